This is an optimization exercise on Yosys and OpenROAD, whose aim is small area and a short achievable clock period, not a production implementation. The RTL was checked by simulation tests, not by an equivalence proof against the original design. Runs are listed by start time; runs that overlapped did not see each other's results, and the first one shown may already differ from the original design. Not every run is shown, and edits may drop behaviour that the tests do not exercise. In runs 14 to 22 and 24 to 35 the design's own scripts or RTL, not TritonCTS, make the clock network. No driver is modelled on the clock port, so clock power and skew are understated where the tree is cut down; a real chip needs a root buffer or a tree. No activity file was given, so power comes from the tool's default toggle rates.

$ cat run.sh
#!/bin/bash
# synth_recipe.tcl (not shown) runs the flow's synth.tcl, then flattens the netlist and writes it again
# the make line also repeats each setting of config.mk as NAME=value (left out here)
make -C /OpenROAD-flow-scripts/flow DESIGN_CONFIG=/design/flow/config.mk WORK_HOME=/design/flow/orfs CLKGATE_MAP_FILE= SYNTH_SCRIPT=/design/flow/synth_recipe.tcl finish
$ cat config.mk
export PLATFORM = sky130hd
export DESIGN_NAME = timer
export DESIGN_NICKNAME = timer
export VERILOG_FILES = /design/flow/design.v
export SDC_FILE = /design/flow/constraint.sdc
export NUM_CORES = 4
export LEC_CHECK = 0
export ABC_CLOCK_PERIOD_IN_PS = 2000
export CAP_MARGIN = 20
export CORE_MARGIN = 2
export CORE_UTILIZATION = 40
export SETUP_SLACK_MARGIN = 1.0
export SLEW_MARGIN = 20
$ cat design.v
module timer #(
    parameter FREQUENCY_VALUE = 50_000_000 
) (
    input logic clk,
    input logic reset_n,
    input 	logic   [1:0]	avmms_address,
	input 	logic			avmms_write,
	input 	logic	[31:0]	avmms_writedata,
    input   logic   [3:0]   avmms_byteenable, 
	input 	logic			avmms_read,
	output 	logic 	[31:0]	avmms_readdata,
    output  logic           coe_interrupt
);
logic [63:0] counter, counter_reg;
logic complete;
logic busy;
logic start;
logic stop;
always_ff @ (posedge clk or negedge reset_n)
    if(!reset_n) {stop, start} <= 2'h0;
    else if(avmms_write && (avmms_address == 2'h0)) begin
        if(avmms_byteenable[0]) {stop, start} <= avmms_writedata[1:0];
    end
    else {stop, start} <= 2'h0;
always_ff @ (posedge clk or negedge reset_n)
    if(!reset_n) counter_reg[31:0] <= 32'h0;
    else if(avmms_write && (avmms_address == 2'h1)) begin
        if(avmms_byteenable[3]) counter_reg[31:24] <= avmms_writedata[31:24];
        if(avmms_byteenable[2]) counter_reg[23:16] <= avmms_writedata[23:16];
        if(avmms_byteenable[1]) counter_reg[15:8] <= avmms_writedata[15:8];
        if(avmms_byteenable[0]) counter_reg[7:0] <= avmms_writedata[7:0];
    end
always_ff @ (posedge clk or negedge reset_n)
    if(!reset_n) counter_reg[63:32] <= 32'h0;
    else if(avmms_write && (avmms_address == 2'h2)) begin
        if(avmms_byteenable[3]) counter_reg[63:56] <= avmms_writedata[31:24];
        if(avmms_byteenable[2]) counter_reg[55:48] <= avmms_writedata[23:16];
        if(avmms_byteenable[1]) counter_reg[47:40] <= avmms_writedata[15:8];
        if(avmms_byteenable[0]) counter_reg[39:32] <= avmms_writedata[7:0];
    end
always_ff @ (posedge clk) begin
    case(avmms_address)
        2'h0: avmms_readdata <= {28'h0, complete, busy, stop, start};
        2'h1: avmms_readdata <= counter_reg[31:0];
        2'h2: avmms_readdata <= counter_reg[63:32];
        2'h3: avmms_readdata <= 32'h0;
        default: avmms_readdata <= 32'h0;
    endcase
end
always_ff @ (posedge clk or negedge reset_n)
    if(!reset_n) counter <= 64'h0;
    else if(start && (counter_reg > 64'h0)) counter <= counter_reg;
    else if(stop) counter <= 64'h0;
    else if(counter > 64'h0) counter <= counter - 64'h1;
always_ff @ (posedge clk or negedge reset_n)
    if(!reset_n) complete <= 1'b0;
    else if(counter == 64'h1) complete <= 1'b1;
    else if(avmms_write && (avmms_address == 2'h0)) complete <= 1'b0;
always_ff @ (posedge clk or negedge reset_n)
    if(!reset_n) busy <= 1'b0;
    else if(start && (counter_reg > 64'h0)) busy <= 1'b1;
    else if(stop || (counter == 64'h1)) busy <= 1'b0;
assign coe_interrupt = complete;
endmodule
$ cat constraint.sdc
create_clock -name core_clock -period 3.0 [get_ports {clk}]
set_input_delay 0.6000 -clock core_clock [delete_from_list [all_inputs] [get_ports {clk}]]
set_output_delay 0.6000 -clock core_clock [all_outputs]
set_load 0.01 [all_outputs]
==> results of run 1 <==
==> kinds of logic after synthesis <==
| family | share of synthesized area |
|---|---|
| simple gates | 0.175 |
| fa+ha+maj | 0.00329 |
| mux | 0.104 |
| xor+xnor | 0.0715 |
| compound gates | 0.107 |
| flops | 0.519 |
| buf+inv | 0.0203 |
==> worst min-delay path by stage <==
stage / slack (ns) / cells past startpoint / start / end
6_report: 0.14 / 1 / reset_n / counter_reg[36]
3_5_place_dp: 0.51 / 1 / complete / complete
3_3_place_gp: 0.50 / 1 / complete / complete
4_1_cts: 0.16 / 1 / reset_n / counter_reg[5]
5_1_grt: 0.18 / 1 / reset_n / counter_reg[5]
2_1_floorplan: 0.30 / 0 / reset_n / busy
==> synthesized netlist by cell type, drive strengths merged <==
cell	count
dfrtp	132
nand2	73
mux2	64
o31ai	47
xnor2	40
nor4	36
a22o	33
dfxtp	32
nor2	29
nor3	29
clkbuf	26
xor2	22
o21ai	19
nand3	17
or4	15
nand4	14
or3	8
buf	7
mux2i	7
or2	4
inv	3
a21o	2
ha	2
nor2b	2
nor4b	2
o21bai	2
a211oi	1
and2	1
and3	1
and4	1
nand2b	1
nand3b	1
nand4bb	1
nor3b	1
o41a	1
or3b	1
or4b	1
==> layer usage <==
| layer | global-route usage | wire, um |
|---|---|---|
| met5 | 0 | 0 |
| met4 | 0.0879 | 759 |
| met2 | 0.358 | 10800 |
| met3 | 0.0381 | 1010 |
| met1 | 0.313 | 9970 |
==> where the power goes <==
part / switching, mW / internal (mW) / leakage [nW] / total (mW)
clock network: 0.975 / 1.21 / 0.287 / 2.19
registers: 0.696 / 2.72 / 1.92 / 3.42
logic: 1.20 / 1.30 / 1.92 / 2.51
total: 2.87 / 5.24 / 4.13 / 8.12
==> cell type report <==
type	instances	area, um2	share of cell area
clock inverter	13	136	0.0131
multi-input combinational	481	4150	0.398
clock buffer	19	453	0.0435
timing repair buffer	143	1430	0.137
sequential	164	3950	0.379
tap	234	293	0.0281
inverter	3	11.3	0.00108
==> layout by cell type, fill, tap and decap left out, types with 19 or more instances in the layout <==
cell type and instances:
dfxtp_1 32, clkbuf_16 19, dfrtp_1 124, clkdlybuf4s50_1 70, xor2_1 21, buf_4 55
xnor2_1 40, a22o_1 33, o31ai_1 37, nand2_1 71, nor2_1 27, mux2_2 64
==> metrics by stage <==
stage / area [um2] / worst slack [ns] / total power [mW] / utilization / cells
6_report: 10400 / 0.547 / 8.12 / 0.559 / 1057
5_1_grt: 10400 / 0.463 / 8.49 / 0.559 / 1057
4_1_cts: 9980 / 0.430 / 7.87 / 0.535 / 1046
3_5_place_dp: 8810 / 0.297 / 5.36 / 0.473 / 980
3_3_place_gp: 8810 / 0.365 / 5.30 / 0.473 / 980
2_1_floorplan: 7710 / 0.666 / 4.57 / - / 678
==> repair_timing <==
| item | CTS | global route |
|---|---|---|
| pin swaps | 14 | 23 |
| setup endpoints to repair | 130 | 98 |
| gates resized for setup | 59 | 61 |
| buffers inserted | 30 | 9 |
| cloned | 4 | 2 |
| endpoints found under the hold margin | 0 | 0 |
==> flow_metrics.py, run 1 <==
metrics = {
    "global_route": {
        "grt_pass1_vias": 6153,
        "grt_pass1_wl_um": 34700,
        "grt-ovfl-total": 0,
        "grt_max_degree": 62,
        "grt.total_usage": 0.226,
        "antenna_found_initial": 0,
    },
    "synth": {
        "yosys.area.top_type": "dfrtp_1",
        "ys_ff_latch": 164,
        "ys_seq_area_frac": 0.519,
        "synthTopCellsByArea": "dfrtp_1 43%, mux2_2 9.5%, dfxtp_1 8.4%",
        "yosys_warnings": 1,
        "synthCells": 678,
        "syn_nets": 722,
        "synth_area_um2": 7600,
        "synth.top_cell.area_share": 0.435,
        "syn_area_per_cell_um2": 11.2,
        "synth_cell_types": 49,
    },
    "clock_network": {
        "clkLatencyLatePin_ns": 0.44,
        "clockBufferDepth": 2,
        "h-tree-depth": 4,
        "clk_pin_slew_ns": 0.07,
        "cts-buffers-inserted": 17,
        "cts-root-buf": "clkbuf_16",
        "cts_sinks": 164,
        "cts_tree": "done",
        "hold_buffers": 0,
    },
    "timing": {
        "min_period_over_period": 0.818,
        "slew_headroom": 0.416,
        "final.setup.tns_ns": 0,
        "hold_ws_ns": 0.142,
        "clock-skew-final_ns": 0.00818,
        "fmaxAchievable_mhz": 408,
        "report.final.setup_viol": 0,
        "tightestPinTransition_ns": 0.876,
        "drv_slew": 0,
        "rsz0062_at_grt": "yes",
        "period_minus_slack_ns": 2.45,
        "finalHoldViolations": 0,
    },
    "layout": {
        "area_growth_pct": 37.2,
        "layout-drive-gt1-share": 0.339,
        "largest_reg_flops": 128,
        "fill_cells": 1536,
        "diodes": 0,
        "fin_nets": 854,
    },
    "power": {
        "p_per_area_nw_per_um2": 779,
        "vdd_drop_max_uv": 471,
        "p_leak_nw": 4.13,
    },
    "routing": {
        "drt_first_pass_iters": 4,
        "drc": 0,
        "wl_um": 22600,
        "drt_iter0_markers": 492,
        "wl_per_cell_um": 21.3,
        "antenna_left": 0,
        "routed_via_density": 5.80,
        "vias": 6133,
    },
    "critical_path": {
        "reg2reg_depth": 7,
        "worstSetupEndpoint": "counter[58]",
        "path_depth": 7,
        "slowest_stage": "or4_4",
        "crit_fanout": 6,
        "critical_path_class": "reg2reg",
        "cp.arrival_ns": 2.77,
        "critical_path.top_delay_family": "simple AND/OR/NAND/NOR gates",
        "cp_num_buf_inv": 1,
        "crit_start": "counter[11]",
        "cpMostUsedCell": "or2_4",
        "r2r_start": "counter[11]",
        "start_kind": "register",
        "r2r-end": "counter[58]",
        "worstSetupEndpointType": "register",
        "cp.required_ns": 3.32,
        "cp_cell_sequence": "or4_4 > or2_4 > or3_4 > o21bai_4 > buf_12 > or2_4 > o21ai_1",
        "cp_slowest_stage_delay_ns": 0.60,
        "r2r_slack_ns": 0.55,
    },
    "placement": {
        "portBuffers": 73,
        "hpwl_um": 14900,
        "gp_congestion": 0.863,
    },
    "floorplanning": {
        "rows": 50,
        "die_area_um2": 20100,
        "die_x_um": 142,
        "initial_core_util": 0.408,
        "io_pins": 75,
        "fp.coreArea_um2": 18600,
        "die_y_um": 142,
    },
    "flow_run": {
        "maxCapViolCount": 0,
    },
    "min_path": {
        "hold_class": "in2async",
    },
    "run_status": {
        "status": "timing/DRC/antenna clean",
    },
}
==> run 2, diff against run 1 <==
==> design.v (replaced) <==
module timer #(
    parameter FREQUENCY_VALUE = 50_000_000 
) (
    input logic clk,
    input logic reset_n,
    input   logic   [1:0]   avmms_address,
    input   logic           avmms_write,
    input   logic   [31:0]  avmms_writedata,
    input   logic   [3:0]   avmms_byteenable,
    input   logic           avmms_read,
    output  logic   [31:0]  avmms_readdata,
    output  logic           coe_interrupt
);
logic [63:0] counter_reg;
logic [63:0] counter;
logic complete, busy, start, stop;
logic load;      
wire wr0 = avmms_write && (avmms_address == 2'h0);
wire wr1 = avmms_write && (avmms_address == 2'h1);
wire wr2 = avmms_write && (avmms_address == 2'h2);
wire start_d = wr0 && (avmms_byteenable[0] ? avmms_writedata[0] : start);
wire stop_d  = wr0 && (avmms_byteenable[0] ? avmms_writedata[1] : stop);
always_ff @ (posedge clk or negedge reset_n)
    if (!reset_n) begin
        start <= 1'b0;
        stop  <= 1'b0;
        load  <= 1'b0;
    end else begin
        start <= start_d;
        stop  <= stop_d;
        load  <= start_d && (|counter_reg);
    end
genvar b;
generate
    for (b = 0; b < 4; b = b + 1) begin : g_r
        always_ff @ (posedge clk or negedge reset_n)
            if (!reset_n) counter_reg[8*b +: 8] <= 8'h0;
            else if (wr1 && avmms_byteenable[b]) counter_reg[8*b +: 8] <= avmms_writedata[8*b +: 8];
        always_ff @ (posedge clk or negedge reset_n)
            if (!reset_n) counter_reg[32+8*b +: 8] <= 8'h0;
            else if (wr2 && avmms_byteenable[b]) counter_reg[32+8*b +: 8] <= avmms_writedata[8*b +: 8];
    end
endgenerate
always_ff @ (posedge clk)
    case (avmms_address)
        2'h0: avmms_readdata <= {28'h0, complete, busy, stop, start};
        2'h1: avmms_readdata <= counter_reg[31:0];
        2'h2: avmms_readdata <= counter_reg[63:32];
        default: avmms_readdata <= 32'h0;
    endcase
always_ff @ (posedge clk)
    if (load) counter <= counter_reg;
    else      counter <= counter - 64'h1;
wire one = (counter == 64'h1);
always_ff @ (posedge clk or negedge reset_n)
    if (!reset_n) complete <= 1'b0;
    else complete <= (busy && one) || (complete && !wr0);
always_ff @ (posedge clk or negedge reset_n)
    if (!reset_n) busy <= 1'b0;
    else busy <= load || (busy && !stop && !one);
assign coe_interrupt = complete;
endmodule
==> run 2 against run 1 <==
Effect of this change: still clean on timing, DRC and antenna; fmax grew 5.0%; wire length increased by 2.9%; combinational power decreased by 43%; synthesized cell count up 4.4%; sequential power grew 2%; critical path depth stayed put; global-route usage up 1.3 points; design area fell by 5.7%; first-iteration DRC count rose by 9.3%; die area fell by 4.0%; largest cell class unchanged; highest routed layer unchanged.
==> flow_metrics.py, run 2 <==
metrics = {
    "run_status": {
        "status": "timing/DRC/antenna clean",
    },
    "timing": {
        "clock-skew-final_ns": 0.0107,
        "period_minus_slack_ns": 2.34,
        "fmaxAchievable_mhz": 428,
        "rsz0062_at_grt": "yes",
        "min_period_over_period": 0.779,
        "finalHoldViolations": 0,
        "slew_headroom": 0.447,
        "report.final.setup_viol": 0,
        "tightestPinTransition_ns": 0.830,
        "drv_slew": 0,
        "final.setup.tns_ns": 0,
    },
    "synth": {
        "ys_ff_latch": 165,
        "synth_most_common_cell": "dfxtp_1",
        "synth_area_um2": 7290,
        "synth_cell_types": 52,
        "yosys.area.top_type": "dfxtp_1",
        "yosys-top-cells-count": "96 x dfxtp_1, 69 x dfrtp_1, 64 x mux2_2",
        "synth.top_cell.area_share": 0.264,
        "ys_seq_area_frac": 0.501,
        "async_reset_ff_frac": 0.418,
        "syn_area_per_cell_um2": 10.3,
        "synthTopCellsByArea": "dfxtp_1 26%, dfrtp_1 24%, mux2_2 9.9%",
        "yosys_most_used_dff": "dfxtp_1",
        "synthCells": 708,
        "yosys_warnings": 1,
        "synth_edf_count": 0,
        "syn_nets": 752,
    },
    "layout": {
        "area_growth_pct": 34.9,
        "layout.cells.non_filler": 1067,
        "final_common_cell": "dfxtp_1",
        "layout_common_cells": "87 x dfxtp_1, 71 x clkdlybuf4s50_1, 68 x dfrtp_1",
        "final_util": 0.549,
        "fin_nets": 870,
        "diodes": 0,
        "largest_reg_flops": 128,
        "layout-drive-gt1-share": 0.301,
    },
    "global_route": {
        "grt_pass1_wl_um": 35800,
        "grt_max_degree": 82,
        "grt-ovfl-total": 0,
        "grt_pass1_vias": 6503,
        "antenna_found_initial": 0,
        "grt.total_usage": 0.239,
    },
    "power": {
        "vdd_drop_max_uv": 470,
        "switching_power_mw": 2.22,
        "switching_share": 0.313,
        "p_per_area_nw_per_um2": 721,
        "internal_power_mw": 4.87,
        "combinationalPowerShare": 0.203,
        "power_frac_clock": 0.304,
        "sequentialPowerShare": 0.493,
        "p_leak_nw": 3.70,
    },
    "clock_network": {
        "cts_tree": "done",
        "h-tree-depth": 4,
        "cts_sinks": 165,
        "clk_pin_slew_ns": 0.07,
        "clkLatencyLatePin_ns": 0.44,
        "hold_buffers": 0,
        "cts-root-buf": "clkbuf_16",
        "clockBufferDepth": 2,
        "cts-buffers-inserted": 17,
    },
    "critical_path": {
        "start_kind": "register",
        "worstSetupEndpoint": "counter[50]",
        "crit_fanout": 5,
        "r2r_start": "counter[13]",
        "crit_start": "counter[13]",
        "reg2reg_depth": 7,
        "r2r-end": "counter[50]",
        "cp.required_ns": 3.37,
        "r2r_slack_ns": 0.66,
        "worstSetupEndpointType": "register",
        "cp_cell_sequence": "or4_4 > nor4b_4 > buf_6 > buf_4 > nand3_4 > or4b_1 > a31oi_1",
        "slowest_stage": "or4_4",
        "cp.arrival_ns": 2.71,
        "cp_slowest_stage_delay_ns": 0.56,
        "critical_path_class": "reg2reg",
    },
    "routing": {
        "antenna_left": 0,
        "routed_via_density": 6.02,
        "drt_first_pass_iters": 5,
        "vias": 6423,
        "drc": 0,
        "drt_iter0_markers": 538,
        "wl_um": 23200,
        "wl_per_cell_um": 21.8,
    },
    "floorplanning": {
        "rows": 49,
        "die_y_um": 139,
        "io_pins": 75,
        "initial_core_util": 0.407,
        "die_x_um": 139,
        "die_area_um2": 19300,
        "fp.coreArea_um2": 17900,
    },
    "placement": {
        "hpwl_um": 15500,
        "placedCellCount": 990,
        "portBuffers": 73,
        "gp_congestion": 0.872,
    },
    "min_path": {
        "hold_class": "in2async",
    },
    "flow_run": {
        "maxCapViolCount": 0,
    },
}
==> run 2: changes by cell type after synthesis, sizes merged, moves of 17 or more <==
cell	change
a31oi	+24
dfrtp	-63
dfxtp	+64
nor2	+18
o21ai	+17
o31ai	-32
xnor2	-24
==> run 2: worst min-delay path by stage <==
stage                      startpoint          end  slack, ns  depth (start not counted)
after floorplan               reset_n         busy       0.30                          0
after global placement    counter[43]  counter[43]       0.48                          2
after detailed placement  counter[43]  counter[43]       0.49                          2
after CTS                     reset_n     complete       0.29                          1
after global routing          reset_n     complete       0.32                          1
final                         reset_n     complete       0.27                          1
==> run 2: logic make-up after synthesis <==
| kind of cell | Yosys count | share of synthesized area |
|---|---|---|
| mux | 70 | 0.107 |
| simple gates | 272 | 0.207 |
| flops | 165 | 0.501 |
| xor+xnor | 27 | 0.0325 |
| fa+ha+maj | 2 | 0.00343 |
| compound gates | 129 | 0.125 |
| buf+inv | 43 | 0.0247 |
==> run 2: worst max-delay path, delay by kind of cell, from the launching register on <==
family                 cells  cell delay, ns
AND/OR/NAND/NOR            4            1.52
flip-flops                 1            0.32
buffers and inverters      2            0.27
AO/OA/AOI/OAI              1            0.16
==> run 2: timing repair <==
action / in CTS / in global routing
cloned: 3 / 1
setup buffers: 31 / 11
resized for setup: 78 / 37
hold endpoints to repair: 0 / 0
setup endpoints to repair: 108 / 88
pin swaps: 42 / 27
==> run 2: per-stage QoR <==
| step | worst slack [ns] | hold WS (ns) | area, um2 | power, mW |
|---|---|---|---|---|
| 2_1_floorplan | 0.668 | 0.304 | 7360 | 4.07 |
| 3_3_place_gp | 0.322 | 0.485 | 8360 | 4.62 |
| 3_5_place_dp | 0.277 | 0.489 | 8360 | 4.68 |
| 4_1_cts | 0.672 | 0.285 | 9560 | 6.98 |
| 5_1_grt | 0.614 | 0.318 | 9830 | 7.41 |
| 6_report | 0.663 | 0.268 | 9830 | 7.09 |
==> run 2: power groups by stage <==
stage | clock network [mW] | registers (mW) | logic (mW)
2_1_floorplan | 0 | 3.25 | 0.823
3_3_place_gp | 0 | 3.42 | 1.20
3_5_place_dp | 0 | 3.45 | 1.23
4_1_cts | 2.18 | 3.44 | 1.36
5_1_grt | 2.28 | 3.56 | 1.57
6_report | 2.16 | 3.49 | 1.44
==> run 2: final cells by class <==
class	count	area, um2
fill	1532	8070
multi-input combinational	504	3990
sequential	165	3660
timing repair buffer	132	1290
clock buffer	22	474
tap	229	287
clock inverter	9	104
inverter	6	22.5
==> run 2: layer usage <==
| layer | up-vias | share of wire | track usage |
|---|---|---|---|
| met2 | 254 | 0.49 | 0.402 |
| met1 | 3185 | 0.41 | 0.307 |
| met3 | 59 | 0.059 | 0.0456 |
| met4 | 0 | 0.033 | 0.0888 |
| li1 | 2925 | - | - |
| met5 | - | 0 | 0 |
==> run 3, diff against run 2 <==
==> config.mk (replaced) <==
export PLATFORM = sky130hd
export DESIGN_NAME = timer
export DESIGN_NICKNAME = timer
export VERILOG_FILES = /design/flow/design.v
export SDC_FILE = /design/flow/constraint.sdc
export NUM_CORES = 4
export LEC_CHECK = 0
export ABC_CLOCK_PERIOD_IN_PS = 1200
export CAP_MARGIN = 20
export CORE_MARGIN = 2
export CORE_UTILIZATION = 60
export SETUP_SLACK_MARGIN = 1.6
export SLEW_MARGIN = 20
==> run 3 against run 2 <==
Effect of this change: still clean on timing, DRC and antenna; combinational power up 37%; non-clock buffer count rose by 50; synthesized cell count stayed put; final cell count fell by 3.0%; first-iteration DRC count up 100%; fmax decreased by 5.8%.
==> flow_metrics.py, run 3 <==
metrics = {
    "global_route": {
        "grt_pass1_vias": 7054,
        "antenna_found_initial": 0,
        "grt-ovfl-total": 0,
        "grt_max_degree": 49,
        "grt_pass1_wl_um": 39500,
        "grt.total_usage": 0.402,
    },
    "synth": {
        "yosys_most_used_dff": "dfxtp_1",
        "synthTopCellsByArea": "dfxtp_1 26%, dfrtp_1 24%, mux2_2 9.9%",
        "syn_nets": 752,
        "ys_seq_area_frac": 0.501,
        "async_reset_ff_frac": 0.418,
        "synth_area_um2": 7290,
        "yosys.area.top_type": "dfxtp_1",
        "yosys-top-cells-count": "96 x dfxtp_1, 69 x dfrtp_1, 64 x mux2_2",
        "synth_edf_count": 0,
        "ys_ff_latch": 165,
        "yosys_warnings": 1,
        "synthCells": 708,
        "syn_area_per_cell_um2": 10.3,
        "synth_most_common_cell": "dfxtp_1",
        "synth_cell_types": 52,
        "synth.top_cell.area_share": 0.264,
    },
    "clock_network": {
        "cts_tree": "done",
        "h-tree-depth": 4,
        "cts_sinks": 165,
        "clkLatencyLatePin_ns": 0.43,
        "clk_pin_slew_ns": 0.07,
        "clockBufferDepth": 2,
        "cts-buffers-inserted": 17,
        "cts-root-buf": "clkbuf_16",
        "hold_buffers": 0,
    },
    "layout": {
        "seq_area_um2": 3700,
        "layout-drive-gt1-share": 0.448,
        "layout_common_cells": "74 x dfxtp_1, 74 x buf_4, 60 x nand2_1",
        "final_util": 0.896,
        "diodes": 0,
        "multi_input_area_um2": 4510,
        "fill_cells": 485,
        "largest_reg_flops": 128,
        "fin_nets": 920,
        "area_growth_pct": 46.4,
    },
    "timing": {
        "period_minus_slack_ns": 2.48,
        "min_period_over_period": 0.827,
        "fmaxAchievable_mhz": 403,
        "clock-skew-final_ns": 0.0169,
        "finalHoldViolations": 0,
        "report.final.setup_viol": 0,
        "slew_headroom": 0.584,
        "final.setup.tns_ns": 0,
        "tightestPinTransition_ns": 0.623,
        "rsz0062_at_grt": "yes",
        "drv_slew": 0,
    },
    "routing": {
        "vias": 7536,
        "antenna_left": 0,
        "wl_per_cell_um": 28.6,
        "drt_iter0_markers": 1083,
        "drc": 0,
        "routed_via_density": 7.28,
        "drt_first_pass_iters": 9,
        "wl_um": 29600,
    },
    "power": {
        "switching_power_mw": 2.68,
        "p_leak_nw": 4.32,
        "p_per_area_nw_per_um2": 744,
        "combinationalPowerShare": 0.249,
        "internal_power_mw": 5.26,
        "switching_share": 0.337,
        "power_frac_clock": 0.285,
        "sequentialPowerShare": 0.467,
        "vdd_drop_max_uv": 567,
    },
    "placement": {
        "hpwl_um": 15600,
        "portBuffers": 73,
        "gp_congestion": 0.929,
    },
    "floorplanning": {
        "rows": 40,
        "die_area_um2": 13000,
        "die_x_um": 114,
        "initial_core_util": 0.612,
        "fp.coreArea_um2": 11900,
        "io_pins": 75,
        "die_y_um": 114,
    },
    "critical_path": {
        "r2r_slack_ns": 0.52,
        "r2r-end": "busy",
        "cp.arrival_ns": 2.79,
        "critical_path_class": "reg2reg",
        "crit_fanout": 3,
        "r2r_start": "counter[21]",
        "start_kind": "register",
        "cp.required_ns": 3.31,
        "reg2reg_depth": 8,
        "worstSetupEndpointType": "register",
    },
    "flow_run": {
        "maxCapViolCount": 0,
    },
    "min_path": {
        "hold_class": "in2async",
    },
    "run_status": {
        "status": "timing/DRC/antenna clean",
    },
}
==> run 3: cell count changes in the layout (fill, tap and decap cells not counted), sizes merged <==
cell,change
clkbuf,+1
buf,+84
bufbuf,+1
clkdlybuf4s50,-39
dlygate4sd2,+4
bufinv,+1
clkinv,-2
==> run 3: worst max-delay path by stage <==
stage | slack (ns) | startpoint | end | cells past startpoint
2_1_floorplan | 0.67 | counter[13] | counter[55] | 7
3_3_place_gp | 0.48 | counter[13] | counter[49] | 5
3_5_place_dp | 0.38 | counter[22] | counter[55] | 5
4_1_cts | 0.70 | counter[21] | counter[37] | 7
5_1_grt | 0.50 | counter[21] | counter[40] | 8
6_report | 0.52 | counter[21] | busy | 8
==> run 3: power groups by stage <==
stage	sequential (mW)	clock [mW]	combinational (mW)
3_3_place_gp	3.44	0	1.26
6_report	3.70	2.26	1.97
2_1_floorplan	3.27	0	0.920
5_1_grt	3.72	2.35	2.06
4_1_cts	3.50	2.23	1.58
3_5_place_dp	3.48	0	1.31
==> run 3: repair_timing <==
| action | CTS | global route |
|---|---|---|
| resized for setup | 263 | 90 |
| pin swaps | 58 | 47 |
| buffers inserted | 54 | 33 |
| setup endpoints to repair | 196 | 97 |
| gates cloned | 6 | 0 |
==> run 3: routing by layer <==
layer | part of all wire | GRT usage
met1 | 0.34 | 0.482
met5 | 0 | 0
met3 | 0.12 | 0.106
met4 | 0.079 | 0.198
met2 | 0.46 | 0.672
==> run 3: per-stage QoR <==
stage / cell area (um2) / setup WS (ns) / hold WS, ns / cells / total power, mW
floorplan: 7720 / 0.668 / 0.304 / 708 / 4.19
global placement: 8530 / 0.484 / 0.477 / 911 / 4.70
detailed placement: 8530 / 0.377 / 0.493 / 911 / 4.80
CTS: 10000 / 0.699 / 0.188 / 1002 / 7.31
global route: 10700 / 0.502 / 0.222 / 1035 / 8.13
finish: 10700 / 0.518 / 0.189 / 1035 / 7.93
==> run 3: cell type report <==
| cell class | count | area share |
|---|---|---|
| Timing Repair Buffer | 182 | 0.154 |
| Multi-Input combinational cell | 504 | 0.423 |
| Inverter | 6 | 0.00235 |
| Clock inverter | 8 | 0.0116 |
| Clock buffer | 23 | 0.0448 |
| Tap cell | 147 | 0.0172 |
| Sequential cell | 165 | 0.347 |
==> run 3: logic make-up (layout without fill, tap and decap cells) <==
kind of cell / Yosys count / after routing / synth area share
AOI/OAI and AO/OA: 129 / 129 / 0.125
xor gates and xnor gates: 27 / 27 / 0.0325
adders and majority gates: 2 / 2 / 0.00343
buffers and inverters: 43 / 219 / 0.0247
DFF: 165 / 165 / 0.501
muxes: 70 / 70 / 0.107
and+or+nand+nor: 272 / 276 / 0.207
==> run 3: worst max-delay path, cell delays in order (launching register included) <==
cell and delay, ns:
dfxtp_2 0.33, or4_4 0.59, nor4_4 0.25, buf_4 0.20
buf_4 0.14, buf_6 0.10, and3_4 0.20, nand4_1 0.23
a31o_2 0.33
==> run 4, diff against run 3 <==
--- a/design.v
+++ b/design.v
@@ -28,7 +28,7 @@
     end else begin
         start <= start_d;
         stop  <= stop_d;
-        load  <= start_d && (|counter_reg);
+        load  <= start_d && !zr_pre[NS];
     end
 genvar b;
 generate
@@ -48,10 +48,41 @@
         2'h2: avmms_readdata <= counter_reg[63:32];
         default: avmms_readdata <= 32'h0;
     endcase
-always_ff @ (posedge clk)
-    if (load) counter <= counter_reg;
-    else      counter <= counter - 64'h1;
-wire one = (counter == 64'h1);
+localparam NS = 8;
+logic [NS-1:1] en;
+wire [NS-1:0] zero_c, zero_r;
+wire [NS:1] zc_pre, zr_pre;
+assign zc_pre[1] = 1'b1;
+assign zr_pre[1] = zero_r[0];
+genvar k;
+generate
+    for (k = 2; k <= NS; k = k + 1) begin : g_pre
+        assign zc_pre[k] = zc_pre[k-1] & zero_c[k-1];
+        assign zr_pre[k] = zr_pre[k-1] & zero_r[k-1];
+    end
+endgenerate
+wire [7:0] seg0_next = counter[7:0] - 8'h1;
+wire seg0_one = (counter[7:0] == 8'h1);
+genvar j;
+generate
+    for (j = 0; j < NS; j = j + 1) begin : g_seg
+        assign zero_c[j] = (counter[8*j +: 8] == 8'h0);
+        assign zero_r[j] = (counter_reg[8*j +: 8] == 8'h0);
+        if (j == 0) begin : g_lo
+            always_ff @ (posedge clk)
+                if (load) counter[7:0] <= counter_reg[7:0];
+                else      counter[7:0] <= seg0_next;
+        end else begin : g_hi
+            always_ff @ (posedge clk)
+                if (load)       counter[8*j +: 8] <= counter_reg[8*j +: 8];
+                else if (en[j]) counter[8*j +: 8] <= counter[8*j +: 8] - 8'h1;
+            always_ff @ (posedge clk)
+                if (load) en[j] <= zr_pre[j];
+                else      en[j] <= seg0_one && zc_pre[j];
+        end
+    end
+endgenerate
+wire one = seg0_one && zc_pre[NS];
 always_ff @ (posedge clk or negedge reset_n)
     if (!reset_n) complete <= 1'b0;
     else complete <= (busy && one) || (complete && !wr0);
==> config.mk (replaced) <==
export PLATFORM = sky130hd
export DESIGN_NAME = timer
export DESIGN_NICKNAME = timer
export VERILOG_FILES = /design/flow/design.v
export SDC_FILE = /design/flow/constraint.sdc
export NUM_CORES = 4
export LEC_CHECK = 0
export ABC_CLOCK_PERIOD_IN_PS = 2000
export CAP_MARGIN = 20
export CORE_MARGIN = 2
export CORE_UTILIZATION = 40
export SETUP_SLACK_MARGIN = 1.0
export SLEW_MARGIN = 20
==> run 4 against run 3 <==
Effect of this change: still clean; count of clock-buffer cells in the layout down 2; die area increased by 55%; first-iteration DRC count down 71%; clock power fell by 2%; synthesized area increased by 4.8%; wire length fell by 41%; sequential power shrank 17%; setup slack better by 0.11 ns; global-route usage shrank 22 points; fmax grew 4.6%; total power is 24% lower; clock skew fell by 0.0075 ns; largest cell class is now sequential cells.
==> flow_metrics.py, run 4 <==
metrics = {
    "clock_network": {
        "cts-root-buf": "clkbuf_16",
        "cts_tree": "done",
        "clk_pin_slew_ns": 0.07,
        "h-tree-depth": 4,
        "clockBufferDepth": 2,
        "cts-buffers-inserted": 17,
        "clkLatencyLatePin_ns": 0.43,
        "cts_sinks": 172,
    },
    "synth": {
        "ys_ff_latch": 172,
        "synth_most_common_cell": "nand2_1",
        "yosys_most_used_dff": "dfrtp_1",
        "yosys-top-cells-count": "77 x nand2_1, 69 x dfrtp_1, 56 x edfxtp_1",
        "async_reset_ff_frac": 0.401,
        "synthTopCellsByArea": "dfrtp_1 23%, edfxtp_1 22%, dfxtp_1 12%",
        "yosys.area.top_type": "dfrtp_1",
        "syn_area_per_cell_um2": 11.8,
        "synth_edf_count": 56,
        "synth_cell_types": 47,
        "synth_area_um2": 7640,
        "synth.top_cell.area_share": 0.226,
        "yosys_warnings": 1,
        "syn_nets": 702,
        "synthCells": 645,
        "ys_seq_area_frac": 0.570,
    },
    "global_route": {
        "use_met2": 0.302,
        "grt.total_usage": 0.179,
        "grt_pass1_vias": 5517,
        "globalRouteMet3Util": 0.0333,
        "grt_pass1_wl_um": 28000,
        "grt-ovfl-total": 0,
        "grt_max_degree": 94,
        "antenna_found_initial": 0,
        "busiest_layer": "met2",
        "grt_use_met1": 0.223,
    },
    "critical_path": {
        "r2r_start": "counter[22]",
        "cp.arrival_ns": 2.70,
        "cpMostUsedCell": "or4_4",
        "crit_fanout": 2,
        "cp.required_ns": 3.32,
        "worstSetupEndpointType": "register",
        "cp_cell_sequence": "or4_4 > or4b_4 > or4_4 > a31o_1",
        "start_kind": "register",
        "critical_path_class": "reg2reg",
        "slowest_stage": "or4_4",
        "r2r_slack_ns": 0.63,
        "crit_start": "counter[22]",
        "cp_slowest_stage_delay_ns": 0.57,
    },
    "timing": {
        "slew_headroom": 0.403,
        "finalHoldViolations": 0,
        "fmaxAchievable_mhz": 422,
        "final.setup.tns_ns": 0,
        "period_minus_slack_ns": 2.37,
        "clock-skew-final_ns": 0.00940,
        "rsz0062_at_grt": "yes",
        "report.final.setup_viol": 0,
        "min_period_over_period": 0.791,
        "tightestPinTransition_ns": 0.896,
        "drv_slew": 0,
    },
    "routing": {
        "drt_iter0_markers": 309,
        "vias": 5292,
        "routed_via_density": 5.34,
        "antenna_left": 0,
        "drc": 0,
        "wl_um": 17400,
        "drt_first_pass_iters": 4,
        "wl_per_cell_um": 17.5,
    },
    "layout": {
        "final_common_cell": "nand2_1",
        "fin_nets": 801,
        "layout_common_cells": "76 x nand2_1, 69 x clkdlybuf4s50_1, 68 x dfrtp_1",
        "layout-drive-gt1-share": 0.181,
        "largest_reg_flops": 128,
        "layout.cells.non_filler": 991,
        "diodes": 0,
        "area_growth_pct": 25.2,
        "fin_area_um2": 9560,
    },
    "floorplanning": {
        "die_x_um": 142,
        "die_y_um": 142,
        "io_pins": 75,
        "initial_core_util": 0.408,
        "fp.coreArea_um2": 18700,
        "rows": 50,
        "die_area_um2": 20200,
    },
    "power": {
        "sequentialPowerShare": 0.509,
        "power_frac_clock": 0.365,
        "combinationalPowerShare": 0.126,
        "p_leak_nw": 3.64,
        "switching_power_mw": 1.59,
        "p_per_area_nw_per_um2": 633,
        "vdd_drop_max_uv": 365,
        "internal_power_mw": 4.46,
        "switching_share": 0.263,
    },
    "placement": {
        "hpwl_um": 12200,
        "portBuffers": 73,
        "gp_congestion": 0.805,
        "postPlaceCellArea_um2": 8690,
        "placedCellCount": 941,
    },
    "flow_run": {
        "maxCapViolCount": 0,
    },
    "run_status": {
        "status": "timing/DRC/antenna clean",
    },
    "min_path": {
        "hold_class": "in2async",
    },
}
## run 4: cell types whose count changed after synthesis, sizes merged, moves of 17 or more
cell,previous run,this run
edfxtp,0,56
dfxtp,96,47
or4,29,4
a31oi,24,0
nor2,47,26
o21ai,36,55
inv,6,23
## run 4: area by class of cell
class	instances	area [um2]
Clock buffer	21	493
Clock inverter	11	108
Fill cell	1594	9140
Inverter	23	86.3
Multi-Input combinational cell	425	3220
Sequential cell	172	4350
Tap cell	234	293
Timing Repair Buffer	105	1010
## run 4: stage by stage
stage                     utilization  total power [mW]  hold slack (ns)  setup slack, ns
final                           0.511              6.05            0.293            0.628
after global placement          0.464              3.85            0.507            0.362
after global routing            0.511              6.31            0.354            0.603
after detailed placement        0.464              3.89            0.522            0.358
after floorplan                     -              3.46            0.304            0.731
after CTS                       0.507              6.10            0.307            0.655
## run 4: power groups by stage
| stage | Sequential, mW | Combinational, mW | Clock [mW] |
|---|---|---|---|
| floorplan | 3.03 | 0.428 | 0 |
| detailed placement | 3.13 | 0.756 | 0 |
| finish | 3.08 | 0.762 | 2.21 |
| global placement | 3.12 | 0.731 | 0 |
| global route | 3.13 | 0.843 | 2.34 |
| CTS | 3.08 | 0.768 | 2.25 |
## run 4: per-layer routing
layer,vias up,part of all wire
li1,2518,-
met1,2648,0.44
met2,95,0.50
met3,31,0.029
met4,0,0.028
met5,-,0
## run 4: cell families (layout without fill, tap and decap cells)
family	count (synthesis)	after routing	synth area share
AOI/OAI and AO/OA	100	100	0.0852
DFF	172	172	0.570
muxes	83	83	0.120
adders and majority gates	15	15	0.0246
and+or+nand+nor	183	183	0.125
buffers and inverters	48	160	0.0251
xor gates and xnor gates	44	44	0.0505
## run 4: repair_timing
item | in CTS | in global routing
hold buffers | 0 | 0
endpoints found under the hold margin | 0 | 0
setup buffers | 15 | 3
setup endpoints to repair | 47 | 39
pin swaps | 9 | 3
resized for setup | 18 | 10
cloned | 0 | 0
## run 4: worst paths after layout
check	end	cells after the start
min in group core_clock	complete	2
worst min-delay path	counter_reg[46]	1
worst max-delay path	busy	4
max in group asynchronous	counter_reg[31]	2
worst max register to register	busy	4
worst min register to register	complete	2
## run 4: worst max-delay path, delay by kind of cell (launching register included)
kind               cells  cell delay, ns
AOI/OAI and AO/OA      1            0.23
DFF                    1            0.42
and+or+nand+nor        3            1.62
==> run 5, diff against run 4 <==
--- a/config.mk
+++ b/config.mk
@@ -5,9 +5,9 @@
 export SDC_FILE = /design/flow/constraint.sdc
 export NUM_CORES = 4
 export LEC_CHECK = 0
-export ABC_CLOCK_PERIOD_IN_PS = 2000
+export ABC_CLOCK_PERIOD_IN_PS = 1500
 export CAP_MARGIN = 20
 export CORE_MARGIN = 2
 export CORE_UTILIZATION = 40
-export SETUP_SLACK_MARGIN = 1.0
+export SETUP_SLACK_MARGIN = 1.5
 export SLEW_MARGIN = 20
==> run 5 against run 4 <==
Effect of this change: still clean on timing, DRC and antenna; via count grew 2.6%; final cell count grew 2.5%; die area is the same; largest power group unchanged; highest routed layer unchanged.
==> flow_metrics.py, run 5 <==
metrics = {
    "synth": {
        "synth-xor-area-share": 0.0505,
        "synthCells": 645,
        "synthSimpleGateAreaFrac": 0.125,
        "ys_seq_area_frac": 0.570,
        "async_reset_ff_frac": 0.401,
        "synth.top_cell.area_share": 0.226,
        "yosys-mux-area-fraction": 0.120,
        "synth_cell_types": 47,
        "synth_most_common_cell": "nand2_1",
        "ys_ff_latch": 172,
        "synth_edf_count": 56,
        "synth_compound_area_frac": 0.0852,
        "syn_nets": 702,
        "synthAdderAreaFrac": 0.0246,
        "synth_top_family_by_area": "simple AND/OR/NAND/NOR gates",
        "yosys-top-cells-count": "77 x nand2_1, 69 x dfrtp_1, 56 x edfxtp_1",
        "synth_area_um2": 7640,
        "syn_area_per_cell_um2": 11.8,
        "yosys_most_used_dff": "dfrtp_1",
        "yosys.area.top_type": "dfrtp_1",
        "synthTopCellsByArea": "dfrtp_1 23%, edfxtp_1 22%, dfxtp_1 12%",
        "yosys_warnings": 1,
    },
    "layout": {
        "final_common_cell": "nand2_1",
        "area_growth_pct": 33.7,
        "largest_reg_flops": 128,
        "fin_nets": 826,
        "fill_cells": 1560,
        "layout-drive-gt1-share": 0.361,
        "final_util": 0.546,
        "diodes": 0,
        "fin_area_um2": 10200,
        "layout_common_cells": "74 x nand2_1, 61 x dfrtp_1, 56 x edfxtp_1",
    },
    "timing": {
        "tightestPinTransition_ns": 0.696,
        "final.setup.tns_ns": 0,
        "finalHoldViolations": 0,
        "clock-skew-final_ns": 0.00924,
        "min_period_over_period": 0.788,
        "rsz0062_at_grt": "yes",
        "hold_ws_ns": 0.212,
        "drv_slew": 0,
        "period_minus_slack_ns": 2.36,
        "slew_headroom": 0.536,
        "report.final.setup_viol": 0,
        "setup_slack_ns": 0.637,
        "fmaxAchievable_mhz": 423,
    },
    "clock_network": {
        "clockBufferDepth": 2,
        "cts-buffers-inserted": 17,
        "clk_pin_slew_ns": 0.06,
        "cts-root-buf": "clkbuf_16",
        "clkLatencyLatePin_ns": 0.43,
        "cts_tree": "done",
        "h-tree-depth": 4,
        "hold_buffers": 0,
        "cts_sinks": 172,
    },
    "floorplanning": {
        "fp.coreArea_um2": 18700,
        "die_area_um2": 20200,
        "rows": 50,
        "die_y_um": 142,
        "initial_core_util": 0.408,
        "io_pins": 75,
        "die_x_um": 142,
    },
    "critical_path": {
        "cp.required_ns": 3.34,
        "crit_start": "counter[19]",
        "cp_cell_sequence": "or4_4 > or4b_4 > or3_4 > or2_4 > o31ai_4",
        "r2r_slack_ns": 0.64,
        "r2r-end": "en[6]",
        "reg2reg_depth": 5,
        "slowest_stage": "or4_4",
        "cp.arrival_ns": 2.71,
        "crit_fanout": 3,
        "worstSetupEndpointType": "register",
        "start_kind": "register",
        "cp_slowest_stage_delay_ns": 0.55,
        "critical_path_class": "reg2reg",
        "r2r_start": "counter[19]",
    },
    "run_status": {
        "status": "timing/DRC/antenna clean",
    },
    "placement": {
        "portBuffers": 73,
        "dp_slack_ns": 0.387,
        "gp_congestion": 0.879,
        "hpwl_um": 12500,
        "postPlaceCellArea_um2": 8970,
    },
    "routing": {
        "vias": 5427,
        "wl_per_cell_um": 18.9,
        "met2_length_um": 9270,
        "wl_um": 19200,
        "drt_first_pass_iters": 7,
        "drc": 0,
        "routed_via_density": 5.34,
        "wl_met1_um": 8900,
        "wl_met3_um": 787,
        "drt_iter0_markers": 396,
        "antenna_left": 0,
        "routed.top_layer": "met4",
    },
    "power": {
        "vdd_drop_max_uv": 396,
        "switching_share": 0.269,
        "internal_power_mw": 4.59,
        "sequentialPowerShare": 0.499,
        "power_frac_clock": 0.354,
        "p_leak_nw": 4.13,
        "p_per_area_nw_per_um2": 615,
        "switching_power_mw": 1.69,
        "combinationalPowerShare": 0.147,
    },
    "global_route": {
        "grt.total_usage": 0.193,
        "grt-ovfl-total": 0,
        "grt_pass1_wl_um": 29900,
        "antenna_found_initial": 0,
        "grt_pass1_vias": 5570,
        "grt_max_degree": 57,
    },
    "flow_run": {
        "maxCapViolCount": 0,
    },
    "min_path": {
        "hold_class": "in2async",
    },
}
[run 5: cell counts after synthesis]
No cell type changed its count.
[run 5: metrics by stage]
step | power, mW | instances
2_1_floorplan | 3.60 | 645
3_3_place_gp | 3.98 | 936
3_5_place_dp | 4.02 | 936
4_1_cts | 6.26 | 1004
5_1_grt | 6.53 | 1016
6_report | 6.27 | 1016
[run 5: layout make-up]
cell class | instances | area [um2] | area share
clock buffers | 20 | 457 | 0.0447
inverters | 23 | 86.3 | 0.00846
well taps | 234 | 293 | 0.0287
clock inverters | 12 | 134 | 0.0131
flip-flops and latches | 172 | 4370 | 0.428
multi-input cells | 425 | 3730 | 0.365
repair buffers | 130 | 1140 | 0.111
[run 5: kinds of logic (layout without fill, tap and decap cells)]
group | Yosys count | count (layout)
and+or+nand+nor | 183 | 183
DFF | 172 | 172
AOI/OAI and AO/OA | 100 | 100
muxes | 83 | 83
buffers and inverters | 48 | 185
xor gates and xnor gates | 44 | 44
adders and majority gates | 15 | 15
[run 5: worst max-delay path by stage]
stage                 endpoint  slack, ns
6_report                 en[6]       0.64
5_1_grt                   busy       0.61
4_1_cts                   busy       0.64
3_5_place_dp   counter_reg[15]       0.39
3_3_place_gp   counter_reg[19]       0.45
2_1_floorplan             busy       0.73
[run 5: timing repair]
item,4_1_cts,5_1_grt
cloned,1,0
buffers inserted,35,12
gates resized for setup,187,42
pin swaps,26,17
setup endpoints to repair,258,69
endpoints found under the hold margin,0,0
[run 5: routing by layer]
layer / global-route usage / vias up
li1: - / 2562
met1: 0.259 / 2726
met2: 0.314 / 115
met3: 0.0444 / 24
met4: 0.0532 / 0
met5: 0 / -
[run 5: power groups by stage]
stage | clock, mW | sequential [mW] | combinational, mW
after CTS | 2.24 | 3.12 | 0.899
after global routing | 2.36 | 3.18 | 0.995
after detailed placement | 0 | 3.14 | 0.881
after global placement | 0 | 3.13 | 0.856
after floorplan | 0 | 3.04 | 0.563
final | 2.22 | 3.13 | 0.920
[run 5: worst max-delay path, delay by kind of cell, from the launching register on]
family	cells	cell delay (ns)
flops	1	0.40
simple gates	4	1.71
compound gates	1	0.17
==> run 6, diff against run 5 <==
--- a/design.v
+++ b/design.v
@@ -49,36 +49,35 @@
         default: avmms_readdata <= 32'h0;
     endcase
 localparam NS = 8;
-logic [NS-1:1] en;
-wire [NS-1:0] zero_c, zero_r;
-wire [NS:1] zc_pre, zr_pre;
+logic [NS-1:1] en, z;
+wire [NS-1:0] zero_r;      
+wire [NS:1]   zr_pre;      
+wire [NS:1]   zc_pre;      
+wire seg0_one = (counter[7:0] == 8'h1);
 assign zc_pre[1] = 1'b1;
 assign zr_pre[1] = zero_r[0];
-genvar k;
-generate
-    for (k = 2; k <= NS; k = k + 1) begin : g_pre
-        assign zc_pre[k] = zc_pre[k-1] & zero_c[k-1];
-        assign zr_pre[k] = zr_pre[k-1] & zero_r[k-1];
-    end
-endgenerate
-wire [7:0] seg0_next = counter[7:0] - 8'h1;
-wire seg0_one = (counter[7:0] == 8'h1);
 genvar j;
 generate
     for (j = 0; j < NS; j = j + 1) begin : g_seg
-        assign zero_c[j] = (counter[8*j +: 8] == 8'h0);
-        assign zero_r[j] = (counter_reg[8*j +: 8] == 8'h0);
+        assign zero_r[j] = ~|counter_reg[8*j +: 8];
         if (j == 0) begin : g_lo
             always_ff @ (posedge clk)
                 if (load) counter[7:0] <= counter_reg[7:0];
-                else      counter[7:0] <= seg0_next;
+                else      counter[7:0] <= counter[7:0] - 8'h1;
         end else begin : g_hi
+            assign zc_pre[j+1] = &z[j:1];
+            assign zr_pre[j+1] = &zero_r[j:0];
             always_ff @ (posedge clk)
                 if (load)       counter[8*j +: 8] <= counter_reg[8*j +: 8];
                 else if (en[j]) counter[8*j +: 8] <= counter[8*j +: 8] - 8'h1;
             always_ff @ (posedge clk)
-                if (load) en[j] <= zr_pre[j];
-                else      en[j] <= seg0_one && zc_pre[j];
+                if (load) begin
+                    en[j] <= zr_pre[j];
+                    z[j]  <= zero_r[j];
+                end else begin
+                    en[j] <= seg0_one && zc_pre[j];
+                    if (en[j]) z[j] <= (counter[8*j +: 8] == 8'h1);
+                end
         end
     end
 endgenerate
--- a/config.mk
+++ b/config.mk
@@ -5,9 +5,9 @@
 export SDC_FILE = /design/flow/constraint.sdc
 export NUM_CORES = 4
 export LEC_CHECK = 0
-export ABC_CLOCK_PERIOD_IN_PS = 1500
+export ABC_CLOCK_PERIOD_IN_PS = 2000
 export CAP_MARGIN = 20
 export CORE_MARGIN = 2
 export CORE_UTILIZATION = 40
-export SETUP_SLACK_MARGIN = 1.5
+export SETUP_SLACK_MARGIN = 1.0
 export SLEW_MARGIN = 20
==> run 6 against run 5 <==
Effect of this change: still clean on timing, DRC and antenna; register-to-register slack better by 0.63 ns; first-iteration DRC count is 0.76% lower; sequential power is 2% higher; via count is 1.9% lower; count of clock-buffer cells in the layout is 9 higher; worst hold slack better by 0.036 ns.
==> flow_metrics.py, run 6 <==
metrics = {
    "timing": {
        "slew_headroom": 0.489,
        "finalHoldViolations": 0,
        "drv_slew": 0,
        "report.final.setup_viol": 0,
        "final.setup.tns_ns": 0,
        "hold_ws_ns": 0.248,
        "min_period_over_period": 0.654,
        "clock-skew-final_ns": 0.00803,
        "rsz0062_at_grt": "yes",
        "period_minus_slack_ns": 1.96,
        "fmaxAchievable_mhz": 510,
        "setup_slack_ns": 1.04,
        "tightestPinTransition_ns": 0.766,
    },
    "power": {
        "p_per_area_nw_per_um2": 635,
        "p_leak_nw": 3.51,
        "vdd_drop_max_uv": 416,
    },
    "layout": {
        "largest_reg_flops": 128,
        "fin_nets": 813,
        "fin_area_um2": 9600,
        "layout-drive-gt1-share": 0.171,
        "diodes": 0,
        "layout_common_cells": "89 x nand2_1, 71 x clkdlybuf4s50_1, 68 x dfrtp_1",
        "final_common_cell": "nand2_1",
        "area_growth_pct": 20.5,
    },
    "clock_network": {
        "clk_pin_slew_ns": 0.06,
        "cts-buffers-inserted": 17,
        "hold_buffers": 0,
        "clockBufferDepth": 2,
        "clkLatencyLatePin_ns": 0.42,
        "cts_tree": "done",
        "cts-root-buf": "clkbuf_16",
        "h-tree-depth": 4,
        "cts_sinks": 179,
    },
    "synth": {
        "yosys.area.top_type": "edfxtp_1",
        "synth_cell_types": 39,
        "synthTopCellsByArea": "edfxtp_1 24%, dfrtp_1 22%, dfxtp_1 12%",
        "synth.top_cell.area_share": 0.238,
        "synth_area_um2": 7970,
        "async_reset_ff_frac": 0.385,
        "synth_edf_count": 63,
        "synthCells": 680,
        "synth_most_common_cell": "nand2_1",
        "ys_seq_area_frac": 0.572,
        "yosys_most_used_dff": "dfrtp_1",
        "yosys-top-cells-count": "89 x nand2_1, 69 x dfrtp_1, 66 x mux2_2, 66 x o21ai_0, 63 x edfxtp_1",
        "syn_nets": 738,
        "yosys_warnings": 1,
        "ys_ff_latch": 179,
        "syn_area_per_cell_um2": 11.7,
    },
    "routing": {
        "drc": 0,
        "wl_um": 17500,
        "drt_first_pass_iters": 4,
        "routed_via_density": 5.15,
        "vias": 5325,
        "antenna_left": 0,
        "wl_per_cell_um": 17.0,
        "drt_iter0_markers": 393,
    },
    "floorplanning": {
        "die_area_um2": 21100,
        "rows": 51,
        "initial_core_util": 0.408,
        "die_x_um": 145,
        "fp.coreArea_um2": 19500,
        "io_pins": 75,
        "die_y_um": 145,
    },
    "placement": {
        "postPlaceCellArea_um2": 9010,
        "gp_congestion": 0.825,
        "dp_slack_ns": 0.441,
        "portBuffers": 73,
        "hpwl_um": 12400,
    },
    "critical_path": {
        "crit_start": "avmms_write",
        "r2r_start": "load",
        "critical_path_class": "in2reg",
        "cp.required_ns": 3.31,
        "start_kind": "primary input",
        "worstSetupEndpointType": "register",
        "crit_fanout": 9,
        "cp.arrival_ns": 2.27,
    },
    "global_route": {
        "use_met2": 0.274,
        "grt_pass1_wl_um": 28700,
        "busiest_layer": "met2",
        "grt_pass1_vias": 5513,
        "grt_max_degree": 79,
        "grt.total_usage": 0.170,
        "grt_use_met1": 0.231,
        "antenna_found_initial": 0,
        "grt-ovfl-total": 0,
        "globalRouteMet3Util": 0.0390,
    },
    "flow_run": {
        "maxCapViolCount": 0,
    },
    "min_path": {
        "hold_class": "in2async",
    },
    "run_status": {
        "status": "timing/DRC/antenna clean",
    },
}
==> run 6: through the flow <==
stage	std cells	total power, mW	util
6_report	1033	6.10	0.492
5_1_grt	1033	6.37	0.492
4_1_cts	1032	6.14	0.490
3_5_place_dp	1000	4.05	0.462
3_3_place_gp	1000	4.00	0.462
2_1_floorplan	680	3.62	-
==> run 6: worst max-delay path, stage by stage <==
cell             delay [ns]
clkdlybuf4s50_1        0.89
nand3_2                0.39
mux2_2                 0.38
==> run 6: area by class of cell <==
class / count / area, um2
Clock buffer: 29 / 532
Clock inverter: 3 / 20.0
Inverter: 23 / 86.3
Tap cell: 265 / 332
Fill cell: 1787 / 9930
Sequential cell: 179 / 4560
Multi-Input combinational cell: 451 / 3230
Timing Repair Buffer: 83 / 841
==> run 6: path summary, 6_finish.rpt <==
kind                              endpoint  slack (ns)  cells after the start
min reg2reg                       complete        0.53                      1
max in group asynchronous             load        2.06                      2
max                        counter_reg[49]        1.04                      3
min                        counter_reg[11]        0.25                      1
min in group core_clock           complete        0.53                      1
max reg2reg                          en[6]        1.27                      4
==> run 6: metal layers <==
| metal | share of wire | up-vias |
|---|---|---|
| li1 | - | 2587 |
| met1 | 0.48 | 2601 |
| met2 | 0.47 | 124 |
| met3 | 0.040 | 13 |
| met4 | 0.010 | 0 |
| met5 | 0 | - |
==> run 6: power breakdown <==
group	switching, mW	internal [mW]	total [mW]
Combinational	0.331	0.472	0.802
Clock	0.894	1.20	2.10
Sequential	0.344	2.86	3.20
Total	1.57	4.53	6.10
==> run 6: cells by family (layout without fill, tap and decap cells) <==
group / count (synthesis) / after routing / synth area share
xor gates and xnor gates: 48 / 48 / 0.0528
AOI/OAI and AO/OA: 103 / 103 / 0.0822
DFF: 179 / 179 / 0.572
muxes: 78 / 78 / 0.108
and+or+nand+nor: 206 / 206 / 0.134
adders and majority gates: 16 / 16 / 0.0251
buffers and inverters: 50 / 138 / 0.0248
==> run 6: repair_timing <==
| action | CTS | global route |
|---|---|---|
| resized for setup | 1 | 3 |
| pin swaps | 0 | 0 |
| setup buffers | 0 | 1 |
| setup endpoints to repair | 48 | 50 |
==> run 7, diff against run 6 <==
--- a/config.mk
+++ b/config.mk
@@ -8,6 +8,7 @@
 export ABC_CLOCK_PERIOD_IN_PS = 2000
 export CAP_MARGIN = 20
 export CORE_MARGIN = 2
-export CORE_UTILIZATION = 40
+export CORE_UTILIZATION = 65
+export CTS_BUF_LIST = sky130_fd_sc_hd__clkbuf_4 sky130_fd_sc_hd__clkbuf_8
 export SETUP_SLACK_MARGIN = 1.0
 export SLEW_MARGIN = 20
==> run 7 against run 6 <==
Effect of this change: combinational power is 1% lower; final cell count fell by 12%; synthesized cell count did not move; still clean on timing, DRC and antenna; register-to-register slack worse by 0.04 ns; non-clock buffer count decreased by 2; clock power shrank 17%; first-iteration DRC count shrank 13%; highest routed layer unchanged; wire length shrank 3.2%; synthesized area stayed put; core utilization rose by 28 points; clock skew grew 0.0061 ns.
==> flow_metrics.py, run 7 <==
metrics = {
    "clock_network": {
        "clk_pin_slew_ns": 0.09,
        "h-tree-depth": 4,
        "cts-buffers-inserted": 17,
        "clkLatencyLatePin_ns": 0.48,
        "cts-root-buf": "clkbuf_8",
        "cts_sinks": 179,
        "cts_tree": "done",
        "clockBufferDepth": 2,
    },
    "routing": {
        "drt_first_pass_iters": 4,
        "vias": 5433,
        "antenna_left": 0,
        "wl_per_cell_um": 18.6,
        "wl_um": 17000,
        "drt_iter0_markers": 343,
        "routed_via_density": 5.95,
        "drc": 0,
    },
    "critical_path": {
        "crit_fanout": 1,
        "cp_cell_sequence": "clkdlybuf4s50_1",
        "critical_path.top_delay_family": "buffers and inverters",
        "cp_num_buf_inv": 1,
        "cp.arrival_ns": 1.34,
        "critical_path_class": "reg2out",
        "start_kind": "register",
        "reg2reg_depth": 4,
        "slowest_stage": "clkdlybuf4s50_1",
        "path_depth": 1,
        "worstSetupEndpointType": "output port",
        "cp.required_ns": 2.40,
        "cp_slowest_stage_delay_ns": 0.54,
    },
    "layout": {
        "final_util": 0.775,
        "fin_area_um2": 9310,
        "layout.cells.non_filler": 913,
        "fin_nets": 811,
        "largest_reg_flops": 128,
        "layout_common_cells": "89 x nand2_1, 69 x clkdlybuf4s50_1, 68 x dfrtp_1",
        "diodes": 0,
        "area_growth_pct": 16.8,
        "layout-drive-gt1-share": 0.178,
        "final_common_cell": "nand2_1",
    },
    "placement": {
        "portBuffers": 73,
        "hpwl_um": 11600,
        "placedCellCount": 880,
        "postPlaceCellArea_um2": 8850,
        "gp_congestion": 0.856,
    },
    "floorplanning": {
        "rows": 40,
        "io_pins": 75,
        "die_y_um": 115,
        "die_area_um2": 13200,
        "fp.coreArea_um2": 12000,
        "initial_core_util": 0.663,
        "die_x_um": 115,
    },
    "synth": {
        "synth_most_common_cell": "nand2_1",
        "synthCells": 680,
        "yosys-top-cells-count": "89 x nand2_1, 69 x dfrtp_1, 66 x mux2_2, 66 x o21ai_0, 63 x edfxtp_1",
        "yosys_most_used_dff": "dfrtp_1",
        "ys_ff_latch": 179,
        "synth.top_cell.area_share": 0.238,
        "synth_cell_types": 39,
        "ys_seq_area_frac": 0.572,
        "syn_area_per_cell_um2": 11.7,
        "synth_edf_count": 63,
        "yosys.area.top_type": "edfxtp_1",
        "async_reset_ff_frac": 0.385,
        "yosys_warnings": 1,
        "synthTopCellsByArea": "edfxtp_1 24%, dfrtp_1 22%, dfxtp_1 12%",
        "syn_nets": 738,
        "synth_area_um2": 7970,
    },
    "global_route": {
        "antenna_found_initial": 0,
        "grt_max_degree": 74,
        "grt-ovfl-total": 0,
        "grt_pass1_wl_um": 27600,
        "grt.total_usage": 0.276,
        "grt_pass1_vias": 5514,
    },
    "timing": {
        "fmaxAchievable_mhz": 515,
        "final.setup.tns_ns": 0,
        "clock-skew-final_ns": 0.0142,
        "period_minus_slack_ns": 1.94,
        "report.final.setup_viol": 0,
        "rsz0062_at_grt": "no",
        "finalHoldViolations": 0,
        "min_period_over_period": 0.648,
        "drv_slew": 0,
        "hold_ws_ns": 0.140,
        "tightestPinTransition_ns": 0.614,
        "slew_headroom": 0.590,
    },
    "min_path": {
        "hold_class": "in2async",
    },
    "power": {
        "p_leak_nw": 3.46,
        "vdd_drop_max_uv": 449,
        "p_per_area_nw_per_um2": 616,
    },
    "flow_run": {
        "maxCapViolCount": 0,
    },
    "run_status": {
        "status": "timing/DRC/antenna clean",
    },
}
[run 7: repair_timing]
action,CTS,global route
resized for setup,3,3
buffers inserted,0,1
hold buffers,0,0
endpoints found under the setup margin,13,44
[run 7: kinds of logic after synthesis]
family | count (synthesis) | synth area share
AND/OR/NAND/NOR | 206 | 0.134
flip-flops | 179 | 0.572
AO/OA/AOI/OAI | 103 | 0.0822
multiplexers | 78 | 0.108
buffers and inverters | 50 | 0.0248
XOR/XNOR | 48 | 0.0528
adder cells (fa/ha/maj) | 16 | 0.0251
[run 7: final timing paths]
path,start,endpoint,slack (ns)
max,avmms_readdata[14],avmms_readdata[14],1.06
min,reset_n,counter_reg[41],0.14
max reg2reg,counter_reg[3],en[5],1.23
min reg2reg,z[5],en[6],0.53
max in group asynchronous,reset_n,load,2.50
min in group core_clock,z[5],en[6],0.53
[run 7: power breakdown]
| part | total, mW | leakage [nW] | internal (mW) | switching (mW) |
|---|---|---|---|---|
| clock | 1.74 | 0.221 | 0.879 | 0.857 |
| combinational | 0.794 | 1.45 | 0.469 | 0.325 |
| sequential | 3.20 | 1.79 | 2.85 | 0.348 |
| total | 5.73 | 3.46 | 4.20 | 1.53 |
[run 7: metrics by stage]
step / total power [mW] / setup WS (ns)
6_report: 5.73 / 1.06
4_1_cts: 5.75 / 1.02
3_5_place_dp: 4.03 / 0.467
5_1_grt: 5.99 / 1.00
3_3_place_gp: 3.98 / 0.499
2_1_floorplan: 3.62 / 1.32
[run 7: metal layers]
layer | up-vias | share of wire | global-route usage
li1 | 2588 | - | -
met1 | 2693 | 0.45 | 0.358
met2 | 125 | 0.50 | 0.462
met3 | 27 | 0.038 | 0.0603
met4 | 0 | 0.017 | 0.0988
met5 | - | 0 | 0
[run 7: cell type report]
cell class / instances / area [um2]
Sequential cell: 179 / 4560
Clock buffer: 20 / 269
Timing Repair Buffer: 81 / 820
Inverter: 23 / 86.3
Fill cell: 797 / 2710
Tap cell: 147 / 184
Clock inverter: 12 / 153
Multi-Input combinational cell: 451 / 3230
==> run 8, diff against run 7 <==
--- a/config.mk
+++ b/config.mk
@@ -10,5 +10,5 @@
 export CORE_MARGIN = 2
 export CORE_UTILIZATION = 65
 export CTS_BUF_LIST = sky130_fd_sc_hd__clkbuf_4 sky130_fd_sc_hd__clkbuf_8
-export SETUP_SLACK_MARGIN = 1.0
+export SETUP_SLACK_MARGIN = 1.4
 export SLEW_MARGIN = 20
==> run 8 against run 7 <==
Effect of this change: clock skew down 0.0052 ns; die area unchanged; global-route usage up 0.96 points; critical path type is now reg2reg; critical endpoint is now counter[15].
==> flow_metrics.py, run 8 <==
metrics = {
    "routing": {
        "drt_first_pass_iters": 5,
        "drt_iter0_markers": 386,
        "wl_um": 18100,
        "vias": 5627,
        "drc": 0,
        "wl_per_cell_um": 19.4,
        "routed_via_density": 6.02,
        "antenna_left": 0,
    },
    "clock_network": {
        "hold_buffers": 0,
        "cts_tree": "done",
        "h-tree-depth": 4,
        "clkLatencyLatePin_ns": 0.46,
        "cts-buffers-inserted": 17,
        "clk_pin_slew_ns": 0.08,
        "cts_sinks": 179,
        "cts-root-buf": "clkbuf_8",
        "clockBufferDepth": 2,
    },
    "synth": {
        "synthCells": 680,
        "yosys.area.top_type": "edfxtp_1",
        "async_reset_ff_frac": 0.385,
        "syn_area_per_cell_um2": 11.7,
        "synth.top_cell.area_share": 0.238,
        "synth_area_um2": 7970,
        "ys_seq_area_frac": 0.572,
        "synth_most_common_cell": "nand2_1",
        "synth_cell_types": 39,
        "syn_nets": 738,
        "yosys_most_used_dff": "dfrtp_1",
        "yosys_warnings": 1,
        "synthTopCellsByArea": "edfxtp_1 24%, dfrtp_1 22%, dfxtp_1 12%",
        "yosys-top-cells-count": "89 x nand2_1, 69 x dfrtp_1, 66 x mux2_2, 66 x o21ai_0, 63 x edfxtp_1",
        "synth_edf_count": 63,
        "ys_ff_latch": 179,
    },
    "timing": {
        "rsz0062_at_grt": "yes",
        "report.final.setup_viol": 0,
        "min_period_over_period": 0.542,
        "setup_slack_ns": 1.37,
        "fmaxAchievable_mhz": 615,
        "slew_headroom": 0.508,
        "clock-skew-final_ns": 0.00901,
        "period_minus_slack_ns": 1.63,
        "hold_ws_ns": 0.192,
        "tightestPinTransition_ns": 0.737,
        "final.setup.tns_ns": 0,
        "finalHoldViolations": 0,
        "drv_slew": 0,
    },
    "layout": {
        "fin_nets": 833,
        "area_growth_pct": 21.3,
        "layout_common_cells": "89 x nand2_1, 66 x mux2_2, 65 x o21ai_0",
        "diodes": 0,
        "layout-drive-gt1-share": 0.287,
        "largest_reg_flops": 128,
        "final_common_cell": "nand2_1",
    },
    "critical_path": {
        "r2r_start": "counter[13]",
        "reg2reg_depth": 4,
        "cp.required_ns": 3.21,
        "crit_start": "counter[13]",
        "start_kind": "register",
        "cp.arrival_ns": 1.84,
        "worstSetupEndpointType": "register",
        "critical_path_class": "reg2reg",
        "crit_fanout": 3,
    },
    "flow_run": {
        "maxCapViolCount": 0,
    },
    "min_path": {
        "hold_class": "in2async",
    },
    "floorplanning": {
        "die_area_um2": 13200,
        "die_y_um": 115,
        "initial_core_util": 0.663,
        "rows": 40,
        "die_x_um": 115,
        "io_pins": 75,
        "fp.coreArea_um2": 12000,
    },
    "global_route": {
        "antenna_found_initial": 0,
        "grt_pass1_vias": 5708,
        "grt.total_usage": 0.285,
        "grt-ovfl-total": 0,
        "grt_max_degree": 41,
        "grt_pass1_wl_um": 28800,
    },
    "power": {
        "vdd_drop_max_uv": 456,
        "p_leak_nw": 3.67,
        "p_per_area_nw_per_um2": 621,
    },
    "placement": {
        "gp_congestion": 0.850,
        "dp_slack_ns": 0.523,
        "portBuffers": 73,
        "hpwl_um": 11800,
    },
    "run_status": {
        "status": "timing/DRC/antenna clean",
    },
}
[run 8: cell type report]
type	instances	area, um2
repair buffers	103	832
flip-flops and latches	179	4570
clock inverters	12	210
inverters	23	86.3
clock buffers	20	263
well taps	147	184
fillers	717	2350
multi-input cells	451	3510
[run 8: final timing paths]
kind	endpoint	slack, ns
setup / recovery	counter[15]	1.37
hold / removal	counter_reg[35]	0.19
setup reg to reg	counter[15]	1.37
hold reg to reg	avmms_readdata[26]	0.54
max in group asynchronous	counter_reg[18]	2.10
min in group core_clock	avmms_readdata[26]	0.54
[run 8: logic make-up (layout without fill, tap and decap cells)]
logic type               after synthesis  in the layout  share of synthesized area
AO/OA/AOI/OAI                        103            103                     0.0822
multiplexers                          78             78                      0.108
XOR/XNOR                              48             48                     0.0528
buffers and inverters                 50            158                     0.0248
AND/OR/NAND/NOR                      206            206                      0.134
flip-flops                           179            179                      0.572
adder cells (fa/ha/maj)               16             16                     0.0251
[run 8: critical path, stage by stage (launching register included)]
cell and delay [ns]:
edfxtp_1 0.41, or4_4 0.59, nor4_4 0.16, xnor2_1 0.16, o21ai_1 0.07
[run 8: through the flow]
step / util / instances / area, um2 / power, mW
finish: 0.804 / 935 / 9660 / 6.00
global route: 0.804 / 935 / 9660 / 6.22
CTS: 0.788 / 930 / 9470 / 5.94
detailed placement: 0.740 / 883 / 8890 / 4.03
global placement: 0.740 / 883 / 8890 / 3.98
floorplan: - / 680 / 8020 / 3.63
[run 8: report_power, final]
| group | total [mW] | internal, mW | switching (mW) |
|---|---|---|---|
| registers | 3.24 | 2.85 | 0.384 |
| logic | 0.837 | 0.465 | 0.371 |
| clock network | 1.93 | 1.11 | 0.820 |
[run 8: timing repair]
item,in CTS,in global routing
gates resized for setup,161,32
endpoints found under the setup margin,186,23
buffers inserted,15,5
pin swaps,6,8
[run 8: layer usage]
metal / wire length, um / GRT usage / part of all wire / up-vias
met5: 0 / 0 / 0 / -
met4: 370 / 0.104 / 0.020 / 0
met3: 847 / 0.0566 / 0.047 / 37
met2: 9220 / 0.479 / 0.51 / 177
met1: 7700 / 0.372 / 0.42 / 2798
li1: - / - / - / 2615
==> run 9, diff against run 8 <==
--- a/config.mk
+++ b/config.mk
@@ -10,5 +10,5 @@
 export CORE_MARGIN = 2
 export CORE_UTILIZATION = 65
 export CTS_BUF_LIST = sky130_fd_sc_hd__clkbuf_4 sky130_fd_sc_hd__clkbuf_8
-export SETUP_SLACK_MARGIN = 1.4
+export SETUP_SLACK_MARGIN = 1.7
 export SLEW_MARGIN = 20
==> run 9 against run 8 <==
Effect of this change: the run now fails in 5_1_grt; synthesized area unchanged; synthesized cell count unchanged.
==> flow_metrics.py, run 9 <==
metrics = {
    "timing": {
        "grt_worst_setup_endpoint": "en[5]$_DFF_P_/D",
        "worst-ep-kind": "sequential cell input",
    },
    "synth": {
        "syn_area_per_cell_um2": 11.7,
        "yosys.area.top_type": "edfxtp_1",
        "synthCells": 680,
        "yosys_warnings": 1,
        "syn_nets": 738,
        "ys_seq_area_frac": 0.572,
        "synth.top_cell.area_share": 0.238,
        "ys_ff_latch": 179,
        "synth_cell_types": 39,
        "yosys-top-cells-count": "89 x nand2_1, 69 x dfrtp_1, 66 x mux2_2, 66 x o21ai_0, 63 x edfxtp_1",
        "async_reset_ff_frac": 0.385,
        "yosys_most_used_dff": "dfrtp_1",
        "synth_area_um2": 7970,
        "synthTopCellsByArea": "edfxtp_1 24%, dfrtp_1 22%, dfxtp_1 12%",
        "synth_edf_count": 63,
        "synth_most_common_cell": "nand2_1",
    },
    "floorplanning": {
        "io_pins": 75,
        "die_y_um": 115,
        "rows": 40,
        "initial_core_util": 0.663,
        "die_x_um": 115,
    },
    "clock_network": {
        "cts-buffers-inserted": 17,
        "hold_buffers": 0,
        "clockBufferDepth": 2,
        "cts-root-buf": "clkbuf_8",
        "h-tree-depth": 4,
        "cts_sinks": 179,
    },
    "run_status": {
        "stop_error": "[ERROR DPL-0038] Utilization greater than 100%, impossible to legalize",
        "status": "did not finish",
        "haltStage": "5_1_grt",
    },
    "placement": {
        "hpwl_um": 12000,
        "postPlaceCellArea_um2": 9050,
        "portBuffers": 73,
        "gp_congestion": 0.843,
    },
    "global_route": {
        "grt_max_degree": 45,
    },
}
run 9: cell counts after synthesis:
Identical to the previous run, type by type.
run 9: stage by stage:
stage / instances / setup slack, ns / hold WS [ns]
CTS: 1008 / 1.38 / 0.144
detailed placement: 883 / 0.454 / 0.498
global placement: 883 / 0.523 / 0.509
floorplan: 680 / 1.42 / 0.304
run 9: cell families after synthesis:
family	after synthesis	synth area share
AO/OA/AOI/OAI	103	0.0822
XOR/XNOR	48	0.0528
adder cells (fa/ha/maj)	16	0.0251
buffers and inverters	50	0.0248
flip-flops	179	0.572
multiplexers	78	0.108
AND/OR/NAND/NOR	206	0.134
run 9: repair_timing:
| item | in CTS |
|---|---|
| gates resized for setup | 353 |
| cloned | 17 |
| pin swaps | 56 |
| endpoints found under the setup margin | 272 |
| buffers inserted | 76 |
run 9: worst max-delay path by stage:
stage                      end  slack (ns)  cells after the start
2_1_floorplan   counter_reg[0]        1.42                      5
3_3_place_gp   counter_reg[53]        0.52                      5
4_1_cts            counter[15]        1.38                      4
3_5_place_dp   counter_reg[42]        0.45                      5
run 9: power groups by stage:
stage	registers [mW]	clock network, mW	logic [mW]
2_1_floorplan	3.17	0	0.494
3_3_place_gp	3.24	0	0.782
3_5_place_dp	3.26	0	0.809
4_1_cts	3.27	1.67	0.957
==> run 10, diff against run 9 <==
--- a/design.v
+++ b/design.v
@@ -56,31 +56,32 @@
 wire seg0_one = (counter[7:0] == 8'h1);
 assign zc_pre[1] = 1'b1;
 assign zr_pre[1] = zero_r[0];
-genvar j;
+wire [63:0] bmask;
+genvar j, i;
 generate
     for (j = 0; j < NS; j = j + 1) begin : g_seg
         assign zero_r[j] = ~|counter_reg[8*j +: 8];
-        if (j == 0) begin : g_lo
-            always_ff @ (posedge clk)
-                if (load) counter[7:0] <= counter_reg[7:0];
-                else      counter[7:0] <= counter[7:0] - 8'h1;
-        end else begin : g_hi
+        assign bmask[8*j] = (j == 0) ? 1'b1 : en[j];
+        for (i = 1; i < 8; i = i + 1) begin : g_bit
+            assign bmask[8*j+i] = bmask[8*j] & ~|counter[8*j +: i];
+        end
+        if (j > 0) begin : g_hi
             assign zc_pre[j+1] = &z[j:1];
             assign zr_pre[j+1] = &zero_r[j:0];
-            always_ff @ (posedge clk)
-                if (load)       counter[8*j +: 8] <= counter_reg[8*j +: 8];
-                else if (en[j]) counter[8*j +: 8] <= counter[8*j +: 8] - 8'h1;
             always_ff @ (posedge clk)
                 if (load) begin
                     en[j] <= zr_pre[j];
                     z[j]  <= zero_r[j];
                 end else begin
                     en[j] <= seg0_one && zc_pre[j];
-                    if (en[j]) z[j] <= (counter[8*j +: 8] == 8'h1);
+                    z[j]  <= en[j] ? (counter[8*j +: 8] == 8'h1) : z[j];
                 end
         end
     end
 endgenerate
+always_ff @ (posedge clk)
+    if (load) counter <= counter_reg;
+    else      counter <= counter ^ bmask;
 wire one = seg0_one && zc_pre[NS];
 always_ff @ (posedge clk or negedge reset_n)
     if (!reset_n) complete <= 1'b0;
--- a/config.mk
+++ b/config.mk
@@ -8,7 +8,7 @@
 export ABC_CLOCK_PERIOD_IN_PS = 2000
 export CAP_MARGIN = 20
 export CORE_MARGIN = 2
-export CORE_UTILIZATION = 65
+export CORE_UTILIZATION = 55
 export CTS_BUF_LIST = sky130_fd_sc_hd__clkbuf_4 sky130_fd_sc_hd__clkbuf_8
-export SETUP_SLACK_MARGIN = 1.7
+export SETUP_SLACK_MARGIN = 1.4
 export SLEW_MARGIN = 20
==> run 10 against run 9 <==
Effect of this change: the run now finishes clean; synthesized area is 5.9% lower; synthesized cell count is 1.2% lower.
==> flow_metrics.py, run 10 <==
metrics = {
    "global_route": {
        "globalRouteMet3Util": 0.0481,
        "antenna_found_initial": 0,
        "busiest_layer": "met2",
        "grt.total_usage": 0.241,
        "grt_pass1_vias": 5317,
        "grt_use_met1": 0.319,
        "grt-ovfl-total": 0,
        "grt_pass1_wl_um": 27100,
        "grt_max_degree": 53,
        "use_met2": 0.389,
    },
    "layout": {
        "final_util": 0.684,
        "final_common_cell": "dfxtp_1",
        "layout-drive-gt1-share": 0.304,
        "area_growth_pct": 21.4,
        "seq_area_um2": 4020,
        "diodes": 0,
        "layout_common_cells": "99 x dfxtp_1, 65 x nand2_1, 61 x dfrtp_1",
        "layout.cells.non_filler": 938,
        "fill_cells": 1011,
        "largest_reg_flops": 128,
        "multi_input_area_um2": 3570,
        "fin_nets": 802,
    },
    "timing": {
        "tightestPinTransition_ns": 0.729,
        "final.setup.tns_ns": 0,
        "clock-skew-final_ns": 0.0110,
        "slew_headroom": 0.514,
        "drv_slew": 0,
        "period_minus_slack_ns": 1.59,
        "hold_ws_ns": 0.187,
        "rsz0062_at_grt": "yes",
        "min_period_over_period": 0.531,
        "report.final.setup_viol": 0,
        "fmaxAchievable_mhz": 628,
        "finalHoldViolations": 0,
    },
    "floorplanning": {
        "fp.coreArea_um2": 13300,
        "initial_core_util": 0.564,
        "io_pins": 75,
        "die_area_um2": 14600,
        "die_y_um": 121,
        "die_x_um": 121,
        "rows": 42,
    },
    "clock_network": {
        "clkLatencyLatePin_ns": 0.46,
        "clockBufferDepth": 2,
        "cts-root-buf": "clkbuf_8",
        "clk_pin_slew_ns": 0.09,
        "cts-buffers-inserted": 17,
        "cts_tree": "done",
        "h-tree-depth": 4,
        "cts_sinks": 179,
        "hold_buffers": 0,
    },
    "critical_path": {
        "crit_start": "complete",
        "cp.arrival_ns": 0.99,
        "slowest_stage": "dfrtp_1",
        "cp.required_ns": 2.40,
        "critical_path.top_delay_family": "flip-flops",
        "crit_fanout": 2,
        "critical_path_class": "reg2out",
        "worstSetupEndpointType": "output port",
        "cp_num_buf_inv": 1,
        "r2r_start": "counter[4]",
        "cp_cell_sequence": "buf_2",
        "start_kind": "register",
        "cp_slowest_stage_delay_ns": 0.39,
    },
    "run_status": {
        "status": "timing/DRC/antenna clean",
    },
    "flow_run": {
        "maxCapViolCount": 0,
    },
    "power": {
        "switching_share": 0.305,
        "p_per_area_nw_per_um2": 725,
        "p_leak_nw": 3.64,
        "switching_power_mw": 2.01,
        "combinationalPowerShare": 0.189,
        "vdd_drop_max_uv": 447,
        "sequentialPowerShare": 0.547,
        "internal_power_mw": 4.58,
        "total_power_mw": 6.60,
        "power_frac_clock": 0.264,
    },
    "synth": {
        "synth_cell_types": 50,
        "yosys.area.top_type": "dfxtp_1",
        "synth.top_cell.area_share": 0.275,
        "yosys-top-cells-count": "103 x dfxtp_1, 69 x dfrtp_1, 65 x mux2_2, 65 x nand2_1",
        "synth_most_common_cell": "dfxtp_1",
        "synth_edf_count": 7,
        "syn_area_per_cell_um2": 11.1,
        "yosys_warnings": 1,
        "synthCells": 672,
        "ys_seq_area_frac": 0.534,
        "syn_nets": 725,
        "synth_area_um2": 7490,
        "ys_ff_latch": 179,
        "synthTopCellsByArea": "dfxtp_1 28%, dfrtp_1 23%, mux2_2 9.8%",
        "yosys_most_used_dff": "dfxtp_1",
        "async_reset_ff_frac": 0.385,
    },
    "routing": {
        "routed_via_density": 5.65,
        "drt_first_pass_iters": 4,
        "wl_per_cell_um": 17.8,
        "antenna_left": 0,
        "wl_um": 16700,
        "vias": 5299,
        "drt_iter0_markers": 278,
        "drc": 0,
    },
    "min_path": {
        "hold_class": "in2async",
    },
    "placement": {
        "placedCellCount": 894,
        "portBuffers": 73,
        "gp_congestion": 0.812,
        "hpwl_um": 11000,
    },
}
run 10: through the flow:
step	worst slack, ns	cell area, um2
floorplan	1.39	7630
global placement	0.473	8460
detailed placement	0.444	8460
CTS	1.38	8920
global route	1.35	9100
finish	1.41	9100
run 10: what timing repair did:
action / in CTS / in global routing
setup endpoints to repair: 147 / 63
cloned: 1 / 0
buffers inserted: 3 / 8
pin swaps: 0 / 15
resized for setup: 158 / 30
run 10: power by group through the flow:
stage	registers (mW)	logic (mW)	clock network [mW]
after detailed placement	3.59	1.22	0
after floorplan	3.45	0.844	0
after CTS	3.57	1.21	1.77
after global routing	3.69	1.40	1.87
after global placement	3.56	1.17	0
final	3.61	1.25	1.74
run 10: cell type report:
type	instances	share of cell area
Tap cell	176	0.0242
Clock inverter	12	0.0171
Sequential cell	179	0.441
Timing Repair Buffer	92	0.0866
Inverter	20	0.00839
Clock buffer	20	0.0303
Multi-Input combinational cell	439	0.392
run 10: cell families (layout without fill, tap and decap cells):
kind of cell             count (synthesis)  in the layout  share of synthesized area
multiplexers                            71             71                      0.106
XOR/XNOR                                34             34                     0.0397
adder cells (fa/ha/maj)                 11             11                     0.0184
flip-flops                             179            179                      0.534
AND/OR/NAND/NOR                        186            186                      0.145
buffers and inverters                   54            144                     0.0334
AO/OA/AOI/OAI                          137            137                      0.124
run 10: metal layers:
metal | vias to the layer above | part of all wire
met5 | - | 0
met4 | 0 | 0.020
met3 | 24 | 0.043
met2 | 104 | 0.49
met1 | 2605 | 0.45
li1 | 2566 | -
run 10: path summary, 6_finish.rpt:
kind                                endpoint  slack [ns]  cells past startpoint
min in group core_clock    avmms_readdata[3]        0.47                      2
min reg2reg                      counter[50]        0.54                      1
max reg2reg                             busy        1.42                      4
max in group asynchronous    counter_reg[17]        2.11                      2
max                            coe_interrupt        1.41                      1
min                           counter_reg[1]        0.19                      1
==> run 11, diff against run 10 <==
==> flow/run.sh (new file) <==
#!/bin/bash
# Standard layout, with plain buf_1 cells as the port buffers instead of the
# delay cell buffer_ports picks by default. Full output goes to standard.log.
export BUFFER_PORTS_ARGS="-buffer_cell sky130_fd_sc_hd__buf_1"
bash standard.sh > standard.log 2>&1
==> standard.sh (new file) <==
#!/bin/bash
# synth_recipe.tcl (not shown) runs the flow's synth.tcl, then flattens the netlist and writes it again
# the make line also repeats each setting of config.mk as NAME=value (left out here)
make -C /OpenROAD-flow-scripts/flow DESIGN_CONFIG=/design/flow/config.mk WORK_HOME=/design/flow/orfs CLKGATE_MAP_FILE= SYNTH_SCRIPT=/design/flow/synth_recipe.tcl "${@:-finish}"
removed: run.sh
==> run 11 against run 10 <==
Effect of this change: synthesized cell count unchanged; clock skew decreased by 0.0029 ns; first-iteration DRC count decreased by 33%; fmax decreased by 0.35%; wire length decreased by 2.8%; highest routed layer unchanged; largest cell class unchanged; still clean on timing, DRC and antenna.
==> flow_metrics.py, run 11 <==
metrics = {
    "timing": {
        "slew_headroom": 0.733,
        "finalHoldViolations": 0,
        "report.final.setup_viol": 0,
        "period_minus_slack_ns": 1.60,
        "rsz0062_at_grt": "yes",
        "drv_slew": 0,
        "min_period_over_period": 0.533,
        "clock-skew-final_ns": 0.00805,
        "final.setup.tns_ns": 0,
        "tightestPinTransition_ns": 0.401,
        "fmaxAchievable_mhz": 626,
        "setup_slack_ns": 1.40,
    },
    "critical_path": {
        "critical_path_class": "reg2out",
        "slowest_stage": "dfrtp_1",
        "r2r_slack_ns": 1.40,
        "critical_path.top_delay_family": "flip-flops",
        "cp_num_buf_inv": 1,
        "worstSetupEndpointType": "output port",
        "cp_slowest_stage_delay_ns": 0.39,
        "cp.arrival_ns": 1.00,
        "crit_fanout": 2,
        "cp_cell_sequence": "buf_2",
        "start_kind": "register",
        "cp.required_ns": 2.40,
    },
    "routing": {
        "drt_iter0_markers": 186,
        "drc": 0,
        "drt_first_pass_iters": 4,
        "routed_via_density": 5.60,
        "vias": 5271,
        "antenna_left": 0,
        "wl_um": 16200,
        "wl_per_cell_um": 17.2,
    },
    "synth": {
        "ys_ff_latch": 179,
        "synthTopCellsByArea": "dfxtp_1 28%, dfrtp_1 23%, mux2_2 9.8%",
        "synth_top_family_by_area": "simple AND/OR/NAND/NOR gates",
        "ys_seq_area_frac": 0.534,
        "synthCells": 672,
        "synth_most_common_cell": "dfxtp_1",
        "synthAdderAreaFrac": 0.0184,
        "synth_cell_types": 50,
        "yosys_most_used_dff": "dfxtp_1",
        "yosys_warnings": 1,
        "synthSimpleGateAreaFrac": 0.145,
        "syn_nets": 725,
        "synth_area_um2": 7490,
        "async_reset_ff_frac": 0.385,
        "yosys-mux-area-fraction": 0.106,
        "synth_edf_count": 7,
        "syn_area_per_cell_um2": 11.1,
        "synth-xor-area-share": 0.0397,
        "synth_compound_area_frac": 0.124,
        "yosys-top-cells-count": "103 x dfxtp_1, 69 x dfrtp_1, 65 x mux2_2, 65 x nand2_1",
        "yosys.area.top_type": "dfxtp_1",
        "synth.top_cell.area_share": 0.275,
    },
    "global_route": {
        "grt-ovfl-total": 0,
        "grt_pass1_wl_um": 26600,
        "antenna_found_initial": 0,
        "grt_max_degree": 55,
        "grt.total_usage": 0.235,
        "grt_pass1_vias": 5271,
    },
    "clock_network": {
        "cts_tree": "done",
        "cts_sinks": 179,
        "clockBufferDepth": 2,
        "cts-buffers-inserted": 17,
        "h-tree-depth": 4,
        "clk_pin_slew_ns": 0.09,
        "cts-root-buf": "clkbuf_8",
        "clkLatencyLatePin_ns": 0.46,
    },
    "floorplanning": {
        "io_pins": 75,
        "die_x_um": 121,
        "rows": 42,
        "initial_core_util": 0.564,
        "fp.coreArea_um2": 13300,
        "die_y_um": 121,
        "die_area_um2": 14600,
    },
    "power": {
        "p_leak_nw": 3.42,
        "vdd_drop_max_uv": 499,
        "p_per_area_nw_per_um2": 732,
    },
    "layout": {
        "multi_input_area_um2": 3540,
        "area_growth_pct": 16.8,
        "layout_common_cells": "96 x dfxtp_1, 67 x buf_1, 66 x dfrtp_1",
        "largest_reg_flops": 128,
        "layout-drive-gt1-share": 0.265,
        "final_common_cell": "dfxtp_1",
        "fill_cells": 1072,
        "seq_area_um2": 4010,
        "diodes": 0,
        "fin_area_um2": 8750,
        "fin_nets": 806,
    },
    "placement": {
        "postPlaceCellArea_um2": 8030,
        "dp_slack_ns": 0.704,
        "hpwl_um": 11100,
        "portBuffers": 73,
        "gp_congestion": 0.824,
    },
    "flow_run": {
        "maxCapViolCount": 0,
    },
    "min_path": {
        "hold_class": "in2reg",
    },
    "run_status": {
        "status": "timing/DRC/antenna clean",
    },
}
run 11: cell counts after synthesis:
Identical to the previous run, type by type.
run 11: final cells by class:
class | count | area share
inverter | 20 | 0.00901
tap | 176 | 0.0252
sequential | 179 | 0.459
multi-input combinational | 439 | 0.405
timing repair buffer | 96 | 0.0582
clock buffer | 19 | 0.0292
clock inverter | 13 | 0.0153
run 11: layer usage:
metal | track usage | vias to the layer above | part of all wire
met5 | 0 | - | 0
met4 | 0.0938 | 0 | 0.017
met3 | 0.0524 | 23 | 0.032
met2 | 0.372 | 99 | 0.49
met1 | 0.314 | 2583 | 0.46
li1 | - | 2566 | -
run 11: what timing repair did:
action	in CTS	in global routing
endpoints found under the hold margin	1	0
buffers inserted	6	6
resized for setup	17	29
pin swaps	0	9
endpoints found under the setup margin	76	30
hold buffers	1	0
run 11: logic make-up (layout without fill, tap and decap cells):
group,count (synthesis),after routing
AOI/OAI and AO/OA,137,137
xor gates and xnor gates,34,34
adders and majority gates,11,11
buffers and inverters,54,148
DFF,179,179
muxes,71,71
and+or+nand+nor,186,186
run 11: worst paths after layout:
path                                      from               to  cells after the start
setup / recovery                      complete    coe_interrupt                      1
hold / removal             avmms_writedata[22]  counter_reg[54]                      2
setup reg to reg                    counter[5]       counter[7]                      4
hold reg to reg                counter_reg[50]      counter[50]                      1
max in group asynchronous              reset_n   counter_reg[1]                      3
min in group asynchronous              reset_n   counter_reg[3]                      2
run 11: through the flow:
step / total power, mW / cells / hold WS [ns] / utilization
after CTS: 6.38 / 936 / 0.356 / 0.646
after detailed placement: 4.70 / 897 / 0.408 / 0.604
after global routing: 6.78 / 942 / 0.373 / 0.658
after global placement: 4.63 / 897 / 0.405 / 0.604
after floorplan: 4.30 / 672 / 0.304 / -
final: 6.41 / 942 / 0.390 / 0.658
run 11: power by group:
group / total [mW] / internal (mW) / leakage (nW) / switching (mW)
combinational: 1.18 / 0.652 / 1.46 / 0.529
clock: 1.63 / 0.768 / 0.200 / 0.857
sequential: 3.60 / 2.99 / 1.76 / 0.612
total: 6.41 / 4.41 / 3.42 / 2.00
==> run 12, diff against run 11 <==
--- a/config.mk
+++ b/config.mk
@@ -9,6 +9,8 @@
 export CAP_MARGIN = 20
 export CORE_MARGIN = 2
 export CORE_UTILIZATION = 55
-export CTS_BUF_LIST = sky130_fd_sc_hd__clkbuf_4 sky130_fd_sc_hd__clkbuf_8
+export CTS_BUF_LIST = sky130_fd_sc_hd__clkbuf_16
+export CTS_CLUSTER_DIAMETER = 200
+export CTS_CLUSTER_SIZE = 50
 export SETUP_SLACK_MARGIN = 1.4
 export SLEW_MARGIN = 20
==> run 12 against run 11 <==
Effect of this change: setup slack gained 0.0093 ns; fmax increased by 0.59%; first-iteration DRC count grew 35%; sequential share of layout area decreased by 0.90 points; sequential power about the same; final cell count decreased by 0.21%; clock power is 29% higher; synthesized area unchanged; non-clock buffer count shrank 2; register-to-register slack is essentially flat.
==> flow_metrics.py, run 12 <==
metrics = {
    "synth": {
        "yosys-mux-area-fraction": 0.106,
        "synth_compound_area_frac": 0.124,
        "yosys-top-cells-count": "103 x dfxtp_1, 69 x dfrtp_1, 65 x mux2_2, 65 x nand2_1",
        "synth.top_cell.area_share": 0.275,
        "synth_top_family_by_area": "simple AND/OR/NAND/NOR gates",
        "yosys_most_used_dff": "dfxtp_1",
        "synth-xor-area-share": 0.0397,
        "synthTopCellsByArea": "dfxtp_1 28%, dfrtp_1 23%, mux2_2 9.8%",
        "ys_seq_area_frac": 0.534,
        "synth_cell_types": 50,
        "async_reset_ff_frac": 0.385,
        "synth_most_common_cell": "dfxtp_1",
        "synth_area_um2": 7490,
        "synthSimpleGateAreaFrac": 0.145,
        "syn_nets": 725,
        "synth_edf_count": 7,
        "ys_ff_latch": 179,
        "syn_area_per_cell_um2": 11.1,
        "synthCells": 672,
        "yosys.area.top_type": "dfxtp_1",
        "yosys_warnings": 1,
        "synthAdderAreaFrac": 0.0184,
    },
    "floorplanning": {
        "die_y_um": 121,
        "die_area_um2": 14600,
        "initial_core_util": 0.564,
        "die_x_um": 121,
        "fp.coreArea_um2": 13300,
        "io_pins": 75,
        "rows": 42,
    },
    "critical_path": {
        "critical_path_class": "reg2reg",
        "cp.required_ns": 3.36,
        "crit_fanout": 3,
        "cp.arrival_ns": 1.95,
        "worstSetupEndpointType": "register",
        "cp_slowest_stage_delay_ns": 0.55,
        "slowest_stage": "or4_4",
        "start_kind": "register",
        "cp_cell_sequence": "or4_4 > or3_4 > xor2_2 > o21ai_2",
    },
    "clock_network": {
        "cts-root-buf": "clkbuf_16",
        "cts_sinks": 179,
        "clk_pin_slew_ns": 0.06,
        "cts-buffers-inserted": 17,
        "cts_tree": "done",
        "clockBufferDepth": 2,
        "h-tree-depth": 4,
        "clkLatencyLatePin_ns": 0.43,
    },
    "timing": {
        "tightestPinTransition_ns": 0.397,
        "rsz0062_at_grt": "yes",
        "report.final.setup_viol": 0,
        "final.setup.tns_ns": 0,
        "setup_slack_ns": 1.41,
        "hold_ws_ns": 0.428,
        "clock-skew-final_ns": 0.00638,
        "period_minus_slack_ns": 1.59,
        "min_period_over_period": 0.530,
        "fmaxAchievable_mhz": 629,
        "drv_slew": 0,
        "slew_headroom": 0.735,
        "finalHoldViolations": 0,
    },
    "layout": {
        "fin_nets": 804,
        "layout_common_cells": "99 x dfxtp_1, 70 x buf_1, 66 x dfrtp_1",
        "diodes": 0,
        "seq_area_um2": 4010,
        "multi_input_area_um2": 3560,
        "layout-drive-gt1-share": 0.257,
        "fin_area_um2": 8920,
        "fill_cells": 1040,
        "layout.cells.non_filler": 940,
        "area_growth_pct": 19.0,
        "final_util": 0.671,
        "largest_reg_flops": 128,
        "final_common_cell": "dfxtp_1",
    },
    "global_route": {
        "antenna_found_initial": 0,
        "grt-ovfl-total": 0,
        "grt_pass1_wl_um": 26800,
        "grt.total_usage": 0.237,
        "grt_pass1_vias": 5308,
        "grt_max_degree": 55,
    },
    "placement": {
        "dp_slack_ns": 0.704,
        "postPlaceCellArea_um2": 8030,
        "placedCellCount": 897,
        "portBuffers": 73,
        "gp_congestion": 0.824,
        "hpwl_um": 11100,
    },
    "power": {
        "p_leak_nw": 3.49,
        "total_power_mw": 6.88,
        "p_per_area_nw_per_um2": 772,
        "vdd_drop_max_uv": 614,
    },
    "routing": {
        "wl_um": 16200,
        "drt_iter0_markers": 251,
        "vias": 5278,
        "antenna_left": 0,
        "wl_per_cell_um": 17.3,
        "drt_first_pass_iters": 5,
        "routed_via_density": 5.61,
        "drc": 0,
    },
    "flow_run": {
        "maxCapViolCount": 0,
    },
    "min_path": {
        "hold_class": "in2reg",
    },
    "run_status": {
        "status": "timing/DRC/antenna clean",
    },
}
[run 12: changes by cell type in the layout (fill, tap and decap cells not counted), moves of 2 or more]
cell       previous run  this run
buf_4                16        14
dfxtp_1              96        99
dfxtp_2               7         4
clkbuf_2              4         1
clkbuf_8             18         0
buf_1                67        70
clkbuf_16             0        18
[run 12: kinds of logic after synthesis]
kind of cell,Yosys count
muxes,71
buffers and inverters,54
adders and majority gates,11
AOI/OAI and AO/OA,137
and+or+nand+nor,186
DFF,179
xor gates and xnor gates,34
[run 12: power breakdown]
part | internal (mW) | leakage, nW | switching, mW
logic | 0.646 | 1.45 | 0.531
registers | 2.99 | 1.76 | 0.614
clock network | 1.18 | 0.280 | 0.920
total | 4.82 | 3.49 | 2.07
[run 12: repair_timing]
action / CTS / global route
setup buffers: 6 / 4
gates cloned: 0 / 0
hold endpoints to repair: 1 / 0
setup endpoints to repair: 90 / 29
pin swaps: 1 / 5
hold buffers: 1 / 0
resized for setup: 15 / 28
[run 12: path summary, 6_finish.rpt]
check                                    start         endpoint  slack, ns  depth (start not counted)
setup / recovery                    counter[5]       counter[7]       1.41                          4
hold / removal             avmms_writedata[13]  counter_reg[45]       0.43                          2
setup reg to reg                    counter[5]       counter[7]       1.41                          4
hold reg to reg                counter_reg[50]      counter[50]       0.54                          1
max in group asynchronous              reset_n   counter_reg[1]       1.90                          3
min in group asynchronous              reset_n   counter_reg[3]       0.50                          2
[run 12: worst max-delay path, delay by kind of cell, from the launching register on]
| family | cells | cell delay (ns) |
|---|---|---|
| AO/OA/AOI/OAI | 1 | 0.12 |
| AND/OR/NAND/NOR | 2 | 0.91 |
| flip-flops | 1 | 0.33 |
| XOR/XNOR | 1 | 0.16 |
[run 12: final cells by class]
cell class | instances | area share
clock buffer | 18 | 0.0505
clock inverter | 14 | 0.0125
inverter | 20 | 0.00884
multi-input combinational | 439 | 0.399
sequential | 179 | 0.450
tap | 176 | 0.0247
timing repair buffer | 94 | 0.0550
[run 12: metal layers]
layer,share of wire,up-vias,GRT usage
li1,-,2565,-
met1,0.46,2585,0.316
met2,0.49,103,0.382
met3,0.036,25,0.0472
met4,0.020,0,0.0908
met5,0,-,0
==> run 13, diff against run 12 <==
--- a/config.mk
+++ b/config.mk
@@ -9,8 +9,8 @@
 export CAP_MARGIN = 20
 export CORE_MARGIN = 2
 export CORE_UTILIZATION = 55
-export CTS_BUF_LIST = sky130_fd_sc_hd__clkbuf_16
-export CTS_CLUSTER_DIAMETER = 200
-export CTS_CLUSTER_SIZE = 50
+export CTS_BUF_LIST = sky130_fd_sc_hd__clkbuf_8 sky130_fd_sc_hd__clkbuf_16
+export CTS_CLUSTER_DIAMETER = 100
+export CTS_CLUSTER_SIZE = 30
 export SETUP_SLACK_MARGIN = 1.4
 export SLEW_MARGIN = 20
==> run 13 against run 12 <==
Effect of this change: first-iteration DRC count grew 2.0%; die area stayed put; setup slack gained 0.0046 ns; sequential cell count unchanged; wire length about the same; via count fell by 0.34%; fmax rose by 0.29%; synthesized area unchanged; critical path type unchanged; largest cell class unchanged; largest power group unchanged.
==> flow_metrics.py, run 13 <==
metrics = {
    "clock_network": {
        "clk_pin_slew_ns": 0.06,
        "h-tree-depth": 4,
        "cts-root-buf": "clkbuf_16",
        "cts_tree": "done",
        "cts_sinks": 179,
        "clockBufferDepth": 2,
        "clkLatencyLatePin_ns": 0.43,
        "cts-buffers-inserted": 17,
    },
    "floorplanning": {
        "initial_core_util": 0.564,
        "fp.coreArea_um2": 13300,
        "die_y_um": 121,
        "die_x_um": 121,
        "io_pins": 75,
        "die_area_um2": 14600,
        "rows": 42,
    },
    "power": {
        "power_frac_clock": 0.308,
        "vdd_drop_max_uv": 615,
        "p_per_area_nw_per_um2": 773,
        "switching_power_mw": 2.06,
        "p_leak_nw": 3.49,
        "total_power_mw": 6.90,
        "combinationalPowerShare": 0.171,
        "internal_power_mw": 4.84,
        "switching_share": 0.299,
        "sequentialPowerShare": 0.522,
    },
    "layout": {
        "final_common_cell": "dfxtp_1",
        "layout-drive-gt1-share": 0.258,
        "area_growth_pct": 19.2,
        "layout.cells.non_filler": 940,
        "fin_nets": 804,
        "largest_reg_flops": 128,
        "layout_common_cells": "99 x dfxtp_1, 70 x buf_1, 66 x dfrtp_1",
        "diodes": 0,
    },
    "synth": {
        "yosys_warnings": 1,
        "yosys.area.top_type": "dfxtp_1",
        "yosys-top-cells-count": "103 x dfxtp_1, 69 x dfrtp_1, 65 x mux2_2, 65 x nand2_1",
        "synth.top_cell.area_share": 0.275,
        "synth_edf_count": 7,
        "async_reset_ff_frac": 0.385,
        "syn_area_per_cell_um2": 11.1,
        "synthCells": 672,
        "synth_most_common_cell": "dfxtp_1",
        "synth_area_um2": 7490,
        "ys_ff_latch": 179,
        "yosys_most_used_dff": "dfxtp_1",
        "syn_nets": 725,
        "synth_cell_types": 50,
        "ys_seq_area_frac": 0.534,
        "synthTopCellsByArea": "dfxtp_1 28%, dfrtp_1 23%, mux2_2 9.8%",
    },
    "critical_path": {
        "crit_fanout": 3,
        "reg2reg_depth": 4,
        "worstSetupEndpointType": "register",
        "cp.required_ns": 3.35,
        "critical_path_class": "reg2reg",
        "r2r_slack_ns": 1.42,
        "cp.arrival_ns": 1.94,
        "r2r-end": "counter[7]",
        "start_kind": "register",
        "r2r_start": "counter[5]",
    },
    "routing": {
        "routed_via_density": 5.60,
        "vias": 5260,
        "wl_um": 16200,
        "antenna_left": 0,
        "drt_iter0_markers": 256,
        "drc": 0,
        "drt_first_pass_iters": 4,
        "wl_per_cell_um": 17.3,
    },
    "timing": {
        "final.setup.tns_ns": 0,
        "tightestPinTransition_ns": 0.393,
        "clock-skew-final_ns": 0.00581,
        "drv_slew": 0,
        "rsz0062_at_grt": "yes",
        "finalHoldViolations": 0,
        "min_period_over_period": 0.528,
        "fmaxAchievable_mhz": 631,
        "report.final.setup_viol": 0,
        "period_minus_slack_ns": 1.58,
        "slew_headroom": 0.738,
    },
    "global_route": {
        "grt.total_usage": 0.237,
        "grt_max_degree": 55,
        "grt_pass1_vias": 5311,
        "grt_use_met1": 0.316,
        "antenna_found_initial": 0,
        "grt_pass1_wl_um": 26800,
        "busiest_layer": "met2",
        "use_met2": 0.383,
        "grt-ovfl-total": 0,
        "globalRouteMet3Util": 0.0472,
    },
    "min_path": {
        "min_from": "avmms_writedata[13]",
        "hold_class": "in2reg",
        "min_delay_path_depth": 2,
        "whs_endpoint": "counter_reg[45]",
    },
    "flow_run": {
        "maxCapViolCount": 0,
    },
    "placement": {
        "portBuffers": 73,
        "placedCellCount": 897,
        "hpwl_um": 11100,
        "gp_congestion": 0.824,
    },
    "run_status": {
        "status": "timing/DRC/antenna clean",
    },
}
run 13: layout make-up:
type                            count  area [um2]
Multi-Input combinational cell    439        3560
Tap cell                          176         220
Inverter                           20        78.8
Timing Repair Buffer               94         490
Sequential cell                   179        4010
Fill cell                        1040        4370
Clock buffer                       19         464
Clock inverter                     13         108
run 13: cells by family (layout without fill, tap and decap cells):
family                     Yosys count  in the layout  share of synthesized area
and+or+nand+nor                    186            186                      0.145
DFF                                179            179                      0.534
AOI/OAI and AO/OA                  137            137                      0.124
muxes                               71             71                      0.106
buffers and inverters               54            146                     0.0334
xor gates and xnor gates            34             34                     0.0397
adders and majority gates           11             11                     0.0184
run 13: per-layer routing:
metal / routed length [um] / up-vias
met5: 0 / -
met4: 345 / 0
met3: 655 / 28
met2: 7880 / 109
met1: 7350 / 2558
li1: - / 2565
run 13: worst max-delay path by stage:
stage | start | end | slack (ns) | cells after the start
after floorplan | avmms_address[0] | counter_reg[0] | 1.39 | 5
after detailed placement | avmms_address[0] | counter_reg[1] | 0.70 | 4
after global routing | counter[56] | counter[62] | 1.34 | 4
final | counter[5] | counter[7] | 1.42 | 4
after CTS | load | z[5] | 1.33 | 3
after global placement | avmms_address[0] | counter_reg[2] | 0.75 | 4
run 13: power groups by stage:
stage / Combinational (mW) / Sequential (mW) / Clock [mW]
after floorplan: 0.844 / 3.45 / 0
after global placement: 1.07 / 3.56 / 0
after detailed placement: 1.12 / 3.59 / 0
after CTS: 1.16 / 3.57 / 2.17
after global routing: 1.33 / 3.68 / 2.27
final: 1.18 / 3.60 / 2.13
run 13: critical path: stages, from the launching register on:
cell and delay [ns]:
dfxtp_1 0.33, or4_4 0.55, or3_4 0.36, xor2_2 0.16
o21ai_2 0.12
run 13: repair_timing:
action	4_1_cts	5_1_grt
resized for setup	15	28
hold buffers	1	0
setup buffers	6	4
pin swaps	1	5
endpoints found under the hold margin	1	0
endpoints found under the setup margin	90	29
run 13: stage by stage:
stage          hold slack (ns)  utilization  setup slack, ns  instance area [um2]
2_1_floorplan            0.304            -             1.39                 7630
3_3_place_gp             0.405        0.604            0.754                 8030
3_5_place_dp             0.408        0.604            0.704                 8030
4_1_cts                  0.418        0.660             1.33                 8770
5_1_grt                  0.433        0.672             1.34                 8930
6_report                 0.429        0.672             1.42                 8930
==> run 14, diff against run 13 <==
--- a/design.v
+++ b/design.v
@@ -49,7 +49,8 @@
         default: avmms_readdata <= 32'h0;
     endcase
 localparam NS = 8;
-logic [NS-1:1] en, z;
+logic [NS-1:1] en;
+wire  [NS-1:1] z;          
 wire [NS-1:0] zero_r;      
 wire [NS:1]   zr_pre;      
 wire [NS:1]   zc_pre;      
@@ -66,15 +67,14 @@
             assign bmask[8*j+i] = bmask[8*j] & ~|counter[8*j +: i];
         end
         if (j > 0) begin : g_hi
+            assign z[j] = ~|counter[8*j +: 8];
             assign zc_pre[j+1] = &z[j:1];
             assign zr_pre[j+1] = &zero_r[j:0];
             always_ff @ (posedge clk)
                 if (load) begin
                     en[j] <= zr_pre[j];
-                    z[j]  <= zero_r[j];
                 end else begin
                     en[j] <= seg0_one && zc_pre[j];
-                    z[j]  <= en[j] ? (counter[8*j +: 8] == 8'h1) : z[j];
                 end
         end
     end
==> flow/run.sh (replaced) <==
#!/bin/bash
# Standard layout with two changes: plain buf_1 cells as the port buffers, and
# a two-level clock tree (flow/cts_hook.tcl) in place of TritonCTS: the clock
# port drives four clkbuf_8 cells, each driving two clkbuf_16 leaves.
# Full output of the flow goes to standard.log.
export BUFFER_PORTS_ARGS="-buffer_cell sky130_fd_sc_hd__buf_1"
export PRE_CTS_TCL="$PWD/flow/cts_hook.tcl"
bash standard.sh > standard.log 2>&1
==> flow/cts_hook.tcl (new file) <==
# Replaces TritonCTS with a two-level clock tree. The registers are split by
# recursive bisection into 8 groups of nearby sinks, each driven by a
# clkbuf_16 leaf. The clock port drives four clkbuf_8 cells, each driving the
# leaves of two neighbouring groups.
proc cts_split {sinks idx} {
  set s [lsort -integer -index $idx $sinks]
  set k [expr {[llength $s] / 2}]
  return [list [lrange $s 0 [expr {$k - 1}]] [lrange $s $k end]]
}

proc cts_center {sinks} {
  set ax 0
  set ay 0
  foreach s $sinks {
    set ax [expr {$ax + [lindex $s 1]}]
    set ay [expr {$ay + [lindex $s 2]}]
  }
  set n [llength $sinks]
  return [list [expr {$ax / $n}] [expr {$ay / $n}]]
}

proc cts_buffer {block master name x y in_net out_name} {
  set inst [odb::dbInst_create $block $master $name]
  $inst setLocation $x $y
  $inst setPlacementStatus PLACED
  set net [odb::dbNet_create $block $out_name]
  $net setSigType CLOCK
  [$inst findITerm A] connect $in_net
  [$inst findITerm X] connect $net
  return $net
}

proc clock_tree_synthesis {args} {
  set block [ord::get_db_block]
  set db [ord::get_db]
  set clk [$block findNet clk]
  set leaf_master [$db findMaster sky130_fd_sc_hd__clkbuf_16]
  set mid_master [$db findMaster sky130_fd_sc_hd__clkbuf_8]
  set sinks {}
  foreach it [$clk getITerms] {
    set box [[$it getInst] getBBox]
    set x [expr {([$box xMin] + [$box xMax]) / 2}]
    set y [expr {([$box yMin] + [$box yMax]) / 2}]
    lappend sinks [list $it $x $y]
  }
  set quads {}
  foreach half [cts_split $sinks 1] {
    foreach q [cts_split $half 2] {
      lappend quads $q
    }
  }
  set i 0
  foreach q $quads {
    lassign [cts_center $q] qx qy
    set mid_net [cts_buffer $block $mid_master clkbuf_m$i $qx $qy $clk clknet_m$i]
    set j 0
    foreach g [cts_split $q 1] {
      lassign [cts_center $g] gx gy
      set leaf_net [cts_buffer $block $leaf_master clkbuf_l${i}_$j $gx $gy $mid_net clknet_l${i}_$j]
      foreach s $g {
        set it [lindex $s 0]
        $it disconnect
        $it connect $leaf_net
      }
      puts "clock leaf clkbuf_l${i}_$j at $gx $gy drives [llength $g] sinks"
      incr j
    }
    incr i
  }
  $clk setSigType CLOCK
  set_propagated_clock [all_clocks]
}
--- a/config.mk
+++ b/config.mk
@@ -9,8 +9,5 @@
 export CAP_MARGIN = 20
 export CORE_MARGIN = 2
 export CORE_UTILIZATION = 55
-export CTS_BUF_LIST = sky130_fd_sc_hd__clkbuf_8 sky130_fd_sc_hd__clkbuf_16
-export CTS_CLUSTER_DIAMETER = 100
-export CTS_CLUSTER_SIZE = 30
-export SETUP_SLACK_MARGIN = 1.4
+export SETUP_SLACK_MARGIN = 1.6
 export SLEW_MARGIN = 20
==> run 14 against run 13 <==
Effect of this change: still clean on timing, DRC and antenna; synthesized area is 7.3% lower; synthesized cell count decreased by 5.5%; setup slack worse by 0.39 ns; register-to-register slack got worse by 0.39 ns; global-route usage increased by 0.30 points; core utilization up 1.9 points; final cell count decreased by 3.2%; critical path depth increased by 3; critical endpoint is now en[7]; largest power group unchanged.
==> flow_metrics.py, run 14 <==
metrics = {
    "routing": {
        "routed_via_density": 5.60,
        "drc": 0,
        "drt_iter0_markers": 244,
        "wl_per_cell_um": 17.8,
        "wl_met1_um": 7150,
        "antenna_left": 0,
        "drt_first_pass_iters": 4,
        "routed.top_layer": "met4",
        "vias": 5095,
        "wl_um": 16200,
        "wl_met3_um": 631,
        "met2_length_um": 8170,
    },
    "timing": {
        "fmaxAchievable_mhz": 507,
        "tightestPinTransition_ns": 0.431,
        "slew_headroom": 0.713,
        "clock-skew-final_ns": 0.0126,
        "min_period_over_period": 0.658,
        "report.final.setup_viol": 0,
        "rsz0062_at_grt": "yes",
        "period_minus_slack_ns": 1.97,
        "final.setup.tns_ns": 0,
        "drv_slew": 0,
        "setup_slack_ns": 1.03,
        "finalHoldViolations": 0,
    },
    "floorplanning": {
        "rows": 41,
        "die_area_um2": 13500,
        "initial_core_util": 0.557,
        "io_pins": 75,
        "fp.coreArea_um2": 12500,
        "die_y_um": 116,
        "die_x_um": 116,
    },
    "layout": {
        "final_common_cell": "dfxtp_1",
        "diodes": 0,
        "largest_reg_flops": 128,
        "fill_cells": 989,
        "layout.cells.non_filler": 910,
        "layout-drive-gt1-share": 0.280,
        "layout_common_cells": "97 x dfxtp_1, 69 x nand2_1, 62 x dfrtp_1",
        "fin_nets": 793,
        "final_util": 0.691,
        "area_growth_pct": 24.0,
    },
    "critical_path": {
        "slowest_stage": "or3_4",
        "worstSetupEndpointType": "register",
        "start_kind": "register",
        "crit_fanout": 3,
        "cp.required_ns": 3.20,
        "cpMostUsedCell": "or3_4",
        "cp.arrival_ns": 2.17,
        "critical_path.top_delay_family": "simple AND/OR/NAND/NOR gates",
        "r2r_start": "counter[1]",
        "cp_cell_sequence": "inv_2 > ha_4 > nor3b_4 > nand4_2 > or3_4 > or3_4 > o32ai_2",
        "critical_path_class": "reg2reg",
        "cp_num_buf_inv": 1,
        "cp_slowest_stage_delay_ns": 0.37,
        "crit_start": "counter[1]",
    },
    "clock_network": {
        "clk_pin_slew_ns": 0.09,
        "clkLatencyLatePin_ns": 0.29,
    },
    "power": {
        "p_leak_nw": 3.47,
        "vdd_drop_max_uv": 540,
        "p_per_area_nw_per_um2": 699,
    },
    "synth": {
        "synth_edf_count": 0,
        "syn_area_per_cell_um2": 10.9,
        "yosys-top-cells-count": "103 x dfxtp_1, 71 x nand2_1, 69 x dfrtp_1",
        "syn_nets": 688,
        "synth_most_common_cell": "dfxtp_1",
        "synthTopCellsByArea": "dfxtp_1 30%, dfrtp_1 25%, mux2_2 11%",
        "ys_ff_latch": 172,
        "synth_cell_types": 42,
        "yosys.area.top_type": "dfxtp_1",
        "synth.top_cell.area_share": 0.297,
        "synthCells": 635,
        "ys_seq_area_frac": 0.546,
        "async_reset_ff_frac": 0.401,
        "yosys_most_used_dff": "dfxtp_1",
        "yosys_warnings": 1,
        "synth_area_um2": 6940,
    },
    "global_route": {
        "grt_pass1_wl_um": 26000,
        "antenna_found_initial": 0,
        "grt_pass1_vias": 5136,
        "grt_max_degree": 35,
        "grt-ovfl-total": 0,
        "grt.total_usage": 0.240,
    },
    "run_status": {
        "status": "timing/DRC/antenna clean",
    },
    "placement": {
        "dp_slack_ns": 0.751,
        "gp_congestion": 0.848,
        "hpwl_um": 10900,
        "placedCellCount": 865,
        "portBuffers": 73,
    },
    "flow_run": {
        "maxCapViolCount": 0,
    },
    "min_path": {
        "hold_class": "in2async",
    },
}
run 14: metrics by stage:
step           power [mW]  hold WS (ns)  area, um2
3_3_place_gp         4.47         0.485       7660
2_1_floorplan        4.16         0.304       7250
3_5_place_dp         4.55         0.487       7660
5_1_grt              6.36         0.168       8610
4_1_cts              5.97         0.174       8410
6_report             6.02         0.170       8610
run 14: where the power goes:
part | switching (mW) | internal (mW)
logic | 0.558 | 0.716
clock network | 0.671 | 0.601
registers | 0.600 | 2.87
run 14: cell type report:
| cell class | instances | area [um2] | share of cell area |
|---|---|---|---|
| multi-input combinational | 420 | 3520 | 0.409 |
| tap | 172 | 215 | 0.0250 |
| timing repair buffer | 116 | 741 | 0.0860 |
| sequential | 172 | 3810 | 0.442 |
| inverter | 18 | 67.6 | 0.00785 |
| buffer | 12 | 255 | 0.0297 |
run 14: kinds of logic (layout without fill, tap and decap cells):
| group | Yosys count | in the layout | share of synthesized area |
|---|---|---|---|
| AO/OA/AOI/OAI | 112 | 112 | 0.103 |
| XOR/XNOR | 43 | 43 | 0.0542 |
| adder cells (fa/ha/maj) | 11 | 11 | 0.0198 |
| buffers and inverters | 43 | 146 | 0.0234 |
| flip-flops | 172 | 172 | 0.546 |
| multiplexers | 78 | 78 | 0.124 |
| AND/OR/NAND/NOR | 176 | 176 | 0.129 |
run 14: worst paths after layout:
kind | endpoint | slack (ns) | depth (start not counted)
hold reg to reg | counter[52] | 0.53 | 2
min in group core_clock | counter[52] | 0.53 | 2
setup reg to reg | en[7] | 1.03 | 7
setup / recovery | en[7] | 1.03 | 7
max in group asynchronous | counter_reg[50] | 2.10 | 2
hold / removal | counter_reg[5] | 0.17 | 1
run 14: timing repair:
action / CTS / global route
pin swaps: 13 / 6
hold buffers: 0 / 0
setup endpoints to repair: 143 / 76
cloned: 1 / 0
resized for setup: 55 / 38
setup buffers: 23 / 9
run 14: worst register-to-register path: stages (launching register included):
cell	delay [ns]
dfxtp_2	0.32
inv_2	0.06
ha_4	0.11
nor3b_4	0.26
nand4_2	0.17
or3_4	0.37
or3_4	0.35
o32ai_2	0.22
run 14: routing by layer:
layer	vias up	global-route usage
li1	2460	-
met1	2523	0.327
met2	97	0.436
met3	15	0.0156
met4	0	0.0294
met5	-	0
==> run 15, diff against run 14 <==
--- a/design.v
+++ b/design.v
@@ -49,8 +49,7 @@
         default: avmms_readdata <= 32'h0;
     endcase
 localparam NS = 8;
-logic [NS-1:1] en;
-wire  [NS-1:1] z;          
+logic [NS-1:1] en, z;
 wire [NS-1:0] zero_r;      
 wire [NS:1]   zr_pre;      
 wire [NS:1]   zc_pre;      
@@ -67,14 +66,15 @@
             assign bmask[8*j+i] = bmask[8*j] & ~|counter[8*j +: i];
         end
         if (j > 0) begin : g_hi
-            assign z[j] = ~|counter[8*j +: 8];
             assign zc_pre[j+1] = &z[j:1];
             assign zr_pre[j+1] = &zero_r[j:0];
             always_ff @ (posedge clk)
                 if (load) begin
                     en[j] <= zr_pre[j];
+                    z[j]  <= zero_r[j];
                 end else begin
                     en[j] <= seg0_one && zc_pre[j];
+                    z[j]  <= en[j] ? (counter[8*j +: 8] == 8'h1) : z[j];
                 end
         end
     end
==> run 15 against run 14 <==
Effect of this change: still clean on timing, DRC and antenna; sequential share of layout area fell by 1.0 points; clock skew fell by 0.0048 ns; wire length rose by 9.2%; total power rose by 7.0%; die area rose by 7.6%; core utilization rose by 1.6 points; largest power group unchanged; highest routed layer unchanged.
==> flow_metrics.py, run 15 <==
metrics = {
    "run_status": {
        "status": "timing/DRC/antenna clean",
    },
    "synth": {
        "syn_nets": 725,
        "synthCells": 672,
        "async_reset_ff_frac": 0.385,
        "ys_ff_latch": 179,
        "synthTopCellsByArea": "dfxtp_1 28%, dfrtp_1 23%, mux2_2 9.8%",
        "synth_most_common_cell": "dfxtp_1",
        "synth.top_cell.area_share": 0.275,
        "synth_area_um2": 7490,
        "ys_seq_area_frac": 0.534,
        "synth_cell_types": 50,
        "yosys_warnings": 1,
        "yosys-top-cells-count": "103 x dfxtp_1, 69 x dfrtp_1, 65 x mux2_2, 65 x nand2_1",
        "yosys_most_used_dff": "dfxtp_1",
        "yosys.area.top_type": "dfxtp_1",
        "synth_edf_count": 7,
        "syn_area_per_cell_um2": 11.1,
    },
    "placement": {
        "postPlaceCellArea_um2": 8140,
        "portBuffers": 73,
        "hpwl_um": 11000,
        "placedCellCount": 895,
        "gp_congestion": 0.834,
    },
    "timing": {
        "clock-skew-final_ns": 0.00779,
        "tightestPinTransition_ns": 0.666,
        "period_minus_slack_ns": 1.56,
        "finalHoldViolations": 0,
        "final.setup.tns_ns": 0,
        "drv_slew": 0,
        "report.final.setup_viol": 0,
        "slew_headroom": 0.556,
        "min_period_over_period": 0.520,
        "rsz0062_at_grt": "yes",
        "fmaxAchievable_mhz": 641,
    },
    "routing": {
        "routed_via_density": 5.73,
        "wl_per_cell_um": 18.4,
        "drt_iter0_markers": 349,
        "wl_um": 17600,
        "wl_met1_um": 7970,
        "drc": 0,
        "antenna_left": 0,
        "routed.top_layer": "met4",
        "vias": 5483,
        "wl_met3_um": 752,
        "met2_length_um": 8590,
        "drt_first_pass_iters": 6,
    },
    "clock_network": {
        "clk_pin_slew_ns": 0.09,
        "clkLatencyLatePin_ns": 0.30,
    },
    "layout": {
        "diodes": 0,
        "layout.cells.non_filler": 957,
        "fin_nets": 836,
        "multi_input_area_um2": 3890,
        "area_growth_pct": 25.3,
        "final_util": 0.706,
        "largest_reg_flops": 128,
        "fin_area_um2": 9390,
        "layout-drive-gt1-share": 0.359,
        "final_common_cell": "dfxtp_1",
        "seq_area_um2": 4060,
        "fill_cells": 989,
        "layout_common_cells": "75 x dfxtp_1, 63 x nand2_1, 61 x buf_1",
    },
    "critical_path": {
        "r2r-end": "counter[7]",
        "crit_fanout": 4,
        "critical_path_class": "reg2reg",
        "cp_cell_sequence": "or4_4 > or3_4 > xor2_2 > o21ai_2",
        "cp_slowest_stage_delay_ns": 0.54,
        "cp.required_ns": 3.23,
        "cp.arrival_ns": 1.79,
        "start_kind": "register",
        "worstSetupEndpointType": "register",
        "slowest_stage": "or4_4",
        "cp_num_buf_inv": 0,
        "r2r_start": "counter[2]",
        "reg2reg_depth": 4,
        "r2r_slack_ns": 1.44,
        "critical_path.top_delay_family": "simple AND/OR/NAND/NOR gates",
    },
    "floorplanning": {
        "die_area_um2": 14600,
        "die_x_um": 121,
        "io_pins": 75,
        "die_y_um": 121,
        "fp.coreArea_um2": 13300,
        "rows": 42,
        "initial_core_util": 0.564,
    },
    "global_route": {
        "grt_pass1_wl_um": 28500,
        "grt_max_degree": 50,
        "grt.total_usage": 0.241,
        "grt_pass1_vias": 5377,
        "antenna_found_initial": 0,
        "grt-ovfl-total": 0,
    },
    "power": {
        "p_per_area_nw_per_um2": 685,
        "switching_share": 0.309,
        "p_leak_nw": 3.75,
        "combinationalPowerShare": 0.228,
        "power_frac_clock": 0.201,
        "switching_power_mw": 1.99,
        "sequentialPowerShare": 0.571,
        "internal_power_mw": 4.44,
        "vdd_drop_max_uv": 547,
    },
    "min_path": {
        "hold_class": "in2async",
    },
    "flow_run": {
        "maxCapViolCount": 0,
    },
}
==> run 15: layer usage <==
layer	vias up	track usage
li1	2618	-
met1	2737	0.347
met2	107	0.404
met3	21	0.0255
met4	0	0.0400
met5	-	0
==> run 15: kinds of logic after synthesis <==
logic type	Yosys count	share of synthesized area
AO/OA/AOI/OAI	137	0.124
adder cells (fa/ha/maj)	11	0.0184
XOR/XNOR	34	0.0397
buffers and inverters	54	0.0334
flip-flops	179	0.534
AND/OR/NAND/NOR	186	0.145
multiplexers	71	0.106
==> run 15: power by group through the flow <==
stage / clock [mW] / combinational, mW / sequential [mW]
6_report: 1.30 / 1.47 / 3.67
5_1_grt: 1.41 / 1.62 / 3.75
4_1_cts: 1.33 / 1.35 / 3.63
3_5_place_dp: 0 / 1.15 / 3.62
3_3_place_gp: 0 / 1.10 / 3.59
2_1_floorplan: 0 / 0.884 / 3.48
==> run 15: how the worst max path moves through the flow <==
stage,cells after the start,endpoint,startpoint,slack [ns]
floorplan,5,counter_reg[0],avmms_address[0],1.39
global placement,5,counter_reg[19],avmms_address[0],0.86
detailed placement,5,counter_reg[18],avmms_address[0],0.81
CTS,4,counter[7],counter[2],1.44
global route,4,counter[7],counter[2],1.38
finish,4,counter[7],counter[2],1.44
==> run 15: area by class of cell <==
| type | instances | area share |
|---|---|---|
| inverters | 20 | 0.00813 |
| flip-flops and latches | 179 | 0.432 |
| plain buffers | 12 | 0.0272 |
| well taps | 176 | 0.0235 |
| repair buffers | 131 | 0.0955 |
| multi-input cells | 439 | 0.414 |
==> run 15: through the flow <==
step | power (mW) | hold slack [ns] | setup slack, ns
CTS | 6.30 | 0.353 | 1.44
finish | 6.44 | 0.335 | 1.44
global route | 6.78 | 0.380 | 1.38
detailed placement | 4.77 | 0.519 | 0.815
global placement | 4.69 | 0.510 | 0.856
floorplan | 4.36 | 0.304 | 1.39
==> run 15: repair_timing <==
action	CTS	global route
buffers inserted	28	20
hold buffers	0	0
endpoints found under the setup margin	145	106
cloned	2	0
resized for setup	86	62
pin swaps	22	33
==> run 16, diff against run 15 <==
--- a/design.v
+++ b/design.v
@@ -49,7 +49,8 @@
         default: avmms_readdata <= 32'h0;
     endcase
 localparam NS = 8;
-logic [NS-1:1] en, z;
+logic [NS-1:1] en;
+wire  [NS-1:1] z;          
 wire [NS-1:0] zero_r;      
 wire [NS:1]   zr_pre;      
 wire [NS:1]   zc_pre;      
@@ -66,15 +67,14 @@
             assign bmask[8*j+i] = bmask[8*j] & ~|counter[8*j +: i];
         end
         if (j > 0) begin : g_hi
+            assign z[j] = ~|counter[8*j +: 8];
             assign zc_pre[j+1] = &z[j:1];
             assign zr_pre[j+1] = &zero_r[j:0];
             always_ff @ (posedge clk)
                 if (load) begin
                     en[j] <= zr_pre[j];
-                    z[j]  <= zero_r[j];
                 end else begin
                     en[j] <= seg0_one && zc_pre[j];
-                    z[j]  <= en[j] ? (counter[8*j +: 8] == 8'h1) : z[j];
                 end
         end
     end
--- a/config.mk
+++ b/config.mk
@@ -5,6 +5,7 @@
 export SDC_FILE = /design/flow/constraint.sdc
 export NUM_CORES = 4
 export LEC_CHECK = 0
+export ABC_AREA = 1
 export ABC_CLOCK_PERIOD_IN_PS = 2000
 export CAP_MARGIN = 20
 export CORE_MARGIN = 2
==> run 16 against run 15 <==
Effect of this change: combinational power down 15%; die area up 1.7%; sequential cell count down 7; still clean; register-to-register slack better by 0.22 ns; clock skew up 0.0057 ns; design area down 7.9%; highest routed layer unchanged; synthesized cell count up 37%; wire length down 0.18%; critical path depth down 3; sequential share of layout area up 0.66 points; core utilization down 7.6 points; first-iteration DRC count up 15%.
==> flow_metrics.py, run 16 <==
metrics = {
    "run_status": {
        "status": "timing/DRC/antenna clean",
    },
    "timing": {
        "rsz0062_at_grt": "yes",
        "clock-skew-final_ns": 0.0135,
        "min_period_over_period": 0.480,
        "setup_slack_ns": 1.56,
        "period_minus_slack_ns": 1.44,
        "report.final.setup_viol": 0,
        "finalHoldViolations": 0,
        "fmaxAchievable_mhz": 695,
        "hold_ws_ns": 0.107,
        "tightestPinTransition_ns": 0.498,
        "slew_headroom": 0.668,
        "final.setup.tns_ns": 0,
        "drv_slew": 0,
    },
    "layout": {
        "fill_cells": 1286,
        "fin_area_um2": 8650,
        "layout_common_cells": "181 x nand2_1, 124 x inv_1, 103 x dfxtp_1",
        "final_util": 0.630,
        "diodes": 0,
        "area_growth_pct": 13.4,
        "final_common_cell": "nand2_1",
        "layout.cells.non_filler": 1173,
        "multi_input_area_um2": 3400,
        "largest_reg_flops": 128,
        "layout-drive-gt1-share": 0.178,
        "seq_area_um2": 3790,
        "fin_nets": 1048,
    },
    "global_route": {
        "antenna_found_initial": 0,
        "grt.total_usage": 0.237,
        "grt_pass1_vias": 5964,
        "grt-ovfl-total": 0,
        "grt_max_degree": 55,
        "grt_pass1_wl_um": 28600,
    },
    "clock_network": {
        "clkLatencyLatePin_ns": 0.29,
        "clk_pin_slew_ns": 0.09,
    },
    "routing": {
        "routed_via_density": 5.23,
        "wl_um": 17600,
        "drt_iter0_markers": 402,
        "antenna_left": 0,
        "drc": 0,
        "wl_per_cell_um": 15.0,
        "drt_first_pass_iters": 5,
        "vias": 6139,
    },
    "synth": {
        "yosys.area.top_type": "dfxtp_1",
        "synth.top_cell.area_share": 0.271,
        "syn_nets": 973,
        "async_reset_ff_frac": 0.401,
        "ys_ff_latch": 172,
        "ys_seq_area_frac": 0.497,
        "synth_cell_types": 33,
        "synth_area_um2": 7620,
        "yosys_warnings": 1,
        "synth_edf_count": 0,
        "synth_most_common_cell": "nand2_1",
        "yosys-top-cells-count": "205 x nand2_1, 124 x inv_1, 107 x nor2_1",
        "synthTopCellsByArea": "dfxtp_1 27%, dfrtp_1 23%, nand2_1 10%",
        "syn_area_per_cell_um2": 8.29,
        "yosys_most_used_dff": "dfxtp_1",
        "synthCells": 920,
    },
    "placement": {
        "placedCellCount": 1149,
        "dp_slack_ns": 0.643,
        "portBuffers": 73,
        "postPlaceCellArea_um2": 8000,
        "gp_congestion": 0.851,
        "hpwl_um": 12200,
    },
    "critical_path": {
        "cp.required_ns": 2.40,
        "cp_slowest_stage_delay_ns": 0.41,
        "crit_fanout": 2,
        "cp_cell_sequence": "clkbuf_2",
        "start_kind": "register",
        "cp_num_buf_inv": 1,
        "crit_start": "complete",
        "r2r_start": "counter_reg[15]",
        "slowest_stage": "dfrtp_1",
        "critical_path_class": "reg2out",
        "critical_path.top_delay_family": "flip-flops",
        "cp.arrival_ns": 0.84,
        "worstSetupEndpointType": "output port",
    },
    "power": {
        "p_leak_nw": 3.96,
        "sequentialPowerShare": 0.558,
        "total_power_mw": 5.73,
        "p_per_area_nw_per_um2": 663,
        "power_frac_clock": 0.225,
        "switching_power_mw": 1.82,
        "combinationalPowerShare": 0.217,
        "internal_power_mw": 3.92,
        "vdd_drop_max_uv": 520,
        "switching_share": 0.317,
    },
    "floorplanning": {
        "die_area_um2": 14800,
        "die_y_um": 122,
        "initial_core_util": 0.556,
        "die_x_um": 122,
        "fp.coreArea_um2": 13700,
        "rows": 43,
        "io_pins": 75,
    },
    "flow_run": {
        "maxCapViolCount": 0,
    },
    "min_path": {
        "hold_class": "in2async",
    },
}
-- run 16: cell count changes after synthesis, sizes merged, moves of 30 or more --
cell / delta
nand2: +150
nand3: +34
a22o: -30
inv: +108
o21ai: +58
nor2: +86
mux2: -65
-- run 16: final timing paths --
check                             endpoint  slack [ns]  depth (start not counted)
max                          coe_interrupt        1.56                          1
min                        counter_reg[37]        0.11                          1
max reg2reg                          en[7]        1.66                          7
min reg2reg                    counter[54]        0.48                          2
max in group asynchronous  counter_reg[15]        2.21                          2
min in group core_clock        counter[54]        0.48                          2
-- run 16: power by group through the flow --
stage | clock [mW] | combinational [mW] | sequential, mW
final | 1.29 | 1.25 | 3.20
after global placement | 0 | 1.11 | 3.20
after global routing | 1.39 | 1.44 | 3.26
after CTS | 1.30 | 1.20 | 3.18
after detailed placement | 0 | 1.16 | 3.22
after floorplan | 0 | 0.884 | 3.14
-- run 16: layout make-up --
cell class,instances,area share
well taps,180,0.0260
repair buffers,89,0.0556
flip-flops and latches,172,0.438
multi-input cells,593,0.393
inverters,127,0.0577
plain buffers,12,0.0295
-- run 16: what timing repair did --
action / in CTS / in global routing
resized for setup: 27 / 60
cloned: 1 / 0
pin swaps: 3 / 4
hold endpoints to repair: 0 / 0
hold buffers: 0 / 0
setup endpoints to repair: 128 / 89
setup buffers: 8 / 3
-- run 16: logic make-up after synthesis --
logic type	after synthesis	synth area share
DFF	172	0.497
xor gates and xnor gates	12	0.0138
adders and majority gates	11	0.0181
and+or+nand+nor	397	0.227
AOI/OAI and AO/OA	172	0.154
buffers and inverters	156	0.0901
-- run 16: routing by layer --
metal  up-vias  track usage  wire, um
met4         0       0.0345       237
li1       3106            -         -
met1      2891        0.322      7920
met5         -            0         0
met2       121        0.425      8820
met3        21       0.0169       634
==> run 17, diff against run 16 <==
--- a/config.mk
+++ b/config.mk
@@ -10,5 +10,5 @@
 export CAP_MARGIN = 20
 export CORE_MARGIN = 2
 export CORE_UTILIZATION = 55
-export SETUP_SLACK_MARGIN = 1.6
+export SETUP_SLACK_MARGIN = 1.7
 export SLEW_MARGIN = 20
==> run 17 against run 16 <==
Effect of this change: first-iteration DRC count down 4.2%; worst hold slack worse by 0.0015 ns; fmax down 0.18%; sequential share of layout area down 2.9 points; synthesized area unchanged; wire length up 5.4%; via count up 2.9%; synthesized cell count unchanged; core utilization up 5.0 points; critical path depth unchanged; largest power group unchanged; highest routed layer unchanged.
==> flow_metrics.py, run 17 <==
metrics = {
    "critical_path": {
        "start_kind": "register",
        "r2r_slack_ns": 1.72,
        "slowest_stage": "dfrtp_1",
        "cp.required_ns": 2.40,
        "critical_path.top_delay_family": "flip-flops",
        "cp_num_buf_inv": 1,
        "reg2reg_depth": 7,
        "cp_slowest_stage_delay_ns": 0.41,
        "cp.arrival_ns": 0.84,
        "worstSetupEndpointType": "output port",
        "cp_cell_sequence": "clkbuf_2",
        "crit_fanout": 2,
        "critical_path_class": "reg2out",
        "r2r-end": "counter[19]",
        "r2r_start": "counter[16]",
    },
    "floorplanning": {
        "rows": 43,
        "initial_core_util": 0.556,
        "die_area_um2": 14800,
        "die_x_um": 122,
        "die_y_um": 122,
        "io_pins": 75,
        "fp.coreArea_um2": 13700,
    },
    "placement": {
        "portBuffers": 73,
        "hpwl_um": 12200,
        "postPlaceCellArea_um2": 8000,
        "placedCellCount": 1149,
        "gp_congestion": 0.851,
        "dp_slack_ns": 0.643,
    },
    "timing": {
        "drv_slew": 0,
        "final.setup.tns_ns": 0,
        "rsz0062_at_grt": "yes",
        "slew_headroom": 0.699,
        "fmaxAchievable_mhz": 694,
        "finalHoldViolations": 0,
        "tightestPinTransition_ns": 0.452,
        "clock-skew-final_ns": 0.0121,
        "hold_ws_ns": 0.105,
        "report.final.setup_viol": 0,
        "period_minus_slack_ns": 1.44,
        "min_period_over_period": 0.481,
        "setup_slack_ns": 1.56,
    },
    "synth": {
        "yosys.area.top_type": "dfxtp_1",
        "synth_area_um2": 7620,
        "yosys-top-cells-count": "205 x nand2_1, 124 x inv_1, 107 x nor2_1",
        "ys_seq_area_frac": 0.497,
        "synthCells": 920,
        "synth_edf_count": 0,
        "synthTopCellsByArea": "dfxtp_1 27%, dfrtp_1 23%, nand2_1 10%",
        "yosys_most_used_dff": "dfxtp_1",
        "syn_area_per_cell_um2": 8.29,
        "syn_nets": 973,
        "synth.top_cell.area_share": 0.271,
        "yosys_warnings": 1,
        "synth_cell_types": 33,
        "ys_ff_latch": 172,
        "async_reset_ff_frac": 0.401,
        "synth_most_common_cell": "nand2_1",
    },
    "routing": {
        "routed_via_density": 5.23,
        "drt_iter0_markers": 385,
        "wl_met1_um": 8360,
        "drt_first_pass_iters": 5,
        "vias": 6320,
        "met2_length_um": 9280,
        "wl_per_cell_um": 15.4,
        "wl_met3_um": 686,
        "wl_um": 18600,
        "antenna_left": 0,
        "routed.top_layer": "met4",
        "drc": 0,
    },
    "clock_network": {
        "hold_buffers": 0,
        "clk_pin_slew_ns": 0.09,
        "clkLatencyLatePin_ns": 0.29,
    },
    "min_path": {
        "hold_class": "in2async",
    },
    "flow_run": {
        "maxCapViolCount": 0,
    },
    "run_status": {
        "status": "timing/DRC/antenna clean",
    },
    "layout": {
        "fin_area_um2": 9330,
        "final_util": 0.680,
        "final_common_cell": "nand2_1",
        "layout_common_cells": "170 x nand2_1, 119 x inv_1, 84 x dfxtp_1",
        "largest_reg_flops": 128,
        "area_growth_pct": 22.4,
        "fin_nets": 1083,
        "layout-drive-gt1-share": 0.298,
        "diodes": 0,
        "layout.cells.non_filler": 1208,
    },
    "global_route": {
        "grt-ovfl-total": 0,
        "grt.total_usage": 0.243,
        "grt_pass1_wl_um": 29300,
        "grt_max_degree": 55,
        "grt_pass1_vias": 6122,
        "antenna_found_initial": 0,
    },
    "power": {
        "vdd_drop_max_uv": 530,
        "p_leak_nw": 4.28,
        "total_power_mw": 6.05,
        "p_per_area_nw_per_um2": 649,
    },
}
[run 17: changes by cell type in the layout (fill, tap and decap cells not counted), moves of 8 or more]
cell      delta
buf_2       +21
nor2_1      -22
nor2_4      +13
buf_6       +13
dfxtp_1     -19
buf_4       +30
nand2_1     -11
buf_1       -25
nor2_2       +9
dfxtp_2     +17
clkbuf_2     -8
[run 17: layout make-up]
cell class | instances | area [um2]
fill | 1178 | 4390
sequential | 172 | 3820
multi-input combinational | 595 | 3670
timing repair buffer | 122 | 853
inverter | 127 | 507
buffer | 12 | 255
tap | 180 | 225
[run 17: cell families after synthesis]
| kind of cell | synth area share |
|---|---|
| simple gates | 0.227 |
| compound gates | 0.154 |
| flops | 0.497 |
| buf+inv | 0.0901 |
| xor+xnor | 0.0138 |
| fa+ha+maj | 0.0181 |
[run 17: how the worst max path moves through the flow]
| stage | startpoint | end | cells past startpoint |
|---|---|---|---|
| 2_1_floorplan | avmms_address[1] | counter_reg[13] | 8 |
| 3_3_place_gp | avmms_address[0] | counter_reg[26] | 6 |
| 3_5_place_dp | avmms_address[0] | counter_reg[31] | 6 |
| 4_1_cts | complete | coe_interrupt | 1 |
| 5_1_grt | complete | coe_interrupt | 1 |
| 6_report | complete | coe_interrupt | 1 |
[run 17: power by group]
part	total, mW	internal, mW	switching, mW	leakage (nW)
registers	3.24	2.82	0.426	1.73
logic	1.53	0.683	0.846	2.43
clock network	1.28	0.602	0.682	0.127
[run 17: repair_timing]
action	4_1_cts	5_1_grt
setup endpoints to repair	166	132
gates resized for setup	103	124
pin swaps	11	30
gates cloned	2	1
setup buffers	20	24
[run 17: per-layer routing]
layer / global-route usage / up-vias
met5: 0 / -
met4: 0.0352 / 0
met3: 0.0220 / 23
met2: 0.435 / 116
met1: 0.330 / 3006
li1: - / 3175
==> run 18, diff against run 17 <==
==> flow/run.sh (replaced) <==
#!/bin/bash
# Standard layout with three changes:
#  - after the standard synthesis, its combinational logic is mapped again by
#    ABC (flow/abc_remap.script) without the slow or3/or4 cells; the registers
#    are kept as the standard synthesis made them (same names and cells);
#  - plain buf_1 cells as the port buffers;
#  - a two-level clock tree (flow/cts_hook.tcl) in place of TritonCTS: the
#    clock port drives four clkbuf_8 cells, each driving two clkbuf_16 leaves.
# Each tool's full output goes to a log file in this folder.
set -euo pipefail
W=$PWD
RES=$W/orfs/results/$FLOW_PLATFORM/timer/base
LIB=$FLOW_HOME/platforms/$FLOW_PLATFORM/lib/sky130_fd_sc_hd__tt_025C_1v80.lib
YOSYS=$FLOW_HOME/../tools/install/yosys/bin/yosys
export BUFFER_PORTS_ARGS="-buffer_cell sky130_fd_sc_hd__buf_1"
export PRE_CTS_TCL="$W/flow/cts_hook.tcl"

bash standard.sh synth > synth.log 2>&1
cp $RES/1_2_yosys.v $W/standard_synth.v

python3 $W/flow/genmodels.py $LIB $W/standard_synth.v $W/cell_models.v > genmodels.log 2>&1
du=""
for c in $(sed -n '/DONT_USE_CELLS += \\/,/^$/p' $FLOW_HOME/platforms/$FLOW_PLATFORM/config.mk | grep -o 'sky130_fd_sc_hd__[a-z0-9_]*') \
         sky130_fd_sc_hd__or3_1 sky130_fd_sc_hd__or3_2 sky130_fd_sc_hd__or3_4 \
         sky130_fd_sc_hd__or3b_1 sky130_fd_sc_hd__or3b_2 sky130_fd_sc_hd__or3b_4 \
         sky130_fd_sc_hd__or4_1 sky130_fd_sc_hd__or4_2 sky130_fd_sc_hd__or4_4 \
         sky130_fd_sc_hd__or4b_1 sky130_fd_sc_hd__or4b_2 sky130_fd_sc_hd__or4b_4 \
         sky130_fd_sc_hd__or4bb_1 sky130_fd_sc_hd__or4bb_2 sky130_fd_sc_hd__or4bb_4; do
  du="$du -dont_use $c"
done
cat > $W/remap.ys <<EOT
read_verilog $W/cell_models.v
read_liberty -lib -nooverwrite $LIB
read_verilog $W/standard_synth.v
hierarchy -top $FLOW_TOP
flatten
proc
techmap
opt -fast -purge
abc -script $W/flow/abc_remap.script -liberty $LIB $du
opt_clean -purge
rename -hide w:*.*
splitnets
setundef -zero
hilomap -singleton -hicell sky130_fd_sc_hd__conb_1 HI -locell sky130_fd_sc_hd__conb_1 LO
insbuf -buf sky130_fd_sc_hd__buf_1 A X
opt_clean -purge
stat -liberty $LIB
write_verilog -noattr -noexpr -nohex -nodec $W/remapped.v
EOT
$YOSYS -l $W/remap.log $W/remap.ys > /dev/null 2>&1
cp $W/remapped.v $RES/1_2_yosys.v
rm -f $RES/1_synth.odb $RES/1_synth.sdc

bash standard.sh > standard.log 2>&1
==> flow/abc_remap.script (new file) <==
&get -n
&st
&dch
&nf
&st
&syn2
&if -g -K 6
&synch2
&nf
&st
&syn2
&if -g -K 6
&synch2
&nf
&st
&syn2
&if -g -K 6
&synch2
&nf
&st
&syn2
&if -g -K 6
&synch2
&nf
&st
&syn2
&if -g -K 6
&synch2
&nf
&put
buffer -c
topo
stime -c
upsize -c
dnsize -c
==> flow/genmodels.py (new file) <==
# Writes Verilog models of the combinational sky130hd cells used in a netlist,
# from the liberty 'function' attributes, so yosys can flatten and remap them.
import re, sys
lib = open(sys.argv[1]).read()
net = open(sys.argv[2]).read()
used = set(re.findall(r'^\s*(sky130_fd_sc_hd__\w+)\s', net, re.M))
out = []
for c in re.split(r'\n\s*cell\s*\(', lib)[1:]:
    name = re.match(r'\s*"?(\w+)', c).group(1)
    if name not in used:
        continue
    if re.search(r'\b(ff|latch|statetable)\s*\(', c):
        continue
    pins = re.findall(r'\n\s*pin\s*\(\s*"?(\w+)"?\s*\)\s*\{(.*?)\n\s{8}\}', c, re.S)
    ins, outs = [], []
    for p, body in pins:
        d = re.search(r'direction\s*:\s*"?(\w+)', body).group(1)
        if d == 'input':
            ins.append(p)
        elif d == 'output':
            f = re.search(r'function\s*:\s*"([^"]*)"', body)
            outs.append((p, f.group(1) if f else None))
    if not outs or any(f is None for _, f in outs):
        continue
    def conv(f):
        f = f.replace('!', '~').replace('+', '|').replace('*', '&')
        f = re.sub(r'(\w|\))\s+(?=[\w~(])', r'\1 & ', f)
        return f
    ports = ', '.join(ins + [o for o, _ in outs])
    s = f'module {name} ({ports});\n'
    s += ''.join(f'  input {i};\n' for i in ins)
    s += ''.join(f'  output {o};\n  assign {o} = {conv(f)};\n' for o, f in outs)
    s += 'endmodule\n'
    out.append(s)
open(sys.argv[3], 'w').write('\n'.join(out))
print(len(out), 'models', file=sys.stderr)
--- a/config.mk
+++ b/config.mk
@@ -5,10 +5,9 @@
 export SDC_FILE = /design/flow/constraint.sdc
 export NUM_CORES = 4
 export LEC_CHECK = 0
-export ABC_AREA = 1
 export ABC_CLOCK_PERIOD_IN_PS = 2000
 export CAP_MARGIN = 20
 export CORE_MARGIN = 2
 export CORE_UTILIZATION = 55
-export SETUP_SLACK_MARGIN = 1.7
+export SETUP_SLACK_MARGIN = 1.6
 export SLEW_MARGIN = 20
==> run 18 against run 17 <==
Effect of this change: global-route usage down 0.26 points; design area shrank 8.1%; core utilization is 0.76 points higher; critical path depth increased by 4; sequential share of layout area increased by 3.7 points; wire length shrank 12%; register-to-register slack got worse by 0.34 ns; synthesized area fell by 8.7%; clock skew increased by 0.0053 ns; setup slack worse by 0.18 ns; worst hold slack improved by 0.042 ns; largest cell class unchanged.
==> flow_metrics.py, run 18 <==
metrics = {
    "run_status": {
        "status": "timing/DRC/antenna clean",
    },
    "layout": {
        "final_common_cell": "dfxtp_1",
        "largest_reg_flops": 128,
        "layout.cells.non_filler": 916,
        "fin_nets": 788,
        "diodes": 0,
        "final_util": 0.688,
        "layout-drive-gt1-share": 0.282,
        "layout_common_cells": "89 x dfxtp_1, 70 x nand2_1, 64 x mux2_2",
        "fill_cells": 997,
        "multi_input_area_um2": 3520,
        "area_growth_pct": 23.1,
        "seq_area_um2": 3830,
    },
    "critical_path": {
        "r2r_start": "counter_reg[5]",
        "cp.arrival_ns": 1.84,
        "slowest_stage": "dfrtp_2",
        "cp.required_ns": 3.23,
        "cp_cell_sequence": "nor4_4 > nand4_1 > buf_4 > nor3_4 > a31o_1",
        "start_kind": "register",
        "critical_path_class": "reg2reg",
        "cp_slowest_stage_delay_ns": 0.44,
        "critical_path.top_delay_family": "simple AND/OR/NAND/NOR gates",
        "cp_num_buf_inv": 1,
        "path_depth": 5,
        "worstSetupEndpointType": "register",
        "crit_fanout": 4,
        "reg2reg_depth": 5,
        "crit_start": "counter_reg[5]",
    },
    "power": {
        "total_power_mw": 6.12,
        "vdd_drop_max_uv": 685,
        "internal_power_mw": 4.24,
        "switching_share": 0.308,
        "combinationalPowerShare": 0.209,
        "p_per_area_nw_per_um2": 714,
        "switching_power_mw": 1.88,
        "sequentialPowerShare": 0.584,
        "p_leak_nw": 3.27,
        "power_frac_clock": 0.207,
    },
    "floorplanning": {
        "die_y_um": 117,
        "rows": 41,
        "die_x_um": 117,
        "fp.coreArea_um2": 12500,
        "io_pins": 75,
        "initial_core_util": 0.558,
        "die_area_um2": 13600,
    },
    "global_route": {
        "grt_pass1_wl_um": 26200,
        "grt.total_usage": 0.241,
        "grt-ovfl-total": 0,
        "grt_max_degree": 55,
        "grt_pass1_vias": 5118,
        "antenna_found_initial": 0,
    },
    "timing": {
        "setup_slack_ns": 1.38,
        "min_period_over_period": 0.539,
        "slew_headroom": 0.673,
        "finalHoldViolations": 0,
        "drv_slew": 0,
        "report.final.setup_viol": 0,
        "clock-skew-final_ns": 0.0174,
        "final.setup.tns_ns": 0,
        "period_minus_slack_ns": 1.62,
        "tightestPinTransition_ns": 0.491,
        "fmaxAchievable_mhz": 618,
        "rsz0062_at_grt": "yes",
    },
    "placement": {
        "gp_congestion": 0.791,
        "hpwl_um": 10900,
        "portBuffers": 73,
        "placedCellCount": 866,
        "dp_slack_ns": 0.763,
    },
    "flow_run": {
        "maxCapViolCount": 0,
    },
    "clock_network": {
        "clk_pin_slew_ns": 0.08,
        "hold_buffers": 0,
        "clkLatencyLatePin_ns": 0.30,
    },
    "routing": {
        "met2_length_um": 8270,
        "drc": 0,
        "routed.top_layer": "met4",
        "wl_met3_um": 537,
        "wl_um": 16400,
        "drt_iter0_markers": 297,
        "drt_first_pass_iters": 4,
        "vias": 5204,
        "wl_met1_um": 7320,
        "wl_per_cell_um": 17.9,
        "routed_via_density": 5.68,
        "antenna_left": 0,
    },
    "synth": {
        "synth_area_um2": 6960,
        "syn_nets": 665,
        "yosys_warnings": 1,
        "syn_area_per_cell_um2": 11.2,
        "synthCells": 623,
    },
    "min_path": {
        "hold_class": "in2async",
    },
}
==> run 18: final timing paths <==
kind	to	slack, ns
worst max-delay path	en[4]	1.38
worst min-delay path	counter_reg[41]	0.15
worst max register to register	en[4]	1.38
worst min register to register	counter[61]	0.51
max in group asynchronous	load	2.09
min in group core_clock	counter[61]	0.51
==> run 18: area by class of cell <==
class,count,share of cell area
Sequential cell,172,0.447
Multi-Input combinational cell,436,0.411
Timing Repair Buffer,120,0.0854
Buffer,12,0.0298
Tap cell,172,0.0251
Inverter,4,0.00175
==> run 18: timing repair <==
action	CTS	global route
cloned	0	0
pin swaps	20	27
setup buffers	23	15
gates resized for setup	61	48
setup endpoints to repair	145	105
==> run 18: metal layers <==
layer | up-vias | global-route usage
met1 | 2594 | 0.325
met2 | 92 | 0.429
met4 | 0 | 0.0397
li1 | 2496 | -
met5 | - | 0
met3 | 22 | 0.0249
==> run 18: power groups by stage <==
stage	registers, mW	logic [mW]	clock network [mW]
after floorplan	3.38	0.764	0
after global placement	3.48	0.989	0
after detailed placement	3.51	1.02	0
after CTS	3.53	1.16	1.29
after global routing	3.67	1.41	1.36
final	3.57	1.28	1.27
==> run 18: through the flow <==
step           cell area [um2]  hold WS, ns
3_5_place_dp              7550        0.458
2_1_floorplan             7070        0.304
5_1_grt                   8570        0.150
4_1_cts                   8300        0.150
3_3_place_gp              7550        0.455
6_report                  8570        0.147
==> run 19, diff against run 18 <==
--- a/design.v
+++ b/design.v
@@ -14,6 +14,7 @@
 logic [63:0] counter_reg;
 logic [63:0] counter;
 logic complete, busy, start, stop;
+logic complete_o;  
 logic load;      
 wire wr0 = avmms_write && (avmms_address == 2'h0);
 wire wr1 = avmms_write && (avmms_address == 2'h1);
@@ -87,7 +88,10 @@
     if (!reset_n) complete <= 1'b0;
     else complete <= (busy && one) || (complete && !wr0);
 always_ff @ (posedge clk or negedge reset_n)
+    if (!reset_n) complete_o <= 1'b0;
+    else complete_o <= (busy && one) || (complete_o && !wr0);
+always_ff @ (posedge clk or negedge reset_n)
     if (!reset_n) busy <= 1'b0;
     else busy <= load || (busy && !stop && !one);
-assign coe_interrupt = complete;
+assign coe_interrupt = complete_o;
 endmodule
==> flow/run.sh (replaced) <==
#!/bin/bash
# Standard layout with two changes: plain buf_1 cells as the port buffers, and
# a two-level clock tree (flow/cts_hook.tcl) in place of TritonCTS: the clock
# port drives four clkbuf_8 cells, each driving two clkbuf_16 leaves.
# Full output of the flow goes to standard.log.
export BUFFER_PORTS_ARGS="-buffer_cell sky130_fd_sc_hd__buf_1"
export PRE_CTS_TCL="$PWD/flow/cts_hook.tcl"
bash standard.sh > standard.log 2>&1
--- a/config.mk
+++ b/config.mk
@@ -5,6 +5,7 @@
 export SDC_FILE = /design/flow/constraint.sdc
 export NUM_CORES = 4
 export LEC_CHECK = 0
+export ABC_AREA = 1
 export ABC_CLOCK_PERIOD_IN_PS = 2000
 export CAP_MARGIN = 20
 export CORE_MARGIN = 2
removed: flow/abc_remap.script
removed: flow/genmodels.py
==> run 19 against run 18 <==
Effect of this change: largest cell class unchanged; core utilization is 4.9 points lower; synthesized cell count is 48% higher; sequential share of layout area is 1.2 points lower; wire length is 9.7% higher; critical endpoint is now coe_interrupt; global-route usage is 0.082 points higher; first-iteration DRC count is 60% higher; still clean on timing, DRC and antenna; fmax is 12% higher; sequential power is about 10% lower; clock skew is 0.0058 ns lower.
==> flow_metrics.py, run 19 <==
metrics = {
    "floorplanning": {
        "initial_core_util": 0.557,
        "rows": 43,
        "die_y_um": 122,
        "die_x_um": 122,
        "fp.coreArea_um2": 13700,
        "die_area_um2": 14800,
        "io_pins": 75,
    },
    "timing": {
        "report.final.setup_viol": 0,
        "period_minus_slack_ns": 1.44,
        "tightestPinTransition_ns": 0.681,
        "finalHoldViolations": 0,
        "slew_headroom": 0.546,
        "drv_slew": 0,
        "clock-skew-final_ns": 0.0116,
        "fmaxAchievable_mhz": 693,
        "final.setup.tns_ns": 0,
        "rsz0062_at_grt": "yes",
        "hold_ws_ns": 0.321,
        "min_period_over_period": 0.481,
    },
    "critical_path": {
        "cp_slowest_stage_delay_ns": 0.42,
        "worstSetupEndpointType": "output port",
        "cp.required_ns": 2.40,
        "cp_num_buf_inv": 1,
        "cp_cell_sequence": "buf_6",
        "crit_fanout": 2,
        "critical_path.top_delay_family": "flip-flops",
        "r2r_slack_ns": 1.67,
        "critical_path_class": "reg2out",
        "slowest_stage": "dfrtp_1",
        "start_kind": "register",
        "reg2reg_depth": 7,
        "cp.arrival_ns": 0.84,
        "r2r_start": "counter_reg[18]",
        "r2r-end": "en[7]",
    },
    "placement": {
        "gp_congestion": 0.874,
        "hpwl_um": 12300,
        "portBuffers": 73,
        "placedCellCount": 1150,
    },
    "synth": {
        "yosys.area.top_type": "dfxtp_1",
        "yosys_warnings": 1,
        "synth_edf_count": 0,
        "yosys_most_used_dff": "dfxtp_1",
        "synthTopCellsByArea": "dfxtp_1 27%, dfrtp_1 23%, nand2_1 10%",
        "synth_most_common_cell": "nand2_1",
        "ys_ff_latch": 173,
        "async_reset_ff_frac": 0.405,
        "synth_area_um2": 7640,
        "syn_nets": 973,
        "synth_cell_types": 32,
        "syn_area_per_cell_um2": 8.30,
        "synth.top_cell.area_share": 0.270,
        "yosys-top-cells-count": "208 x nand2_1, 121 x inv_1, 107 x nor2_1",
        "ys_seq_area_frac": 0.499,
        "synthCells": 920,
    },
    "routing": {
        "routed_via_density": 5.24,
        "wl_um": 18000,
        "wl_per_cell_um": 15.3,
        "vias": 6182,
        "antenna_left": 0,
        "drt_iter0_markers": 476,
        "drt_first_pass_iters": 5,
        "drc": 0,
    },
    "global_route": {
        "grt_pass1_wl_um": 29000,
        "grt_max_degree": 54,
        "antenna_found_initial": 0,
        "grt.total_usage": 0.242,
        "grt_pass1_vias": 6041,
        "grt-ovfl-total": 0,
    },
    "power": {
        "switching_share": 0.314,
        "p_leak_nw": 3.98,
        "sequentialPowerShare": 0.559,
        "power_frac_clock": 0.222,
        "internal_power_mw": 3.94,
        "combinationalPowerShare": 0.220,
        "switching_power_mw": 1.81,
        "vdd_drop_max_uv": 466,
        "p_per_area_nw_per_um2": 656,
    },
    "layout": {
        "area_growth_pct": 14.7,
        "layout.cells.non_filler": 1179,
        "fill_cells": 1214,
        "final_common_cell": "nand2_1",
        "largest_reg_flops": 128,
        "fin_nets": 1054,
        "layout-drive-gt1-share": 0.175,
        "diodes": 0,
        "layout_common_cells": "184 x nand2_1, 121 x inv_1, 102 x dfxtp_1",
    },
    "clock_network": {
        "clk_pin_slew_ns": 0.09,
        "clkLatencyLatePin_ns": 0.29,
    },
    "run_status": {
        "status": "timing/DRC/antenna clean",
    },
    "flow_run": {
        "maxCapViolCount": 0,
    },
    "min_path": {
        "hold_class": "in2async",
    },
}
## run 19: repair_timing
action | 4_1_cts | 5_1_grt
buffers inserted | 8 | 4
pin swaps | 5 | 6
hold buffers | 0 | 0
gates cloned | 3 | 2
gates resized for setup | 29 | 41
endpoints found under the setup margin | 123 | 39
## run 19: per-stage QoR
stage | util | setup slack, ns | cell area, um2 | power [mW]
after floorplan | - | 1.52 | 7720 | 4.03
after global placement | 0.586 | 0.760 | 8040 | 4.32
after detailed placement | 0.586 | 0.738 | 8040 | 4.39
after CTS | 0.625 | 1.54 | 8570 | 5.70
after global routing | 0.639 | 1.52 | 8760 | 6.11
final | 0.639 | 1.56 | 8760 | 5.75
## run 19: worst max-delay path by stage
stage	slack (ns)	end	cells past startpoint	from
6_report	1.56	coe_interrupt	1	complete_o
5_1_grt	1.52	coe_interrupt	1	complete_o
4_1_cts	1.54	coe_interrupt	1	complete_o
3_5_place_dp	0.74	counter_reg[3]	7	avmms_address[0]
2_1_floorplan	1.52	counter_reg[15]	8	avmms_address[1]
3_3_place_gp	0.76	counter_reg[33]	6	avmms_address[1]
## run 19: power by group through the flow
| stage | clock network [mW] | logic [mW] | registers (mW) |
|---|---|---|---|
| 5_1_grt | 1.38 | 1.45 | 3.27 |
| 6_report | 1.27 | 1.26 | 3.21 |
| 2_1_floorplan | 0 | 0.879 | 3.15 |
| 3_5_place_dp | 0 | 1.16 | 3.23 |
| 3_3_place_gp | 0 | 1.11 | 3.21 |
| 4_1_cts | 1.30 | 1.21 | 3.19 |
## run 19: cells by family after synthesis
logic type	after synthesis	share of synthesized area
AND/OR/NAND/NOR	398	0.227
buffers and inverters	153	0.0881
adder cells (fa/ha/maj)	11	0.0180
XOR/XNOR	12	0.0138
AO/OA/AOI/OAI	173	0.154
flip-flops	173	0.499
## run 19: final cells by class
type,count,area (um2),share of cell area
inverter,124,488,0.0557
multi-input combinational,599,3470,0.396
sequential,173,3820,0.435
tap,180,225,0.0257
buffer,12,255,0.0291
timing repair buffer,91,509,0.0581
## run 19: layer usage
metal  GRT usage  up-vias  routed length [um]
met4      0.0395        0                 281
met2       0.433       99                8920
met1       0.323     2948                8210
met5           0        -                   0
li1            -     3119                   -
met3      0.0215       16                 584
==> run 20, diff against run 19 <==
--- a/config.mk
+++ b/config.mk
@@ -9,6 +9,6 @@
 export ABC_CLOCK_PERIOD_IN_PS = 2000
 export CAP_MARGIN = 20
 export CORE_MARGIN = 2
-export CORE_UTILIZATION = 55
+export CORE_UTILIZATION = 70
 export SETUP_SLACK_MARGIN = 1.6
 export SLEW_MARGIN = 20
==> run 20 against run 19 <==
Effect of this change: still clean on timing, DRC and antenna; wire length shrank 0.77%; synthesized area is the same; setup slack gained 0.028 ns; first-iteration DRC count shrank 4.6%; sequential cell count is the same; critical path type unchanged.
==> flow_metrics.py, run 20 <==
metrics = {
    "run_status": {
        "status": "timing/DRC/antenna clean",
    },
    "layout": {
        "final_common_cell": "nand2_1",
        "layout_common_cells": "184 x nand2_1, 119 x inv_1, 102 x dfxtp_1",
        "area_growth_pct": 13.3,
        "fin_nets": 1057,
        "fill_cells": 690,
        "final_util": 0.806,
        "diodes": 0,
        "largest_reg_flops": 128,
        "layout-drive-gt1-share": 0.183,
    },
    "routing": {
        "wl_um": 17900,
        "drt_iter0_markers": 454,
        "drc": 0,
        "wl_per_cell_um": 15.6,
        "drt_first_pass_iters": 6,
        "antenna_left": 0,
        "vias": 6421,
        "routed_via_density": 5.62,
    },
    "synth": {
        "yosys.area.top_type": "dfxtp_1",
        "synthSimpleGateAreaFrac": 0.227,
        "yosys_warnings": 1,
        "synth.top_cell.area_share": 0.270,
        "syn_area_per_cell_um2": 8.30,
        "async_reset_ff_frac": 0.405,
        "synth_most_common_cell": "nand2_1",
        "syn_nets": 973,
        "synth_area_um2": 7640,
        "synth_cell_types": 32,
        "ys_seq_area_frac": 0.499,
        "yosys-mux-area-fraction": 0,
        "synth_compound_area_frac": 0.154,
        "synthTopCellsByArea": "dfxtp_1 27%, dfrtp_1 23%, nand2_1 10%",
        "synth_top_family_by_area": "simple AND/OR/NAND/NOR gates",
        "synthCells": 920,
        "synth_edf_count": 0,
        "yosys_most_used_dff": "dfxtp_1",
        "yosys-top-cells-count": "208 x nand2_1, 121 x inv_1, 107 x nor2_1",
        "synth-xor-area-share": 0.0138,
        "ys_ff_latch": 173,
        "synthAdderAreaFrac": 0.0180,
    },
    "global_route": {
        "grt_pass1_vias": 5990,
        "grt.total_usage": 0.298,
        "grt-ovfl-total": 0,
        "grt_pass1_wl_um": 28100,
        "antenna_found_initial": 0,
        "grt_max_degree": 54,
    },
    "timing": {
        "fmaxAchievable_mhz": 707,
        "report.final.setup_viol": 0,
        "clock-skew-final_ns": 0.0113,
        "rsz0062_at_grt": "yes",
        "period_minus_slack_ns": 1.42,
        "slew_headroom": 0.501,
        "finalHoldViolations": 0,
        "drv_slew": 0,
        "tightestPinTransition_ns": 0.749,
        "min_period_over_period": 0.472,
        "setup_slack_ns": 1.58,
        "final.setup.tns_ns": 0,
        "hold_ws_ns": 0.371,
    },
    "clock_network": {
        "clkLatencyLatePin_ns": 0.29,
        "clk_pin_slew_ns": 0.09,
    },
    "power": {
        "p_per_area_nw_per_um2": 669,
        "vdd_drop_max_uv": 513,
        "sequentialPowerShare": 0.558,
        "p_leak_nw": 3.98,
        "internal_power_mw": 3.95,
        "switching_share": 0.317,
        "power_frac_clock": 0.219,
        "switching_power_mw": 1.84,
        "combinationalPowerShare": 0.223,
    },
    "critical_path": {
        "slowest_stage": "dfrtp_1",
        "critical_path_class": "reg2out",
        "cp_slowest_stage_delay_ns": 0.39,
        "crit_fanout": 2,
        "cp_num_buf_inv": 1,
        "critical_path.top_delay_family": "flip-flops",
        "reg2reg_depth": 7,
        "r2r_start": "counter[5]",
        "worstSetupEndpointType": "output port",
        "cp_cell_sequence": "clkbuf_2",
        "r2r_slack_ns": 1.63,
        "start_kind": "register",
        "r2r-end": "en[6]",
        "cp.required_ns": 2.40,
        "cp.arrival_ns": 0.82,
    },
    "placement": {
        "gp_congestion": 0.910,
        "dp_slack_ns": 0.711,
        "portBuffers": 73,
        "hpwl_um": 12100,
    },
    "floorplanning": {
        "die_y_um": 108,
        "rows": 38,
        "fp.coreArea_um2": 10700,
        "initial_core_util": 0.711,
        "die_area_um2": 11800,
        "io_pins": 75,
        "die_x_um": 108,
    },
    "flow_run": {
        "maxCapViolCount": 0,
    },
    "min_path": {
        "hold_class": "in2async",
    },
}
run 20: cell counts after synthesis:
Identical to the previous run, type by type.
run 20: cell type report:
cell class	count	area (um2)	area share
buffer	12	255	0.0295
inverter	124	483	0.0558
multi-input combinational	595	3390	0.392
sequential	173	3810	0.441
tap	140	175	0.0202
timing repair buffer	98	536	0.0618
run 20: stage by stage:
stage	power, mW	std cells	instance area, um2
2_1_floorplan	4.03	920	7720
3_3_place_gp	4.30	1110	7990
3_5_place_dp	4.40	1110	7990
4_1_cts	5.68	1133	8470
5_1_grt	6.11	1142	8660
6_report	5.79	1142	8660
run 20: repair_timing:
item,4_1_cts,5_1_grt
gates resized for setup,27,43
hold buffers,0,0
cloned,1,0
pin swaps,3,5
endpoints found under the setup margin,110,78
buffers inserted,10,9
run 20: worst max-delay path by stage:
stage | start | to | slack [ns] | cells after the start
final | complete_o | coe_interrupt | 1.58 | 1
after floorplan | avmms_address[1] | counter_reg[15] | 1.52 | 8
after global routing | counter_reg[2] | en[5] | 1.56 | 7
after CTS | complete_o | coe_interrupt | 1.58 | 1
after detailed placement | avmms_address[0] | counter_reg[20] | 0.71 | 6
after global placement | avmms_address[0] | counter_reg[19] | 0.75 | 6
run 20: kinds of logic after synthesis:
| logic type | Yosys count |
|---|---|
| XOR/XNOR | 12 |
| AND/OR/NAND/NOR | 398 |
| adder cells (fa/ha/maj) | 11 |
| AO/OA/AOI/OAI | 173 |
| flip-flops | 173 |
| buffers and inverters | 153 |
run 20: power groups by stage:
stage / registers [mW] / clock network, mW / logic (mW)
finish: 3.23 / 1.27 / 1.29
global route: 3.28 / 1.36 / 1.47
CTS: 3.20 / 1.27 / 1.22
detailed placement: 3.24 / 0 / 1.16
global placement: 3.21 / 0 / 1.09
floorplan: 3.15 / 0 / 0.879
run 20: layer usage:
| metal | track usage | vias up | share of wire |
|---|---|---|---|
| met2 | 0.544 | 239 | 0.51 |
| met5 | 0 | - | 0 |
| met3 | 0.0313 | 48 | 0.054 |
| li1 | - | 3119 | - |
| met4 | 0.0733 | 0 | 0.029 |
| met1 | 0.378 | 3015 | 0.40 |
==> run 21, diff against run 20 <==
==> flow/run.sh (replaced) <==
#!/bin/bash
# Standard layout with two changes: plain buf_1 cells as the port buffers, and
# a two-level clock tree (flow/cts_hook.tcl) in place of TritonCTS: the clock
# port drives four clkbuf_8 cells, each driving two clkbuf_16 leaves. The hook
# also gives the register behind coe_interrupt its strongest drive strength.
# Full output of the flow goes to standard.log.
export BUFFER_PORTS_ARGS="-buffer_cell sky130_fd_sc_hd__buf_1"
export PRE_CTS_TCL="$PWD/flow/cts_hook.tcl"
bash standard.sh > standard.log 2>&1
--- a/flow/cts_hook.tcl
+++ b/flow/cts_hook.tcl
@@ -70,3 +70,10 @@
   $clk setSigType CLOCK
   set_propagated_clock [all_clocks]
 }
+
+# The register behind coe_interrupt drives only the output buffer; use the
+# strongest drive of its cell so the output path is not slowed by it.
+foreach inst [get_cells {complete_o*}] {
+  puts "upsizing [get_full_name $inst] to sky130_fd_sc_hd__dfrtp_4"
+  replace_cell $inst sky130_fd_sc_hd__dfrtp_4
+}
--- a/config.mk
+++ b/config.mk
@@ -9,6 +9,6 @@
 export ABC_CLOCK_PERIOD_IN_PS = 2000
 export CAP_MARGIN = 20
 export CORE_MARGIN = 2
-export CORE_UTILIZATION = 70
+export CORE_UTILIZATION = 55
 export SETUP_SLACK_MARGIN = 1.6
 export SLEW_MARGIN = 20
==> run 21 against run 20 <==
Effect of this change: clock power barely moved; sequential share of layout area fell by 0.58 points; combinational power barely moved; core utilization fell by 17 points; critical path depth did not move; synthesized cell count did not move; total power fell by 0.48%; critical endpoint unchanged; wire length rose by 1.1%; synthesized area did not move; critical path type unchanged; design area rose by 1.5%.
==> flow_metrics.py, run 21 <==
metrics = {
    "layout": {
        "fin_area_um2": 8780,
        "layout_common_cells": "183 x nand2_1, 121 x inv_1, 102 x dfxtp_1",
        "multi_input_area_um2": 3490,
        "layout.cells.non_filler": 1179,
        "diodes": 0,
        "final_util": 0.640,
        "largest_reg_flops": 128,
        "seq_area_um2": 3820,
        "final_common_cell": "nand2_1",
        "layout-drive-gt1-share": 0.180,
        "fill_cells": 1209,
        "fin_nets": 1054,
        "area_growth_pct": 15.0,
    },
    "synth": {
        "yosys_most_used_dff": "dfxtp_1",
        "syn_area_per_cell_um2": 8.30,
        "syn_nets": 973,
        "synth_area_um2": 7640,
        "yosys-top-cells-count": "208 x nand2_1, 121 x inv_1, 107 x nor2_1",
        "synth_edf_count": 0,
        "synth_most_common_cell": "nand2_1",
        "ys_ff_latch": 173,
        "async_reset_ff_frac": 0.405,
        "synth_cell_types": 32,
        "ys_seq_area_frac": 0.499,
        "synthCells": 920,
        "synth.top_cell.area_share": 0.270,
        "yosys_warnings": 1,
        "synthTopCellsByArea": "dfxtp_1 27%, dfrtp_1 23%, nand2_1 10%",
        "yosys.area.top_type": "dfxtp_1",
    },
    "timing": {
        "tightestPinTransition_ns": 0.685,
        "slew_headroom": 0.544,
        "hold_ws_ns": 0.316,
        "drv_slew": 0,
        "period_minus_slack_ns": 1.52,
        "fmaxAchievable_mhz": 659,
        "rsz0062_at_grt": "yes",
        "min_period_over_period": 0.506,
        "report.final.setup_viol": 0,
        "clock-skew-final_ns": 0.0106,
        "final.setup.tns_ns": 0,
        "setup_slack_ns": 1.48,
        "finalHoldViolations": 0,
    },
    "floorplanning": {
        "die_x_um": 122,
        "die_y_um": 122,
        "fp.coreArea_um2": 13700,
        "initial_core_util": 0.557,
        "die_area_um2": 14800,
        "io_pins": 75,
        "rows": 43,
    },
    "critical_path": {
        "worstSetupEndpointType": "output port",
        "reg2reg_depth": 5,
        "worstSetupEndpoint": "coe_interrupt",
        "critical_path_class": "reg2out",
        "critical_path.top_delay_family": "flip-flops",
        "crit_fanout": 2,
        "crit_start": "complete_o",
        "start_kind": "register",
        "r2r-end": "en[3]",
        "path_depth": 1,
        "r2r_start": "load",
        "cp.required_ns": 2.40,
        "cp_cell_sequence": "buf_6",
        "cp_num_buf_inv": 1,
        "cp_slowest_stage_delay_ns": 0.50,
        "cp.arrival_ns": 0.92,
        "slowest_stage": "dfrtp_4",
        "r2r_slack_ns": 1.68,
    },
    "routing": {
        "antenna_left": 0,
        "wl_um": 18100,
        "drt_iter0_markers": 435,
        "drt_first_pass_iters": 5,
        "vias": 6226,
        "drc": 0,
        "routed_via_density": 5.28,
        "wl_per_cell_um": 15.3,
    },
    "clock_network": {
        "hold_buffers": 0,
        "clkLatencyLatePin_ns": 0.29,
        "clk_pin_slew_ns": 0.09,
    },
    "global_route": {
        "grt.total_usage": 0.242,
        "antenna_found_initial": 0,
        "grt_pass1_vias": 6047,
        "grt-ovfl-total": 0,
        "grt_pass1_wl_um": 29100,
        "grt_max_degree": 54,
    },
    "min_path": {
        "hold_class": "in2async",
    },
    "placement": {
        "hpwl_um": 12300,
        "postPlaceCellArea_um2": 8040,
        "placedCellCount": 1150,
        "gp_congestion": 0.874,
        "portBuffers": 73,
        "dp_slack_ns": 0.738,
    },
    "power": {
        "p_per_area_nw_per_um2": 656,
        "total_power_mw": 5.76,
        "vdd_drop_max_uv": 465,
        "p_leak_nw": 3.98,
    },
    "run_status": {
        "status": "timing/DRC/antenna clean",
    },
    "flow_run": {
        "maxCapViolCount": 0,
    },
}
==> run 21: cells by family (layout without fill, tap and decap cells) <==
kind of cell / Yosys count / after routing / share of synthesized area
AOI/OAI and AO/OA: 173 / 173 / 0.154
xor gates and xnor gates: 12 / 12 / 0.0138
adders and majority gates: 11 / 11 / 0.0180
buffers and inverters: 153 / 227 / 0.0881
DFF: 173 / 173 / 0.499
and+or+nand+nor: 398 / 403 / 0.227
==> run 21: layout make-up <==
cell class / instances / area share
flip-flops and latches: 173 / 0.435
multi-input cells: 599 / 0.397
repair buffers: 91 / 0.0580
inverters: 124 / 0.0555
plain buffers: 12 / 0.0291
well taps: 180 / 0.0256
==> run 21: worst min-delay path by stage <==
stage               slack (ns)        start              to
floorplan                 0.30      reset_n            busy
global placement          0.46   counter[0]      counter[0]
detailed placement        0.46  counter[50]     counter[50]
CTS                       0.34      reset_n  counter_reg[6]
global route              0.36      reset_n  counter_reg[6]
finish                    0.32      reset_n  counter_reg[6]
==> run 21: power breakdown <==
group	internal, mW	leakage (nW)	switching, mW
registers	2.81	1.74	0.401
logic	0.533	2.11	0.740
clock network	0.602	0.127	0.676
total	3.95	3.98	1.82
==> run 21: what timing repair did <==
item / CTS / global route
endpoints found under the setup margin: 123 / 39
cloned: 3 / 2
pin swaps: 5 / 6
gates resized for setup: 30 / 45
buffers inserted: 8 / 4
==> run 21: routing by layer <==
metal	GRT usage	part of all wire	up-vias
met4	0.0395	0.017	0
met3	0.0211	0.039	18
met1	0.324	0.45	2976
met2	0.434	0.49	114
li1	-	-	3118
met5	0	0	-
==> run 22, diff against run 21 <==
--- a/design.v
+++ b/design.v
@@ -14,7 +14,6 @@
 logic [63:0] counter_reg;
 logic [63:0] counter;
 logic complete, busy, start, stop;
-logic complete_o;  
 logic load;      
 wire wr0 = avmms_write && (avmms_address == 2'h0);
 wire wr1 = avmms_write && (avmms_address == 2'h1);
@@ -88,10 +87,7 @@
     if (!reset_n) complete <= 1'b0;
     else complete <= (busy && one) || (complete && !wr0);
 always_ff @ (posedge clk or negedge reset_n)
-    if (!reset_n) complete_o <= 1'b0;
-    else complete_o <= (busy && one) || (complete_o && !wr0);
-always_ff @ (posedge clk or negedge reset_n)
     if (!reset_n) busy <= 1'b0;
     else busy <= load || (busy && !stop && !one);
-assign coe_interrupt = complete_o;
+assign coe_interrupt = complete;
 endmodule
==> flow/run.sh (replaced) <==
#!/bin/bash
# Standard layout with two changes: plain buf_1 cells as the port buffers, and
# a two-level clock tree (flow/cts_hook.tcl) in place of TritonCTS: the clock
# port drives four clkbuf_8 cells, each driving two clkbuf_16 leaves.
# Full output of the flow goes to standard.log.
export BUFFER_PORTS_ARGS="-buffer_cell sky130_fd_sc_hd__buf_1"
export PRE_CTS_TCL="$PWD/flow/cts_hook.tcl"
bash standard.sh > standard.log 2>&1
--- a/flow/cts_hook.tcl
+++ b/flow/cts_hook.tcl
@@ -70,10 +70,3 @@
   $clk setSigType CLOCK
   set_propagated_clock [all_clocks]
 }
-
-# The register behind coe_interrupt drives only the output buffer; use the
-# strongest drive of its cell so the output path is not slowed by it.
-foreach inst [get_cells {complete_o*}] {
-  puts "upsizing [get_full_name $inst] to sky130_fd_sc_hd__dfrtp_4"
-  replace_cell $inst sky130_fd_sc_hd__dfrtp_4
-}
--- a/config.mk
+++ b/config.mk
@@ -9,6 +9,6 @@
 export ABC_CLOCK_PERIOD_IN_PS = 2000
 export CAP_MARGIN = 20
 export CORE_MARGIN = 2
-export CORE_UTILIZATION = 55
+export CORE_UTILIZATION = 75
 export SETUP_SLACK_MARGIN = 1.6
 export SLEW_MARGIN = 20
==> run 22 against run 21 <==
Effect of this change: sequential cell count shrank 1; critical path type is now reg2reg; final cell count shrank 3.6%; wire length grew 12%.
==> flow_metrics.py, run 22 <==
metrics = {
    "run_status": {
        "status": "timing/DRC/antenna clean",
    },
    "layout": {
        "fin_area_um2": 8750,
        "final_common_cell": "nand2_1",
        "fin_nets": 1059,
        "largest_reg_flops": 128,
        "layout-drive-gt1-share": 0.202,
        "fill_cells": 486,
        "layout_common_cells": "174 x nand2_1, 121 x inv_1, 102 x dfxtp_1",
        "area_growth_pct": 14.8,
        "diodes": 0,
    },
    "synth": {
        "syn_nets": 973,
        "synth_area_um2": 7620,
        "ys_seq_area_frac": 0.497,
        "synth_most_common_cell": "nand2_1",
        "ys_ff_latch": 172,
        "yosys_most_used_dff": "dfxtp_1",
        "synthCells": 920,
        "synth_edf_count": 0,
        "synthTopCellsByArea": "dfxtp_1 27%, dfrtp_1 23%, nand2_1 10%",
        "yosys_warnings": 1,
        "syn_area_per_cell_um2": 8.29,
        "yosys-top-cells-count": "205 x nand2_1, 124 x inv_1, 107 x nor2_1",
        "synth.top_cell.area_share": 0.271,
        "synth_cell_types": 33,
        "yosys.area.top_type": "dfxtp_1",
        "async_reset_ff_frac": 0.401,
    },
    "power": {
        "switching_share": 0.330,
        "p_leak_nw": 4.00,
        "vdd_drop_max_uv": 603,
        "combinationalPowerShare": 0.238,
        "internal_power_mw": 3.97,
        "total_power_mw": 5.93,
        "power_frac_clock": 0.215,
        "switching_power_mw": 1.96,
        "p_per_area_nw_per_um2": 678,
        "sequentialPowerShare": 0.547,
    },
    "placement": {
        "hpwl_um": 12100,
        "portBuffers": 73,
        "postPlaceCellArea_um2": 7950,
        "gp_congestion": 0.876,
    },
    "floorplanning": {
        "die_area_um2": 11000,
        "fp.coreArea_um2": 9820,
        "initial_core_util": 0.776,
        "rows": 36,
        "die_y_um": 105,
        "io_pins": 75,
        "die_x_um": 105,
    },
    "timing": {
        "rsz0062_at_grt": "yes",
        "period_minus_slack_ns": 1.49,
        "tightestPinTransition_ns": 0.856,
        "drv_slew": 0,
        "min_period_over_period": 0.497,
        "final.setup.tns_ns": 0,
        "fmaxAchievable_mhz": 671,
        "finalHoldViolations": 0,
        "clock-skew-final_ns": 0.0181,
        "slew_headroom": 0.429,
        "report.final.setup_viol": 0,
    },
    "global_route": {
        "grt.total_usage": 0.331,
        "grt_pass1_wl_um": 30200,
        "antenna_found_initial": 0,
        "grt_pass1_vias": 6687,
        "grt-ovfl-total": 0,
        "grt_max_degree": 55,
    },
    "critical_path": {
        "crit_fanout": 4,
        "worstSetupEndpointType": "register",
        "worstSetupEndpoint": "en[7]",
        "cp.required_ns": 3.24,
        "critical_path_class": "reg2reg",
        "r2r_start": "counter_reg[30]",
        "r2r_slack_ns": 1.51,
        "reg2reg_depth": 7,
        "cp.arrival_ns": 1.73,
        "crit_start": "counter_reg[30]",
        "start_kind": "register",
        "r2r-end": "en[7]",
    },
    "routing": {
        "wl_um": 20200,
        "wl_per_cell_um": 17.8,
        "vias": 6827,
        "drc": 0,
        "drt_iter0_markers": 618,
        "drt_first_pass_iters": 5,
        "routed_via_density": 6.00,
        "antenna_left": 0,
    },
    "min_path": {
        "hold_class": "in2async",
    },
    "clock_network": {
        "clkLatencyLatePin_ns": 0.30,
        "clk_pin_slew_ns": 0.10,
    },
    "flow_run": {
        "maxCapViolCount": 0,
    },
}
run 22: cell types whose count changed in the layout (fill, tap and decap cells not counted), moves of 3 or more:
cell	change
nor2_2	+3
o21ai_0	-3
nor2_4	+3
nand3_1	+4
dfrtp_2	+4
inv_2	+3
nor2_1	-6
nand2_1	-9
dfrtp_1	-4
nand2_2	+9
buf_4	+11
nand2_4	-5
run 22: cells by family (layout without fill, tap and decap cells):
| logic type | count (synthesis) | count (layout) | share of synthesized area |
|---|---|---|---|
| xor gates and xnor gates | 12 | 12 | 0.0138 |
| adders and majority gates | 11 | 11 | 0.0181 |
| DFF | 172 | 172 | 0.497 |
| and+or+nand+nor | 397 | 398 | 0.227 |
| buffers and inverters | 156 | 239 | 0.0901 |
| AOI/OAI and AO/OA | 172 | 172 | 0.154 |
run 22: worst min-delay path by stage:
stage / startpoint / to / slack [ns] / cells after the start
2_1_floorplan: reset_n / busy / 0.30 / 0
5_1_grt: reset_n / counter_reg[0] / 0.45 / 1
4_1_cts: reset_n / counter_reg[37] / 0.42 / 1
6_report: reset_n / counter_reg[0] / 0.41 / 1
3_3_place_gp: counter[0] / counter[0] / 0.45 / 1
3_5_place_dp: counter[58] / counter[58] / 0.47 / 2
run 22: power by group through the flow:
stage	clock (mW)	combinational (mW)	sequential, mW
6_report	1.27	1.41	3.24
4_1_cts	1.26	1.22	3.18
3_5_place_dp	0	1.17	3.22
2_1_floorplan	0	0.884	3.14
5_1_grt	1.35	1.57	3.29
3_3_place_gp	0	1.09	3.19
run 22: layout make-up:
cell class	instances	area (um2)	share of cell area
buffer	12	255	0.0292
tap	133	166	0.0190
sequential	172	3800	0.434
timing repair buffer	100	566	0.0647
multi-input combinational	593	3460	0.396
inverter	127	502	0.0574
run 22: metrics by stage:
step                setup slack [ns]  std cells  hold slack, ns   util
detailed placement             0.706       1103           0.467  0.809
global route                    1.46       1137           0.453  0.891
finish                          1.51       1137           0.405  0.891
global placement               0.785       1103           0.453  0.809
floorplan                       1.52        920           0.304      -
CTS                             1.56       1125           0.419  0.858
run 22: timing repair:
| item | 4_1_cts | 5_1_grt |
|---|---|---|
| pin swaps | 3 | 14 |
| setup endpoints to repair | 121 | 88 |
| resized for setup | 23 | 75 |
| setup buffers | 9 | 12 |
| hold endpoints to repair | 0 | 0 |
| hold buffers | 0 | 0 |
| gates cloned | 1 | 0 |
run 22: critical path, stage by stage (launching register included):
cell,delay (ns)
dfrtp_1,0.45
nor2_1,0.17
nand3_1,0.17
nor2_4,0.18
nand2_1,0.11
nor2_4,0.10
nand3_1,0.11
nand2_2,0.13
run 22: layer usage:
metal	up-vias	global-route usage	share of wire
met3	101	0.0399	0.075
met1	3212	0.411	0.38
li1	3119	-	-
met2	395	0.583	0.50
met5	-	0	0
met4	0	0.140	0.047
==> run 23, diff against run 22 <==
--- a/config.mk
+++ b/config.mk
@@ -9,6 +9,6 @@
 export ABC_CLOCK_PERIOD_IN_PS = 2000
 export CAP_MARGIN = 20
 export CORE_MARGIN = 2
-export CORE_UTILIZATION = 75
+export CORE_UTILIZATION = 85
 export SETUP_SLACK_MARGIN = 1.6
 export SLEW_MARGIN = 20
==> run 23 against run 22 <==
Effect of this change: the flow now stops in 5_1_grt; synthesized cell count unchanged; synthesized area unchanged.
==> flow_metrics.py, run 23 <==
metrics = {
    "run_status": {
        "status": "did not finish",
        "haltStage": "5_1_grt",
        "stop_error": "[ERROR DPL-0038] Utilization greater than 100%, impossible to legalize",
    },
    "placement": {
        "dp_slack_ns": 0.720,
        "hpwl_um": 13100,
        "portBuffers": 73,
        "postPlaceCellArea_um2": 7920,
        "gp_congestion": 0.951,
    },
    "synth": {
        "synth_area_um2": 7620,
        "syn_nets": 973,
        "synth_edf_count": 0,
        "ys_seq_area_frac": 0.497,
        "syn_area_per_cell_um2": 8.29,
        "yosys.area.top_type": "dfxtp_1",
        "synth_cell_types": 33,
        "yosys_most_used_dff": "dfxtp_1",
        "synthCells": 920,
        "async_reset_ff_frac": 0.401,
        "ys_ff_latch": 172,
        "yosys_warnings": 1,
        "yosys-top-cells-count": "205 x nand2_1, 124 x inv_1, 107 x nor2_1",
        "synth_most_common_cell": "nand2_1",
        "synthTopCellsByArea": "dfxtp_1 27%, dfrtp_1 23%, nand2_1 10%",
        "synth.top_cell.area_share": 0.271,
    },
    "timing": {
        "grt_worst_setup_endpoint": "busy$_DFF_PN0_/D",
        "worst-ep-kind": "sequential cell input",
    },
    "global_route": {
        "grt_max_degree": 55,
    },
    "floorplanning": {
        "rows": 34,
        "initial_core_util": 0.874,
        "io_pins": 75,
        "die_x_um": 98.7,
        "die_y_um": 98.7,
    },
}
-- run 23: cell counts after synthesis --
No cell type changed its count.
-- run 23: worst max path at each step --
| stage | from | to | slack (ns) | depth (start not counted) |
|---|---|---|---|---|
| 3_3_place_gp | avmms_address[1] | counter_reg[35] | 0.81 | 6 |
| 3_5_place_dp | avmms_address[1] | counter_reg[39] | 0.72 | 6 |
| 2_1_floorplan | avmms_address[1] | counter_reg[13] | 1.52 | 8 |
| 4_1_cts | complete | coe_interrupt | 1.56 | 1 |
-- run 23: per-stage QoR --
| step | util | instances | total power, mW | hold WS, ns |
|---|---|---|---|---|
| CTS | 0.967 | 1102 | 5.73 | 0.0994 |
| detailed placement | 0.908 | 1078 | 4.41 | 0.413 |
| global placement | 0.908 | 1078 | 4.26 | 0.408 |
| floorplan | - | 920 | 4.02 | 0.304 |
-- run 23: power by group through the flow --
stage / Clock (mW) / Sequential [mW] / Combinational, mW
detailed placement: 0 / 3.23 / 1.19
floorplan: 0 / 3.14 / 0.884
CTS: 1.26 / 3.20 / 1.27
global placement: 0 / 3.18 / 1.08
-- run 23: cell families after synthesis --
family,synth area share
and+or+nand+nor,0.227
AOI/OAI and AO/OA,0.154
DFF,0.497
buffers and inverters,0.0901
xor gates and xnor gates,0.0138
adders and majority gates,0.0181
-- run 23: repair_timing --
action,in CTS
cloned,1
buffers inserted,11
pin swaps,4
endpoints found under the setup margin,126
gates resized for setup,37
hold buffers,0
==> run 24, diff against run 23 <==
--- a/design.v
+++ b/design.v
@@ -30,22 +30,31 @@
         stop  <= stop_d;
         load  <= start_d && !zr_pre[NS];
     end
+logic [7:0] valid;
+wire [63:0] rv;
 genvar b;
 generate
     for (b = 0; b < 4; b = b + 1) begin : g_r
+        always_ff @ (posedge clk)
+            if (wr1 && avmms_byteenable[b]) counter_reg[8*b +: 8] <= avmms_writedata[8*b +: 8];
+        always_ff @ (posedge clk)
+            if (wr2 && avmms_byteenable[b]) counter_reg[32+8*b +: 8] <= avmms_writedata[8*b +: 8];
         always_ff @ (posedge clk or negedge reset_n)
-            if (!reset_n) counter_reg[8*b +: 8] <= 8'h0;
-            else if (wr1 && avmms_byteenable[b]) counter_reg[8*b +: 8] <= avmms_writedata[8*b +: 8];
+            if (!reset_n) valid[b] <= 1'b0;
+            else if (wr1 && avmms_byteenable[b]) valid[b] <= 1'b1;
         always_ff @ (posedge clk or negedge reset_n)
-            if (!reset_n) counter_reg[32+8*b +: 8] <= 8'h0;
-            else if (wr2 && avmms_byteenable[b]) counter_reg[32+8*b +: 8] <= avmms_writedata[8*b +: 8];
+            if (!reset_n) valid[4+b] <= 1'b0;
+            else if (wr2 && avmms_byteenable[b]) valid[4+b] <= 1'b1;
+    end
+    for (b = 0; b < 8; b = b + 1) begin : g_rv
+        assign rv[8*b +: 8] = counter_reg[8*b +: 8] & {8{valid[b]}};
     end
 endgenerate
 always_ff @ (posedge clk)
     case (avmms_address)
         2'h0: avmms_readdata <= {28'h0, complete, busy, stop, start};
-        2'h1: avmms_readdata <= counter_reg[31:0];
-        2'h2: avmms_readdata <= counter_reg[63:32];
+        2'h1: avmms_readdata <= rv[31:0];
+        2'h2: avmms_readdata <= rv[63:32];
         default: avmms_readdata <= 32'h0;
     endcase
 localparam NS = 8;
@@ -61,7 +70,7 @@
 genvar j, i;
 generate
     for (j = 0; j < NS; j = j + 1) begin : g_seg
-        assign zero_r[j] = ~|counter_reg[8*j +: 8];
+        assign zero_r[j] = ~valid[j] | ~|counter_reg[8*j +: 8];
         assign bmask[8*j] = (j == 0) ? 1'b1 : en[j];
         for (i = 1; i < 8; i = i + 1) begin : g_bit
             assign bmask[8*j+i] = bmask[8*j] & ~|counter[8*j +: i];
@@ -80,7 +89,7 @@
     end
 endgenerate
 always_ff @ (posedge clk)
-    if (load) counter <= counter_reg;
+    if (load) counter <= rv;
     else      counter <= counter ^ bmask;
 wire one = seg0_one && zc_pre[NS];
 always_ff @ (posedge clk or negedge reset_n)
--- a/config.mk
+++ b/config.mk
@@ -9,6 +9,6 @@
 export ABC_CLOCK_PERIOD_IN_PS = 2000
 export CAP_MARGIN = 20
 export CORE_MARGIN = 2
-export CORE_UTILIZATION = 85
+export CORE_UTILIZATION = 70
 export SETUP_SLACK_MARGIN = 1.6
 export SLEW_MARGIN = 20
==> run 24 against run 23 <==
Effect of this change: the run now finishes clean; synthesized area shrank 3.8%; synthesized cell count shrank 15%.
==> flow_metrics.py, run 24 <==
metrics = {
    "routing": {
        "drt_first_pass_iters": 6,
        "routed_via_density": 5.80,
        "wl_per_cell_um": 16.7,
        "wl_um": 16800,
        "routed.top_layer": "met4",
        "wl_met3_um": 1250,
        "drt_iter0_markers": 445,
        "vias": 5830,
        "wl_met1_um": 6710,
        "drc": 0,
        "antenna_left": 0,
        "met2_length_um": 8530,
    },
    "global_route": {
        "grt-ovfl-total": 0,
        "grt_pass1_vias": 5442,
        "antenna_found_initial": 0,
        "grt_max_degree": 71,
        "grt_pass1_wl_um": 25700,
        "grt.total_usage": 0.280,
    },
    "layout": {
        "area_growth_pct": 15.3,
        "fin_nets": 925,
        "layout-drive-gt1-share": 0.147,
        "diodes": 0,
        "final_common_cell": "nand2_1",
        "largest_reg_flops": 128,
        "layout_common_cells": "138 x nand2_1, 101 x dfxtp_1, 74 x nand3_1",
    },
    "critical_path": {
        "reg2reg_depth": 7,
        "worstSetupEndpointType": "register",
        "r2r_start": "counter_reg[8]",
        "cp.arrival_ns": 1.68,
        "start_kind": "register",
        "r2r_slack_ns": 1.56,
        "cp.required_ns": 3.24,
        "crit_fanout": 5,
        "r2r-end": "en[7]",
        "critical_path_class": "reg2reg",
    },
    "placement": {
        "hpwl_um": 10900,
        "portBuffers": 73,
        "gp_congestion": 0.846,
    },
    "synth": {
        "synthCells": 779,
        "async_reset_ff_frac": 0.0722,
        "syn_area_per_cell_um2": 9.41,
        "yosys-top-cells-count": "142 x nand2_1, 103 x dfxtp_1, 79 x nand3_1",
        "ys_ff_latch": 180,
        "synthTopCellsByArea": "dfxtp_1 28%, edfxtp_1 26%, nand2_1 7.3%",
        "yosys_warnings": 1,
        "yosys_most_used_dff": "dfxtp_1",
        "yosys.area.top_type": "dfxtp_1",
        "synth_edf_count": 64,
        "synth_most_common_cell": "nand2_1",
        "synth_cell_types": 36,
        "ys_seq_area_frac": 0.588,
        "syn_nets": 832,
        "synth.top_cell.area_share": 0.281,
        "synth_area_um2": 7330,
    },
    "floorplanning": {
        "die_y_um": 106,
        "rows": 37,
        "initial_core_util": 0.717,
        "die_area_um2": 11300,
        "die_x_um": 106,
        "fp.coreArea_um2": 10200,
        "io_pins": 75,
    },
    "min_path": {
        "hold_class": "in2async",
    },
    "timing": {
        "report.final.setup_viol": 0,
        "tightestPinTransition_ns": 1.01,
        "min_period_over_period": 0.481,
        "finalHoldViolations": 0,
        "rsz0062_at_grt": "yes",
        "drv_slew": 0,
        "slew_headroom": 0.328,
        "period_minus_slack_ns": 1.44,
        "fmaxAchievable_mhz": 693,
        "final.setup.tns_ns": 0,
        "clock-skew-final_ns": 0.0123,
    },
    "clock_network": {
        "clkLatencyLatePin_ns": 0.29,
        "clk_pin_slew_ns": 0.09,
    },
    "power": {
        "p_leak_nw": 3.39,
        "p_per_area_nw_per_um2": 609,
        "total_power_mw": 5.15,
        "vdd_drop_max_uv": 712,
    },
    "flow_run": {
        "maxCapViolCount": 0,
    },
    "run_status": {
        "status": "timing/DRC/antenna clean",
    },
}
## run 24: cell types whose count changed after synthesis, moves of 20 or more
cell / delta
dfrtp_1: -56
nand2_1: -63
nand3_1: +28
edfxtp_1: +64
o21ai_2: -63
inv_1: -65
nor2_1: -38
a21oi_1: +20
## run 24: power by group
group | switching (mW) | internal, mW | total, mW
combinational | 0.470 | 0.337 | 0.807
sequential | 0.221 | 2.85 | 3.07
clock | 0.671 | 0.601 | 1.27
total | 1.36 | 3.78 | 5.15
## run 24: critical path, stage by stage, from the launching register on
cell and delay [ns]:
edfxtp_1 0.44, nor2_1 0.17, nand2_1 0.10, o21ai_2 0.19
nand2_2 0.11, nor2_4 0.18, nand3_2 0.09, nand2_2 0.10
## run 24: per-stage QoR
stage                      util  cell area [um2]  hold WS, ns  cells  setup slack [ns]
final                     0.826             8450        0.449   1006              1.56
after global routing      0.826             8450        0.498   1006              1.50
after CTS                 0.797             8160        0.460    985              1.60
after detailed placement  0.759             7770        0.469    964             0.990
after global placement    0.759             7770        0.462    964              1.03
after floorplan               -             7400        0.304    779              1.45
## run 24: layout make-up
type / count / area (um2)
timing repair buffer: 104 / 577
sequential: 180 / 4310
inverter: 68 / 295
fill: 608 / 1780
buffer: 12 / 255
multi-input combinational: 506 / 2840
tap: 136 / 170
## run 24: cells by family (layout without fill, tap and decap cells)
kind of cell | after synthesis | in the layout | synth area share
AO/OA/AOI/OAI | 131 | 131 | 0.102
flip-flops | 180 | 180 | 0.588
AND/OR/NAND/NOR | 333 | 336 | 0.206
adder cells (fa/ha/maj) | 11 | 11 | 0.0188
buffers and inverters | 96 | 184 | 0.0514
XOR/XNOR | 28 | 28 | 0.0335
## run 24: how the worst max path moves through the flow
stage	to	from	slack, ns	cells after the start
after global placement	counter_reg[14]	avmms_address[0]	1.03	7
after detailed placement	counter_reg[14]	avmms_address[0]	0.99	7
after global routing	en[7]	counter_reg[40]	1.50	7
after CTS	coe_interrupt	complete	1.60	1
after floorplan	counter_reg[10]	avmms_address[1]	1.45	5
final	en[7]	counter_reg[8]	1.56	7
## run 24: what timing repair did
| item | in CTS | in global routing |
|---|---|---|
| pin swaps | 10 | 20 |
| setup buffers | 6 | 20 |
| setup endpoints to repair | 109 | 93 |
| gates cloned | 3 | 1 |
| hold endpoints to repair | 0 | 0 |
| resized for setup | 25 | 41 |
| hold buffers | 0 | 0 |
## run 24: per-layer routing
metal | track usage | vias to the layer above
met2 | 0.492 | 268
met1 | 0.380 | 2723
met3 | 0.0313 | 35
met4 | 0.0555 | 0
met5 | 0 | -
li1 | - | 2804
==> run 25, diff against run 24 <==
--- a/config.mk
+++ b/config.mk
@@ -9,6 +9,6 @@
 export ABC_CLOCK_PERIOD_IN_PS = 2000
 export CAP_MARGIN = 20
 export CORE_MARGIN = 2
-export CORE_UTILIZATION = 70
+export CORE_UTILIZATION = 55
 export SETUP_SLACK_MARGIN = 1.6
 export SLEW_MARGIN = 20
==> run 25 against run 24 <==
Effect of this change: still clean; wire length shrank 4.3%; die area is 26% higher; synthesized cell count unchanged; core utilization fell by 18 points; total power is 0.39% lower; sequential share of layout area fell by 0.11 points; sequential cell count stayed put; combinational power down 2%; setup slack improved by 0.035 ns; critical endpoint is now coe_interrupt; highest routed layer unchanged.
==> flow_metrics.py, run 25 <==
metrics = {
    "run_status": {
        "status": "timing/DRC/antenna clean",
    },
    "timing": {
        "slew_headroom": 0.352,
        "period_minus_slack_ns": 1.41,
        "min_period_over_period": 0.469,
        "report.final.setup_viol": 0,
        "rsz0062_at_grt": "yes",
        "fmaxAchievable_mhz": 711,
        "clock-skew-final_ns": 0.0149,
        "tightestPinTransition_ns": 0.973,
        "finalHoldViolations": 0,
        "drv_slew": 0,
        "setup_slack_ns": 1.59,
        "final.setup.tns_ns": 0,
    },
    "synth": {
        "synth_edf_count": 64,
        "yosys.area.top_type": "dfxtp_1",
        "synth_most_common_cell": "nand2_1",
        "synth-xor-area-share": 0.0335,
        "async_reset_ff_frac": 0.0722,
        "ys_seq_area_frac": 0.588,
        "synth.top_cell.area_share": 0.281,
        "synthTopCellsByArea": "dfxtp_1 28%, edfxtp_1 26%, nand2_1 7.3%",
        "ys_ff_latch": 180,
        "yosys_most_used_dff": "dfxtp_1",
        "syn_nets": 832,
        "synthAdderAreaFrac": 0.0188,
        "synth_top_family_by_area": "simple AND/OR/NAND/NOR gates",
        "synth_area_um2": 7330,
        "synthSimpleGateAreaFrac": 0.206,
        "synthCells": 779,
        "yosys_warnings": 1,
        "syn_area_per_cell_um2": 9.41,
        "synth_compound_area_frac": 0.102,
        "yosys-top-cells-count": "142 x nand2_1, 103 x dfxtp_1, 79 x nand3_1",
        "synth_cell_types": 36,
        "yosys-mux-area-fraction": 0,
    },
    "power": {
        "p_leak_nw": 3.39,
        "total_power_mw": 5.13,
        "p_per_area_nw_per_um2": 605,
        "vdd_drop_max_uv": 446,
    },
    "global_route": {
        "grt_pass1_vias": 5398,
        "grt_max_degree": 72,
        "antenna_found_initial": 0,
        "grt_pass1_wl_um": 26100,
        "grt-ovfl-total": 0,
        "grt.total_usage": 0.222,
    },
    "critical_path": {
        "slowest_stage": "dfrtp_1",
        "critical_path_class": "reg2out",
        "crit_fanout": 2,
        "cp_cell_sequence": "buf_2",
        "cp_slowest_stage_delay_ns": 0.38,
        "start_kind": "register",
        "cp.arrival_ns": 0.81,
        "worstSetupEndpointType": "output port",
        "cp.required_ns": 2.40,
        "cp_num_buf_inv": 1,
        "critical_path.top_delay_family": "flip-flops",
    },
    "floorplanning": {
        "die_y_um": 119,
        "die_x_um": 119,
        "fp.coreArea_um2": 13100,
        "die_area_um2": 14300,
        "io_pins": 75,
        "rows": 42,
        "initial_core_util": 0.558,
    },
    "layout": {
        "area_growth_pct": 15.5,
        "fin_nets": 922,
        "fill_cells": 1128,
        "diodes": 0,
        "layout-drive-gt1-share": 0.137,
        "final_common_cell": "nand2_1",
        "largest_reg_flops": 128,
        "fin_area_um2": 8470,
        "layout.cells.non_filler": 1043,
        "layout_common_cells": "140 x nand2_1, 101 x dfxtp_1, 77 x nand3_1",
    },
    "routing": {
        "wl_per_cell_um": 15.4,
        "drc": 0,
        "antenna_left": 0,
        "drt_first_pass_iters": 5,
        "drt_iter0_markers": 347,
        "vias": 5500,
        "routed_via_density": 5.27,
        "wl_um": 16100,
    },
    "placement": {
        "dp_slack_ns": 0.951,
        "portBuffers": 73,
        "gp_congestion": 0.832,
        "placedCellCount": 1004,
        "postPlaceCellArea_um2": 7820,
        "hpwl_um": 11200,
    },
    "min_path": {
        "hold_class": "in2async",
    },
    "flow_run": {
        "maxCapViolCount": 0,
    },
    "clock_network": {
        "clkLatencyLatePin_ns": 0.30,
        "hold_buffers": 0,
        "clk_pin_slew_ns": 0.09,
    },
}
[run 25: cell types whose count changed in the layout (fill, tap and decap cells not counted), sizes merged]
cell    delta
buf        -3
clkbuf     +1
nor2       -1
[run 25: what timing repair did]
action / in CTS / in global routing
pin swaps: 11 / 13
resized for setup: 29 / 28
setup endpoints to repair: 115 / 86
buffers inserted: 11 / 13
endpoints found under the hold margin: 0 / 0
cloned: 1 / 2
[run 25: path summary, 6_finish.rpt]
path / end / from / cells after the start / slack, ns
hold reg to reg: counter[14] / counter[14] / 2 / 0.49
min in group core_clock: counter[14] / counter[14] / 2 / 0.49
max in group asynchronous: valid[1] / reset_n / 1 / 1.97
setup reg to reg: en[7] / counter_reg[14] / 7 / 1.62
setup / recovery: coe_interrupt / complete / 1 / 1.59
hold / removal: start / reset_n / 1 / 0.43
[run 25: cell type report]
type	instances	area (um2)	share of cell area
plain buffers	12	255	0.0301
repair buffers	102	582	0.0687
flip-flops and latches	180	4310	0.509
well taps	176	220	0.0260
multi-input cells	505	2810	0.331
inverters	68	295	0.0349
[run 25: cells by family (layout without fill, tap and decap cells)]
| group | Yosys count | count (layout) |
|---|---|---|
| adder cells (fa/ha/maj) | 11 | 11 |
| AO/OA/AOI/OAI | 131 | 131 |
| XOR/XNOR | 28 | 28 |
| AND/OR/NAND/NOR | 333 | 335 |
| buffers and inverters | 96 | 182 |
| flip-flops | 180 | 180 |
[run 25: routing by layer]
| metal | track usage | routed length, um | vias to the layer above |
|---|---|---|---|
| li1 | - | - | 2783 |
| met1 | 0.304 | 7170 | 2589 |
| met2 | 0.388 | 7900 | 105 |
| met3 | 0.0182 | 702 | 23 |
| met4 | 0.0485 | 331 | 0 |
| met5 | 0 | 0 | - |
[run 25: per-stage QoR]
stage	hold WS [ns]	util
6_report	0.427	0.645
5_1_grt	0.483	0.645
4_1_cts	0.449	0.629
3_5_place_dp	0.467	0.595
3_3_place_gp	0.463	0.595
2_1_floorplan	0.304	-
[run 25: where the power goes]
part	leakage, nW	internal, mW	total [mW]	switching (mW)
combinational	1.68	0.342	0.792	0.450
sequential	1.58	2.84	3.05	0.209
clock	0.127	0.602	1.28	0.678
total	3.39	3.79	5.13	1.34
==> run 26, diff against run 25 <==
--- a/config.mk
+++ b/config.mk
@@ -9,6 +9,6 @@
 export ABC_CLOCK_PERIOD_IN_PS = 2000
 export CAP_MARGIN = 20
 export CORE_MARGIN = 2
-export CORE_UTILIZATION = 55
-export SETUP_SLACK_MARGIN = 1.6
+export CORE_UTILIZATION = 70
+export SETUP_SLACK_MARGIN = 1.5
 export SLEW_MARGIN = 20
==> run 26 against run 25 <==
Effect of this change: still clean on timing, DRC and antenna; die area shrank 21%; sequential power is essentially flat; synthesized area is the same; sequential cell count is the same; clock skew grew 0.0015 ns; setup slack lost 0.091 ns; first-iteration DRC count grew 21%; wire length shrank 1.2%; worst hold slack gained 0.0068 ns; via count grew 4.2%; total power shrank 1.2%; critical endpoint is now counter_reg[8]; largest power group unchanged.
==> flow_metrics.py, run 26 <==
metrics = {
    "run_status": {
        "status": "timing/DRC/antenna clean",
    },
    "critical_path": {
        "critical_path_class": "in2reg",
        "crit_fanout": 8,
        "cp.arrival_ns": 1.46,
        "cp.required_ns": 2.97,
        "worstSetupEndpointType": "register",
        "start_kind": "primary input",
    },
    "synth": {
        "yosys.area.top_type": "dfxtp_1",
        "syn_nets": 832,
        "synth_cell_types": 36,
        "yosys-top-cells-count": "142 x nand2_1, 103 x dfxtp_1, 79 x nand3_1",
        "ys_seq_area_frac": 0.588,
        "async_reset_ff_frac": 0.0722,
        "synthCells": 779,
        "synth_area_um2": 7330,
        "yosys_most_used_dff": "dfxtp_1",
        "synth.top_cell.area_share": 0.281,
        "synth_edf_count": 64,
        "ys_ff_latch": 180,
        "yosys_warnings": 1,
        "syn_area_per_cell_um2": 9.41,
        "synth_most_common_cell": "nand2_1",
        "synthTopCellsByArea": "dfxtp_1 28%, edfxtp_1 26%, nand2_1 7.3%",
    },
    "layout": {
        "area_growth_pct": 11.3,
        "layout_common_cells": "140 x nand2_1, 103 x dfxtp_1, 79 x nand3_1",
        "final_common_cell": "nand2_1",
        "largest_reg_flops": 128,
        "layout-drive-gt1-share": 0.102,
        "fin_nets": 907,
        "diodes": 0,
        "final_util": 0.797,
    },
    "routing": {
        "drt_first_pass_iters": 5,
        "antenna_left": 0,
        "drc": 0,
        "wl_um": 15900,
        "drt_iter0_markers": 419,
        "wl_per_cell_um": 16.1,
        "routed_via_density": 5.80,
        "vias": 5733,
    },
    "timing": {
        "clock-skew-final_ns": 0.0164,
        "fmaxAchievable_mhz": 667,
        "final.setup.tns_ns": 0,
        "report.final.setup_viol": 0,
        "period_minus_slack_ns": 1.50,
        "rsz0062_at_grt": "yes",
        "slew_headroom": 0.347,
        "drv_slew": 0,
        "tightestPinTransition_ns": 0.979,
        "min_period_over_period": 0.499,
        "finalHoldViolations": 0,
    },
    "min_path": {
        "hold_class": "in2async",
    },
    "global_route": {
        "grt_pass1_vias": 5597,
        "antenna_found_initial": 0,
        "grt.total_usage": 0.282,
        "grt-ovfl-total": 0,
        "grt_max_degree": 61,
        "grt_pass1_wl_um": 25800,
    },
    "clock_network": {
        "clk_pin_slew_ns": 0.09,
        "clkLatencyLatePin_ns": 0.29,
    },
    "floorplanning": {
        "initial_core_util": 0.717,
        "die_area_um2": 11300,
        "io_pins": 75,
        "rows": 37,
        "die_y_um": 106,
        "fp.coreArea_um2": 10200,
        "die_x_um": 106,
    },
    "placement": {
        "hpwl_um": 10900,
        "portBuffers": 73,
        "gp_congestion": 0.874,
    },
    "power": {
        "vdd_drop_max_uv": 485,
        "p_leak_nw": 3.25,
        "total_power_mw": 5.07,
        "p_per_area_nw_per_um2": 621,
    },
    "flow_run": {
        "maxCapViolCount": 0,
    },
}
run 26: logic make-up (layout without fill, tap and decap cells):
group,Yosys count,in the layout,synth area share
compound gates,131,131,0.102
xor+xnor,28,28,0.0335
fa+ha+maj,11,11,0.0188
buf+inv,96,166,0.0514
flops,180,180,0.588
simple gates,333,336,0.206
run 26: repair_timing:
action / 4_1_cts / 5_1_grt
gates cloned: 3 / 0
endpoints found under the setup margin: 73 / 40
hold buffers: 0 / 0
buffers inserted: 1 / 7
gates resized for setup: 18 / 18
pin swaps: 5 / 10
run 26: final timing paths:
check	start	end	slack, ns	cells after the start
setup / recovery	avmms_address[0]	counter_reg[8]	1.50	7
hold / removal	reset_n	start	0.43	1
setup reg to reg	counter_reg[23]	en[6]	1.57	7
hold reg to reg	counter[62]	counter[62]	0.49	2
max in group asynchronous	reset_n	valid[5]	1.96	1
min in group core_clock	counter[62]	counter[62]	0.49	2
run 26: metal layers:
metal	track usage	routed length [um]	share of wire
met4	0.0865	391	0.025
met1	0.373	6580	0.41
met5	0	0	0
met3	0.0325	1110	0.070
met2	0.490	7830	0.49
run 26: worst max-delay path, cell delays in order:
cell and delay (ns):
buf_4 0.14, inv_6 0.03, nor2_4 0.16, inv_8 0.04, nor2_4 0.13, inv_6 0.09, nor2_4 0.27
run 26: cell type report:
cell class                 instances  area (um2)
sequential                       180        4310
multi-input combinational        506        2770
fill                             691        2070
timing repair buffer              86         377
inverter                          68         283
buffer                            12         255
tap                              136         170
run 26: per-stage QoR:
step	setup slack (ns)	cells	hold slack, ns	cell area [um2]
floorplan	1.43	779	0.304	7370
global placement	0.900	965	0.460	7730
detailed placement	0.837	965	0.475	7730
CTS	1.51	981	0.468	8070
global route	1.45	988	0.482	8160
finish	1.50	988	0.434	8160
run 26: report_power, final:
| part | internal, mW | total, mW | leakage [nW] | switching (mW) |
|---|---|---|---|---|
| Sequential | 2.84 | 3.05 | 1.58 | 0.208 |
| Combinational | 0.306 | 0.750 | 1.55 | 0.444 |
| Clock | 0.601 | 1.27 | 0.127 | 0.665 |
| Total | 3.75 | 5.07 | 3.25 | 1.32 |
==> run 27, diff against run 26 <==
--- a/config.mk
+++ b/config.mk
@@ -9,6 +9,6 @@
 export ABC_CLOCK_PERIOD_IN_PS = 2000
 export CAP_MARGIN = 20
 export CORE_MARGIN = 2
-export CORE_UTILIZATION = 70
-export SETUP_SLACK_MARGIN = 1.5
+export CORE_UTILIZATION = 45
+export SETUP_SLACK_MARGIN = 1.6
 export SLEW_MARGIN = 20
==> run 27 against run 26 <==
Effect of this change: die area grew 53%; total power grew 1.1%; critical path depth shrank 1; worst hold slack gained 0.034 ns; design area grew 3.8%; register-to-register slack gained 0.04 ns; global-route usage shrank 9.9 points; setup slack gained 0.084 ns; sequential power is essentially flat; sequential cell count is the same; clock skew shrank 0.0020 ns; highest routed layer unchanged.
==> flow_metrics.py, run 27 <==
metrics = {
    "power": {
        "vdd_drop_max_uv": 491,
        "p_leak_nw": 3.37,
        "internal_power_mw": 3.78,
        "sequentialPowerShare": 0.595,
        "p_per_area_nw_per_um2": 605,
        "power_frac_clock": 0.252,
        "switching_share": 0.263,
        "switching_power_mw": 1.35,
        "combinationalPowerShare": 0.153,
    },
    "critical_path": {
        "cp_cell_sequence": "buf_6 > nor2_4 > inv_8 > nor2_4 > inv_6 > nor2_4",
        "cp.required_ns": 2.97,
        "critical_path_class": "in2reg",
        "cp_slowest_stage_delay_ns": 0.24,
        "slowest_stage": "nor2_4",
        "start_kind": "primary input",
        "cp_num_buf_inv": 3,
        "cpMostUsedCell": "nor2_4",
        "worstSetupEndpointType": "register",
        "cp.arrival_ns": 1.39,
        "crit_fanout": 8,
        "critical_path.top_delay_family": "simple AND/OR/NAND/NOR gates",
        "r2r_slack_ns": 1.61,
    },
    "synth": {
        "synth_edf_count": 64,
        "synth_area_um2": 7330,
        "synth-xor-area-share": 0.0335,
        "synth.top_cell.area_share": 0.281,
        "synth_cell_types": 36,
        "yosys-mux-area-fraction": 0,
        "synthAdderAreaFrac": 0.0188,
        "yosys-top-cells-count": "142 x nand2_1, 103 x dfxtp_1, 79 x nand3_1",
        "syn_area_per_cell_um2": 9.41,
        "synth_most_common_cell": "nand2_1",
        "yosys.area.top_type": "dfxtp_1",
        "synth_compound_area_frac": 0.102,
        "async_reset_ff_frac": 0.0722,
        "synthSimpleGateAreaFrac": 0.206,
        "synthCells": 779,
        "yosys_most_used_dff": "dfxtp_1",
        "synthTopCellsByArea": "dfxtp_1 28%, edfxtp_1 26%, nand2_1 7.3%",
        "synth_top_family_by_area": "simple AND/OR/NAND/NOR gates",
        "ys_seq_area_frac": 0.588,
        "syn_nets": 832,
        "ys_ff_latch": 180,
        "yosys_warnings": 1,
    },
    "timing": {
        "hold_ws_ns": 0.468,
        "finalHoldViolations": 0,
        "tightestPinTransition_ns": 1.06,
        "clock-skew-final_ns": 0.0144,
        "slew_headroom": 0.296,
        "final.setup.tns_ns": 0,
        "min_period_over_period": 0.471,
        "fmaxAchievable_mhz": 707,
        "report.final.setup_viol": 0,
        "period_minus_slack_ns": 1.41,
        "rsz0062_at_grt": "yes",
        "drv_slew": 0,
    },
    "layout": {
        "fin_nets": 920,
        "layout_common_cells": "137 x nand2_1, 102 x dfxtp_1, 77 x nand3_1",
        "final_common_cell": "nand2_1",
        "fill_cells": 1481,
        "layout-drive-gt1-share": 0.145,
        "area_growth_pct": 15.5,
        "largest_reg_flops": 128,
        "diodes": 0,
    },
    "run_status": {
        "status": "timing/DRC/antenna clean",
    },
    "placement": {
        "gp_congestion": 0.785,
        "portBuffers": 73,
        "hpwl_um": 11500,
    },
    "flow_run": {
        "maxCapViolCount": 0,
    },
    "floorplanning": {
        "io_pins": 75,
        "die_area_um2": 17300,
        "rows": 46,
        "fp.coreArea_um2": 15900,
        "initial_core_util": 0.461,
        "die_y_um": 132,
        "die_x_um": 132,
    },
    "clock_network": {
        "clkLatencyLatePin_ns": 0.30,
        "hold_buffers": 0,
        "clk_pin_slew_ns": 0.10,
    },
    "global_route": {
        "grt-ovfl-total": 0,
        "grt.total_usage": 0.183,
        "grt_max_degree": 38,
        "antenna_found_initial": 0,
        "grt_pass1_vias": 5404,
        "grt_pass1_wl_um": 26500,
    },
    "routing": {
        "routed_via_density": 5.08,
        "drt_iter0_markers": 400,
        "drc": 0,
        "vias": 5491,
        "wl_um": 16300,
        "antenna_left": 0,
        "drt_first_pass_iters": 5,
        "wl_per_cell_um": 15.1,
    },
    "min_path": {
        "hold_class": "in2async",
    },
}
==> run 27: cell count changes in the layout (fill, tap and decap cells not counted), sizes merged <==
cell    change
buf         +4
clkbuf      +9
==> run 27: kinds of logic (layout without fill, tap and decap cells) <==
kind of cell | count (synthesis) | count (layout)
AOI/OAI and AO/OA | 131 | 131
xor gates and xnor gates | 28 | 28
adders and majority gates | 11 | 11
buffers and inverters | 96 | 179
DFF | 180 | 180
and+or+nand+nor | 333 | 336
==> run 27: final cells by class <==
cell class	instances	area, um2	area share
plain buffers	12	255	0.0301
inverters	68	293	0.0346
multi-input cells	506	2830	0.334
flip-flops and latches	180	4310	0.509
well taps	216	270	0.0319
repair buffers	99	512	0.0604
==> run 27: path summary, 6_finish.rpt <==
check	cells past startpoint	start	end
max in group asynchronous	1	reset_n	valid[0]
min in group core_clock	2	counter[62]	counter[62]
min	1	reset_n	start
max reg2reg	8	counter[1]	complete
min reg2reg	2	counter[62]	counter[62]
max	6	avmms_address[1]	counter_reg[26]
==> run 27: per-stage QoR <==
| step | utilization | power (mW) | instances | cell area [um2] | setup WS [ns] |
|---|---|---|---|---|---|
| 2_1_floorplan | - | 3.60 | 779 | 7400 | 1.45 |
| 5_1_grt | 0.533 | 5.41 | 1081 | 8470 | 1.53 |
| 4_1_cts | 0.521 | 5.10 | 1069 | 8280 | 1.58 |
| 6_report | 0.533 | 5.12 | 1081 | 8470 | 1.59 |
| 3_5_place_dp | 0.495 | 3.81 | 1046 | 7870 | 0.963 |
| 3_3_place_gp | 0.495 | 3.76 | 1046 | 7870 | 0.989 |
==> run 27: what timing repair did <==
action / 4_1_cts / 5_1_grt
pin swaps: 13 / 8
endpoints found under the setup margin: 115 / 83
setup buffers: 8 / 12
resized for setup: 29 / 37
cloned: 3 / 0
==> run 27: power groups by stage <==
stage	Combinational, mW	Sequential, mW	Clock (mW)
6_report	0.782	3.05	1.29
2_1_floorplan	0.535	3.06	0
3_5_place_dp	0.719	3.09	0
3_3_place_gp	0.686	3.08	0
5_1_grt	0.907	3.09	1.41
4_1_cts	0.742	3.04	1.32
==> run 27: worst reg2reg max path, cell delays in order, from the launching register on <==
cell and delay [ns]:
dfxtp_1 0.32, inv_2 0.07, ha_2 0.18, nand3_2 0.09, nor2_4 0.22, nand2_2 0.08, nor2_2 0.10, nand4_1 0.15
nand2_1 0.11
==> run 27: routing by layer <==
metal	GRT usage	vias up	part of all wire
met5	0	-	0
met4	0.0199	0	0.0085
met3	0.0174	11	0.047
met2	0.324	135	0.49
met1	0.251	2557	0.46
li1	-	2788	-
==> run 28, diff against run 27 <==
--- a/config.mk
+++ b/config.mk
@@ -9,6 +9,6 @@
 export ABC_CLOCK_PERIOD_IN_PS = 2000
 export CAP_MARGIN = 20
 export CORE_MARGIN = 2
-export CORE_UTILIZATION = 45
-export SETUP_SLACK_MARGIN = 1.6
+export CORE_UTILIZATION = 55
+export SETUP_SLACK_MARGIN = 1.5
 export SLEW_MARGIN = 20
==> run 28 against run 27 <==
Effect of this change: still clean; register-to-register slack worse by 0.05 ns; die area decreased by 18%; design area shrank 2.7%; wire length shrank 3.8%; sequential share of layout area is 1.4 points higher; synthesized cell count unchanged; clock power hardly changed; sequential cell count did not move; via count decreased by 1.8%; sequential power hardly changed; clock skew shrank 0.0031 ns; global-route usage grew 3.6 points.
==> flow_metrics.py, run 28 <==
metrics = {
    "run_status": {
        "status": "timing/DRC/antenna clean",
    },
    "layout": {
        "area_growth_pct": 12.4,
        "final_common_cell": "nand2_1",
        "diodes": 0,
        "layout_common_cells": "142 x nand2_1, 103 x dfxtp_1, 79 x nand3_1",
        "layout-drive-gt1-share": 0.0985,
        "largest_reg_flops": 128,
        "fin_nets": 908,
    },
    "synth": {
        "yosys-top-cells-count": "142 x nand2_1, 103 x dfxtp_1, 79 x nand3_1",
        "ys_seq_area_frac": 0.588,
        "synthTopCellsByArea": "dfxtp_1 28%, edfxtp_1 26%, nand2_1 7.3%",
        "synthCells": 779,
        "ys_ff_latch": 180,
        "synth.top_cell.area_share": 0.281,
        "yosys_warnings": 1,
        "synth_area_um2": 7330,
        "synth_most_common_cell": "nand2_1",
        "synth_cell_types": 36,
        "syn_area_per_cell_um2": 9.41,
        "yosys.area.top_type": "dfxtp_1",
        "yosys_most_used_dff": "dfxtp_1",
        "synth_edf_count": 64,
        "syn_nets": 832,
        "async_reset_ff_frac": 0.0722,
    },
    "power": {
        "vdd_drop_max_uv": 410,
        "p_leak_nw": 3.27,
        "p_per_area_nw_per_um2": 612,
    },
    "floorplanning": {
        "die_area_um2": 14300,
        "io_pins": 75,
        "die_y_um": 119,
        "initial_core_util": 0.558,
        "fp.coreArea_um2": 13100,
        "die_x_um": 119,
        "rows": 42,
    },
    "critical_path": {
        "reg2reg_depth": 7,
        "path_depth": 1,
        "critical_path_class": "reg2out",
        "worstSetupEndpointType": "output port",
        "cp_num_buf_inv": 1,
        "cp.required_ns": 2.40,
        "cp_cell_sequence": "buf_1",
        "slowest_stage": "dfrtp_1",
        "cp_slowest_stage_delay_ns": 0.39,
        "r2r_slack_ns": 1.56,
        "crit_start": "complete",
        "worstSetupEndpoint": "coe_interrupt",
        "critical_path.top_delay_family": "flip-flops",
        "r2r_start": "counter_reg[31]",
        "cp.arrival_ns": 0.86,
        "crit_fanout": 3,
        "r2r-end": "en[6]",
        "start_kind": "register",
    },
    "timing": {
        "drv_slew": 0,
        "tightestPinTransition_ns": 0.960,
        "slew_headroom": 0.360,
        "finalHoldViolations": 0,
        "final.setup.tns_ns": 0,
        "rsz0062_at_grt": "yes",
        "fmaxAchievable_mhz": 686,
        "report.final.setup_viol": 0,
        "setup_slack_ns": 1.54,
        "min_period_over_period": 0.486,
        "period_minus_slack_ns": 1.46,
        "clock-skew-final_ns": 0.0113,
    },
    "global_route": {
        "grt_pass1_vias": 5187,
        "antenna_found_initial": 0,
        "grt-ovfl-total": 0,
        "grt_max_degree": 57,
        "grt_pass1_wl_um": 25400,
        "grt.total_usage": 0.219,
    },
    "placement": {
        "hpwl_um": 11200,
        "portBuffers": 73,
        "gp_congestion": 0.773,
        "dp_slack_ns": 0.871,
    },
    "routing": {
        "vias": 5392,
        "routed_via_density": 5.24,
        "antenna_left": 0,
        "wl_um": 15700,
        "drt_first_pass_iters": 7,
        "wl_per_cell_um": 15.3,
        "drt_iter0_markers": 324,
        "drc": 0,
    },
    "clock_network": {
        "clkLatencyLatePin_ns": 0.29,
        "hold_buffers": 0,
        "clk_pin_slew_ns": 0.09,
    },
    "min_path": {
        "hold_class": "in2async",
    },
    "flow_run": {
        "maxCapViolCount": 0,
    },
}
[run 28: cell count changes in the layout (fill, tap and decap cells not counted), moves of 4 or more]
cell,before,now
nor2_1,57,61
nand2_1,137,142
clkbuf_2,9,0
buf_4,23,14
nor2_2,15,11
nand2_2,8,3
buf_1,61,71
[run 28: worst min path at each step]
stage / start / endpoint / cells after the start
2_1_floorplan: reset_n / busy / 0
3_3_place_gp: counter[54] / counter[54] / 2
3_5_place_dp: counter[54] / counter[54] / 2
4_1_cts: reset_n / valid[5] / 1
5_1_grt: reset_n / valid[7] / 1
6_report: reset_n / valid[3] / 1
[run 28: through the flow]
step / cell area (um2) / utilization / total power, mW / hold slack, ns / std cells
after floorplan: 7370 / - / 3.59 / 0.304 / 779
after global placement: 7780 / 0.592 / 3.76 / 0.461 / 1004
after detailed placement: 7780 / 0.592 / 3.80 / 0.463 / 1004
after CTS: 8150 / 0.621 / 5.07 / 0.466 / 1021
after global routing: 8240 / 0.627 / 5.31 / 0.478 / 1029
final: 8240 / 0.627 / 5.04 / 0.427 / 1029
[run 28: report_power, final]
part / internal (mW) / switching [mW]
Sequential: 2.84 / 0.200
Clock: 0.601 / 0.671
Combinational: 0.305 / 0.424
Total: 3.75 / 1.29
[run 28: repair_timing]
item / 4_1_cts / 5_1_grt
setup endpoints to repair: 102 / 59
pin swaps: 7 / 6
cloned: 3 / 0
gates resized for setup: 22 / 13
setup buffers: 2 / 8
[run 28: kinds of logic after synthesis]
| kind of cell | after synthesis | share of synthesized area |
|---|---|---|
| AND/OR/NAND/NOR | 333 | 0.206 |
| buffers and inverters | 96 | 0.0514 |
| AO/OA/AOI/OAI | 131 | 0.102 |
| flip-flops | 180 | 0.588 |
| adder cells (fa/ha/maj) | 11 | 0.0188 |
| XOR/XNOR | 28 | 0.0335 |
[run 28: layer usage]
layer / vias up / wire [um] / share of wire / global-route usage
met5: - / 0 / 0 / 0
met2: 135 / 7670 / 0.49 / 0.386
met1: 2485 / 7100 / 0.45 / 0.310
li1: 2762 / - / - / -
met3: 10 / 814 / 0.052 / 0.0168
met4: 0 / 112 / 0.0071 / 0.0169
[run 28: layout make-up]
type | instances | area, um2
Inverter | 68 | 285
Buffer | 12 | 255
Multi-Input combinational cell | 506 | 2770
Sequential cell | 180 | 4310
Fill cell | 1145 | 4890
Tap cell | 176 | 220
Timing Repair Buffer | 87 | 403
==> run 29, diff against run 28 <==
--- a/design.v
+++ b/design.v
@@ -14,6 +14,7 @@
 logic [63:0] counter_reg;
 logic [63:0] counter;
 logic complete, busy, start, stop;
+logic complete_o;  
 logic load;      
 wire wr0 = avmms_write && (avmms_address == 2'h0);
 wire wr1 = avmms_write && (avmms_address == 2'h1);
@@ -96,7 +97,10 @@
     if (!reset_n) complete <= 1'b0;
     else complete <= (busy && one) || (complete && !wr0);
 always_ff @ (posedge clk or negedge reset_n)
+    if (!reset_n) complete_o <= 1'b0;
+    else complete_o <= (busy && one) || (complete_o && !wr0);
+always_ff @ (posedge clk or negedge reset_n)
     if (!reset_n) busy <= 1'b0;
     else busy <= load || (busy && !stop && !one);
-assign coe_interrupt = complete;
+assign coe_interrupt = complete_o;
 endmodule
--- a/config.mk
+++ b/config.mk
@@ -9,6 +9,6 @@
 export ABC_CLOCK_PERIOD_IN_PS = 2000
 export CAP_MARGIN = 20
 export CORE_MARGIN = 2
-export CORE_UTILIZATION = 55
-export SETUP_SLACK_MARGIN = 1.5
+export CORE_UTILIZATION = 45
+export SETUP_SLACK_MARGIN = 1.6
 export SLEW_MARGIN = 20
==> run 29 against run 28 <==
Effect of this change: worst hold slack worse by 0.18 ns; global-route usage is 3.4 points lower; via count increased by 2.7%; final cell count is 6.2% higher; sequential power is 1% higher; critical path depth up 6; wire length is 6.7% higher; die area grew 22%; fmax grew 0.39%; register-to-register slack about the same.
==> flow_metrics.py, run 29 <==
metrics = {
    "layout": {
        "diodes": 0,
        "layout.cells.non_filler": 1093,
        "seq_area_um2": 4340,
        "area_growth_pct": 16.1,
        "fill_cells": 1470,
        "fin_area_um2": 8560,
        "layout_common_cells": "149 x nand2_1, 102 x dfxtp_1, 75 x nand3_1",
        "largest_reg_flops": 128,
        "layout-drive-gt1-share": 0.147,
        "final_common_cell": "nand2_1",
        "fin_nets": 932,
        "multi_input_area_um2": 2870,
    },
    "global_route": {
        "antenna_found_initial": 0,
        "grt.total_usage": 0.185,
        "grt_pass1_wl_um": 26700,
        "grt-ovfl-total": 0,
        "grt_pass1_vias": 5433,
        "grt_max_degree": 54,
    },
    "placement": {
        "hpwl_um": 11800,
        "postPlaceCellArea_um2": 7900,
        "gp_congestion": 0.808,
        "placedCellCount": 1051,
        "portBuffers": 73,
    },
    "min_path": {
        "hold_class": "in2async",
    },
    "power": {
        "p_leak_nw": 3.41,
        "p_per_area_nw_per_um2": 605,
        "vdd_drop_max_uv": 431,
    },
    "routing": {
        "routed_via_density": 5.07,
        "wl_um": 16800,
        "vias": 5540,
        "drt_first_pass_iters": 5,
        "drt_iter0_markers": 358,
        "antenna_left": 0,
        "wl_per_cell_um": 15.3,
        "drc": 0,
    },
    "synth": {
        "yosys-top-cells-count": "153 x nand2_1, 103 x dfxtp_1, 77 x nand3_1",
        "ys_seq_area_frac": 0.588,
        "synth_edf_count": 64,
        "synthTopCellsByArea": "dfxtp_1 28%, edfxtp_1 26%, nand2_1 7.8%",
        "yosys_warnings": 1,
        "yosys_most_used_dff": "dfxtp_1",
        "async_reset_ff_frac": 0.0773,
        "synth_most_common_cell": "nand2_1",
        "synth.top_cell.area_share": 0.280,
        "syn_nets": 839,
        "syn_area_per_cell_um2": 9.37,
        "yosys.area.top_type": "dfxtp_1",
        "synthCells": 786,
        "synth_cell_types": 31,
        "synth_area_um2": 7370,
        "ys_ff_latch": 181,
    },
    "floorplanning": {
        "io_pins": 75,
        "die_area_um2": 17400,
        "fp.coreArea_um2": 15900,
        "die_y_um": 132,
        "initial_core_util": 0.462,
        "rows": 46,
        "die_x_um": 132,
    },
    "critical_path": {
        "cp.arrival_ns": 1.69,
        "r2r_start": "counter_reg[15]",
        "reg2reg_depth": 7,
        "cpMostUsedCell": "nand2_2",
        "cp.required_ns": 3.24,
        "cp_slowest_stage_delay_ns": 0.43,
        "worstSetupEndpointType": "register",
        "crit_start": "counter_reg[15]",
        "start_kind": "register",
        "cp_cell_sequence": "nor2_1 > nand3_1 > o21ai_4 > nand2_2 > nor2_4 > nand3_2 > nand2_2",
        "critical_path_class": "reg2reg",
        "crit_fanout": 5,
        "slowest_stage": "edfxtp_1",
    },
    "clock_network": {
        "clkLatencyLatePin_ns": 0.29,
        "clk_pin_slew_ns": 0.09,
        "hold_buffers": 0,
    },
    "timing": {
        "tightestPinTransition_ns": 0.481,
        "finalHoldViolations": 0,
        "rsz0062_at_grt": "yes",
        "clock-skew-final_ns": 0.0125,
        "slew_headroom": 0.680,
        "fmaxAchievable_mhz": 688,
        "final.setup.tns_ns": 0,
        "report.final.setup_viol": 0,
        "min_period_over_period": 0.484,
        "drv_slew": 0,
        "hold_ws_ns": 0.246,
        "period_minus_slack_ns": 1.45,
    },
    "run_status": {
        "status": "timing/DRC/antenna clean",
    },
    "flow_run": {
        "maxCapViolCount": 0,
    },
}
[run 29: cell types whose count changed in the layout (fill, tap and decap cells not counted), moves of 7 or more]
cell and delta:
o21ai_1 +7, nor2_2 +10, clkbuf_2 +8, buf_1 -9, nand2_1 +7, o21ai_0 -9
nor2_1 -8, buf_4 +14
[run 29: repair_timing]
action / 4_1_cts / 5_1_grt
endpoints found under the setup margin: 117 / 71
setup buffers: 12 / 12
gates resized for setup: 31 / 35
gates cloned: 5 / 1
pin swaps: 14 / 14
[run 29: report_power, final]
| part | internal, mW | leakage (nW) | total, mW | switching (mW) |
|---|---|---|---|---|
| logic | 0.342 | 1.69 | 0.813 | 0.471 |
| registers | 2.86 | 1.59 | 3.08 | 0.222 |
| clock network | 0.602 | 0.127 | 1.28 | 0.682 |
[run 29: stage by stage]
stage	total power [mW]	worst slack, ns	utilization
after floorplan	3.66	1.55	-
after global placement	3.83	0.951	0.496
after detailed placement	3.87	0.947	0.496
after CTS	5.18	1.56	0.525
after global routing	5.47	1.46	0.537
final	5.18	1.55	0.537
[run 29: path summary, 6_finish.rpt]
check                         endpoint  slack (ns)
setup / recovery                 en[6]        1.55
setup reg to reg                 en[6]        1.55
min in group core_clock    counter[62]        0.48
max in group asynchronous     valid[7]        2.54
hold / removal                valid[2]        0.25
hold reg to reg            counter[62]        0.48
[run 29: cells by family (layout without fill, tap and decap cells)]
logic type / Yosys count / after routing / share of synthesized area
AOI/OAI and AO/OA: 127 / 127 / 0.0951
DFF: 181 / 181 / 0.588
xor gates and xnor gates: 29 / 29 / 0.0345
buffers and inverters: 93 / 178 / 0.0501
adders and majority gates: 11 / 11 / 0.0187
and+or+nand+nor: 345 / 351 / 0.213
[run 29: area by class of cell]
class	count	area share
inverters	64	0.0333
repair buffers	102	0.0629
multi-input cells	518	0.336
flip-flops and latches	181	0.507
well taps	216	0.0316
plain buffers	12	0.0298
[run 29: routing by layer]
layer | vias up | global-route usage | wire, um
met3 | 22 | 0.0185 | 688
li1 | 2812 | - | -
met5 | - | 0 | 0
met2 | 130 | 0.330 | 8350
met1 | 2576 | 0.239 | 7310
met4 | 0 | 0.0519 | 411
[run 29: worst max-delay path, delay by kind of cell, from the launching register on]
family	cells	cell delay (ns)
AOI/OAI and AO/OA	1	0.23
DFF	1	0.43
and+or+nand+nor	6	0.74
==> run 30, diff against run 29 <==
--- a/design.v
+++ b/design.v
@@ -14,7 +14,6 @@
 logic [63:0] counter_reg;
 logic [63:0] counter;
 logic complete, busy, start, stop;
-logic complete_o;  
 logic load;      
 wire wr0 = avmms_write && (avmms_address == 2'h0);
 wire wr1 = avmms_write && (avmms_address == 2'h1);
@@ -97,10 +96,7 @@
     if (!reset_n) complete <= 1'b0;
     else complete <= (busy && one) || (complete && !wr0);
 always_ff @ (posedge clk or negedge reset_n)
-    if (!reset_n) complete_o <= 1'b0;
-    else complete_o <= (busy && one) || (complete_o && !wr0);
-always_ff @ (posedge clk or negedge reset_n)
     if (!reset_n) busy <= 1'b0;
     else busy <= load || (busy && !stop && !one);
-assign coe_interrupt = complete_o;
+assign coe_interrupt = complete;
 endmodule
--- a/config.mk
+++ b/config.mk
@@ -10,5 +10,5 @@
 export CAP_MARGIN = 20
 export CORE_MARGIN = 2
 export CORE_UTILIZATION = 45
-export SETUP_SLACK_MARGIN = 1.6
+export SETUP_SLACK_MARGIN = 1.55
 export SLEW_MARGIN = 20
==> run 30 against run 29 <==
Effect of this change: still clean on timing, DRC and antenna; sequential share of layout area increased by 1.1 points; first-iteration DRC count increased by 0.84%; worst hold slack improved by 0.0048 ns; global-route usage decreased by 0.13 points; wire length decreased by 3.8%; critical path depth decreased by 6; largest power group unchanged.
==> flow_metrics.py, run 30 <==
metrics = {
    "timing": {
        "report.final.setup_viol": 0,
        "hold_ws_ns": 0.251,
        "finalHoldViolations": 0,
        "tightestPinTransition_ns": 0.494,
        "period_minus_slack_ns": 1.42,
        "rsz0062_at_grt": "yes",
        "slew_headroom": 0.671,
        "min_period_over_period": 0.474,
        "fmaxAchievable_mhz": 703,
        "final.setup.tns_ns": 0,
        "clock-skew-final_ns": 0.0146,
        "drv_slew": 0,
    },
    "critical_path": {
        "cp_num_buf_inv": 1,
        "worstSetupEndpointType": "output port",
        "r2r-end": "en[7]",
        "cp_slowest_stage_delay_ns": 0.40,
        "cp.required_ns": 2.40,
        "path_depth": 1,
        "reg2reg_depth": 7,
        "r2r_slack_ns": 1.60,
        "crit_start": "complete",
        "cp.arrival_ns": 0.82,
        "cp_cell_sequence": "clkbuf_2",
        "start_kind": "register",
        "critical_path.top_delay_family": "flip-flops",
        "crit_fanout": 3,
        "r2r_start": "counter_reg[4]",
        "slowest_stage": "dfrtp_1",
        "critical_path_class": "reg2out",
    },
    "layout": {
        "diodes": 0,
        "area_growth_pct": 13.6,
        "layout.cells.non_filler": 1071,
        "layout-drive-gt1-share": 0.117,
        "layout_common_cells": "140 x nand2_1, 102 x dfxtp_1, 77 x nand3_1",
        "final_util": 0.524,
        "fin_nets": 910,
        "largest_reg_flops": 128,
        "final_common_cell": "nand2_1",
    },
    "routing": {
        "drc": 0,
        "antenna_left": 0,
        "wl_per_cell_um": 15.1,
        "vias": 5435,
        "routed_via_density": 5.07,
        "wl_um": 16100,
        "drt_first_pass_iters": 5,
        "drt_iter0_markers": 361,
    },
    "global_route": {
        "grt_max_degree": 47,
        "antenna_found_initial": 0,
        "grt-ovfl-total": 0,
        "grt.total_usage": 0.184,
        "grt_pass1_vias": 5462,
        "grt_pass1_wl_um": 26700,
    },
    "floorplanning": {
        "fp.coreArea_um2": 15900,
        "io_pins": 75,
        "die_x_um": 132,
        "die_area_um2": 17300,
        "initial_core_util": 0.461,
        "rows": 46,
        "die_y_um": 132,
    },
    "synth": {
        "synth_area_um2": 7330,
        "yosys_most_used_dff": "dfxtp_1",
        "syn_nets": 832,
        "syn_area_per_cell_um2": 9.41,
        "yosys-top-cells-count": "142 x nand2_1, 103 x dfxtp_1, 79 x nand3_1",
        "ys_ff_latch": 180,
        "synth.top_cell.area_share": 0.281,
        "ys_seq_area_frac": 0.588,
        "synth_cell_types": 36,
        "yosys.area.top_type": "dfxtp_1",
        "synthCells": 779,
        "async_reset_ff_frac": 0.0722,
        "yosys_warnings": 1,
        "synth_edf_count": 64,
        "synthTopCellsByArea": "dfxtp_1 28%, edfxtp_1 26%, nand2_1 7.3%",
        "synth_most_common_cell": "nand2_1",
    },
    "power": {
        "p_per_area_nw_per_um2": 610,
        "p_leak_nw": 3.29,
        "vdd_drop_max_uv": 419,
    },
    "placement": {
        "placedCellCount": 1046,
        "portBuffers": 73,
        "hpwl_um": 11700,
        "gp_congestion": 0.824,
    },
    "flow_run": {
        "maxCapViolCount": 0,
    },
    "run_status": {
        "status": "timing/DRC/antenna clean",
    },
    "min_path": {
        "hold_class": "in2async",
    },
    "clock_network": {
        "hold_buffers": 0,
        "clkLatencyLatePin_ns": 0.30,
        "clk_pin_slew_ns": 0.09,
    },
}
==> run 30: cell count changes in the layout (fill, tap and decap cells not counted), moves of 3 or more <==
cell,before,now
buf_4,28,17
nand2_1,149,140
buf_1,62,69
nor2_2,21,14
o21ai_0,39,46
clkbuf_2,8,2
o21ai_1,19,13
nor2_1,53,58
inv_1,54,57
nor2_4,25,22
o31ai_1,5,8
==> run 30: power breakdown <==
| group | switching, mW | total [mW] | internal, mW |
|---|---|---|---|
| Sequential | 0.204 | 3.05 | 2.84 |
| Combinational | 0.438 | 0.751 | 0.313 |
| Clock | 0.679 | 1.28 | 0.602 |
| Total | 1.32 | 5.08 | 3.76 |
==> run 30: worst reg2reg max path, cell delays in order, from the launching register on <==
cell      delay [ns]
edfxtp_1        0.44
nor2_1          0.13
nand2_1         0.08
o21ai_2         0.24
nand2_2         0.12
nor2_4          0.15
nand3_1         0.08
nand2_1         0.10
==> run 30: worst max-delay path by stage <==
stage,endpoint
2_1_floorplan,counter_reg[10]
3_3_place_gp,counter_reg[15]
3_5_place_dp,counter_reg[13]
4_1_cts,en[7]
5_1_grt,en[5]
6_report,coe_interrupt
==> run 30: cells by family (layout without fill, tap and decap cells) <==
logic type / count (synthesis) / in the layout / share of synthesized area
adder cells (fa/ha/maj): 11 / 11 / 0.0188
AND/OR/NAND/NOR: 333 / 335 / 0.206
AO/OA/AOI/OAI: 131 / 131 / 0.102
buffers and inverters: 96 / 170 / 0.0514
flip-flops: 180 / 180 / 0.588
XOR/XNOR: 28 / 28 / 0.0335
==> run 30: cell type report <==
| cell class | count | area [um2] |
|---|---|---|
| inverter | 68 | 288 |
| tap | 216 | 270 |
| buffer | 12 | 255 |
| sequential | 180 | 4310 |
| timing repair buffer | 90 | 423 |
| multi-input combinational | 505 | 2780 |
| fill | 1523 | 7560 |
==> run 30: per-stage QoR <==
stage	worst slack, ns	area, um2	total power, mW
final	1.58	8330	5.08
after global routing	1.48	8330	5.37
after CTS	1.55	8170	5.09
after detailed placement	0.962	7860	3.81
after global placement	1.01	7860	3.76
after floorplan	1.45	7400	3.60
==> run 30: routing by layer <==
layer,vias up,wire (um),track usage
met5,-,0,0
met2,129,7650,0.312
met4,0,345,0.0399
li1,2759,-,-
met3,25,752,0.0204
met1,2522,7380,0.254
==> run 30: timing repair <==
action | in CTS | in global routing
buffers inserted | 2 | 9
endpoints found under the setup margin | 106 | 54
pin swaps | 5 | 13
hold endpoints to repair | 0 | 0
resized for setup | 17 | 28
cloned | 0 | 2
==> run 31, diff against run 30 <==
--- a/config.mk
+++ b/config.mk
@@ -9,6 +9,6 @@
 export ABC_CLOCK_PERIOD_IN_PS = 2000
 export CAP_MARGIN = 20
 export CORE_MARGIN = 2
-export CORE_UTILIZATION = 45
-export SETUP_SLACK_MARGIN = 1.55
+export CORE_UTILIZATION = 40
+export SETUP_SLACK_MARGIN = 1.6
 export SLEW_MARGIN = 20
==> run 31 against run 30 <==
Effect of this change: still clean on timing, DRC and antenna; sequential share of layout area fell by 0.77 points; first-iteration DRC count rose by 11%; design area rose by 1.5%; clock power barely moved; critical endpoint is now counter_reg[32].
==> flow_metrics.py, run 31 <==
metrics = {
    "run_status": {
        "status": "timing/DRC/antenna clean",
    },
    "critical_path": {
        "r2r_slack_ns": 1.62,
        "r2r-end": "en[5]",
        "cp_num_buf_inv": 4,
        "cp_cell_sequence": "buf_12 > inv_6 > nor2_4 > inv_6 > nor2_2 > bufinv_8 > nor2_4",
        "worstSetupEndpointType": "register",
        "r2r_start": "counter_reg[4]",
        "crit_fanout": 8,
        "critical_path_class": "in2reg",
        "critical_path.top_delay_family": "simple AND/OR/NAND/NOR gates",
        "cp.required_ns": 2.98,
        "reg2reg_depth": 7,
        "start_kind": "primary input",
        "cp.arrival_ns": 1.43,
        "slowest_stage": "bufinv_8",
        "cp_slowest_stage_delay_ns": 0.23,
    },
    "synth": {
        "synth-xor-area-share": 0.0335,
        "syn_nets": 832,
        "yosys_most_used_dff": "dfxtp_1",
        "synth_cell_types": 36,
        "syn_area_per_cell_um2": 9.41,
        "synth.top_cell.area_share": 0.281,
        "synthTopCellsByArea": "dfxtp_1 28%, edfxtp_1 26%, nand2_1 7.3%",
        "yosys_warnings": 1,
        "yosys-mux-area-fraction": 0,
        "ys_seq_area_frac": 0.588,
        "synthCells": 779,
        "synth_most_common_cell": "nand2_1",
        "synthAdderAreaFrac": 0.0188,
        "synthSimpleGateAreaFrac": 0.206,
        "synth_edf_count": 64,
        "yosys.area.top_type": "dfxtp_1",
        "synth_compound_area_frac": 0.102,
        "async_reset_ff_frac": 0.0722,
        "synth_top_family_by_area": "simple AND/OR/NAND/NOR gates",
        "ys_ff_latch": 180,
        "synth_area_um2": 7330,
        "yosys-top-cells-count": "142 x nand2_1, 103 x dfxtp_1, 79 x nand3_1",
    },
    "global_route": {
        "grt_max_degree": 38,
        "antenna_found_initial": 0,
        "use_met2": 0.280,
        "grt_pass1_wl_um": 26200,
        "grt_use_met1": 0.228,
        "grt-ovfl-total": 0,
        "grt.total_usage": 0.163,
        "busiest_layer": "met2",
        "globalRouteMet3Util": 0.0172,
        "grt_pass1_vias": 5250,
    },
    "floorplanning": {
        "initial_core_util": 0.408,
        "die_y_um": 139,
        "die_area_um2": 19400,
        "fp.coreArea_um2": 18000,
        "io_pins": 75,
        "rows": 49,
        "die_x_um": 139,
    },
    "timing": {
        "drv_slew": 0,
        "min_period_over_period": 0.485,
        "final.setup.tns_ns": 0,
        "tightestPinTransition_ns": 0.964,
        "fmaxAchievable_mhz": 687,
        "finalHoldViolations": 0,
        "report.final.setup_viol": 0,
        "slew_headroom": 0.358,
        "period_minus_slack_ns": 1.45,
        "clock-skew-final_ns": 0.0125,
        "rsz0062_at_grt": "yes",
    },
    "layout": {
        "largest_reg_flops": 128,
        "layout_common_cells": "140 x nand2_1, 102 x dfxtp_1, 74 x nand3_1",
        "final_common_cell": "nand2_1",
        "fin_nets": 914,
        "diodes": 0,
        "fill_cells": 1753,
        "layout-drive-gt1-share": 0.139,
        "layout.cells.non_filler": 1088,
        "multi_input_area_um2": 2840,
        "seq_area_um2": 4310,
        "area_growth_pct": 15.4,
    },
    "power": {
        "total_power_mw": 5.11,
        "switching_power_mw": 1.33,
        "internal_power_mw": 3.77,
        "sequentialPowerShare": 0.597,
        "combinationalPowerShare": 0.150,
        "power_frac_clock": 0.253,
        "p_leak_nw": 3.34,
        "p_per_area_nw_per_um2": 604,
        "switching_share": 0.261,
        "vdd_drop_max_uv": 360,
    },
    "routing": {
        "wl_per_cell_um": 14.8,
        "vias": 5484,
        "antenna_left": 0,
        "drt_first_pass_iters": 5,
        "wl_um": 16100,
        "routed_via_density": 5.04,
        "drc": 0,
        "drt_iter0_markers": 402,
    },
    "placement": {
        "placedCellCount": 1059,
        "gp_congestion": 0.792,
        "hpwl_um": 11200,
        "portBuffers": 73,
    },
    "clock_network": {
        "clkLatencyLatePin_ns": 0.30,
        "clk_pin_slew_ns": 0.09,
    },
    "min_path": {
        "hold_class": "in2async",
    },
    "flow_run": {
        "maxCapViolCount": 0,
    },
}
run 31: cell families after synthesis:
group / after synthesis
and+or+nand+nor: 333
adders and majority gates: 11
xor gates and xnor gates: 28
DFF: 180
AOI/OAI and AO/OA: 131
buffers and inverters: 96
run 31: per-layer routing:
metal	share of wire	up-vias
met3	0.044	18
met5	0	-
met1	0.45	2555
li1	-	2777
met2	0.49	134
met4	0.014	0
run 31: what timing repair did:
action	CTS	global route
pin swaps	11	15
setup endpoints to repair	99	89
cloned	4	0
resized for setup	27	42
hold buffers	0	0
hold endpoints to repair	0	0
buffers inserted	4	9
run 31: worst max-delay path by stage:
stage / depth (start not counted) / slack (ns) / startpoint / to
floorplan: 5 / 1.45 / avmms_address[1] / counter_reg[10]
global placement: 7 / 0.96 / avmms_address[0] / counter_reg[12]
detailed placement: 7 / 0.95 / avmms_address[0] / counter_reg[15]
CTS: 7 / 1.54 / avmms_address[1] / counter_reg[33]
global route: 7 / 1.50 / counter_reg[22] / en[5]
finish: 7 / 1.55 / avmms_address[1] / counter_reg[32]
run 31: area by class of cell:
| cell class | instances | area share |
|---|---|---|
| timing repair buffer | 92 | 0.0553 |
| sequential | 180 | 0.510 |
| inverter | 68 | 0.0354 |
| buffer | 12 | 0.0302 |
| multi-input combinational | 507 | 0.335 |
| tap | 229 | 0.0339 |
run 31: metrics by stage:
| stage | area (um2) | hold WS, ns | utilization | setup slack (ns) |
|---|---|---|---|---|
| after floorplan | 7400 | 0.304 | - | 1.45 |
| after global placement | 7890 | 0.464 | 0.439 | 0.963 |
| after detailed placement | 7890 | 0.467 | 0.439 | 0.947 |
| after CTS | 8280 | 0.438 | 0.461 | 1.54 |
| after global routing | 8460 | 0.451 | 0.471 | 1.50 |
| final | 8460 | 0.423 | 0.471 | 1.55 |
run 31: power by group through the flow:
| stage | registers, mW | logic [mW] | clock network (mW) |
|---|---|---|---|
| 3_5_place_dp | 3.09 | 0.710 | 0 |
| 6_report | 3.05 | 0.767 | 1.29 |
| 3_3_place_gp | 3.08 | 0.697 | 0 |
| 5_1_grt | 3.09 | 0.893 | 1.42 |
| 4_1_cts | 3.04 | 0.729 | 1.33 |
| 2_1_floorplan | 3.06 | 0.535 | 0 |
==> run 32, diff against run 31 <==
--- a/design.v
+++ b/design.v
@@ -15,6 +15,17 @@
 logic [63:0] counter;
 logic complete, busy, start, stop;
 logic load;      
+logic [7:0] valid;
+wire [63:0] rv;
+localparam NS = 8;
+logic [NS-1:1] en;
+wire  [NS-1:1] z;          
+wire [NS-1:0] zero_r;      
+wire [NS:1]   zr_pre;      
+wire [NS:1]   zc_pre;      
+wire seg0_one = (counter[7:0] == 8'h1);
+assign zc_pre[1] = 1'b1;
+assign zr_pre[1] = zero_r[0];
 wire wr0 = avmms_write && (avmms_address == 2'h0);
 wire wr1 = avmms_write && (avmms_address == 2'h1);
 wire wr2 = avmms_write && (avmms_address == 2'h2);
@@ -30,8 +41,6 @@
         stop  <= stop_d;
         load  <= start_d && !zr_pre[NS];
     end
-logic [7:0] valid;
-wire [63:0] rv;
 genvar b;
 generate
     for (b = 0; b < 4; b = b + 1) begin : g_r
@@ -57,15 +66,6 @@
         2'h2: avmms_readdata <= rv[63:32];
         default: avmms_readdata <= 32'h0;
     endcase
-localparam NS = 8;
-logic [NS-1:1] en;
-wire  [NS-1:1] z;          
-wire [NS-1:0] zero_r;      
-wire [NS:1]   zr_pre;      
-wire [NS:1]   zc_pre;      
-wire seg0_one = (counter[7:0] == 8'h1);
-assign zc_pre[1] = 1'b1;
-assign zr_pre[1] = zero_r[0];
 wire [63:0] bmask;
 genvar j, i;
 generate
--- a/config.mk
+++ b/config.mk
@@ -9,6 +9,6 @@
 export ABC_CLOCK_PERIOD_IN_PS = 2000
 export CAP_MARGIN = 20
 export CORE_MARGIN = 2
-export CORE_UTILIZATION = 40
+export CORE_UTILIZATION = 45
 export SETUP_SLACK_MARGIN = 1.6
 export SLEW_MARGIN = 20
==> run 32 against run 31 <==
Effect of this change: clock power hardly changed; still clean; global-route usage up 2.0 points; largest power group unchanged; die area shrank 11%; sequential power hardly changed.
==> flow_metrics.py, run 32 <==
metrics = {
    "routing": {
        "vias": 5491,
        "wl_um": 16300,
        "drc": 0,
        "routed_via_density": 5.08,
        "drt_first_pass_iters": 5,
        "antenna_left": 0,
        "wl_per_cell_um": 15.1,
        "drt_iter0_markers": 400,
    },
    "power": {
        "p_per_area_nw_per_um2": 605,
        "power_frac_clock": 0.252,
        "combinationalPowerShare": 0.153,
        "p_leak_nw": 3.37,
        "vdd_drop_max_uv": 491,
        "internal_power_mw": 3.78,
        "sequentialPowerShare": 0.595,
        "switching_share": 0.263,
        "switching_power_mw": 1.35,
    },
    "layout": {
        "final_common_cell": "nand2_1",
        "layout-drive-gt1-share": 0.145,
        "layout.cells.non_filler": 1081,
        "fin_nets": 920,
        "area_growth_pct": 15.5,
        "largest_reg_flops": 128,
        "diodes": 0,
        "layout_common_cells": "137 x nand2_1, 102 x dfxtp_1, 77 x nand3_1",
    },
    "timing": {
        "period_minus_slack_ns": 1.41,
        "rsz0062_at_grt": "yes",
        "report.final.setup_viol": 0,
        "min_period_over_period": 0.471,
        "clock-skew-final_ns": 0.0144,
        "tightestPinTransition_ns": 1.06,
        "final.setup.tns_ns": 0,
        "drv_slew": 0,
        "slew_headroom": 0.296,
        "hold_ws_ns": 0.468,
        "fmaxAchievable_mhz": 707,
        "finalHoldViolations": 0,
    },
    "synth": {
        "syn_nets": 832,
        "ys_ff_latch": 180,
        "yosys-mux-area-fraction": 0,
        "syn_area_per_cell_um2": 9.41,
        "synth-xor-area-share": 0.0335,
        "synth_most_common_cell": "nand2_1",
        "synth_top_family_by_area": "simple AND/OR/NAND/NOR gates",
        "synthAdderAreaFrac": 0.0188,
        "async_reset_ff_frac": 0.0722,
        "synth_edf_count": 64,
        "synth_area_um2": 7330,
        "ys_seq_area_frac": 0.588,
        "synthCells": 779,
        "synthSimpleGateAreaFrac": 0.206,
        "synth.top_cell.area_share": 0.281,
        "synthTopCellsByArea": "dfxtp_1 28%, edfxtp_1 26%, nand2_1 7.3%",
        "synth_cell_types": 36,
        "yosys.area.top_type": "dfxtp_1",
        "synth_compound_area_frac": 0.102,
        "yosys_most_used_dff": "dfxtp_1",
        "yosys_warnings": 1,
        "yosys-top-cells-count": "142 x nand2_1, 103 x dfxtp_1, 79 x nand3_1",
    },
    "critical_path": {
        "slowest_stage": "nor2_4",
        "worstSetupEndpointType": "register",
        "cp_slowest_stage_delay_ns": 0.24,
        "r2r_slack_ns": 1.61,
        "r2r_start": "counter[1]",
        "reg2reg_depth": 8,
        "start_kind": "primary input",
        "crit_fanout": 8,
        "r2r-end": "complete",
        "cp_cell_sequence": "buf_6 > nor2_4 > inv_8 > nor2_4 > inv_6 > nor2_4",
        "cpMostUsedCell": "nor2_4",
        "cp.arrival_ns": 1.39,
        "cp.required_ns": 2.97,
        "critical_path_class": "in2reg",
    },
    "floorplanning": {
        "die_x_um": 132,
        "die_y_um": 132,
        "initial_core_util": 0.461,
        "io_pins": 75,
        "die_area_um2": 17300,
        "rows": 46,
        "fp.coreArea_um2": 15900,
    },
    "placement": {
        "hpwl_um": 11500,
        "placedCellCount": 1046,
        "portBuffers": 73,
        "gp_congestion": 0.785,
    },
    "flow_run": {
        "maxCapViolCount": 0,
    },
    "run_status": {
        "status": "timing/DRC/antenna clean",
    },
    "global_route": {
        "grt_pass1_vias": 5404,
        "grt_max_degree": 38,
        "grt-ovfl-total": 0,
        "antenna_found_initial": 0,
        "grt.total_usage": 0.183,
        "grt_pass1_wl_um": 26500,
    },
    "clock_network": {
        "clkLatencyLatePin_ns": 0.30,
        "clk_pin_slew_ns": 0.10,
        "hold_buffers": 0,
    },
    "min_path": {
        "hold_class": "in2async",
    },
}
run 32: worst max-delay path by stage:
stage | slack [ns] | start | endpoint
2_1_floorplan | 1.45 | avmms_address[1] | counter_reg[10]
3_3_place_gp | 0.99 | avmms_address[0] | counter_reg[14]
3_5_place_dp | 0.96 | avmms_address[0] | counter_reg[15]
4_1_cts | 1.58 | avmms_address[0] | counter_reg[26]
5_1_grt | 1.53 | counter[1] | complete
6_report | 1.59 | avmms_address[1] | counter_reg[26]
run 32: cells by family after synthesis:
| kind of cell | after synthesis |
|---|---|
| buf+inv | 96 |
| fa+ha+maj | 11 |
| compound gates | 131 |
| flops | 180 |
| simple gates | 333 |
| xor+xnor | 28 |
run 32: critical path: cells and delay by family:
kind / cells / cell delay, ns
and+or+nand+nor: 3 / 0.54
buffers and inverters: 3 / 0.24
run 32: metal layers:
metal | track usage | wire, um
met3 | 0.0174 | 760
met2 | 0.324 | 7990
met5 | 0 | 0
met1 | 0.251 | 7430
met4 | 0.0199 | 139
run 32: power by group through the flow:
stage          sequential (mW)  combinational [mW]  clock [mW]
6_report                  3.05               0.782        1.29
5_1_grt                   3.09               0.907        1.41
4_1_cts                   3.04               0.742        1.32
3_5_place_dp              3.09               0.719           0
3_3_place_gp              3.08               0.686           0
2_1_floorplan             3.06               0.535           0
run 32: area by class of cell:
type,instances,area (um2)
fillers,1481,7420
well taps,216,270
repair buffers,99,512
flip-flops and latches,180,4310
inverters,68,293
plain buffers,12,255
multi-input cells,506,2830
run 32: timing repair:
action	in CTS	in global routing
setup endpoints to repair	115	83
gates resized for setup	29	37
setup buffers	8	12
pin swaps	13	8
gates cloned	3	0
run 32: metrics by stage:
step	cell area (um2)	power, mW	worst slack [ns]	utilization
3_5_place_dp	7870	3.81	0.963	0.495
6_report	8470	5.12	1.59	0.533
4_1_cts	8280	5.10	1.58	0.521
2_1_floorplan	7400	3.60	1.45	-
3_3_place_gp	7870	3.76	0.989	0.495
5_1_grt	8470	5.41	1.53	0.533
==> run 33, diff against run 32 <==
--- a/config.mk
+++ b/config.mk
@@ -10,5 +10,5 @@
 export CAP_MARGIN = 20
 export CORE_MARGIN = 2
 export CORE_UTILIZATION = 45
-export SETUP_SLACK_MARGIN = 1.6
+export SETUP_SLACK_MARGIN = 1.55
 export SLEW_MARGIN = 20
==> run 33 against run 32 <==
Effect of this change: still clean; fmax decreased by 0.63%; die area stayed put; worst hold slack got worse by 0.22 ns; clock power about the same; first-iteration DRC count shrank 9.8%; sequential power is essentially flat; synthesized cell count is the same.
==> flow_metrics.py, run 33 <==
metrics = {
    "synth": {
        "ys_ff_latch": 180,
        "async_reset_ff_frac": 0.0722,
        "synth_most_common_cell": "nand2_1",
        "synth_area_um2": 7330,
        "yosys.area.top_type": "dfxtp_1",
        "synth_edf_count": 64,
        "yosys_warnings": 1,
        "synth.top_cell.area_share": 0.281,
        "syn_area_per_cell_um2": 9.41,
        "synth_cell_types": 36,
        "synthTopCellsByArea": "dfxtp_1 28%, edfxtp_1 26%, nand2_1 7.3%",
        "ys_seq_area_frac": 0.588,
        "yosys_most_used_dff": "dfxtp_1",
        "yosys-top-cells-count": "142 x nand2_1, 103 x dfxtp_1, 79 x nand3_1",
        "synthCells": 779,
        "syn_nets": 832,
    },
    "placement": {
        "postPlaceCellArea_um2": 7860,
        "portBuffers": 73,
        "gp_congestion": 0.824,
        "hpwl_um": 11700,
        "dp_slack_ns": 0.962,
    },
    "routing": {
        "drc": 0,
        "routed_via_density": 5.07,
        "vias": 5435,
        "antenna_left": 0,
        "drt_iter0_markers": 361,
        "wl_per_cell_um": 15.1,
        "wl_um": 16100,
        "drt_first_pass_iters": 5,
    },
    "floorplanning": {
        "die_x_um": 132,
        "die_area_um2": 17300,
        "io_pins": 75,
        "rows": 46,
        "die_y_um": 132,
        "fp.coreArea_um2": 15900,
        "initial_core_util": 0.461,
    },
    "critical_path": {
        "crit_fanout": 3,
        "cp_cell_sequence": "clkbuf_2",
        "slowest_stage": "dfrtp_1",
        "critical_path_class": "reg2out",
        "cp_slowest_stage_delay_ns": 0.40,
        "cp.required_ns": 2.40,
        "worstSetupEndpointType": "output port",
        "critical_path.top_delay_family": "flip-flops",
        "cp.arrival_ns": 0.82,
        "start_kind": "register",
        "cp_num_buf_inv": 1,
    },
    "power": {
        "p_per_area_nw_per_um2": 610,
        "switching_power_mw": 1.32,
        "total_power_mw": 5.08,
        "switching_share": 0.260,
        "sequentialPowerShare": 0.600,
        "internal_power_mw": 3.76,
        "combinationalPowerShare": 0.148,
        "p_leak_nw": 3.29,
        "vdd_drop_max_uv": 419,
        "power_frac_clock": 0.252,
    },
    "run_status": {
        "status": "timing/DRC/antenna clean",
    },
    "layout": {
        "fill_cells": 1523,
        "diodes": 0,
        "area_growth_pct": 13.6,
        "fin_area_um2": 8330,
        "layout_common_cells": "140 x nand2_1, 102 x dfxtp_1, 77 x nand3_1",
        "fin_nets": 910,
        "multi_input_area_um2": 2780,
        "seq_area_um2": 4310,
        "final_common_cell": "nand2_1",
        "largest_reg_flops": 128,
        "layout-drive-gt1-share": 0.117,
    },
    "timing": {
        "tightestPinTransition_ns": 0.494,
        "fmaxAchievable_mhz": 703,
        "report.final.setup_viol": 0,
        "rsz0062_at_grt": "yes",
        "slew_headroom": 0.671,
        "finalHoldViolations": 0,
        "period_minus_slack_ns": 1.42,
        "hold_ws_ns": 0.251,
        "clock-skew-final_ns": 0.0146,
        "min_period_over_period": 0.474,
        "final.setup.tns_ns": 0,
        "drv_slew": 0,
        "setup_slack_ns": 1.58,
    },
    "clock_network": {
        "hold_buffers": 0,
        "clkLatencyLatePin_ns": 0.30,
        "clk_pin_slew_ns": 0.09,
    },
    "global_route": {
        "grt_pass1_vias": 5462,
        "antenna_found_initial": 0,
        "grt-ovfl-total": 0,
        "grt.total_usage": 0.184,
        "grt_max_degree": 47,
        "grt_pass1_wl_um": 26700,
    },
    "flow_run": {
        "maxCapViolCount": 0,
    },
    "min_path": {
        "hold_class": "in2async",
    },
}
==> run 33: per-stage QoR <==
stage                     std cells  utilization
after floorplan                 779            -
after CTS                      1060        0.515
after global routing           1071        0.524
after global placement         1046        0.495
final                          1071        0.524
after detailed placement       1046        0.495
==> run 33: routing by layer <==
layer  share of wire  wire (um)  global-route usage  vias up
li1                -          -                   -     2759
met2            0.47       7650               0.312      129
met1            0.46       7380               0.254     2522
met3           0.047        752              0.0204       25
met5               0          0                   0        -
met4           0.021        345              0.0399        0
==> run 33: area by class of cell <==
| cell class | count | share of cell area |
|---|---|---|
| Timing Repair Buffer | 90 | 0.0508 |
| Buffer | 12 | 0.0306 |
| Multi-Input combinational cell | 505 | 0.334 |
| Sequential cell | 180 | 0.517 |
| Inverter | 68 | 0.0346 |
| Tap cell | 216 | 0.0324 |
==> run 33: timing repair <==
item	4_1_cts	5_1_grt
pin swaps	5	13
gates cloned	0	2
gates resized for setup	17	28
setup endpoints to repair	106	54
setup buffers	2	9
==> run 33: cells by family after synthesis <==
group / after synthesis / synth area share
AOI/OAI and AO/OA: 131 / 0.102
xor gates and xnor gates: 28 / 0.0335
adders and majority gates: 11 / 0.0188
buffers and inverters: 96 / 0.0514
DFF: 180 / 0.588
and+or+nand+nor: 333 / 0.206
==> run 33: power groups by stage <==
stage / logic [mW] / registers [mW] / clock network [mW]
floorplan: 0.535 / 3.06 / 0
global placement: 0.688 / 3.08 / 0
detailed placement: 0.718 / 3.09 / 0
CTS: 0.732 / 3.04 / 1.32
global route: 0.875 / 3.09 / 1.41
finish: 0.751 / 3.05 / 1.28
==> run 33: worst paths after layout <==
path | start | end | slack, ns | cells after the start
min in group core_clock | counter[62] | counter[62] | 0.48 | 2
worst min-delay path | reset_n | valid[4] | 0.25 | 1
worst max register to register | counter_reg[4] | en[7] | 1.60 | 7
worst min register to register | counter[62] | counter[62] | 0.48 | 2
max in group asynchronous | reset_n | valid[3] | 2.40 | 1
worst max-delay path | complete | coe_interrupt | 1.58 | 1
==> run 34, diff against run 33 <==
--- a/config.mk
+++ b/config.mk
@@ -9,6 +9,6 @@
 export ABC_CLOCK_PERIOD_IN_PS = 2000
 export CAP_MARGIN = 20
 export CORE_MARGIN = 2
-export CORE_UTILIZATION = 45
+export CORE_UTILIZATION = 50
 export SETUP_SLACK_MARGIN = 1.55
 export SLEW_MARGIN = 20
==> run 34 against run 33 <==
Effect of this change: still clean; design area down 0.48%; wire length down 0.52%; setup slack worse by 0.031 ns; sequential power about the same; critical path depth up 5; register-to-register slack about the same.
==> flow_metrics.py, run 34 <==
metrics = {
    "critical_path": {
        "reg2reg_depth": 7,
        "cp.required_ns": 2.97,
        "cp_slowest_stage_delay_ns": 0.25,
        "worstSetupEndpointType": "register",
        "r2r_start": "counter_reg[2]",
        "cpMostUsedCell": "nor2_4",
        "r2r-end": "en[7]",
        "cp_cell_sequence": "buf_4 > nor2_4 > inv_6 > nor2_4 > inv_6 > nor2_4",
        "critical_path_class": "in2reg",
        "start_kind": "primary input",
        "slowest_stage": "nor2_4",
        "cp.arrival_ns": 1.43,
        "r2r_slack_ns": 1.59,
        "critical_path.top_delay_family": "simple AND/OR/NAND/NOR gates",
        "crit_fanout": 8,
        "cp_num_buf_inv": 3,
    },
    "flow_run": {
        "maxCapViolCount": 0,
    },
    "routing": {
        "wl_um": 16000,
        "vias": 5417,
        "drc": 0,
        "antenna_left": 0,
        "drt_first_pass_iters": 5,
        "drt_iter0_markers": 381,
        "routed_via_density": 5.20,
        "wl_per_cell_um": 15.4,
    },
    "run_status": {
        "status": "timing/DRC/antenna clean",
    },
    "floorplanning": {
        "rows": 44,
        "die_area_um2": 15600,
        "initial_core_util": 0.508,
        "die_y_um": 125,
        "io_pins": 75,
        "die_x_um": 125,
        "fp.coreArea_um2": 14400,
    },
    "synth": {
        "yosys_most_used_dff": "dfxtp_1",
        "yosys-top-cells-count": "142 x nand2_1, 103 x dfxtp_1, 79 x nand3_1",
        "syn_area_per_cell_um2": 9.41,
        "yosys.area.top_type": "dfxtp_1",
        "yosys_warnings": 1,
        "synthCells": 779,
        "synth_most_common_cell": "nand2_1",
        "ys_ff_latch": 180,
        "synthTopCellsByArea": "dfxtp_1 28%, edfxtp_1 26%, nand2_1 7.3%",
        "ys_seq_area_frac": 0.588,
        "synth.top_cell.area_share": 0.281,
        "synth_cell_types": 36,
        "async_reset_ff_frac": 0.0722,
        "syn_nets": 832,
        "synth_edf_count": 64,
        "synth_area_um2": 7330,
    },
    "layout": {
        "fin_nets": 913,
        "final_common_cell": "nand2_1",
        "largest_reg_flops": 128,
        "layout_common_cells": "142 x nand2_1, 103 x dfxtp_1, 79 x nand3_1",
        "layout-drive-gt1-share": 0.110,
        "diodes": 0,
        "area_growth_pct": 13.1,
    },
    "timing": {
        "slew_headroom": 0.325,
        "finalHoldViolations": 0,
        "clock-skew-final_ns": 0.0186,
        "final.setup.tns_ns": 0,
        "setup_slack_ns": 1.55,
        "period_minus_slack_ns": 1.45,
        "drv_slew": 0,
        "tightestPinTransition_ns": 1.01,
        "min_period_over_period": 0.485,
        "rsz0062_at_grt": "yes",
        "report.final.setup_viol": 0,
        "fmaxAchievable_mhz": 688,
    },
    "min_path": {
        "hold_class": "in2async",
    },
    "power": {
        "power_frac_clock": 0.253,
        "switching_share": 0.259,
        "vdd_drop_max_uv": 459,
        "sequentialPowerShare": 0.601,
        "p_leak_nw": 3.29,
        "p_per_area_nw_per_um2": 612,
        "switching_power_mw": 1.31,
        "combinationalPowerShare": 0.146,
        "internal_power_mw": 3.76,
    },
    "global_route": {
        "grt_max_degree": 40,
        "grt_pass1_wl_um": 25300,
        "grt_pass1_vias": 5132,
        "grt-ovfl-total": 0,
        "antenna_found_initial": 0,
        "grt.total_usage": 0.195,
    },
    "clock_network": {
        "hold_buffers": 0,
        "clkLatencyLatePin_ns": 0.30,
        "clk_pin_slew_ns": 0.09,
    },
    "placement": {
        "hpwl_um": 11400,
        "dp_slack_ns": 0.949,
        "portBuffers": 73,
        "gp_congestion": 0.824,
    },
}
## run 34: how the worst max path moves through the flow
stage,start,end,cells after the start
final,avmms_address[0],counter_reg[38],6
after global routing,avmms_address[0],counter_reg[38],6
after CTS,complete,coe_interrupt,1
after detailed placement,avmms_address[0],counter_reg[15],7
after global placement,avmms_address[0],counter_reg[14],7
after floorplan,avmms_address[1],counter_reg[10],5
## run 34: power by group through the flow
| stage | Sequential (mW) | Combinational [mW] | Clock (mW) |
|---|---|---|---|
| 3_3_place_gp | 3.08 | 0.682 | 0 |
| 6_report | 3.05 | 0.742 | 1.28 |
| 4_1_cts | 3.04 | 0.725 | 1.31 |
| 2_1_floorplan | 3.06 | 0.535 | 0 |
| 5_1_grt | 3.09 | 0.853 | 1.40 |
| 3_5_place_dp | 3.09 | 0.711 | 0 |
## run 34: cells by family after synthesis
group / count (synthesis) / share of synthesized area
xor+xnor: 28 / 0.0335
simple gates: 333 / 0.206
fa+ha+maj: 11 / 0.0188
flops: 180 / 0.588
compound gates: 131 / 0.102
buf+inv: 96 / 0.0514
## run 34: per-stage QoR
| step | cells | power, mW | hold slack, ns | area [um2] | utilization |
|---|---|---|---|---|---|
| final | 1042 | 5.07 | 0.446 | 8290 | 0.575 |
| after CTS | 1029 | 5.08 | 0.473 | 8150 | 0.565 |
| after global placement | 1014 | 3.76 | 0.461 | 7820 | 0.542 |
| after floorplan | 779 | 3.60 | 0.304 | 7400 | - |
| after detailed placement | 1014 | 3.81 | 0.464 | 7820 | 0.542 |
| after global routing | 1042 | 5.35 | 0.490 | 8290 | 0.575 |
## run 34: final cells by class
type	count	area [um2]
flip-flops and latches	180	4310
multi-input cells	506	2780
repair buffers	92	425
plain buffers	12	255
well taps	184	230
fillers	1303	6130
inverters	68	288
## run 34: routing by layer
| layer | up-vias | global-route usage | wire, um |
|---|---|---|---|
| met1 | 2531 | 0.279 | 7590 |
| met2 | 105 | 0.332 | 7630 |
| met3 | 14 | 0.0201 | 630 |
| li1 | 2767 | - | - |
| met4 | 0 | 0.0242 | 190 |
| met5 | - | 0 | 0 |
## run 34: what timing repair did
item / CTS / global route
pin swaps: 6 / 11
setup endpoints to repair: 106 / 69
setup buffers: 2 / 11
resized for setup: 20 / 15
gates cloned: 1 / 2
==> run 35, diff against run 34 <==
--- a/config.mk
+++ b/config.mk
@@ -9,6 +9,6 @@
 export ABC_CLOCK_PERIOD_IN_PS = 2000
 export CAP_MARGIN = 20
 export CORE_MARGIN = 2
-export CORE_UTILIZATION = 50
-export SETUP_SLACK_MARGIN = 1.55
+export CORE_UTILIZATION = 45
+export SETUP_SLACK_MARGIN = 1.5
 export SLEW_MARGIN = 20
==> run 35 against run 34 <==
Effect of this change: clock power is essentially flat; core utilization shrank 5.4 points; first-iteration DRC count shrank 30%; synthesized area is the same; highest routed layer unchanged.
==> flow_metrics.py, run 35 <==
metrics = {
    "run_status": {
        "status": "timing/DRC/antenna clean",
    },
    "synth": {
        "yosys.area.top_type": "dfxtp_1",
        "synthTopCellsByArea": "dfxtp_1 28%, edfxtp_1 26%, nand2_1 7.3%",
        "yosys-mux-area-fraction": 0,
        "synth_cell_types": 36,
        "synth.top_cell.area_share": 0.281,
        "synth_most_common_cell": "nand2_1",
        "syn_nets": 832,
        "synthCells": 779,
        "yosys_most_used_dff": "dfxtp_1",
        "syn_area_per_cell_um2": 9.41,
        "synth-xor-area-share": 0.0335,
        "yosys_warnings": 1,
        "yosys-top-cells-count": "142 x nand2_1, 103 x dfxtp_1, 79 x nand3_1",
        "ys_ff_latch": 180,
        "synth_top_family_by_area": "simple AND/OR/NAND/NOR gates",
        "synth_compound_area_frac": 0.102,
        "synth_area_um2": 7330,
        "synth_edf_count": 64,
        "async_reset_ff_frac": 0.0722,
        "synthAdderAreaFrac": 0.0188,
        "synthSimpleGateAreaFrac": 0.206,
        "ys_seq_area_frac": 0.588,
    },
    "routing": {
        "antenna_left": 0,
        "wl_met1_um": 7170,
        "drt_iter0_markers": 268,
        "drt_first_pass_iters": 5,
        "wl_met3_um": 695,
        "wl_per_cell_um": 15.3,
        "routed.top_layer": "met4",
        "drc": 0,
        "routed_via_density": 5.12,
        "vias": 5469,
        "met2_length_um": 8190,
        "wl_um": 16300,
    },
    "global_route": {
        "grt.total_usage": 0.183,
        "grt-ovfl-total": 0,
        "grt_pass1_wl_um": 26400,
        "grt_max_degree": 59,
        "antenna_found_initial": 0,
        "grt_pass1_vias": 5335,
    },
    "timing": {
        "drv_slew": 0,
        "rsz0062_at_grt": "no",
        "slew_headroom": 0.412,
        "fmaxAchievable_mhz": 687,
        "tightestPinTransition_ns": 0.882,
        "finalHoldViolations": 0,
        "min_period_over_period": 0.485,
        "clock-skew-final_ns": 0.00784,
        "report.final.setup_viol": 0,
        "hold_ws_ns": 0.397,
        "period_minus_slack_ns": 1.46,
        "final.setup.tns_ns": 0,
    },
    "floorplanning": {
        "fp.coreArea_um2": 15900,
        "die_area_um2": 17300,
        "io_pins": 75,
        "rows": 46,
        "die_x_um": 132,
        "die_y_um": 132,
        "initial_core_util": 0.461,
    },
    "layout": {
        "fill_cells": 1474,
        "fin_nets": 907,
        "largest_reg_flops": 128,
        "diodes": 0,
        "layout-drive-gt1-share": 0.0974,
        "layout_common_cells": "142 x nand2_1, 103 x dfxtp_1, 79 x nand3_1",
        "final_common_cell": "nand2_1",
        "area_growth_pct": 12.9,
    },
    "power": {
        "p_leak_nw": 3.28,
        "p_per_area_nw_per_um2": 613,
        "vdd_drop_max_uv": 348,
    },
    "critical_path": {
        "cp.arrival_ns": 1.44,
        "r2r_slack_ns": 1.59,
        "cp.required_ns": 2.98,
        "critical_path_class": "in2reg",
        "crit_fanout": 8,
        "start_kind": "primary input",
        "r2r_start": "counter_reg[31]",
        "r2r-end": "en[7]",
        "crit_start": "avmms_address[0]",
        "worstSetupEndpointType": "register",
        "worstSetupEndpoint": "counter_reg[34]",
        "reg2reg_depth": 7,
    },
    "placement": {
        "portBuffers": 73,
        "hpwl_um": 11800,
        "gp_congestion": 0.853,
    },
    "min_path": {
        "hold_class": "in2async",
    },
    "clock_network": {
        "clkLatencyLatePin_ns": 0.29,
        "clk_pin_slew_ns": 0.09,
    },
    "flow_run": {
        "maxCapViolCount": 0,
    },
}
[run 35: worst min path at each step]
stage                     start          end  slack, ns  cells past startpoint
global placement    counter[62]  counter[62]       0.46                      2
detailed placement  counter[62]  counter[62]       0.47                      2
global route            reset_n     valid[5]       0.44                      1
floorplan               reset_n         busy       0.30                      0
CTS                     reset_n     valid[5]       0.43                      1
finish                  reset_n     valid[5]       0.40                      1
[run 35: layout make-up]
cell class                      instances  area (um2)  area share
Tap cell                              216         270      0.0327
Inverter                               68         287      0.0346
Buffer                                 12         255      0.0308
Multi-Input combinational cell        506        2750       0.333
Timing Repair Buffer                   86         400      0.0484
Sequential cell                       180        4310       0.521
[run 35: timing repair]
action | 4_1_cts | 5_1_grt
hold endpoints to repair | 0 | 0
gates cloned | 3 | 0
setup buffers | 1 | 7
endpoints found under the setup margin | 78 | 30
pin swaps | 5 | 5
hold buffers | 0 | 0
gates resized for setup | 17 | 13
[run 35: logic make-up (layout without fill, tap and decap cells)]
| kind of cell | after synthesis | count (layout) |
|---|---|---|
| compound gates | 131 | 131 |
| simple gates | 333 | 336 |
| fa+ha+maj | 11 | 11 |
| flops | 180 | 180 |
| buf+inv | 96 | 166 |
| xor+xnor | 28 | 28 |
[run 35: per-stage QoR]
step / util / setup slack, ns / power, mW / cell area, um2 / cells
after floorplan: - / 1.43 / 3.59 / 7370 / 779
after global placement: 0.494 / 0.834 / 3.76 / 7840 / 1045
after detailed placement: 0.494 / 0.809 / 3.81 / 7840 / 1045
after CTS: 0.515 / 1.51 / 5.09 / 8190 / 1061
after global routing: 0.521 / 1.49 / 5.34 / 8270 / 1068
final: 0.521 / 1.54 / 5.07 / 8270 / 1068
[run 35: metal layers]
layer  vias to the layer above  GRT usage
li1                       2761          -
met1                      2554      0.240
met2                       140      0.333
met4                         0     0.0338
met3                        14     0.0150
met5                         -          0
[run 35: critical path, stage by stage]
cell and delay [ns]:
buf_6 0.11, nor2_4 0.16, inv_6 0.05, nor2_2 0.07
bufinv_8 0.23, nor2_4 0.22
[run 35: where the power goes]
part	internal, mW	switching [mW]	total [mW]	leakage, nW
registers	2.84	0.202	3.04	1.58
logic	0.304	0.430	0.734	1.57
clock network	0.602	0.693	1.30	0.127

==> static timing again, ports no longer ideal <==
Ports are ideal in the flow. The routed layouts listed here were re-timed in OpenROAD. Step 1, drivers: a clkbuf_16 drives clk and a buf_2 each remaining input, both assumed. Step 2 adds t to the input delays and takes it off the output delays; t is the mean of the earliest and latest rising clock arrival at the registers after step 1. Input paths then give back, and output paths get back, about the clock's delay inside the block. Slacks: ideal ports / drivers / drivers and shift; pairs: ideal ports / drivers.
| run | t (ns) | setup WS [ns] | worst setup path after step 2 |
|---|---|---|---|
| run 1 | 0.476 | 0.547 / 0.547 / 0.547 | register to register |
| run 2 | 0.477 | 0.663 / 0.663 / 0.533 | input to register |
| run 3 | 0.471 | 0.518 / 0.518 / 0.518 | register to register |
| run 4 | 0.471 | 0.628 / 0.628 / 0.628 | register to register |
| run 5 | 0.471 | 0.637 / 0.637 / 0.637 | register to register |
| run 6 | 0.459 | 1.037 / 1.015 / 0.593 | input to register |
| run 7 | 0.506 | 1.057 / 1.018 / 0.623 | input to register |
| run 8 | 0.491 | 1.374 / 1.374 / 0.960 | input to register |
| run 10 | 0.494 | 1.407 / 1.370 / 0.966 | input to register |
| run 11 | 0.498 | 1.402 / 1.363 / 1.026 | input to register |
| run 12 | 0.467 | 1.411 / 1.381 / 1.016 | input to register |
| run 13 | 0.464 | 1.416 / 1.384 / 1.016 | input to register |
| run 14 | 0.359 | 1.027 / 1.027 / 1.027 | register to register |
| run 15 | 0.365 | 1.439 / 1.439 / 1.285 | input to register |
| run 16 | 0.362 | 1.561 / 1.487 / 1.306 | input to register |
| run 17 | 0.366 | 1.558 / 1.481 / 1.376 | input to register |
| run 18 | 0.362 | 1.383 / 1.383 / 1.174 | input to register |
| run 19 | 0.362 | 1.557 / 1.482 / 1.310 | input to register |
| run 20 | 0.359 | 1.585 / 1.514 / 1.325 | input to register |
| run 21 | 0.362 | 1.483 / 1.409 / 1.313 | input to register |
| run 22 | 0.358 | 1.509 / 1.469 / 1.239 | input to register |
| run 24 | 0.359 | 1.557 / 1.498 / 1.229 | input to register |
| run 25 | 0.368 | 1.593 / 1.515 / 1.297 | input to register |
| run 26 | 0.360 | 1.502 / 1.511 / 1.190 | input to register |
| run 27 | 0.365 | 1.586 / 1.524 / 1.262 | input to register |
| run 28 | 0.360 | 1.542 / 1.468 / 1.233 | input to register |
| run 29 | 0.362 | 1.547 / 1.482 / 1.272 | input to register |
| run 30 | 0.365 | 1.577 / 1.500 / 1.267 | input to register |
| run 31 | 0.366 | 1.545 / 1.521 / 1.192 | input to register |
| run 32 | 0.365 | 1.586 / 1.524 / 1.262 | input to register |
| run 33 | 0.365 | 1.577 / 1.500 / 1.267 | input to register |
| run 34 | 0.368 | 1.546 / 1.488 / 1.236 | input to register |
| run 35 | 0.363 | 1.544 / 1.472 / 1.214 | input to register |
After both steps every run listed still meets setup and hold. The setup slack of run 6, which loses most, moves by -0.022 ns with the drivers and by -0.444 ns with both steps.
